From an optimization exercise on the open Yosys and OpenROAD flow, aimed at small area, a short achievable clock period and few clock cycles per item; shortcuts taken in it are not production practice.
RTL that was checked went through simulation tests only; none was proved equivalent to the original.
Runs are listed by start time; runs that overlapped did not see each other's results, and the first one shown may already differ from the original design.
The series may have gaps, and a smaller design here may also do less where the tests do not look.
Only the layout flow was run in runs 3 to 7, 10, 14, 20 and 24 to 26; the RTL was not checked for function there.

$ cat design/flow/run.sh
#!/bin/bash
# synth_recipe.tcl (not shown) runs the flow's synth.tcl, then flattens the netlist and writes it again
# the make line also repeats each setting of config.mk as NAME=value (left out here)
make -C /OpenROAD-flow-scripts/flow DESIGN_CONFIG=/design/flow/config.mk WORK_HOME=/design/flow/orfs CLKGATE_MAP_FILE= SYNTH_SCRIPT=/design/flow/synth_recipe.tcl finish
$ cat design/flow/config.mk
export PLATFORM = sky130hd
export DESIGN_NAME = loop_compact
export DESIGN_NICKNAME = loop_compact
export VERILOG_FILES = /design/flow/design.v
export SDC_FILE = /design/flow/constraint.sdc
export NUM_CORES = 4
export LEC_CHECK = 0
export CAP_MARGIN = 20
export CORE_MARGIN = 2
export CORE_UTILIZATION = 30
export SLEW_MARGIN = 20
$ cat design/flow/constraint.sdc
create_clock -name core_clock -period 16.0 [get_ports {clk}]
set_input_delay 3.2000 -clock core_clock [delete_from_list [all_inputs] [get_ports {clk}]]
set_output_delay 3.2000 -clock core_clock [all_outputs]
set_load 0.01 [all_outputs]
$ cat design/flow/design.v
module loop_compact(
    input           clk,
    input           rst_n,
    input           input_valid_i,
    input [63:0]    input_block_index_i,
    input [63:0]    din,
    output          input_ready_o,
    output          output_valid_o,
    output [255:0]  dout
    );
    localparam [255:0] SM3_IV = 256'h7380166f4914b2b9172442d7da8a0600a96f30bc163138aae38dee4db0fb0e4e;
    localparam [31:0]  SM3_T0 = 32'h79cc4519;
    localparam [31:0]  SM3_T1 = 32'h7a879d8a;
    localparam [31:0]  SM3_T1_16 = {SM3_T1[15:0], SM3_T1[31:16]};  
    function [31:0] rotl;
        input [31:0] x;
        input integer n;
        begin
            rotl = (x << n) | (x >> (32 - n));
        end
    endfunction
    function [31:0] p0;
        input [31:0] x;
        begin
            p0 = x ^ rotl(x, 9) ^ rotl(x, 17);
        end
    endfunction
    function [31:0] p1;
        input [31:0] x;
        begin
            p1 = x ^ rotl(x, 15) ^ rotl(x, 23);
        end
    endfunction
    reg        run;       
    reg  [5:0] cnt;       
    reg        fin;       
    reg        ovalid;
    reg        idx0;      
    reg        ffsel;     
    wire accept = input_valid_i & input_ready_o;
    assign input_ready_o  = ~run | (cnt == 6'd33);
    assign output_valid_o = ovalid;
    always @(posedge clk or negedge rst_n) begin
        if (~rst_n) begin
            run    <= 1'b0;
            cnt    <= 6'd0;
            fin    <= 1'b0;
            ovalid <= 1'b0;
        end else begin
            fin    <= run & (cnt == 6'd33);
            ovalid <= fin;
            if (accept) begin
                run <= 1'b1;
                cnt <= 6'd0;
            end else begin
                if (cnt == 6'd33) run <= 1'b0;
                cnt <= cnt + 6'd1;
            end
        end
    end
    reg  [31:0] w [0:15];
    wire [31:0] w16 = p1(w[0] ^ w[7] ^ rotl(w[13], 15)) ^ rotl(w[3], 7) ^ w[10];
    wire [31:0] w17 = p1(w[1] ^ w[8] ^ rotl(w[14], 15)) ^ rotl(w[4], 7) ^ w[11];
    wire        use_exp = run & (cnt >= 6'd7) & (cnt <= 6'd32);
    integer i;
    always @(posedge clk) begin
        for (i = 0; i < 14; i = i + 1) w[i] <= w[i+2];
        w[14] <= use_exp ? w16 : din[63:32];
        w[15] <= use_exp ? w17 : din[31:0];
    end
    reg  [31:0] A, B, C, D, E, F, G, H;
    reg  [31:0] V0, V1, V2, V3, V4, V5, V6, V7;
    reg  [31:0] T;        
    wire [31:0] Wa  = w[10];
    wire [31:0] Wb  = w[11];
    wire [31:0] Wpa = w[10] ^ w[14];
    wire [31:0] Wpb = w[11] ^ w[15];
    wire [31:0] a12   = rotl(A, 12);
    wire [31:0] ss1a  = rotl(a12 + E + T, 7);
    wire [31:0] ss2a  = ss1a ^ a12;
    wire [31:0] ffa   = ffsel ? (A ^ B ^ C) : ((A & B) | (A & C) | (B & C));
    wire [31:0] gga   = ffsel ? (E ^ F ^ G) : ((E & F) | (~E & G));
    wire [31:0] tt1a  = ffa + D + ss2a + Wpa;
    wire [31:0] tt2a  = gga + H + ss1a + Wa;
    wire [31:0] A1 = tt1a, B1 = A, C1 = rotl(B, 9), D1 = C;
    wire [31:0] E1 = p0(tt2a), F1 = E, G1 = rotl(F, 19), H1 = G;
    wire [31:0] b12   = rotl(A1, 12);
    wire [31:0] ss1b  = rotl(b12 + E1 + rotl(T, 1), 7);
    wire [31:0] ss2b  = ss1b ^ b12;
    wire [31:0] ffb   = ffsel ? (A1 ^ B1 ^ C1) : ((A1 & B1) | (A1 & C1) | (B1 & C1));
    wire [31:0] ggb   = ffsel ? (E1 ^ F1 ^ G1) : ((E1 & F1) | (~E1 & G1));
    wire [31:0] tt1b  = ffb + D1 + ss2b + Wpb;
    wire [31:0] tt2b  = ggb + H1 + ss1b + Wb;
    wire init = (cnt == 6'd1);    
    wire [255:0] start = idx0 ? SM3_IV : {V0, V1, V2, V3, V4, V5, V6, V7};
    always @(posedge clk) begin
        if (accept) idx0 <= (input_block_index_i == 64'd0);
        if (init) begin
            {A, B, C, D, E, F, G, H} <= start;
            T     <= SM3_T0;
            ffsel <= 1'b1;
        end else begin
            A <= tt1b;
            B <= A1;
            C <= rotl(B1, 9);
            D <= C1;
            E <= p0(tt2b);
            F <= E1;
            G <= rotl(F1, 19);
            H <= G1;
            if (cnt == 6'd9) begin
                T     <= SM3_T1_16;
                ffsel <= 1'b0;
            end else begin
                T     <= rotl(T, 2);
            end
        end
        if (init & run)
            {V0, V1, V2, V3, V4, V5, V6, V7} <= start;
        else if (fin)
            {V0, V1, V2, V3, V4, V5, V6, V7} <= {V0 ^ A, V1 ^ B, V2 ^ C, V3 ^ D, V4 ^ E, V5 ^ F, V6 ^ G, V7 ^ H};
    end
    assign dout = {V0, V1, V2, V3, V4, V5, V6, V7};
endmodule
==> impl_metrics.py, run 1 <==
metrics = {
    "setup_path": {
        "crit_path_top_delay_cell": "fa_1",
        "start_kind": "flop",
        "worstPathArrival_ns": 16.06,
        "cp-end-kind": "flop",
        "crit_family": "compound AO/OA/AOI/OAI gates",
        "cp_slowest_stage_delay_ns": 0.51,
        "crit_type": "reg -> reg",
        "crit_path_max_fanout": 4,
        "path_buf_inv": 13,
        "cp.required_ns": 16.65,
        "cp_common_cell": "buf_4",
    },
    "clock_network": {
        "h-tree-depth": 3,
        "clk_pin_slew_ns": 0.07,
        "cts-root-buf": "clkbuf_16",
        "clock_sinks": 1067,
        "postCtsHoldBufs": 0,
        "cts_made_buffers": 115,
        "clockBufferDepth": 3,
        "cts_tree": "yes",
        "insertion_delay_ns": 0.82,
    },
    "finish": {
        "fillCellCount": 19913,
        "final_common_cell": "o21ai_0",
        "multiInputGateArea_um2": 33520,
        "top_register": "w",
        "nets": 7571,
        "regArea_um2": 23980,
        "final_cells": 9639,
        "drive_gt1_share_pct": 12.51,
        "stdcell_area_um2": 74850,
        "largest_reg_flops": 512,
        "area_growth_pct": 24.29,
        "mostFrequentLayoutCells": "901 x o21ai_0, 800 x dfxtp_1, 669 x nand2_1",
        "fin_util_pct": 37.49,
    },
    "detailed_routing": {
        "drt-vias-per-instance": 5.151,
        "vias": 49649,
        "drt_iter0_markers": 5529,
        "ant_nets": 0,
        "first_pass_iters": 9,
        "wirelength_um": 294400,
        "wl_per_cell_um": 30.55,
        "drc": 0,
    },
    "yosys": {
        "yosysWarnings": 2,
        "yosysUniqueCellTypes": 97,
        "netlist_instances": 6144,
        "synth_edf_count": 257,
        "syn_area_um2": 60230,
        "yosysSeqAreaShare_pct": 39.81,
        "syn-num-nets": 6838,
        "async_flop_share_pct": 0.8435,
        "ys.flop_type": "dfxtp_1",
        "synth_area_per_cell_um2": 9.802,
        "yosys_register_bits": 1067,
    },
    "floorplanning": {
        "core_area_um2": 199700,
        "die_width_um": 452.1,
        "rows": 164,
        "die_h_um": 452.1,
        "dieArea_um2": 204300,
        "ioPinCount": 389,
        "initial_core_util_pct": 30.16,
    },
    "timing": {
        "worstMarginPinSlew_ns": 1.377,
        "hold_viol_final": 0,
        "setup_viol": 0,
        "period_minus_slack_ns": 15.40,
        "period_share_pct": 96.28,
        "max-slew-margin-rel_pct": 8.202,
        "slew_violations": 0,
        "fin_worst_skew_ns": 0.09607,
        "max_freq_mhz": 64.92,
    },
    "placed_design": {
        "post-dp-hpwl_um": 241700,
        "dpl-instance-area_um2": 70450,
        "gp_congestion": 1.050,
        "portBuffers": 388,
        "dpl.cell_count": 9413,
    },
    "global_routing": {
        "grtUsageTotal_pct": 28.14,
        "grt_pass1_wl_um": 396500,
        "grt_overflow": 0,
        "antenna_found_initial": 20,
        "grt_pass1_vias": 47436,
        "grt_max_degree": 198,
    },
    "outcome": {
        "outcome": "timing/DRC/antenna clean",
    },
    "worst_hold_path": {
        "hold_class": "reg -> reg",
    },
    "flow_run": {
        "cap_violations": 0,
    },
}
-- cell type report --
type                    count  share of cell area, %
flip-flops and latches   1067                  32.04
multi-input cells        4250                  44.78
repair buffers            894                  10.45
well taps                2656                  4.440
clock inverters            71                  1.205
diodes                      4                0.01337
clock buffers             148                  4.321
inverters                 549                  2.753
-- Yosys cell counts, types with 48 or more instances --
master | n | area (um2)
xor2_1 | 279 | 2444
nand3b_1 | 154 | 1156
inv_1 | 549 | 2061
a21oi_1 | 171 | 855.8
a21o_1 | 80 | 600.6
nand2_1 | 671 | 2519
edfxtp_1 | 257 | 7717
ha_1 | 194 | 2427
nand3_1 | 48 | 240.2
dfxtp_1 | 801 | 16040
o31ai_1 | 68 | 510.5
nor2_1 | 109 | 409.1
clkbuf_1 | 231 | 867.1
fa_1 | 369 | 7387
xnor2_1 | 587 | 5141
o21ai_0 | 904 | 4524
-- cells by family after synthesis --
group	share of synthesized area [%]
compound gates	14.36
simple gates	9.316
flops	39.81
xor+xnor	13.23
buf+inv	5.171
fa+ha+maj	16.67
mux	1.444
-- worst paths after layout --
kind / start / to / slack [ns] / cells after the start
worst max register to register: A[20]$_DFF_P_ / A[30]$_DFF_P_ / 0.60 / 68
worst min register to register: w[12][1]$_DFF_P_ / w[10][1]$_DFF_P_ / 0.30 / 0
worst max-delay path: A[20]$_DFF_P_ / A[30]$_DFF_P_ / 0.60 / 68
min in group asynchronous: rst_n / ovalid$_DFF_PN0_ / 2.74 / 1
worst min-delay path: w[12][1]$_DFF_P_ / w[10][1]$_DFF_P_ / 0.30 / 0
max in group asynchronous: rst_n / cnt[3]$_DFF_PN0_ / 12.96 / 1
-- worst reg2reg max path: cells and delay by family, from the launching register on --
| family | cells | cell delay (ns) |
|---|---|---|
| AOI/OAI and AO/OA | 32 | 6.89 |
| xor gates and xnor gates | 5 | 0.92 |
| adders and majority gates | 10 | 4.28 |
| buffers and inverters | 13 | 1.68 |
| DFF | 1 | 0.35 |
| and+or+nand+nor | 8 | 1.15 |
-- per-stage QoR --
stage | setup TNS [ns] | setup slack [ns] | hold slack, ns
floorplan | 0 | 2.399 | 0.3096
global placement | -0.02102 | -0.02102 | 0.3097
detailed placement | 0 | 0.06851 | 0.3121
CTS | 0 | 0.2200 | 0.3078
global route | -0.01891 | -0.01171 | 0.3217
finish | 0 | 0.5954 | 0.2999
-- metal layers --
layer | track usage (%) | share of wire [%]
met1 | 37.01 | 42
met3 | 4.928 | 7.5
met4 | 14.40 | 6.0
met5 | 0 | 0.036
met2 | 44.26 | 45
-- what timing repair did --
action / 4_1_cts / 5_1_grt
pin swaps: 0 / 8
buffers inserted: 0 / 2
resized for setup: 1 / 43
endpoints found under the setup margin: 1 / 49
Testbench counts, summed over its fixed seeds: cycles 13,080, items 384.
Power of run 1 is left out: the tool's default activity adds up to more than one toggle a clock period on the data nets, which glitch-free logic cannot reach.
==> run 2, diff against run 1 <==
--- a/design/flow/design.v
+++ b/design/flow/design.v
@@ -9,8 +9,7 @@
     output [255:0]  dout
     );
-    localparam [255:0] SM3_IV = 256'h7380166f4914b2b9172442d7da8a0600a96f30bc163138aae38dee4db0fb0e4e;
-    localparam [31:0]  SM3_T0 = 32'h79cc4519;
-    localparam [31:0]  SM3_T1 = 32'h7a879d8a;
-    localparam [31:0]  SM3_T1_16 = {SM3_T1[15:0], SM3_T1[31:16]};  
+    localparam [255:0] SM3_IV    = 256'h7380166f4914b2b9172442d7da8a0600a96f30bc163138aae38dee4db0fb0e4e;
+    localparam [31:0]  SM3_T0    = 32'h79cc4519;
+    localparam [31:0]  SM3_T1_16 = 32'h9d8a7a87;    
     function [31:0] rotl;
         input [31:0] x;
@@ -32,4 +31,58 @@
         end
     endfunction
+    function [31:0] add;
+        input [31:0] x;
+        input [31:0] y;
+        reg   [31:0] g, p, gn, pn;
+        integer d, k;
+        begin
+            g = x & y;
+            p = x ^ y;
+            for (d = 1; d < 32; d = d * 2) begin
+                gn = g;
+                pn = p;
+                for (k = d; k < 32; k = k + 1) begin
+                    gn[k] = g[k] | (p[k] & g[k-d]);
+                    pn[k] = p[k] & p[k-d];
+                end
+                g = gn;
+                p = pn;
+            end
+            add = (x ^ y) ^ {g[30:0], 1'b0};
+        end
+    endfunction
+    function [31:0] csa_s;
+        input [31:0] x;
+        input [31:0] y;
+        input [31:0] z;
+        begin
+            csa_s = x ^ y ^ z;
+        end
+    endfunction
+    function [31:0] csa_c;
+        input [31:0] x;
+        input [31:0] y;
+        input [31:0] z;
+        begin
+            csa_c = {(x[30:0] & y[30:0]) | (x[30:0] & z[30:0]) | (y[30:0] & z[30:0]), 1'b0};
+        end
+    endfunction
+    function [31:0] add3;
+        input [31:0] x;
+        input [31:0] y;
+        input [31:0] z;
+        begin
+            add3 = add(csa_s(x, y, z), csa_c(x, y, z));
+        end
+    endfunction
+    function [31:0] add4;
+        input [31:0] x;
+        input [31:0] y;
+        input [31:0] u;
+        input [31:0] z;
+        begin
+            add4 = add3(csa_s(x, y, u), csa_c(x, y, u), z);
+        end
+    endfunction
     reg        run;       
     reg  [5:0] cnt;       
@@ -39,5 +92,6 @@
     reg        ffsel;     
     wire accept = input_valid_i & input_ready_o;
-    assign input_ready_o  = ~run | (cnt == 6'd33);
+    wire last   = (cnt == 6'd33);
+    assign input_ready_o  = ~run | last;
     assign output_valid_o = ovalid;
     always @(posedge clk or negedge rst_n) begin
@@ -48,5 +102,5 @@
             ovalid <= 1'b0;
         end else begin
-            fin    <= run & (cnt == 6'd33);
+            fin    <= run & last;
             ovalid <= fin;
             if (accept) begin
@@ -54,5 +108,5 @@
                 cnt <= 6'd0;
             end else begin
-                if (cnt == 6'd33) run <= 1'b0;
+                if (last) run <= 1'b0;
                 cnt <= cnt + 6'd1;
             end
@@ -63,35 +117,33 @@
     wire [31:0] w17 = p1(w[1] ^ w[8] ^ rotl(w[14], 15)) ^ rotl(w[4], 7) ^ w[11];
     wire        use_exp = run & (cnt >= 6'd7) & (cnt <= 6'd32);
+    wire [31:0] in_hi = use_exp ? w16 : din[63:32];
+    wire [31:0] in_lo = use_exp ? w17 : din[31:0];
     integer i;
     always @(posedge clk) begin
         for (i = 0; i < 14; i = i + 1) w[i] <= w[i+2];
-        w[14] <= use_exp ? w16 : din[63:32];
-        w[15] <= use_exp ? w17 : din[31:0];
+        w[14] <= in_hi;
+        w[15] <= in_lo;
     end
     reg  [31:0] A, B, C, D, E, F, G, H;
     reg  [31:0] V0, V1, V2, V3, V4, V5, V6, V7;
     reg  [31:0] T;        
-    wire [31:0] Wa  = w[10];
-    wire [31:0] Wb  = w[11];
-    wire [31:0] Wpa = w[10] ^ w[14];
-    wire [31:0] Wpb = w[11] ^ w[15];
+    wire init = (cnt == 6'd1);    
+    wire [255:0] start = idx0 ? SM3_IV : {V0, V1, V2, V3, V4, V5, V6, V7};
     wire [31:0] a12   = rotl(A, 12);
-    wire [31:0] ss1a  = rotl(a12 + E + T, 7);
+    wire [31:0] ss1a  = rotl(add3(E, T, a12), 7);
     wire [31:0] ss2a  = ss1a ^ a12;
     wire [31:0] ffa   = ffsel ? (A ^ B ^ C) : ((A & B) | (A & C) | (B & C));
     wire [31:0] gga   = ffsel ? (E ^ F ^ G) : ((E & F) | (~E & G));
-    wire [31:0] tt1a  = ffa + D + ss2a + Wpa;
-    wire [31:0] tt2a  = gga + H + ss1a + Wa;
+    wire [31:0] tt1a  = add4(ffa, D, w[10] ^ w[14], ss2a);
+    wire [31:0] tt2a  = add4(gga, H, w[10], ss1a);
     wire [31:0] A1 = tt1a, B1 = A, C1 = rotl(B, 9), D1 = C;
     wire [31:0] E1 = p0(tt2a), F1 = E, G1 = rotl(F, 19), H1 = G;
     wire [31:0] b12   = rotl(A1, 12);
-    wire [31:0] ss1b  = rotl(b12 + E1 + rotl(T, 1), 7);
+    wire [31:0] ss1b  = rotl(add3(rotl(T, 1), b12, E1), 7);
     wire [31:0] ss2b  = ss1b ^ b12;
     wire [31:0] ffb   = ffsel ? (A1 ^ B1 ^ C1) : ((A1 & B1) | (A1 & C1) | (B1 & C1));
     wire [31:0] ggb   = ffsel ? (E1 ^ F1 ^ G1) : ((E1 & F1) | (~E1 & G1));
-    wire [31:0] tt1b  = ffb + D1 + ss2b + Wpb;
-    wire [31:0] tt2b  = ggb + H1 + ss1b + Wb;
-    wire init = (cnt == 6'd1);    
-    wire [255:0] start = idx0 ? SM3_IV : {V0, V1, V2, V3, V4, V5, V6, V7};
+    wire [31:0] tt1b  = add4(D1, w[11] ^ w[15], ffb, ss2b);
+    wire [31:0] tt2b  = add4(H1, w[11], ggb, ss1b);
     always @(posedge clk) begin
         if (accept) idx0 <= (input_block_index_i == 64'd0);
==> run 2 against run 1 <==
Against the previous run: setup slack improved by 0.32 ns; cell area shrank 3.6%; global-route usage shrank 1.2 points; register-to-register slack gained 0.32 ns; fmax increased by 2.1%; synthesized cell count grew 1.8%; first-iteration DRC count is 2.5% higher; clock skew increased by 0.0022 ns; critical endpoint is now E[7]$_DFF_P_; count of clock-buffer cells in the layout rose by 10; synthesized area up 0.70%; critical path depth decreased by 9.
==> impl_metrics.py, run 2 <==
metrics = {
    "yosys": {
        "yosysMostFrequentCell": "o21ai_0",
        "synth_area_per_cell_um2": 9.694,
        "yosysTopAreaCell": "dfxtp_1",
        "netlist_top_cells_count": "916 x o21ai_0, 801 x dfxtp_1, 692 x nand2_1",
        "syn-num-nets": 6950,
        "async_flop_share_pct": 0.8435,
        "synth_top_area_share_pct": 26.44,
        "synthTopCellsByArea": "dfxtp_1 26%, edfxtp_1 13%, fa_1 12%",
        "yosysSeqAreaShare_pct": 39.54,
        "netlist_instances": 6256,
        "synth_edf_count": 257,
        "yosysWarnings": 2,
        "ys.flop_type": "dfxtp_1",
        "yosysUniqueCellTypes": 86,
        "yosys_register_bits": 1067,
        "syn_area_um2": 60650,
    },
    "floorplanning": {
        "core_area_um2": 201500,
        "ioPinCount": 389,
        "dieArea_um2": 205800,
        "die_h_um": 453.6,
        "die_width_um": 453.6,
        "initial_core_util_pct": 30.10,
        "rows": 165,
    },
    "placed_design": {
        "post-dp-hpwl_um": 231900,
        "portBuffers": 388,
        "gp_congestion": 1.041,
    },
    "detailed_routing": {
        "drt-vias-per-instance": 5.167,
        "drc": 0,
        "drt_iter0_markers": 5669,
        "wirelength_um": 285200,
        "ant_nets": 0,
        "wl_per_cell_um": 30.35,
        "first_pass_iters": 8,
        "vias": 48551,
    },
    "timing": {
        "period_minus_slack_ns": 15.09,
        "period_share_pct": 94.29,
        "fin_worst_skew_ns": 0.09830,
        "worstMarginPinSlew_ns": 1.329,
        "max-slew-margin-rel_pct": 11.13,
        "slew_violations": 0,
        "rsz0062_at_grt": "false",
        "setup_viol": 0,
        "hold_viol_final": 0,
        "max_freq_mhz": 66.28,
        "setup-tns-final_ns": 0,
    },
    "finish": {
        "largest_reg_flops": 512,
        "drive_gt1_share_pct": 6.310,
        "top_register": "w",
        "nets": 7315,
        "mostFrequentLayoutCells": "913 x o21ai_0, 800 x dfxtp_1, 689 x nand2_1",
        "final_common_cell": "o21ai_0",
        "area_growth_pct": 18.98,
    },
    "clock_network": {
        "cts_tree": "yes",
        "clockBufferDepth": 3,
        "h-tree-depth": 3,
        "clk_pin_slew_ns": 0.07,
        "cts_setup_buffers": 0,
        "ctsResizeCount": 0,
        "clock_sinks": 1067,
        "cts-root-buf": "clkbuf_16",
        "cts_made_buffers": 114,
        "postCtsHoldBufs": 0,
        "insertion_delay_ns": 0.81,
    },
    "global_routing": {
        "grt_pass1_vias": 45770,
        "grt_overflow": 0,
        "grt_pass1_wl_um": 380500,
        "grtUsageTotal_pct": 26.95,
        "grt_max_degree": 227,
        "antenna_found_initial": 23,
    },
    "setup_path": {
        "crit_type": "reg -> reg",
        "crit_path_top_delay_cell": "fa_1",
        "path_buf_inv": 6,
        "crit_path_max_fanout": 6,
        "worstPathArrival_ns": 15.74,
        "cp-end-kind": "flop",
        "cp_slowest_stage_delay_ns": 0.58,
        "crit_family": "compound AO/OA/AOI/OAI gates",
        "cp.required_ns": 16.65,
        "start_kind": "flop",
    },
    "worst_hold_path": {
        "hold_class": "reg -> reg",
    },
    "flow_run": {
        "cap_violations": 0,
    },
    "outcome": {
        "outcome": "timing/DRC/antenna clean",
    },
}
==> run 2: path summary, 6_finish.rpt <==
kind	start	end	slack [ns]	depth (start not counted)
setup reg to reg	E[1]$_DFF_P_	E[7]$_DFF_P_	0.91	59
hold / removal	w[2][14]$_DFF_P_	w[0][14]$_DFF_P_	0.31	0
setup / recovery	E[1]$_DFF_P_	E[7]$_DFF_P_	0.91	59
max in group asynchronous	rst_n	cnt[2]$_DFF_PN0_	13.01	1
hold reg to reg	w[2][14]$_DFF_P_	w[0][14]$_DFF_P_	0.31	0
min in group asynchronous	rst_n	cnt[5]$_DFF_PN0_	2.68	1
==> run 2: metal layers <==
| layer | GRT usage (%) | vias up | part of all wire (%) |
|---|---|---|---|
| met1 | 34.79 | 24178 | 41 |
| met3 | 5.262 | 486 | 7.9 |
| met5 | 0 | - | 0.024 |
| met4 | 15.74 | 12 | 6.9 |
| met2 | 41.88 | 2355 | 44 |
| li1 | - | 21520 | - |
==> run 2: through the flow <==
step	setup slack, ns	instance area, um2	hold slack [ns]	util, %	instances
floorplan	3.093	60650	0.3096	-	6256
detailed placement	0.6000	68120	0.3121	33.81	9175
global route	0.05693	72150	0.2991	35.81	9391
finish	0.9132	72160	0.3086	35.81	9396
global placement	0.7118	68080	0.3095	33.79	9175
CTS	0.6355	72050	0.2916	35.76	9389
==> run 2: area by class of cell <==
| class | instances | area, um2 |
|---|---|---|
| multi-input combinational | 4267 | 33500 |
| timing repair buffer | 519 | 4943 |
| inverter | 652 | 2447 |
| clock inverter | 56 | 694.4 |
| sequential | 1067 | 23980 |
| antenna | 5 | 12.51 |
| tap | 2672 | 3343 |
| clock buffer | 158 | 3232 |
| fill | 20390 | 129300 |
==> run 2: worst reg2reg max path, delay by kind of cell, from the launching register on <==
kind	cells	cell delay (ns)
buf+inv	6	0.76
simple gates	4	0.67
xor+xnor	6	1.29
fa+ha+maj	10	4.10
compound gates	33	7.71
flops	1	0.44
==> run 2: kinds of logic after synthesis <==
group	share of synthesized area [%]
adder cells (fa/ha/maj)	16.95
multiplexers	1.170
XOR/XNOR	13.03
AO/OA/AOI/OAI	13.83
AND/OR/NAND/NOR	9.766
flip-flops	39.54
buffers and inverters	5.719
Testbench counts for the RTL of run 2, summed over its fixed seeds: cycles 13,080, items 384.
Power of run 2 is left out for the same reason.
==> run 3, diff against run 2 <==
--- a/design/flow/design.v
+++ b/design/flow/design.v
@@ -42,7 +42,9 @@
                 gn = g;
                 pn = p;
-                for (k = d; k < 32; k = k + 1) begin
-                    gn[k] = g[k] | (p[k] & g[k-d]);
-                    pn[k] = p[k] & p[k-d];
+                for (k = 0; k < 32; k = k + 1) begin
+                    if ((k / d) % 2 == 1) begin
+                        gn[k] = g[k] | (p[k] & g[(k/d)*d-1]);
+                        pn[k] = p[k] & p[(k/d)*d-1];
+                    end
                 end
                 g = gn;
--- a/design/flow/config.mk
+++ b/design/flow/config.mk
@@ -9,3 +9,4 @@
 export CORE_MARGIN = 2
 export CORE_UTILIZATION = 30
+export SETUP_SLACK_MARGIN = 5
 export SLEW_MARGIN = 20
==> run 3 against run 2 <==
Against the previous run: cell count down 3.4%; critical path type unchanged; synthesized area down 3.3%; clock skew down 0.0045 ns; worst hold slack worse by 0.0026 ns; non-clock buffer count up 103; critical path depth up 3; still clean on timing, DRC and antenna; utilization up 1.8 points; first-iteration DRC count up 0.60%; via count down 2.6%; cell area up 1.3%.
==> impl_metrics.py, run 3 <==
metrics = {
    "yosys": {
        "yosysTopAreaCell": "dfxtp_1",
        "netlist_top_cells_count": "857 x o21ai_0, 801 x dfxtp_1, 653 x inv_1",
        "syn-num-nets": 6669,
        "syn_area_um2": 58650,
        "synth_top_area_share_pct": 27.34,
        "yosys.area_share.adder_pct": 18.25,
        "yosysSeqAreaShare_pct": 40.88,
        "synth-xor-area-share_pct": 13.17,
        "yosysWarnings": 2,
        "yosys_register_bits": 1067,
        "synthTopCellsByArea": "dfxtp_1 27%, fa_1 13%, edfxtp_1 13%",
        "synth_area_per_cell_um2": 9.845,
        "yosysUniqueCellTypes": 69,
        "ys.flop_type": "dfxtp_1",
        "synth_top_family_by_area": "adder cells",
        "async_flop_share_pct": 0.8435,
        "netlist_instances": 5957,
        "yosysMostFrequentCell": "o21ai_0",
        "synth_compound_area_share_pct": 12.17,
        "synth_edf_count": 257,
        "muxShareOfSynthArea_pct": 1.190,
        "yosys.area_share.simple_pct": 8.448,
    },
    "timing": {
        "setup-tns-final_ns": 0,
        "period_share_pct": 83.62,
        "fin_worst_skew_ns": 0.09381,
        "setup_viol": 0,
        "max_freq_mhz": 74.75,
        "period_minus_slack_ns": 13.38,
        "whs_ns": 0.3060,
        "worstMarginPinSlew_ns": 1.283,
        "hold_viol_final": 0,
        "rsz0062_at_grt": "true",
        "slew_violations": 0,
        "worst_slack_ns": 2.621,
        "max-slew-margin-rel_pct": 14.15,
    },
    "flow_run": {
        "cap_violations": 0,
    },
    "finish": {
        "top_register": "w",
        "fin_util_pct": 37.57,
        "area_growth_pct": 24.66,
        "final_common_cell": "o21ai_0",
        "nets": 7140,
        "mostFrequentLayoutCells": "809 x o21ai_0, 760 x dfxtp_1, 633 x inv_1",
        "fillCellCount": 19325,
        "largest_reg_flops": 512,
        "drive_gt1_share_pct": 12.42,
    },
    "setup_path": {
        "reg2reg_slack_ns": 2.62,
        "crit_type": "reg -> reg",
        "critPathLaunch": "E[17]$_DFF_P_",
        "crit_path_max_fanout": 7,
        "worstPathArrival_ns": 13.98,
        "worstReg2RegStart": "E[17]$_DFF_P_",
        "cp_slowest_stage_delay_ns": 0.60,
        "cp.required_ns": 16.60,
        "cp_common_cell": "o21a_1",
        "endpoint": "E[3]$_DFF_P_",
        "rr_worst_depth": 62,
        "crit_path_top_delay_cell": "fa_1",
        "cp-end-kind": "flop",
        "r2r-end": "E[3]$_DFF_P_",
        "start_kind": "flop",
    },
    "placed_design": {
        "dp_slack_ns": 1.192,
        "gp_congestion": 1.018,
        "portBuffers": 388,
        "post-dp-hpwl_um": 226200,
    },
    "global_routing": {
        "grt_pass1_vias": 44327,
        "grt_max_degree": 172,
        "grtUsageTotal_pct": 27.32,
        "antenna_found_initial": 19,
        "grt_pass1_wl_um": 372500,
        "grt_overflow": 0,
    },
    "floorplanning": {
        "die_h_um": 446.1,
        "die_width_um": 446.1,
        "dieArea_um2": 199000,
        "core_area_um2": 194600,
        "initial_core_util_pct": 30.14,
        "ioPinCount": 389,
        "rows": 162,
    },
    "detailed_routing": {
        "first_pass_iters": 7,
        "wirelength_um": 278600,
        "wl_per_cell_um": 30.70,
        "drc": 0,
        "drt_iter0_markers": 5703,
        "drt-vias-per-instance": 5.211,
        "vias": 47282,
        "ant_nets": 0,
    },
    "clock_network": {
        "cts_made_buffers": 114,
        "clock_sinks": 1067,
        "cts-root-buf": "clkbuf_16",
        "h-tree-depth": 3,
        "clockBufferDepth": 3,
        "postCtsHoldBufs": 0,
        "clk_pin_slew_ns": 0.07,
        "cts_tree": "yes",
        "insertion_delay_ns": 0.82,
    },
    "worst_hold_path": {
        "hold_class": "reg -> reg",
    },
    "outcome": {
        "outcome": "timing/DRC/antenna clean",
    },
}
run 3: changes by cell type after synthesis, moves of 11 or more:
cell      delta
a211oi_1    -11
a21o_1      -24
a21oi_1     -24
buf_1       -11
clkbuf_1    +11
fa_1        +19
nand2_1     -52
nand2b_1    -13
nand3_1    +108
nand3b_1   -134
nor2b_1     -15
o21a_1      -12
o21ai_0     -59
xnor2_1     -15
run 3: area by class of cell:
| cell class | count | area (um2) | share of cell area [%] |
|---|---|---|---|
| Inverter | 654 | 2476 | 3.387 |
| Multi-Input combinational cell | 3969 | 33430 | 45.73 |
| Clock buffer | 157 | 3264 | 4.465 |
| Clock inverter | 60 | 830.8 | 1.136 |
| Tap cell | 2542 | 3181 | 4.350 |
| Antenna cell | 3 | 7.507 | 0.01027 |
| Sequential cell | 1067 | 24080 | 32.93 |
| Timing Repair Buffer | 622 | 5842 | 7.991 |
run 3: how the worst min path moves through the flow:
stage                       from                end  slack, ns  cells past startpoint
2_1_floorplan    w[2][0]$_DFF_P_    w[0][0]$_DFF_P_       0.31                      0
3_3_place_gp    w[6][27]$_DFF_P_   w[4][27]$_DFF_P_       0.31                      0
3_5_place_dp    w[2][14]$_DFF_P_   w[0][14]$_DFF_P_       0.31                      0
4_1_cts        w[12][23]$_DFF_P_  w[10][23]$_DFF_P_       0.31                      0
5_1_grt        w[12][23]$_DFF_P_  w[10][23]$_DFF_P_       0.32                      0
6_report       w[12][23]$_DFF_P_  w[10][23]$_DFF_P_       0.31                      0
run 3: what timing repair did:
action                                  CTS  global route
endpoints found under the setup margin   64            64
buffers inserted                         76            47
gates resized for setup                 248           111
pin swaps                               142           127
run 3: metal layers:
layer  part of all wire, %  wire length, um  GRT usage (%)  up-vias
li1                      -                -              -    20546
met1                    42           116600          37.12    23795
met2                    44           123200          42.25     2461
met3                   8.2            22750          4.542      474
met4                   5.7            15950          12.89        6
met5                 0.014               40              0        -
run 3: kinds of logic (layout without fill, tap and decap cells):
family | Yosys count | count (layout)
adders and majority gates | 629 | 629
DFF | 1067 | 1067
muxes | 65 | 65
xor gates and xnor gates | 877 | 877
buffers and inverters | 921 | 1493
and+or+nand+nor | 1124 | 1124
other | 0 | 3
AOI/OAI and AO/OA | 1274 | 1274
run 3: worst max-delay path, delay by kind of cell, from the launching register on:
family / cells / cell delay, ns
and+or+nand+nor: 11 / 1.28
buffers and inverters: 7 / 0.73
DFF: 1 / 0.32
AOI/OAI and AO/OA: 29 / 6.59
adders and majority gates: 8 / 3.01
xor gates and xnor gates: 7 / 1.27
run 3: per-stage QoR:
stage | cells | area [um2]
global route | 9071 | 73100
CTS | 9024 | 72130
global placement | 8731 | 66190
finish | 9074 | 73110
floorplan | 5957 | 59110
detailed placement | 8731 | 66200
Power of run 3 is left out for the same reason.
==> run 4, diff against run 3 <==
--- a/design/flow/config.mk
+++ b/design/flow/config.mk
@@ -6,4 +6,5 @@
 export NUM_CORES = 4
 export LEC_CHECK = 0
+export ABC_AREA = 1
 export CAP_MARGIN = 20
 export CORE_MARGIN = 2
==> run 4 against run 3 <==
Against the previous run: highest routed layer unchanged; sequential share of layout area down 0.85 points; count of clock-buffer cells in the layout down 7; clock skew up 0.018 ns; still clean.
==> impl_metrics.py, run 4 <==
metrics = {
    "outcome": {
        "outcome": "timing/DRC/antenna clean",
    },
    "setup_path": {
        "cp_slowest_stage_delay_ns": 0.60,
        "start_kind": "flop",
        "cp_common_cell": "nand2_2",
        "worstReg2RegStart": "E[8]$_DFF_P_",
        "cp-end-kind": "flop",
        "crit_path_max_fanout": 3,
        "reg2reg_slack_ns": 4.48,
        "cp.required_ns": 16.68,
        "crit_path_top_delay_cell": "fa_2",
        "worstPathArrival_ns": 12.20,
        "rr_worst_depth": 72,
        "crit_type": "reg -> reg",
        "r2r-end": "A[31]$_DFF_P_",
    },
    "timing": {
        "fin_worst_skew_ns": 0.1121,
        "period_share_pct": 72.00,
        "hold_viol_final": 0,
        "max_freq_mhz": 86.80,
        "setup-tns-final_ns": 0,
        "period_minus_slack_ns": 11.52,
        "worst_slack_ns": 4.479,
        "slew_violations": 0,
        "worstMarginPinSlew_ns": 1.278,
        "rsz0062_at_grt": "true",
        "max-slew-margin-rel_pct": 14.81,
        "setup_viol": 0,
    },
    "floorplanning": {
        "rows": 163,
        "dieArea_um2": 201400,
        "die_h_um": 448.8,
        "core_area_um2": 197000,
        "initial_core_util_pct": 30.13,
        "ioPinCount": 389,
        "die_width_um": 448.8,
    },
    "worst_hold_path": {
        "worstHoldPathCells": 0,
        "min_from": "w[6][17]$_DFF_P_",
        "whs_endpoint": "w[4][17]$_DFF_P_",
        "hold_class": "reg -> reg",
    },
    "placed_design": {
        "portBuffers": 388,
        "dp_slack_ns": 2.146,
        "gp_congestion": 1.038,
        "dpl-instance-area_um2": 66610,
        "post-dp-hpwl_um": 221100,
    },
    "yosys": {
        "yosysTopAreaCell": "dfxtp_1",
        "synthTopCellsByArea": "dfxtp_1 27%, fa_1 13%, edfxtp_1 13%",
        "syn-num-nets": 7019,
        "synth_edf_count": 257,
        "synth_area_per_cell_um2": 9.411,
        "ys.flop_type": "dfxtp_1",
        "synth_top_area_share_pct": 27.02,
        "netlist_top_cells_count": "1114 x nand2_1, 869 x inv_1, 847 x xor2_1",
        "syn_area_um2": 59350,
        "netlist_instances": 6307,
        "yosysUniqueCellTypes": 67,
        "yosysSeqAreaShare_pct": 40.40,
        "yosys_register_bits": 1067,
        "yosysMostFrequentCell": "nand2_1",
        "yosysWarnings": 2,
        "async_flop_share_pct": 0.8435,
    },
    "finish": {
        "drive_gt1_share_pct": 14.20,
        "fillCellCount": 19776,
        "nets": 7601,
        "area_growth_pct": 26.65,
        "final_common_cell": "nand2_1",
        "multiInputGateArea_um2": 34040,
        "largest_reg_flops": 512,
        "regArea_um2": 24120,
        "stdcell_area_um2": 75170,
        "mostFrequentLayoutCells": "1001 x nand2_1, 829 x inv_1, 777 x xor2_1",
        "top_register": "w",
    },
    "global_routing": {
        "grt_overflow": 0,
        "grtUsageTotal_pct": 26.57,
        "grt_pass1_wl_um": 369400,
        "antenna_found_initial": 6,
        "grt_max_degree": 235,
        "grt_pass1_vias": 45151,
    },
    "clock_network": {
        "clockBufferDepth": 3,
        "h-tree-depth": 3,
        "cts_made_buffers": 116,
        "cts_tree": "yes",
        "clock_sinks": 1067,
        "cts-root-buf": "clkbuf_16",
        "insertion_delay_ns": 0.85,
        "postCtsHoldBufs": 0,
        "clk_pin_slew_ns": 0.07,
    },
    "flow_run": {
        "cap_violations": 0,
    },
    "detailed_routing": {
        "drt-vias-per-instance": 4.794,
        "drc": 0,
        "ant_nets": 0,
        "drt_iter0_markers": 4874,
        "wl_per_cell_um": 28.44,
        "first_pass_iters": 6,
        "wirelength_um": 274000,
        "vias": 46196,
    },
}
## run 4: cell count changes in the layout (fill, tap and decap cells not counted), sizes merged, moves of 88 or more
cell   previous run  this run
inv             658       876
nand2           640      1130
nor2            100       188
o21ai           858       704
xnor2           585       211
xor2            291       862
## run 4: worst max-delay path by stage
stage / start / end / slack [ns] / cells after the start
2_1_floorplan: A[28]$_DFF_P_ / E[26]$_DFF_P_ / 5.09 / 77
3_3_place_gp: A[4]$_DFF_P_ / A[29]$_DFF_P_ / 2.07 / 79
3_5_place_dp: A[4]$_DFF_P_ / E[26]$_DFF_P_ / 2.15 / 72
4_1_cts: E[8]$_DFF_P_ / A[30]$_DFF_P_ / 4.41 / 81
5_1_grt: T[4]$_SDFF_PP1_ / E[12]$_DFF_P_ / 4.00 / 85
6_report: E[8]$_DFF_P_ / A[31]$_DFF_P_ / 4.48 / 72
## run 4: final cells by class
class / instances / area share (%)
Clock inverter: 70 / 1.308
Sequential cell: 1067 / 32.09
Antenna cell: 5 / 0.01664
Multi-Input combinational cell: 4172 / 45.28
Inverter: 880 / 4.477
Tap cell: 2640 / 4.394
Clock buffer: 150 / 4.166
Timing Repair Buffer: 652 / 8.274
## run 4: logic make-up (layout without fill, tap and decap cells)
family                     count (synthesis)  in the layout  share of synthesized area (%)
DFF                                     1067           1067                          40.40
and+or+nand+nor                         1549           1549                          10.67
buffers and inverters                   1068           1752                          6.777
xor gates and xnor gates                1074           1074                          16.14
AOI/OAI and AO/OA                        943            943                          8.373
muxes                                     25             25                         0.4216
adders and majority gates                581            581                          17.22
other                                      0              5                              0
## run 4: layer usage
layer	track usage, %	vias up	wire [um]
met4	10.64	4	12430
li1	-	20909	-
met2	41.14	2030	122400
met1	35.74	22858	116700
met5	0	-	34
met3	6.098	395	22400
## run 4: repair_timing
action                                  in CTS  in global routing
resized for setup                          444                213
pin swaps                                  143                156
endpoints found under the setup margin      64                 62
buffers inserted                           126                 57
cloned                                       0                  0
## run 4: critical path: cells and delay by family (launching register included)
family / cells / cell delay [ns]
buffers and inverters: 16 / 2.06
AO/OA/AOI/OAI: 12 / 2.15
AND/OR/NAND/NOR: 32 / 3.09
flip-flops: 1 / 0.38
XOR/XNOR: 4 / 0.65
adder cells (fa/ha/maj): 8 / 3.10
## run 4: per-stage QoR
stage	hold WS [ns]	utilization, %	cells
after floorplan	0.3096	-	6307
after global placement	0.3097	33.79	9228
after detailed placement	0.3121	33.81	9228
after CTS	0.2881	37.39	9574
after global routing	0.3031	38.15	9632
final	0.2849	38.16	9636
Power of run 4 is left out for the same reason.
==> run 5, diff against run 4 <==
--- a/design/flow/config.mk
+++ b/design/flow/config.mk
@@ -6,8 +6,8 @@
 export NUM_CORES = 4
 export LEC_CHECK = 0
-export ABC_AREA = 1
 export CAP_MARGIN = 20
 export CORE_MARGIN = 2
 export CORE_UTILIZATION = 30
+export CTS_BUF_LIST = sky130_fd_sc_hd__clkbuf_4 sky130_fd_sc_hd__clkbuf_8
 export SETUP_SLACK_MARGIN = 5
 export SLEW_MARGIN = 20
==> run 5 against run 4 <==
Against the previous run: still clean; fmax shrank 14%; synthesized cell count decreased by 5.5%; worst hold slack improved by 0.028 ns; first-iteration DRC count rose by 14%; die area down 1.2%; sequential cell count did not move; wire length is 2.2% higher; cell count is 4.6% lower; register-to-register slack got worse by 2.0 ns; sequential share of layout area rose by 0.89 points; critical endpoint is now A[22]$_DFF_P_; largest cell class unchanged.
==> impl_metrics.py, run 5 <==
metrics = {
    "detailed_routing": {
        "wirelength_um": 279900,
        "drt_iter0_markers": 5571,
        "drt-vias-per-instance": 5.190,
        "ant_nets": 0,
        "first_pass_iters": 15,
        "drc": 0,
        "vias": 47733,
        "wl_per_cell_um": 30.44,
    },
    "setup_path": {
        "cp_slowest_stage_delay_ns": 0.59,
        "cp.required_ns": 16.81,
        "cp_common_cell": "o21a_1",
        "crit_path_top_delay_cell": "fa_1",
        "cp-end-kind": "flop",
        "crit_family": "compound AO/OA/AOI/OAI gates",
        "crit_type": "reg -> reg",
        "crit_path_max_fanout": 7,
        "worstPathArrival_ns": 14.28,
        "start_kind": "flop",
        "path_buf_inv": 9,
    },
    "finish": {
        "top_register": "w",
        "final_common_cell": "o21ai_0",
        "multiInputGateArea_um2": 33400,
        "drive_gt1_share_pct": 14.13,
        "largest_reg_flops": 512,
        "nets": 7206,
        "fillCellCount": 19424,
        "regArea_um2": 24080,
        "area_growth_pct": 24.51,
        "mostFrequentLayoutCells": "811 x o21ai_0, 759 x dfxtp_1, 636 x inv_1",
        "final_cells": 9197,
    },
    "yosys": {
        "syn_area_um2": 58650,
        "synth_compound_area_share_pct": 12.17,
        "yosysTopAreaCell": "dfxtp_1",
        "netlist_top_cells_count": "857 x o21ai_0, 801 x dfxtp_1, 653 x inv_1",
        "yosysUniqueCellTypes": 69,
        "synthTopCellsByArea": "dfxtp_1 27%, fa_1 13%, edfxtp_1 13%",
        "synth_area_per_cell_um2": 9.845,
        "muxShareOfSynthArea_pct": 1.190,
        "yosysWarnings": 2,
        "yosys_register_bits": 1067,
        "yosysSeqAreaShare_pct": 40.88,
        "yosys.area_share.simple_pct": 8.448,
        "synth_top_family_by_area": "adder cells",
        "ys.flop_type": "dfxtp_1",
        "yosysMostFrequentCell": "o21ai_0",
        "async_flop_share_pct": 0.8435,
        "yosys.area_share.adder_pct": 18.25,
        "netlist_instances": 5957,
        "syn-num-nets": 6669,
        "synth-xor-area-share_pct": 13.17,
        "synth_top_area_share_pct": 27.34,
        "synth_edf_count": 257,
    },
    "flow_run": {
        "cap_violations": 0,
    },
    "global_routing": {
        "antenna_found_initial": 22,
        "grt_util_met2_pct": 42.31,
        "grt_overflow": 0,
        "grt_pass1_vias": 45282,
        "grtUsageMet1_pct": 36.64,
        "grt_busiest_layer": "met2",
        "grt_max_degree": 172,
        "grtUsageTotal_pct": 27.49,
        "use_met3_pct": 5.621,
        "grt_pass1_wl_um": 375000,
    },
    "clock_network": {
        "postCtsHoldBufs": 0,
        "clk_pin_slew_ns": 0.06,
        "h-tree-depth": 4,
        "clock_sinks": 1067,
        "insertion_delay_ns": 1.01,
        "clockBufferDepth": 3,
        "cts_made_buffers": 184,
        "cts_tree": "yes",
        "cts-root-buf": "clkbuf_8",
    },
    "floorplanning": {
        "core_area_um2": 194600,
        "rows": 162,
        "die_h_um": 446.1,
        "dieArea_um2": 199000,
        "ioPinCount": 389,
        "initial_core_util_pct": 30.14,
        "die_width_um": 446.1,
    },
    "timing": {
        "max_freq_mhz": 74.23,
        "setup-tns-final_ns": 0,
        "period_minus_slack_ns": 13.47,
        "rsz0062_at_grt": "true",
        "worstMarginPinSlew_ns": 1.325,
        "setup_viol": 0,
        "fin_worst_skew_ns": 0.09470,
        "max-slew-margin-rel_pct": 11.39,
        "hold_viol_final": 0,
        "period_share_pct": 84.20,
        "slew_violations": 0,
    },
    "placed_design": {
        "dpl.cell_count": 8731,
        "portBuffers": 388,
        "post-dp-hpwl_um": 226200,
        "gp_congestion": 1.018,
    },
    "worst_hold_path": {
        "hold_class": "reg -> reg",
    },
    "outcome": {
        "outcome": "timing/DRC/antenna clean",
    },
}
==> run 5: final timing paths <==
| check | from | endpoint | slack (ns) | depth (start not counted) |
|---|---|---|---|---|
| max reg2reg | E[17]$_DFF_P_ | A[22]$_DFF_P_ | 2.53 | 62 |
| min | w[5][19]$_DFF_P_ | w[3][19]$_DFF_P_ | 0.31 | 0 |
| min reg2reg | w[5][19]$_DFF_P_ | w[3][19]$_DFF_P_ | 0.31 | 0 |
| max | E[17]$_DFF_P_ | A[22]$_DFF_P_ | 2.53 | 62 |
| max in group asynchronous | rst_n | cnt[1]$_DFF_PN0_ | 13.11 | 1 |
| min in group asynchronous | rst_n | run$_DFFE_PN0P_ | 2.57 | 1 |
==> run 5: final cells by class <==
type                    instances  area share [%]
flip-flops and latches       1067           32.97
clock buffers                 280           4.815
diodes                          8         0.02742
clock inverters                59          0.7642
multi-input cells            3969           45.75
repair buffers                618           7.928
inverters                     654           3.388
well taps                    2542           4.356
==> run 5: what timing repair did <==
action	4_1_cts	5_1_grt
endpoints found under the setup margin	64	64
buffers inserted	76	43
pin swaps	131	125
gates resized for setup	242	98
==> run 5: metal layers <==
metal / vias to the layer above / routed length [um]
li1: 20705 / -
met1: 23897 / 114800
met5: - / 50
met3: 544 / 25270
met4: 8 / 16310
met2: 2579 / 123500
==> run 5: worst register-to-register path: cells and delay by family, from the launching register on <==
kind | cells | cell delay, ns
DFF | 1 | 0.32
adders and majority gates | 8 | 3.03
buffers and inverters | 9 | 0.94
xor gates and xnor gates | 6 | 1.35
AOI/OAI and AO/OA | 28 | 6.54
and+or+nand+nor | 11 | 1.10
==> run 5: per-stage QoR <==
stage | cell area, um2 | worst slack [ns] | utilization (%) | hold WS, ns
6_report | 73020 | 2.528 | 37.53 | 0.3132
5_1_grt | 73010 | 2.173 | 37.52 | 0.3227
4_1_cts | 72100 | 2.448 | 37.05 | 0.3195
3_5_place_dp | 66200 | 1.192 | 34.02 | 0.3121
3_3_place_gp | 66190 | 1.118 | 34.01 | 0.3095
2_1_floorplan | 59110 | 3.670 | - | 0.3096
==> run 5: logic make-up (layout without fill, tap and decap cells) <==
| logic type | Yosys count | count (layout) |
|---|---|---|
| other | 0 | 8 |
| multiplexers | 65 | 65 |
| flip-flops | 1067 | 1067 |
| adder cells (fa/ha/maj) | 629 | 629 |
| AO/OA/AOI/OAI | 1274 | 1274 |
| AND/OR/NAND/NOR | 1124 | 1124 |
| XOR/XNOR | 877 | 877 |
| buffers and inverters | 921 | 1611 |
Power of run 5 is left out for the same reason.
==> run 6, diff against run 5 <==
==> design/flow/flow/run.sh (new file) <==
#!/bin/bash
# Layout: the standard flow (standard.sh, unchanged synthesis), with
# buf_1 cells as the port buffers and timing repair aiming at 5 ns of slack.
set -euo pipefail
bash standard.sh "BUFFER_PORTS_ARGS=-buffer_cell sky130_fd_sc_hd__buf_1" SETUP_SLACK_MARGIN=5 finish > standard_flow.log 2>&1
==> design/flow/standard.sh (new file) <==
#!/bin/bash
# synth_recipe.tcl (not shown) runs the flow's synth.tcl, then flattens the netlist and writes it again
# the make line also repeats each setting of config.mk as NAME=value (left out here)
make -C /OpenROAD-flow-scripts/flow DESIGN_CONFIG=/design/flow/config.mk WORK_HOME=/design/flow/orfs CLKGATE_MAP_FILE= SYNTH_SCRIPT=/design/flow/synth_recipe.tcl "${@:-finish}"
--- a/design/flow/config.mk
+++ b/design/flow/config.mk
@@ -9,5 +9,3 @@
 export CORE_MARGIN = 2
 export CORE_UTILIZATION = 30
-export CTS_BUF_LIST = sky130_fd_sc_hd__clkbuf_4 sky130_fd_sc_hd__clkbuf_8
-export SETUP_SLACK_MARGIN = 5
 export SLEW_MARGIN = 20
removed: design/flow/run.sh
==> run 6 against run 5 <==
Against the previous run: non-clock buffer count down 23; via count decreased by 1.3%; cell area down 3.5%; count of clock-buffer cells in the layout shrank 127.
==> impl_metrics.py, run 6 <==
metrics = {
    "outcome": {
        "outcome": "timing/DRC/antenna clean",
    },
    "setup_path": {
        "crit_path_max_fanout": 4,
        "reg2reg_slack_ns": 2.71,
        "cp.required_ns": 16.60,
        "cp_common_cell": "o21a_1",
        "crit_path_top_delay_cell": "fa_1",
        "worstPathArrival_ns": 13.89,
        "crit_type": "reg -> reg",
        "cp-end-kind": "flop",
        "cp_slowest_stage_delay_ns": 0.57,
        "start_kind": "flop",
    },
    "timing": {
        "period_share_pct": 83.03,
        "rsz0062_at_grt": "true",
        "slew_violations": 0,
        "setup_viol": 0,
        "period_minus_slack_ns": 13.29,
        "max_freq_mhz": 75.27,
        "setup-tns-final_ns": 0,
        "worstMarginPinSlew_ns": 1.325,
        "whs_ns": 0.2819,
        "hold_viol_final": 0,
        "max-slew-margin-rel_pct": 11.40,
        "fin_worst_skew_ns": 0.08159,
    },
    "clock_network": {
        "cts_made_buffers": 114,
        "insertion_delay_ns": 0.83,
        "cts-root-buf": "clkbuf_16",
        "postCtsHoldBufs": 0,
        "clockBufferDepth": 3,
        "h-tree-depth": 3,
        "clk_pin_slew_ns": 0.06,
        "cts_tree": "yes",
        "clock_sinks": 1067,
    },
    "yosys": {
        "async_flop_share_pct": 0.8435,
        "synth_top_area_share_pct": 27.34,
        "syn-num-nets": 6669,
        "yosys_register_bits": 1067,
        "yosysWarnings": 2,
        "yosysUniqueCellTypes": 69,
        "synthTopCellsByArea": "dfxtp_1 27%, fa_1 13%, edfxtp_1 13%",
        "synth_edf_count": 257,
        "synth_area_per_cell_um2": 9.845,
        "yosysMostFrequentCell": "o21ai_0",
        "netlist_instances": 5957,
        "syn_area_um2": 58650,
        "yosysSeqAreaShare_pct": 40.88,
        "yosysTopAreaCell": "dfxtp_1",
        "ys.flop_type": "dfxtp_1",
        "netlist_top_cells_count": "857 x o21ai_0, 801 x dfxtp_1, 653 x inv_1",
    },
    "global_routing": {
        "grt_pass1_vias": 45197,
        "grt_overflow": 0,
        "grt_pass1_wl_um": 376600,
        "grtUsageTotal_pct": 27.59,
        "grt_max_degree": 160,
        "antenna_found_initial": 22,
    },
    "detailed_routing": {
        "vias": 47109,
        "drt-vias-per-instance": 5.207,
        "drt_iter0_markers": 5528,
        "drc": 0,
        "wl_per_cell_um": 31.00,
        "ant_nets": 0,
        "first_pass_iters": 6,
        "wirelength_um": 280500,
    },
    "floorplanning": {
        "dieArea_um2": 199000,
        "initial_core_util_pct": 30.14,
        "ioPinCount": 389,
        "rows": 162,
        "die_h_um": 446.1,
        "core_area_um2": 194600,
        "die_width_um": 446.1,
    },
    "placed_design": {
        "dpl.cell_count": 8727,
        "post-dp-hpwl_um": 227800,
        "portBuffers": 388,
        "gp_congestion": 1.025,
    },
    "finish": {
        "final_cells": 9048,
        "fillCellCount": 19621,
        "area_growth_pct": 20.15,
        "final_common_cell": "o21ai_0",
        "drive_gt1_share_pct": 12.00,
        "largest_reg_flops": 512,
        "top_register": "w",
        "nets": 7113,
        "mostFrequentLayoutCells": "816 x o21ai_0, 761 x dfxtp_1, 635 x inv_1",
    },
    "worst_hold_path": {
        "hold_class": "reg -> reg",
    },
    "flow_run": {
        "cap_violations": 0,
    },
}
-- run 6: cell types whose count changed in the layout (fill, tap and decap cells not counted), moves of 6 or more --
| cell | before | now |
|---|---|---|
| clkbuf_4 | 54 | 1 |
| inv_6 | 1 | 10 |
| buf_4 | 194 | 185 |
| dfxtp_2 | 23 | 17 |
| clkinv_2 | 29 | 19 |
| buf_6 | 31 | 16 |
| a21oi_1 | 105 | 111 |
| clkbuf_8 | 226 | 17 |
| a21oi_2 | 21 | 13 |
| buf_1 | 0 | 388 |
| clkdlybuf4s50_1 | 388 | 0 |
| clkbuf_16 | 0 | 121 |
| clkinvlp_4 | 3 | 9 |
| clkbuf_1 | 0 | 15 |
-- run 6: worst max-delay path: cells and delay by family, from the launching register on --
family | cells | cell delay [ns]
buffers and inverters | 4 | 0.45
xor gates and xnor gates | 6 | 0.95
AOI/OAI and AO/OA | 37 | 7.78
DFF | 1 | 0.38
and+or+nand+nor | 3 | 0.36
adders and majority gates | 8 | 3.18
-- run 6: cells by family (layout without fill, tap and decap cells) --
| kind of cell | Yosys count | count (layout) | synth area share (%) |
|---|---|---|---|
| buf+inv | 921 | 1464 | 5.897 |
| compound gates | 1274 | 1274 | 12.17 |
| simple gates | 1124 | 1124 | 8.448 |
| fa+ha+maj | 629 | 629 | 18.25 |
| other cells | 0 | 6 | 0 |
| flops | 1067 | 1067 | 40.88 |
| xor+xnor | 877 | 877 | 13.17 |
| mux | 65 | 65 | 1.190 |
-- run 6: cell type report --
class	count	area [um2]	share of cell area, %
inverter	654	2479	3.517
multi-input combinational	3969	33490	47.53
timing repair buffer	595	3133	4.446
tap	2542	3181	4.513
clock inverter	62	764.5	1.085
antenna	6	15.01	0.02131
clock buffer	153	3318	4.709
sequential	1067	24090	34.18
-- run 6: what timing repair did --
action	CTS	global route
endpoints found under the setup margin	64	64
gates resized for setup	226	98
pin swaps	146	98
buffers inserted	72	27
-- run 6: routing by layer --
layer,global-route usage (%),up-vias,share of wire [%]
met1,36.61,23728,41
met2,42.38,2406,44
li1,-,20487,-
met5,0,-,0.030
met4,14.48,12,6.1
met3,5.462,476,8.7
-- run 6: worst paths after layout --
path,from,end,cells after the start
max in group asynchronous,rst_n,cnt[4]$_DFF_PN0_,1
min in group asynchronous,rst_n,ovalid$_DFF_PN0_,1
min,w[2][14]$_DFF_P_,w[0][14]$_DFF_P_,0
max,A[3]$_DFF_P_,A[30]$_DFF_P_,58
min reg2reg,w[2][14]$_DFF_P_,w[0][14]$_DFF_P_,0
max reg2reg,A[3]$_DFF_P_,A[30]$_DFF_P_,58
-- run 6: through the flow --
step | setup WS [ns] | util, % | instance area, um2
after CTS | 2.438 | 35.78 | 69620
after global placement | 1.064 | 32.74 | 63710
after detailed placement | 1.014 | 32.76 | 63750
after global routing | 2.313 | 36.21 | 70460
final | 2.715 | 36.21 | 70470
after floorplan | 3.670 | - | 59110
Power of run 6 is left out for the same reason.
==> run 7, diff against run 6 <==
==> design/flow/flow/run.sh (replaced) <==
#!/bin/bash
# Layout: the standard flow (standard.sh, unchanged synthesis), with
# buf_1 cells as the port buffers and timing repair aiming at 8 ns of slack.
set -euo pipefail
bash standard.sh "BUFFER_PORTS_ARGS=-buffer_cell sky130_fd_sc_hd__buf_1" SETUP_SLACK_MARGIN=8 finish > standard_flow.log 2>&1
==> run 7 against run 6 <==
Against the previous run: still clean; synthesized cell count stayed put; count of clock-buffer cells in the layout is 12 higher; fmax is 2.4% lower; worst hold slack better by 0.012 ns; critical path type unchanged; critical endpoint is now E[8]$_DFF_P_.
==> impl_metrics.py, run 7 <==
metrics = {
    "outcome": {
        "outcome": "timing/DRC/antenna clean",
    },
    "floorplanning": {
        "core_area_um2": 194600,
        "initial_core_util_pct": 30.14,
        "die_h_um": 446.1,
        "rows": 162,
        "ioPinCount": 389,
        "die_width_um": 446.1,
        "dieArea_um2": 199000,
    },
    "clock_network": {
        "insertion_delay_ns": 0.80,
        "h-tree-depth": 3,
        "clock_sinks": 1067,
        "clk_pin_slew_ns": 0.07,
        "clockBufferDepth": 3,
        "cts-root-buf": "clkbuf_16",
        "cts_made_buffers": 117,
        "cts_tree": "yes",
    },
    "detailed_routing": {
        "drt_iter0_markers": 5626,
        "wl_per_cell_um": 30.93,
        "wirelength_um": 281000,
        "ant_nets": 0,
        "vias": 47484,
        "drc": 0,
        "drt-vias-per-instance": 5.226,
        "first_pass_iters": 6,
    },
    "yosys": {
        "yosysTopAreaCell": "dfxtp_1",
        "yosys_register_bits": 1067,
        "synth_edf_count": 257,
        "async_flop_share_pct": 0.8435,
        "netlist_instances": 5957,
        "syn-num-nets": 6669,
        "synth_top_area_share_pct": 27.34,
        "netlist_top_cells_count": "857 x o21ai_0, 801 x dfxtp_1, 653 x inv_1",
        "yosysWarnings": 2,
        "synthTopCellsByArea": "dfxtp_1 27%, fa_1 13%, edfxtp_1 13%",
        "yosysSeqAreaShare_pct": 40.88,
        "yosysMostFrequentCell": "o21ai_0",
        "ys.flop_type": "dfxtp_1",
        "syn_area_um2": 58650,
        "yosysUniqueCellTypes": 69,
        "synth_area_per_cell_um2": 9.845,
    },
    "setup_path": {
        "cp_slowest_stage_delay_ns": 0.56,
        "start_kind": "flop",
        "cp-end-kind": "flop",
        "cp.required_ns": 16.56,
        "crit_path_max_fanout": 4,
        "crit_type": "reg -> reg",
        "crit_path_top_delay_cell": "fa_1",
        "reg2reg_slack_ns": 2.38,
        "worstPathArrival_ns": 14.18,
        "r2r-end": "E[8]$_DFF_P_",
        "worstReg2RegStart": "A[8]$_DFF_P_",
        "rr_worst_depth": 58,
    },
    "finish": {
        "drive_gt1_share_pct": 12.78,
        "nets": 7144,
        "top_register": "w",
        "final_common_cell": "o21ai_0",
        "largest_reg_flops": 512,
        "fillCellCount": 19596,
        "area_growth_pct": 21.02,
        "mostFrequentLayoutCells": "808 x o21ai_0, 752 x dfxtp_1, 630 x nand2_1",
    },
    "timing": {
        "period_minus_slack_ns": 13.62,
        "max-slew-margin-rel_pct": 10.83,
        "rsz0062_at_grt": "true",
        "setup_viol": 0,
        "worstMarginPinSlew_ns": 1.333,
        "worst_slack_ns": 2.382,
        "slew_violations": 0,
        "fin_worst_skew_ns": 0.1056,
        "hold_viol_final": 0,
        "period_share_pct": 85.12,
        "setup-tns-final_ns": 0,
        "max_freq_mhz": 73.43,
    },
    "global_routing": {
        "grt_pass1_wl_um": 374600,
        "antenna_found_initial": 21,
        "grt_pass1_vias": 44736,
        "grtUsageTotal_pct": 27.45,
        "grt_overflow": 0,
        "grt_max_degree": 163,
    },
    "worst_hold_path": {
        "hold_class": "reg -> reg",
        "min_from": "w[2][2]$_DFF_P_",
        "whs_endpoint": "w[0][2]$_DFF_P_",
        "worstHoldPathCells": 0,
    },
    "placed_design": {
        "dp_slack_ns": 1.158,
        "post-dp-hpwl_um": 227400,
        "portBuffers": 388,
        "gp_congestion": 1.036,
    },
    "flow_run": {
        "cap_violations": 0,
    },
}
run 7: critical path, delay by kind of cell, from the launching register on:
| kind | cells | cell delay, ns |
|---|---|---|
| XOR/XNOR | 7 | 1.54 |
| flip-flops | 1 | 0.39 |
| AO/OA/AOI/OAI | 31 | 6.18 |
| AND/OR/NAND/NOR | 8 | 1.29 |
| buffers and inverters | 4 | 0.62 |
| adder cells (fa/ha/maj) | 8 | 3.29 |
run 7: cells by family (layout without fill, tap and decap cells):
| logic type | count (synthesis) | after routing | share of synthesized area [%] |
|---|---|---|---|
| xor+xnor | 877 | 877 | 13.17 |
| compound gates | 1274 | 1274 | 12.17 |
| simple gates | 1124 | 1124 | 8.448 |
| fa+ha+maj | 629 | 629 | 18.25 |
| flops | 1067 | 1067 | 40.88 |
| buf+inv | 921 | 1500 | 5.897 |
| other cells | 0 | 8 | 0 |
| mux | 65 | 65 | 1.190 |
run 7: metal layers:
| layer | vias up | global-route usage, % | share of wire [%] |
|---|---|---|---|
| met4 | 6 | 14.00 | 6.0 |
| met3 | 478 | 4.866 | 8.5 |
| li1 | 20528 | - | - |
| met1 | 24028 | 37.54 | 42 |
| met2 | 2444 | 41.44 | 43 |
| met5 | - | 0 | 0.014 |
run 7: area by class of cell:
type | count | area [um2] | share of cell area, %
clock inverter | 58 | 929.6 | 1.310
antenna | 8 | 20.02 | 0.02821
sequential | 1067 | 24100 | 33.96
timing repair buffer | 623 | 3362 | 4.737
multi-input combinational | 3969 | 33540 | 47.25
clock buffer | 165 | 3361 | 4.735
tap | 2542 | 3181 | 4.481
inverter | 654 | 2480 | 3.494
run 7: timing repair:
item | CTS | global route
resized for setup | 261 | 113
endpoints found under the setup margin | 79 | 65
buffers inserted | 84 | 44
pin swaps | 144 | 127
hold buffers | 0 | 0
run 7: worst max-delay path by stage:
stage                       start             to  slack [ns]  depth (start not counted)
finish               A[8]$_DFF_P_   E[8]$_DFF_P_        2.38                         58
global route        A[24]$_DFF_P_   E[8]$_DFF_P_        2.15                         59
CTS                  A[1]$_DFF_P_  A[31]$_DFF_P_        2.54                         60
detailed placement  E[11]$_DFF_P_   E[8]$_DFF_P_        1.16                         53
global placement    A[28]$_DFF_P_   E[8]$_DFF_P_        1.31                         60
floorplan           E[16]$_DFF_P_  A[31]$_DFF_P_        3.67                         63
run 7: through the flow:
stage,area [um2],hold WS (ns),instances,utilization [%]
after floorplan,59150,0.3096,5957,-
after CTS,69970,0.2832,9034,35.96
after global placement,63700,0.3096,8726,32.73
after global routing,70950,0.2992,9078,36.46
after detailed placement,63700,0.3121,8727,32.74
final,70970,0.2942,9086,36.47
Power of run 7 is left out for the same reason.
==> run 8, diff against run 7 <==
--- a/design/flow/design.v
+++ b/design/flow/design.v
@@ -170,8 +170,8 @@
             end
         end
-        if (init & run)
-            {V0, V1, V2, V3, V4, V5, V6, V7} <= start;
-        else if (fin)
+        if (fin)
             {V0, V1, V2, V3, V4, V5, V6, V7} <= {V0 ^ A, V1 ^ B, V2 ^ C, V3 ^ D, V4 ^ E, V5 ^ F, V6 ^ G, V7 ^ H};
+        else if (init & run & idx0)
+            {V0, V1, V2, V3, V4, V5, V6, V7} <= SM3_IV;
     end
     assign dout = {V0, V1, V2, V3, V4, V5, V6, V7};
==> design/flow/run.sh (new file) <==
#!/bin/bash
# synth_recipe.tcl (not shown) runs the flow's synth.tcl, then flattens the netlist and writes it again
# the make line also repeats each setting of config.mk as NAME=value (left out here)
make -C /OpenROAD-flow-scripts/flow DESIGN_CONFIG=/design/flow/config.mk WORK_HOME=/design/flow/orfs CLKGATE_MAP_FILE= SYNTH_SCRIPT=/design/flow/synth_recipe.tcl finish
--- a/design/flow/config.mk
+++ b/design/flow/config.mk
@@ -6,6 +6,8 @@
 export NUM_CORES = 4
 export LEC_CHECK = 0
+export ABC_AREA = 1
 export CAP_MARGIN = 20
 export CORE_MARGIN = 2
 export CORE_UTILIZATION = 30
+export SETUP_SLACK_MARGIN = 5
 export SLEW_MARGIN = 20
removed: design/flow/flow/run.sh
removed: design/flow/standard.sh
==> run 8 against run 7 <==
Against the previous run: synthesized area fell by 2.7%; sequential share of layout area fell by 0.72 points; cell count increased by 0.34%; count of clock-buffer cells in the layout is 11 lower; first-iteration DRC count down 20%; non-clock buffer count decreased by 21; critical path depth increased by 2; synthesized cell count shrank 0.82%; sequential cell count stayed put; critical path type unchanged.
==> impl_metrics.py, run 8 <==
metrics = {
    "worst_hold_path": {
        "min_from": "w[6][27]$_DFF_P_",
        "whs_endpoint": "w[4][27]$_DFF_P_",
        "worstHoldPathCells": 0,
        "hold_class": "reg -> reg",
    },
    "yosys": {
        "netlist_top_cells_count": "952 x inv_1, 801 x dfxtp_1, 800 x nand2_1",
        "yosysSeqAreaShare_pct": 42.01,
        "yosysMostFrequentCell": "inv_1",
        "synthTopCellsByArea": "dfxtp_1 28%, fa_1 14%, edfxtp_1 14%",
        "yosysUniqueCellTypes": 62,
        "synth_area_per_cell_um2": 9.661,
        "ys.flop_type": "dfxtp_1",
        "synth_top_area_share_pct": 28.09,
        "syn_area_um2": 57080,
        "syn-num-nets": 6620,
        "async_flop_share_pct": 0.8435,
        "yosysTopAreaCell": "dfxtp_1",
        "synth_edf_count": 257,
        "yosys_register_bits": 1067,
        "yosysWarnings": 2,
        "netlist_instances": 5908,
    },
    "timing": {
        "slew_violations": 0,
        "period_minus_slack_ns": 11.41,
        "period_share_pct": 71.32,
        "rsz0062_at_grt": "true",
        "fin_worst_skew_ns": 0.1157,
        "max-slew-margin-rel_pct": 21.76,
        "hold_viol_final": 0,
        "setup_viol": 0,
        "whs_ns": 0.3018,
        "setup-tns-final_ns": 0,
        "worstMarginPinSlew_ns": 1.170,
        "max_freq_mhz": 87.63,
    },
    "floorplanning": {
        "core_area_um2": 189600,
        "initial_core_util_pct": 30.11,
        "ioPinCount": 389,
        "die_h_um": 440.2,
        "die_width_um": 440.2,
        "dieArea_um2": 193800,
        "rows": 160,
    },
    "finish": {
        "final_common_cell": "inv_1",
        "mostFrequentLayoutCells": "915 x inv_1, 764 x dfxtp_1, 696 x nand2_1",
        "fin_util_pct": 38.15,
        "drive_gt1_share_pct": 13.84,
        "area_growth_pct": 26.70,
        "top_register": "w",
        "largest_reg_flops": 512,
        "stdcell_area_um2": 72320,
        "nets": 7209,
    },
    "global_routing": {
        "grt_overflow": 0,
        "grtUsageTotal_pct": 26.49,
        "grt_pass1_vias": 42778,
        "grt_max_degree": 108,
        "antenna_found_initial": 16,
        "grt_pass1_wl_um": 350500,
    },
    "detailed_routing": {
        "drc": 0,
        "ant_nets": 0,
        "wl_per_cell_um": 28.97,
        "wirelength_um": 264100,
        "first_pass_iters": 8,
        "drt-vias-per-instance": 4.904,
        "drt_iter0_markers": 4522,
        "vias": 44710,
    },
    "setup_path": {
        "worstReg2RegStart": "E[4]$_DFF_P_",
        "reg2reg_slack_ns": 4.59,
        "start_kind": "flop",
        "worstPathArrival_ns": 12.08,
        "cp.required_ns": 16.67,
        "crit_path_top_delay_cell": "fa_2",
        "r2r-end": "E[2]$_DFF_P_",
        "path_buf_inv": 6,
        "crit_path_max_fanout": 5,
        "crit_family": "adder cells",
        "cp_slowest_stage_delay_ns": 0.63,
        "crit_type": "reg -> reg",
        "rr_worst_depth": 60,
        "cp-end-kind": "flop",
    },
    "clock_network": {
        "clockBufferDepth": 3,
        "cts_made_buffers": 110,
        "clk_pin_slew_ns": 0.07,
        "clock_sinks": 1067,
        "insertion_delay_ns": 0.82,
        "cts_tree": "yes",
        "h-tree-depth": 3,
        "cts-root-buf": "clkbuf_16",
    },
    "placed_design": {
        "post-dp-hpwl_um": 215000,
        "gp_congestion": 1.035,
        "portBuffers": 388,
        "dpl-instance-area_um2": 64080,
    },
    "outcome": {
        "outcome": "timing/DRC/antenna clean",
    },
    "flow_run": {
        "cap_violations": 0,
    },
}
-- run 8: cell types whose count changed in the layout (fill, tap and decap cells not counted), moves of 75 or more --
| cell | change |
|---|---|
| inv_1 | +288 |
| a21oi_1 | +182 |
| nor2_1 | +207 |
| xnor2_1 | -229 |
| buf_1 | -388 |
| o21ai_0 | -389 |
| clkdlybuf4s50_1 | +388 |
| nand3_1 | -85 |
| nand2_2 | +75 |
| xor2_1 | +270 |
-- run 8: cell families (layout without fill, tap and decap cells) --
| group | after synthesis | count (layout) | synth area share [%] |
|---|---|---|---|
| AOI/OAI and AO/OA | 889 | 889 | 8.433 |
| xor gates and xnor gates | 922 | 922 | 14.34 |
| adders and majority gates | 581 | 581 | 17.90 |
| buffers and inverters | 1084 | 1771 | 7.177 |
| DFF | 1067 | 1067 | 42.01 |
| muxes | 25 | 25 | 0.4384 |
| other | 0 | 11 | 0 |
| and+or+nand+nor | 1340 | 1340 | 9.693 |
-- run 8: timing repair --
action	4_1_cts	5_1_grt
buffers inserted	112	51
resized for setup	358	232
pin swaps	120	120
setup endpoints to repair	63	59
hold buffers	0	0
-- run 8: worst max path at each step --
stage / from / end / cells after the start
final: E[4]$_DFF_P_ / E[2]$_DFF_P_ / 60
after global routing: E[20]$_DFF_P_ / E[5]$_DFF_P_ / 61
after CTS: E[16]$_DFF_P_ / E[2]$_DFF_P_ / 74
after detailed placement: A[28]$_DFF_P_ / E[2]$_DFF_P_ / 79
after global placement: A[22]$_DFF_P_ / E[2]$_DFF_P_ / 77
after floorplan: A[24]$_DFF_P_ / E[17]$_DFF_P_ / 78
-- run 8: cell type report --
type                    count  area (um2)
multi-input cells        3757       31810
well taps                2511        3142
diodes                     11       27.53
clock buffers             154        3196
clock inverters            56       793.3
fillers                 18856      117300
repair buffers            602        5669
flip-flops and latches   1067       24040
inverters                 959        3645
-- run 8: per-stage QoR --
stage          worst slack (ns)  instances
6_report                  4.589       9117
5_1_grt                   4.294       9108
4_1_cts                   4.815       9055
3_5_place_dp              2.607       8733
3_3_place_gp              2.685       8733
2_1_floorplan             5.176       5908
-- run 8: layer usage --
layer  routed length, um  vias to the layer above  GRT usage (%)
met5                  13                        -              0
met4               19570                        2          16.22
met3               19370                      510          4.218
met2              119200                     2129          42.06
met1              105900                    22383          33.77
li1                    -                    19686              -
-- run 8: worst reg2reg max path: cells and delay by family (launching register included) --
family / cells / cell delay [ns]
AOI/OAI and AO/OA: 12 / 2.33
xor gates and xnor gates: 6 / 1.91
adders and majority gates: 9 / 3.57
buffers and inverters: 6 / 0.71
DFF: 1 / 0.35
and+or+nand+nor: 27 / 2.41
Testbench counts for the RTL of run 8, summed over its fixed seeds: cycles 13,080, items 384.
Power of run 8 is left out for the same reason.
==> run 9, diff against run 8 <==
--- a/design/flow/config.mk
+++ b/design/flow/config.mk
@@ -9,5 +9,5 @@
 export CAP_MARGIN = 20
 export CORE_MARGIN = 2
-export CORE_UTILIZATION = 30
+export CORE_UTILIZATION = 45
 export SETUP_SLACK_MARGIN = 5
 export SLEW_MARGIN = 20
==> run 9 against run 8 <==
Against the previous run: sequential cell count stayed put; utilization increased by 18 points; cell count fell by 9.8%; wire length is 3.9% lower; die area fell by 33%; non-clock buffer count shrank 30.
==> impl_metrics.py, run 9 <==
metrics = {
    "timing": {
        "hold_viol_final": 0,
        "max_freq_mhz": 87.50,
        "worst_slack_ns": 4.571,
        "setup-tns-final_ns": 0,
        "period_minus_slack_ns": 11.43,
        "period_share_pct": 71.43,
        "slew_violations": 0,
        "setup_viol": 0,
        "rsz0062_at_grt": "true",
        "whs_ns": 0.3127,
        "worstMarginPinSlew_ns": 1.305,
        "max-slew-margin-rel_pct": 13.02,
        "fin_worst_skew_ns": 0.06469,
    },
    "yosys": {
        "synth_top_area_share_pct": 28.09,
        "yosysWarnings": 2,
        "async_flop_share_pct": 0.8435,
        "yosysSeqAreaShare_pct": 42.01,
        "syn_area_um2": 57080,
        "yosys.area_share.adder_pct": 17.90,
        "synthTopCellsByArea": "dfxtp_1 28%, fa_1 14%, edfxtp_1 14%",
        "yosysTopAreaCell": "dfxtp_1",
        "ys.flop_type": "dfxtp_1",
        "synth-xor-area-share_pct": 14.34,
        "synth_edf_count": 257,
        "synth_compound_area_share_pct": 8.433,
        "synth_area_per_cell_um2": 9.661,
        "syn-num-nets": 6620,
        "netlist_top_cells_count": "952 x inv_1, 801 x dfxtp_1, 800 x nand2_1",
        "yosysMostFrequentCell": "inv_1",
        "yosys.area_share.simple_pct": 9.693,
        "netlist_instances": 5908,
        "yosys_register_bits": 1067,
        "synth_top_family_by_area": "adder cells",
        "yosysUniqueCellTypes": 62,
        "muxShareOfSynthArea_pct": 0.4384,
    },
    "clock_network": {
        "clk_pin_slew_ns": 0.07,
        "postCtsHoldBufs": 0,
        "clock_sinks": 1067,
        "cts-root-buf": "clkbuf_16",
        "insertion_delay_ns": 0.77,
        "cts_made_buffers": 112,
        "h-tree-depth": 3,
        "cts_tree": "yes",
        "clockBufferDepth": 3,
    },
    "detailed_routing": {
        "ant_nets": 0,
        "drc": 0,
        "wl_per_cell_um": 30.87,
        "met1_length_um": 105000,
        "drt-vias-per-instance": 5.420,
        "drt_iter0_markers": 5151,
        "dr.max_layer_used": "met5",
        "first_pass_iters": 6,
        "wl_met2_um": 105100,
        "vias": 44572,
        "wirelength_um": 253800,
        "wl_met3_um": 22520,
    },
    "worst_hold_path": {
        "hold_class": "reg -> reg",
    },
    "global_routing": {
        "grt_pass1_wl_um": 341400,
        "grt_max_degree": 136,
        "antenna_found_initial": 13,
        "grt_pass1_vias": 42303,
        "grt_overflow": 0,
        "grtUsageTotal_pct": 38.54,
    },
    "floorplanning": {
        "initial_core_util_pct": 45.40,
        "ioPinCount": 389,
        "core_area_um2": 125700,
        "rows": 130,
        "die_width_um": 360.1,
        "dieArea_um2": 129700,
        "die_h_um": 360.1,
    },
    "finish": {
        "top_register": "w",
        "mostFrequentLayoutCells": "922 x inv_1, 761 x dfxtp_1, 706 x nand2_1",
        "fillCellCount": 11176,
        "stdcell_area_um2": 70570,
        "final_common_cell": "inv_1",
        "drive_gt1_share_pct": 12.67,
        "area_growth_pct": 23.64,
        "largest_reg_flops": 512,
        "nets": 7181,
    },
    "setup_path": {
        "crit_path_top_delay_cell": "xor2_1",
        "start_kind": "flop",
        "worstPathArrival_ns": 12.12,
        "cp_slowest_stage_delay_ns": 0.75,
        "cp.required_ns": 16.69,
        "crit_type": "reg -> reg",
        "cp-end-kind": "flop",
        "crit_path_max_fanout": 4,
    },
    "placed_design": {
        "gp_congestion": 1.056,
        "dpl-instance-area_um2": 63070,
        "dp_slack_ns": 2.667,
        "post-dp-hpwl_um": 205700,
        "portBuffers": 388,
    },
    "flow_run": {
        "cap_violations": 0,
    },
    "outcome": {
        "outcome": "timing/DRC/antenna clean",
    },
}
[run 9: cells by family (layout without fill, tap and decap cells)]
| group | count (synthesis) | count (layout) |
|---|---|---|
| AOI/OAI and AO/OA | 889 | 889 |
| xor gates and xnor gates | 922 | 922 |
| adders and majority gates | 581 | 581 |
| buffers and inverters | 1084 | 1743 |
| DFF | 1067 | 1067 |
| muxes | 25 | 25 |
| other | 0 | 6 |
| and+or+nand+nor | 1340 | 1340 |
[run 9: layout make-up]
class                           count  area [um2]  area share, %
Multi-Input combinational cell   3757       31340          44.41
Sequential cell                  1067       24070          34.10
Timing Repair Buffer              572        5390          7.638
Inverter                          959        3654          5.177
Clock buffer                      146        3177          4.501
Tap cell                         1650        2064          2.925
Clock inverter                     66       865.8          1.227
Antenna cell                        6       15.01        0.02128
[run 9: what timing repair did]
item	CTS	global route
gates resized for setup	313	173
setup endpoints to repair	63	60
pin swaps	101	111
buffers inserted	90	37
cloned	0	1
[run 9: critical path, delay by kind of cell, from the launching register on]
kind | cells | cell delay (ns)
AOI/OAI and AO/OA | 9 | 1.73
xor gates and xnor gates | 6 | 2.25
adders and majority gates | 7 | 3.04
buffers and inverters | 8 | 0.93
DFF | 1 | 0.68
and+or+nand+nor | 15 | 2.68
[run 9: stage by stage]
step,cells,util (%)
6_report,8223,56.13
3_3_place_gp,7875,50.15
5_1_grt,8217,56.12
3_5_place_dp,7876,50.16
2_1_floorplan,5908,-
4_1_cts,8178,55.21
[run 9: path summary, 6_finish.rpt]
kind                            startpoint          endpoint  slack (ns)  cells past startpoint
min in group asynchronous            rst_n  ovalid$_DFF_PN0_        2.74                      1
hold reg to reg            w[5][3]$_DFF_P_   w[3][3]$_DFF_P_        0.31                      0
hold / removal             w[5][3]$_DFF_P_   w[3][3]$_DFF_P_        0.31                      0
max in group asynchronous            rst_n  cnt[4]$_DFF_PN0_       12.95                      1
setup / recovery             E[18]$_DFF_P_      E[8]$_DFF_P_        4.57                     45
setup reg to reg             E[18]$_DFF_P_      E[8]$_DFF_P_        4.57                     45
[run 9: routing by layer]
layer	up-vias	global-route usage [%]
li1	19631	-
met1	21998	52.53
met2	2423	55.24
met3	514	7.134
met4	6	26.99
met5	-	0
Power of run 9 is left out for the same reason.
==> run 10, diff against run 9 <==
--- a/design/flow/design.v
+++ b/design/flow/design.v
@@ -31,5 +31,5 @@
         end
     endfunction
-    function [31:0] add;
+    function [31:0] cry;
         input [31:0] x;
         input [31:0] y;
@@ -51,5 +51,29 @@
                 p = pn;
             end
-            add = (x ^ y) ^ {g[30:0], 1'b0};
+            cry = {g[30:0], 1'b0};
+        end
+    endfunction
+    function [31:0] late_s;
+        input [31:0] x;
+        input [31:0] y;
+        input [31:0] zp;
+        input [31:0] zc;
+        begin
+            late_s = (x ^ y ^ zp) ^ zc;
+        end
+    endfunction
+    function [31:0] late_c;
+        input [31:0] x;
+        input [31:0] y;
+        input [31:0] zp;
+        input [31:0] zc;
+        reg   [31:0] a, o, k0, k1, m;
+        begin
+            a  = x & y;
+            o  = x | y;
+            k0 = a | (o & zp);     
+            k1 = a | (o & ~zp);    
+            m  = (zc & k1) | (~zc & k0);
+            late_c = {m[30:0], 1'b0};
         end
     endfunction
@@ -68,21 +92,4 @@
         begin
             csa_c = {(x[30:0] & y[30:0]) | (x[30:0] & z[30:0]) | (y[30:0] & z[30:0]), 1'b0};
-        end
-    endfunction
-    function [31:0] add3;
-        input [31:0] x;
-        input [31:0] y;
-        input [31:0] z;
-        begin
-            add3 = add(csa_s(x, y, z), csa_c(x, y, z));
-        end
-    endfunction
-    function [31:0] add4;
-        input [31:0] x;
-        input [31:0] y;
-        input [31:0] u;
-        input [31:0] z;
-        begin
-            add4 = add3(csa_s(x, y, u), csa_c(x, y, u), z);
         end
     endfunction
@@ -132,20 +139,34 @@
     wire init = (cnt == 6'd1);    
     wire [255:0] start = idx0 ? SM3_IV : {V0, V1, V2, V3, V4, V5, V6, V7};
-    wire [31:0] a12   = rotl(A, 12);
-    wire [31:0] ss1a  = rotl(add3(E, T, a12), 7);
-    wire [31:0] ss2a  = ss1a ^ a12;
-    wire [31:0] ffa   = ffsel ? (A ^ B ^ C) : ((A & B) | (A & C) | (B & C));
-    wire [31:0] gga   = ffsel ? (E ^ F ^ G) : ((E & F) | (~E & G));
-    wire [31:0] tt1a  = add4(ffa, D, w[10] ^ w[14], ss2a);
-    wire [31:0] tt2a  = add4(gga, H, w[10], ss1a);
-    wire [31:0] A1 = tt1a, B1 = A, C1 = rotl(B, 9), D1 = C;
-    wire [31:0] E1 = p0(tt2a), F1 = E, G1 = rotl(F, 19), H1 = G;
-    wire [31:0] b12   = rotl(A1, 12);
-    wire [31:0] ss1b  = rotl(add3(rotl(T, 1), b12, E1), 7);
-    wire [31:0] ss2b  = ss1b ^ b12;
-    wire [31:0] ffb   = ffsel ? (A1 ^ B1 ^ C1) : ((A1 & B1) | (A1 & C1) | (B1 & C1));
-    wire [31:0] ggb   = ffsel ? (E1 ^ F1 ^ G1) : ((E1 & F1) | (~E1 & G1));
-    wire [31:0] tt1b  = add4(D1, w[11] ^ w[15], ffb, ss2b);
-    wire [31:0] tt2b  = add4(H1, w[11], ggb, ss1b);
+    wire [31:0] a12  = rotl(A, 12);
+    wire [31:0] sxa  = csa_s(E, T, a12), sya = csa_c(E, T, a12);
+    wire [31:0] spa  = rotl(sxa ^ sya, 7);         
+    wire [31:0] sca  = rotl(cry(sxa, sya), 7);
+    wire [31:0] ffa  = ffsel ? (A ^ B ^ C) : ((A & B) | (A & C) | (B & C));
+    wire [31:0] gga  = ffsel ? (E ^ F ^ G) : ((E & F) | (~E & G));
+    wire [31:0] u1a  = csa_s(ffa, D, w[10] ^ w[14]), v1a = csa_c(ffa, D, w[10] ^ w[14]);
+    wire [31:0] u2a  = csa_s(gga, H, w[10]),         v2a = csa_c(gga, H, w[10]);
+    wire [31:0] x1a  = late_s(u1a, v1a, spa ^ a12, sca), y1a = late_c(u1a, v1a, spa ^ a12, sca);
+    wire [31:0] x2a  = late_s(u2a, v2a, spa, sca),       y2a = late_c(u2a, v2a, spa, sca);
+    wire [31:0] p1a  = x1a ^ y1a, c1a = cry(x1a, y1a);    
+    wire [31:0] p2a  = x2a ^ y2a, c2a = cry(x2a, y2a);    
+    wire [31:0] e1p  = p0(p2a), e1c = p0(c2a);           
+    wire [31:0] A1 = p1a ^ c1a, B1 = A, C1 = rotl(B, 9), D1 = C;
+    wire [31:0] E1 = e1p ^ e1c, F1 = E, G1 = rotl(F, 19), H1 = G;
+    wire [31:0] b12  = rotl(A1, 12);
+    wire [31:0] tb   = rotl(T, 1);
+    wire [31:0] sxb  = (tb ^ b12 ^ e1p) ^ e1c;
+    wire [31:0] myb  = (E1 & (tb | b12)) | (~E1 & (tb & b12));
+    wire [31:0] syb  = {myb[30:0], 1'b0};
+    wire [31:0] spb  = rotl(sxb ^ syb, 7);
+    wire [31:0] scb  = rotl(cry(sxb, syb), 7);
+    wire [31:0] ffb  = ffsel ? (A1 ^ B1 ^ C1) : ((A1 & B1) | (A1 & C1) | (B1 & C1));
+    wire [31:0] ggb  = ffsel ? (E1 ^ F1 ^ G1) : ((E1 & F1) | (~E1 & G1));
+    wire [31:0] u1b  = csa_s(D1, w[11] ^ w[15], ffb), v1b = csa_c(D1, w[11] ^ w[15], ffb);
+    wire [31:0] u2b  = csa_s(H1, w[11], ggb),         v2b = csa_c(H1, w[11], ggb);
+    wire [31:0] x1b  = late_s(u1b, v1b, spb ^ b12, scb), y1b = late_c(u1b, v1b, spb ^ b12, scb);
+    wire [31:0] x2b  = late_s(u2b, v2b, spb, scb),       y2b = late_c(u2b, v2b, spb, scb);
+    wire [31:0] p1b  = x1b ^ y1b, c1b = cry(x1b, y1b);
+    wire [31:0] p2b  = x2b ^ y2b, c2b = cry(x2b, y2b);
     always @(posedge clk) begin
         if (accept) idx0 <= (input_block_index_i == 64'd0);
@@ -155,9 +176,9 @@
             ffsel <= 1'b1;
         end else begin
-            A <= tt1b;
+            A <= p1b ^ c1b;
             B <= A1;
             C <= rotl(B1, 9);
             D <= C1;
-            E <= p0(tt2b);
+            E <= p0(p2b) ^ p0(c2b);
             F <= E1;
             G <= rotl(F1, 19);
--- a/design/flow/config.mk
+++ b/design/flow/config.mk
@@ -9,5 +9,5 @@
 export CAP_MARGIN = 20
 export CORE_MARGIN = 2
-export CORE_UTILIZATION = 45
+export CORE_UTILIZATION = 30
 export SETUP_SLACK_MARGIN = 5
 export SLEW_MARGIN = 20
==> run 10 against run 9 <==
Against the previous run: register-to-register slack better by 0.64 ns; still clean; setup slack better by 0.64 ns; critical path depth down 1; first-iteration DRC count up 18%; sequential share of layout area down 2.7 points; die area up 63%; cell area up 8.7%; non-clock buffer count up 36.
==> impl_metrics.py, run 10 <==
metrics = {
    "outcome": {
        "outcome": "timing/DRC/antenna clean",
    },
    "timing": {
        "max-slew-margin-rel_pct": 19.17,
        "setup_viol": 0,
        "worstMarginPinSlew_ns": 1.209,
        "setup-tns-final_ns": 0,
        "rsz0062_at_grt": "true",
        "hold_viol_final": 0,
        "fin_worst_skew_ns": 0.08614,
        "slew_violations": 0,
        "period_minus_slack_ns": 10.78,
        "period_share_pct": 67.40,
        "max_freq_mhz": 92.73,
    },
    "floorplanning": {
        "die_h_um": 459.9,
        "initial_core_util_pct": 30.14,
        "ioPinCount": 389,
        "dieArea_um2": 211500,
        "core_area_um2": 206900,
        "die_width_um": 459.9,
        "rows": 167,
    },
    "detailed_routing": {
        "vias": 48788,
        "drt_iter0_markers": 6090,
        "wirelength_um": 328200,
        "wl_per_cell_um": 33.81,
        "drt-vias-per-instance": 5.026,
        "ant_nets": 0,
        "drc": 0,
        "first_pass_iters": 6,
    },
    "setup_path": {
        "crit_path_max_fanout": 21,
        "cp-end-kind": "flop",
        "cp_slowest_stage_delay_ns": 0.76,
        "crit_family": "compound AO/OA/AOI/OAI gates",
        "worstPathArrival_ns": 11.47,
        "crit_type": "reg -> reg",
        "path_buf_inv": 10,
        "cp_common_cell": "nand2_1",
        "start_kind": "flop",
        "crit_path_top_delay_cell": "xnor2_2",
        "cp.required_ns": 16.69,
    },
    "global_routing": {
        "grt_pass1_wl_um": 427400,
        "grt_pass1_vias": 47284,
        "antenna_found_initial": 20,
        "grt_max_degree": 131,
        "grt_overflow": 0,
        "grtUsageTotal_pct": 30.43,
    },
    "finish": {
        "mostFrequentLayoutCells": "847 x inv_1, 749 x dfxtp_1, 699 x nand2_1",
        "nets": 7737,
        "drive_gt1_share_pct": 11.52,
        "stdcell_area_um2": 76710,
        "top_register": "w",
        "largest_reg_flops": 512,
        "area_growth_pct": 23.04,
        "final_common_cell": "inv_1",
    },
    "yosys": {
        "netlist_instances": 6337,
        "synth_edf_count": 257,
        "synth_top_area_share_pct": 25.72,
        "yosysSeqAreaShare_pct": 38.46,
        "ys.flop_type": "dfxtp_1",
        "yosysWarnings": 2,
        "yosysTopAreaCell": "dfxtp_1",
        "netlist_top_cells_count": "864 x inv_1, 801 x dfxtp_1, 735 x nand2_1",
        "synth_area_per_cell_um2": 9.838,
        "yosys_register_bits": 1067,
        "yosysUniqueCellTypes": 64,
        "yosysMostFrequentCell": "inv_1",
        "async_flop_share_pct": 0.8435,
        "synthTopCellsByArea": "dfxtp_1 26%, fa_1 15%, edfxtp_1 12%",
        "syn-num-nets": 7177,
        "syn_area_um2": 62340,
    },
    "clock_network": {
        "clock_sinks": 1067,
        "clockBufferDepth": 3,
        "h-tree-depth": 3,
        "postCtsHoldBufs": 0,
        "cts_tree": "yes",
        "insertion_delay_ns": 0.84,
        "cts_made_buffers": 117,
        "cts-root-buf": "clkbuf_16",
        "clk_pin_slew_ns": 0.07,
    },
    "worst_hold_path": {
        "hold_class": "reg -> reg",
    },
    "placed_design": {
        "portBuffers": 388,
        "post-dp-hpwl_um": 274700,
        "gp_congestion": 1.066,
        "dpl-instance-area_um2": 69750,
    },
    "flow_run": {
        "cap_violations": 0,
    },
}
==> run 10: changes by cell type in the layout (fill, tap and decap cells not counted), sizes merged, moves of 36 or more <==
cell | previous run | this run
buf | 184 | 220
fa | 393 | 456
ha | 188 | 253
inv | 957 | 872
mux2i | 25 | 102
nand2 | 817 | 754
nand3 | 130 | 86
nor2 | 293 | 332
o21ai | 452 | 506
xnor2 | 304 | 452
xor2 | 618 | 719
==> run 10: logic make-up after synthesis <==
kind of cell	Yosys count	share of synthesized area [%]
flip-flops	1067	38.46
XOR/XNOR	1171	16.50
AO/OA/AOI/OAI	964	8.650
buffers and inverters	1039	6.318
AND/OR/NAND/NOR	1261	8.281
adder cells (fa/ha/maj)	709	19.72
multiplexers	126	2.071
==> run 10: metal layers <==
| layer | wire length [um] | vias to the layer above | global-route usage, % |
|---|---|---|---|
| li1 | - | 21010 | - |
| met1 | 134500 | 24743 | 39.88 |
| met2 | 145300 | 2461 | 46.89 |
| met3 | 27760 | 562 | 6.335 |
| met4 | 20610 | 12 | 16.44 |
| met5 | 85 | - | 0 |
==> run 10: final timing paths <==
check | startpoint | to | slack, ns | cells after the start
max in group asynchronous | rst_n | cnt[4]$_DFF_PN0_ | 12.91 | 1
worst min-delay path | w[6][2]$_DFF_P_ | w[4][2]$_DFF_P_ | 0.31 | 0
worst max register to register | ffsel$_SDFFE_PP1P_ | E[4]$_DFF_P_ | 5.22 | 44
min in group asynchronous | rst_n | ovalid$_DFF_PN0_ | 2.77 | 1
worst max-delay path | ffsel$_SDFFE_PP1P_ | E[4]$_DFF_P_ | 5.22 | 44
worst min register to register | w[6][2]$_DFF_P_ | w[4][2]$_DFF_P_ | 0.31 | 0
==> run 10: through the flow <==
stage | worst slack (ns) | instances | utilization [%] | hold WS [ns]
6_report | 5.216 | 9708 | 37.08 | 0.3116
5_1_grt | 4.902 | 9698 | 37.07 | 0.3263
4_1_cts | 5.002 | 9654 | 36.58 | 0.3220
3_5_place_dp | 1.605 | 9349 | 33.72 | 0.3121
3_3_place_gp | 1.872 | 9349 | 33.71 | 0.3097
2_1_floorplan | 5.315 | 6337 | - | 0.3096
==> run 10: worst register-to-register path, delay by kind of cell (launching register included) <==
kind | cells | cell delay (ns)
xor gates and xnor gates | 3 | 1.39
and+or+nand+nor | 13 | 1.80
buffers and inverters | 10 | 1.55
AOI/OAI and AO/OA | 13 | 3.19
adders and majority gates | 5 | 2.41
DFF | 1 | 0.40
==> run 10: layout make-up <==
type	count	area (um2)
multi-input cells	4231	36130
repair buffers	608	5715
inverters	872	3314
flip-flops and latches	1067	24110
clock inverters	52	716.9
diodes	10	25.02
clock buffers	164	3308
well taps	2704	3383
fillers	20897	130200
==> run 10: what timing repair did <==
item	CTS	global route
hold endpoints to repair	0	0
endpoints found under the setup margin	64	58
gates resized for setup	271	155
pin swaps	60	73
setup buffers	89	43
Power of run 10 is left out for the same reason.
==> run 11, diff against run 10 <==
==> design/flow/design.v: back to that of run 8 <==
==> design/flow/flow/run.sh (new file) <==
#!/bin/bash
set -euo pipefail
bash standard.sh "BUFFER_PORTS_ARGS=-buffer_cell sky130_fd_sc_hd__buf_1" SETUP_SLACK_MARGIN=7 finish > standard_flow.log 2>&1
==> design/flow/standard.sh (new file) <==
#!/bin/bash
# synth_recipe.tcl (not shown) runs the flow's synth.tcl, then flattens the netlist and writes it again
# the make line also repeats each setting of config.mk as NAME=value (left out here)
make -C /OpenROAD-flow-scripts/flow DESIGN_CONFIG=/design/flow/config.mk WORK_HOME=/design/flow/orfs CLKGATE_MAP_FILE= SYNTH_SCRIPT=/design/flow/synth_recipe.tcl "${@:-finish}"
--- a/design/flow/config.mk
+++ b/design/flow/config.mk
@@ -10,4 +10,3 @@
 export CORE_MARGIN = 2
 export CORE_UTILIZATION = 30
-export SETUP_SLACK_MARGIN = 5
 export SLEW_MARGIN = 20
removed: design/flow/run.sh
==> run 11 against run 10 <==
Against the previous run: still clean; register-to-register slack got worse by 0.73 ns; via count decreased by 8.7%; sequential cell count unchanged; highest routed layer unchanged.
==> impl_metrics.py, run 11 <==
metrics = {
    "flow_run": {
        "cap_violations": 0,
    },
    "setup_path": {
        "reg2reg_slack_ns": 4.48,
        "cp_common_cell": "nand2_2",
        "path_buf_inv": 8,
        "worstReg2RegStart": "A[4]$_DFF_P_",
        "r2r-end": "E[2]$_DFF_P_",
        "crit_path_top_delay_cell": "fa_2",
        "cp_slowest_stage_delay_ns": 0.60,
        "crit_family": "adder cells",
        "crit_type": "reg -> reg",
        "cp.required_ns": 16.66,
        "crit_path_max_fanout": 4,
        "start_kind": "flop",
        "critPathLaunch": "A[4]$_DFF_P_",
        "worstPathArrival_ns": 12.17,
        "cp-end-kind": "flop",
        "rr_worst_depth": 73,
    },
    "yosys": {
        "async_flop_share_pct": 0.8435,
        "ys.flop_type": "dfxtp_1",
        "synth_edf_count": 257,
        "yosysSeqAreaShare_pct": 42.01,
        "synthTopCellsByArea": "dfxtp_1 28%, fa_1 14%, edfxtp_1 14%",
        "yosys_register_bits": 1067,
        "yosysUniqueCellTypes": 62,
        "synth_top_area_share_pct": 28.09,
        "yosysWarnings": 2,
        "netlist_instances": 5908,
        "syn-num-nets": 6620,
        "syn_area_um2": 57080,
        "synth_area_per_cell_um2": 9.661,
        "netlist_top_cells_count": "952 x inv_1, 801 x dfxtp_1, 800 x nand2_1",
        "yosysTopAreaCell": "dfxtp_1",
        "yosysMostFrequentCell": "inv_1",
    },
    "placed_design": {
        "portBuffers": 388,
        "post-dp-hpwl_um": 220500,
        "gp_congestion": 1.030,
    },
    "floorplanning": {
        "die_h_um": 440.2,
        "initial_core_util_pct": 30.11,
        "core_area_um2": 189600,
        "dieArea_um2": 193800,
        "ioPinCount": 389,
        "die_width_um": 440.2,
        "rows": 160,
    },
    "clock_network": {
        "h-tree-depth": 3,
        "cts-root-buf": "clkbuf_16",
        "clk_pin_slew_ns": 0.06,
        "postCtsHoldBufs": 0,
        "insertion_delay_ns": 0.82,
        "clock_sinks": 1067,
        "cts_tree": "yes",
        "cts_made_buffers": 115,
        "clockBufferDepth": 3,
    },
    "timing": {
        "slew_violations": 0,
        "setup-tns-final_ns": 0,
        "period_share_pct": 71.97,
        "fin_worst_skew_ns": 0.1208,
        "period_minus_slack_ns": 11.52,
        "max-slew-margin-rel_pct": 15.63,
        "max_freq_mhz": 86.84,
        "rsz0062_at_grt": "true",
        "setup_viol": 0,
        "worstMarginPinSlew_ns": 1.261,
        "hold_viol_final": 0,
    },
    "outcome": {
        "outcome": "timing/DRC/antenna clean",
    },
    "detailed_routing": {
        "first_pass_iters": 7,
        "wl_per_cell_um": 29.32,
        "drt_iter0_markers": 4431,
        "vias": 44557,
        "ant_nets": 0,
        "wirelength_um": 268100,
        "drt-vias-per-instance": 4.873,
        "drc": 0,
    },
    "finish": {
        "area_growth_pct": 22.93,
        "nets": 7242,
        "drive_gt1_share_pct": 14.92,
        "largest_reg_flops": 512,
        "mostFrequentLayoutCells": "917 x inv_1, 741 x dfxtp_1, 683 x nand2_1",
        "fin_util_pct": 37.01,
        "top_register": "w",
        "final_common_cell": "inv_1",
    },
    "global_routing": {
        "grt_max_degree": 127,
        "grt_pass1_vias": 42659,
        "grt_overflow": 0,
        "grtUsageTotal_pct": 27.14,
        "grt_pass1_wl_um": 357100,
        "antenna_found_initial": 14,
    },
    "worst_hold_path": {
        "min_from": "w[12][25]$_DFF_P_",
        "hold_class": "reg -> reg",
        "worstHoldPathCells": 0,
        "whs_endpoint": "w[10][25]$_DFF_P_",
    },
}
[run 11: final cells by class]
type	count	area [um2]
diodes	5	12.51
clock buffers	154	3268
clock inverters	61	606.8
fillers	19044	119400
inverters	959	3664
multi-input cells	3757	31890
flip-flops and latches	1067	24120
well taps	2511	3142
repair buffers	630	3462
[run 11: logic make-up after synthesis]
group | after synthesis | share of synthesized area, %
buffers and inverters | 1084 | 7.177
xor gates and xnor gates | 922 | 14.34
and+or+nand+nor | 1340 | 9.693
DFF | 1067 | 42.01
muxes | 25 | 0.4384
AOI/OAI and AO/OA | 889 | 8.433
adders and majority gates | 581 | 17.90
[run 11: repair_timing]
| item | in CTS | in global routing |
|---|---|---|
| setup endpoints to repair | 64 | 64 |
| resized for setup | 344 | 185 |
| setup buffers | 140 | 46 |
| pin swaps | 136 | 128 |
| endpoints found under the hold margin | 0 | 0 |
[run 11: how the worst max path moves through the flow]
stage,end,slack [ns],cells after the start
final,E[2]$_DFF_P_,4.48,73
after global placement,E[2]$_DFF_P_,2.62,73
after detailed placement,E[2]$_DFF_P_,2.65,73
after global routing,A[17]$_DFF_P_,4.00,81
after floorplan,E[17]$_DFF_P_,5.77,79
after CTS,E[2]$_DFF_P_,4.63,80
[run 11: metrics by stage]
step	setup WS, ns	hold WS (ns)	area [um2]	cells
6_report	4.485	0.3204	70170	9144
5_1_grt	3.997	0.3225	70150	9139
4_1_cts	4.635	0.3200	68920	9093
3_5_place_dp	2.649	0.3121	62210	8738
3_3_place_gp	2.619	0.3096	62200	8738
2_1_floorplan	5.769	0.3096	57580	5908
[run 11: metal layers]
metal	part of all wire (%)	up-vias	track usage, %	routed length, um
met5	0.025	-	0	67
met2	45	1989	42.84	121200
met1	41	22335	34.97	109100
li1	-	19766	-	-
met4	6.9	10	15.76	18520
met3	7.2	457	4.585	19170
Testbench counts for the RTL of run 11, summed over its fixed seeds: cycles 13,080, items 384.
Power of run 11 is left out for the same reason.
==> run 12, diff against run 11 <==
==> design/flow/run.sh (new file) <==
#!/bin/bash
# synth_recipe.tcl (not shown) runs the flow's synth.tcl, then flattens the netlist and writes it again
# the make line also repeats each setting of config.mk as NAME=value (left out here)
make -C /OpenROAD-flow-scripts/flow DESIGN_CONFIG=/design/flow/config.mk WORK_HOME=/design/flow/orfs CLKGATE_MAP_FILE= SYNTH_SCRIPT=/design/flow/synth_recipe.tcl finish
--- a/design/flow/config.mk
+++ b/design/flow/config.mk
@@ -10,3 +10,6 @@
 export CORE_MARGIN = 2
 export CORE_UTILIZATION = 30
+export CTS_CLUSTER_DIAMETER = 100
+export CTS_CLUSTER_SIZE = 22
+export SETUP_SLACK_MARGIN = 5
 export SLEW_MARGIN = 20
removed: design/flow/flow/run.sh
removed: design/flow/standard.sh
==> run 12 against run 11 <==
Against the previous run: synthesized area stayed put; highest routed layer unchanged; sequential share of layout area barely moved; fmax is 1.6% higher; critical endpoint unchanged; worst hold slack lost 0.0073 ns; register-to-register slack improved by 0.18 ns; via count decreased by 1.0%; non-clock buffer count shrank 47; setup slack better by 0.18 ns; critical path type unchanged; first-iteration DRC count grew 4.6%; count of clock-buffer cells in the layout fell by 74; global-route usage down 0.82 points.
==> impl_metrics.py, run 12 <==
metrics = {
    "outcome": {
        "outcome": "timing/DRC/antenna clean",
    },
    "floorplanning": {
        "die_width_um": 440.2,
        "ioPinCount": 389,
        "rows": 160,
        "initial_core_util_pct": 30.11,
        "dieArea_um2": 193800,
        "die_h_um": 440.2,
        "core_area_um2": 189600,
    },
    "finish": {
        "largest_reg_flops": 512,
        "stdcell_area_um2": 70070,
        "fin_util_pct": 36.96,
        "top_register": "w",
        "mostFrequentLayoutCells": "913 x inv_1, 755 x dfxtp_1, 685 x nand2_1",
        "drive_gt1_share_pct": 12.61,
        "final_common_cell": "inv_1",
        "fillCellCount": 19065,
        "nets": 7140,
        "area_growth_pct": 22.77,
        "multiInputGateArea_um2": 31810,
        "regArea_um2": 24070,
    },
    "setup_path": {
        "start_kind": "flop",
        "cp_common_cell": "nand2_2",
        "worstPathArrival_ns": 11.97,
        "crit_family": "adder cells",
        "crit_path_max_fanout": 5,
        "crit_path_top_delay_cell": "fa_2",
        "cp_slowest_stage_delay_ns": 0.64,
        "path_buf_inv": 6,
        "reg2reg_slack_ns": 4.66,
        "crit_type": "reg -> reg",
        "cp-end-kind": "flop",
        "cp.required_ns": 16.64,
    },
    "clock_network": {
        "cts_tree": "yes",
        "h-tree-depth": 2,
        "clk_pin_slew_ns": 0.10,
        "clockBufferDepth": 3,
        "insertion_delay_ns": 0.75,
        "cts-root-buf": "clkbuf_16",
        "clock_sinks": 1067,
        "cts_made_buffers": 60,
    },
    "yosys": {
        "async_flop_share_pct": 0.8435,
        "yosys_register_bits": 1067,
        "synthTopCellsByArea": "dfxtp_1 28%, fa_1 14%, edfxtp_1 14%",
        "yosysSeqAreaShare_pct": 42.01,
        "yosysMostFrequentCell": "inv_1",
        "syn_area_um2": 57080,
        "yosysWarnings": 2,
        "synth_edf_count": 257,
        "netlist_instances": 5908,
        "synth_area_per_cell_um2": 9.661,
        "yosysTopAreaCell": "dfxtp_1",
        "ys.flop_type": "dfxtp_1",
        "netlist_top_cells_count": "952 x inv_1, 801 x dfxtp_1, 800 x nand2_1",
        "yosysUniqueCellTypes": 62,
        "synth_top_area_share_pct": 28.09,
        "syn-num-nets": 6620,
    },
    "timing": {
        "period_share_pct": 70.85,
        "hold_viol_final": 0,
        "setup-tns-final_ns": 0,
        "worstMarginPinSlew_ns": 1.184,
        "max_freq_mhz": 88.22,
        "max-slew-margin-rel_pct": 20.83,
        "period_minus_slack_ns": 11.34,
        "setup_viol": 0,
        "slew_violations": 0,
        "fin_worst_skew_ns": 0.04222,
        "rsz0062_at_grt": "true",
    },
    "detailed_routing": {
        "drc": 0,
        "drt_iter0_markers": 4635,
        "wirelength_um": 262200,
        "first_pass_iters": 6,
        "vias": 44105,
        "wl_per_cell_um": 29.19,
        "ant_nets": 0,
        "drt-vias-per-instance": 4.909,
    },
    "flow_run": {
        "cap_violations": 0,
    },
    "placed_design": {
        "dpl-instance-area_um2": 64080,
        "gp_congestion": 1.035,
        "portBuffers": 388,
        "post-dp-hpwl_um": 215000,
    },
    "global_routing": {
        "antenna_found_initial": 15,
        "grt_max_degree": 108,
        "grtUsageTotal_pct": 26.32,
        "grt_pass1_vias": 42327,
        "grt_pass1_wl_um": 348900,
        "grt_overflow": 0,
    },
    "worst_hold_path": {
        "hold_class": "reg -> reg",
    },
}
==> run 12: cell counts after synthesis <==
Identical to the previous run, type by type.
==> run 12: layer usage <==
| layer | vias to the layer above | GRT usage [%] | routed length, um |
|---|---|---|---|
| met3 | 477 | 4.171 | 19970 |
| met2 | 2092 | 41.56 | 117900 |
| met4 | 10 | 16.46 | 19800 |
| met5 | - | 0 | 70 |
| met1 | 22047 | 33.64 | 104400 |
| li1 | 19479 | - | - |
==> run 12: worst paths after layout <==
kind,from,endpoint,cells after the start
worst max-delay path,E[4]$_DFF_P_,E[2]$_DFF_P_,58
worst min-delay path,w[2][17]$_DFF_P_,w[0][17]$_DFF_P_,0
worst max register to register,E[4]$_DFF_P_,E[2]$_DFF_P_,58
worst min register to register,w[2][17]$_DFF_P_,w[0][17]$_DFF_P_,0
max in group asynchronous,rst_n,fin$_DFF_PN0_,1
min in group asynchronous,rst_n,cnt[2]$_DFF_PN0_,1
==> run 12: layout make-up <==
type,count,area share (%)
diodes,9,0.03214
clock buffers,80,2.278
clock inverters,18,0.3482
inverters,959,5.214
multi-input cells,3757,45.39
flip-flops and latches,1067,34.35
well taps,2511,4.483
repair buffers,583,7.903
==> run 12: repair_timing <==
action / in CTS / in global routing
hold buffers: 0 / 0
pin swaps: 125 / 145
buffers inserted: 113 / 31
setup endpoints to repair: 63 / 58
gates resized for setup: 408 / 226
==> run 12: per-stage QoR <==
stage / hold slack (ns) / std cells / setup slack [ns]
final: 0.3131 / 8984 / 4.665
after global routing: 0.3272 / 8976 / 4.290
after CTS: 0.3261 / 8944 / 4.846
after detailed placement: 0.3121 / 8733 / 2.607
after global placement: 0.3100 / 8733 / 2.685
after floorplan: 0.3096 / 5908 / 5.176
==> run 12: cells by family (layout without fill, tap and decap cells) <==
group / count (synthesis) / in the layout / synth area share, %
xor+xnor: 922 / 922 / 14.34
other cells: 0 / 9 / 0
simple gates: 1340 / 1340 / 9.693
compound gates: 889 / 889 / 8.433
flops: 1067 / 1067 / 42.01
fa+ha+maj: 581 / 581 / 17.90
mux: 25 / 25 / 0.4384
buf+inv: 1084 / 1640 / 7.177
==> run 12: worst register-to-register path, delay by kind of cell, from the launching register on <==
family | cells | cell delay [ns]
buffers and inverters | 6 | 0.72
and+or+nand+nor | 26 | 2.26
DFF | 1 | 0.37
AOI/OAI and AO/OA | 11 | 2.22
adders and majority gates | 9 | 3.67
xor gates and xnor gates | 6 | 1.98
Power of run 12 is left out for the same reason.
==> run 13, diff against run 12 <==
==> design/flow/flow/run.sh (new file) <==
#!/bin/bash
# Layout: the standard flow (standard.sh, with its synthesis unchanged and
# the settings of config.mk), except that the port buffers are buf_1 cells
# instead of the delay buffers buffer_ports picks by default. The make output
# goes to standard_flow.log; ORFS keeps each step's log under orfs/logs/.
set -euo pipefail
bash standard.sh "BUFFER_PORTS_ARGS=-buffer_cell sky130_fd_sc_hd__buf_1" finish > standard_flow.log 2>&1
==> design/flow/standard.sh (new file) <==
#!/bin/bash
# synth_recipe.tcl (not shown) runs the flow's synth.tcl, then flattens the netlist and writes it again
# the make line also repeats each setting of config.mk as NAME=value (left out here)
make -C /OpenROAD-flow-scripts/flow DESIGN_CONFIG=/design/flow/config.mk WORK_HOME=/design/flow/orfs CLKGATE_MAP_FILE= SYNTH_SCRIPT=/design/flow/synth_recipe.tcl "${@:-finish}"
--- a/design/flow/config.mk
+++ b/design/flow/config.mk
@@ -10,6 +10,4 @@
 export CORE_MARGIN = 2
 export CORE_UTILIZATION = 30
-export CTS_CLUSTER_DIAMETER = 100
-export CTS_CLUSTER_SIZE = 22
 export SETUP_SLACK_MARGIN = 5
 export SLEW_MARGIN = 20
removed: design/flow/run.sh
==> run 13 against run 12 <==
Against the previous run: cell count grew 1.6%; clock skew is 0.069 ns higher; fmax is 0.95% higher; worst hold slack got worse by 0.0073 ns; global-route usage up 0.49 points; cell area grew 0.30%; first-iteration DRC count is 1.8% lower; critical path type unchanged; critical endpoint unchanged.
==> impl_metrics.py, run 13 <==
metrics = {
    "outcome": {
        "outcome": "timing/DRC/antenna clean",
    },
    "yosys": {
        "netlist_top_cells_count": "952 x inv_1, 801 x dfxtp_1, 800 x nand2_1",
        "yosysWarnings": 2,
        "syn-num-nets": 6620,
        "yosysUniqueCellTypes": 62,
        "synth_edf_count": 257,
        "yosys_register_bits": 1067,
        "yosysMostFrequentCell": "inv_1",
        "async_flop_share_pct": 0.8435,
        "yosysSeqAreaShare_pct": 42.01,
        "yosysTopAreaCell": "dfxtp_1",
        "synth_top_area_share_pct": 28.09,
        "synthTopCellsByArea": "dfxtp_1 28%, fa_1 14%, edfxtp_1 14%",
        "synth_area_per_cell_um2": 9.661,
        "syn_area_um2": 57080,
        "ys.flop_type": "dfxtp_1",
        "netlist_instances": 5908,
    },
    "detailed_routing": {
        "wl_met2_um": 120800,
        "ant_nets": 0,
        "vias": 44395,
        "dr.max_layer_used": "met5",
        "drt_iter0_markers": 4551,
        "drc": 0,
        "wl_per_cell_um": 29.09,
        "first_pass_iters": 6,
        "drt-vias-per-instance": 4.861,
        "wl_met3_um": 17810,
        "wirelength_um": 265700,
        "met1_length_um": 107500,
    },
    "finish": {
        "nets": 7223,
        "area_growth_pct": 23.14,
        "drive_gt1_share_pct": 14.67,
        "largest_reg_flops": 512,
        "final_cells": 9132,
        "mostFrequentLayoutCells": "914 x inv_1, 755 x dfxtp_1, 686 x nand2_1",
        "stdcell_area_um2": 70290,
        "final_common_cell": "inv_1",
        "top_register": "w",
    },
    "placed_design": {
        "post-dp-hpwl_um": 218600,
        "portBuffers": 388,
        "gp_congestion": 1.017,
        "dpl-instance-area_um2": 61650,
        "dpl.cell_count": 8732,
    },
    "setup_path": {
        "critPathLaunch": "ffsel$_SDFFE_PP1P_",
        "crit_type": "reg -> reg",
        "worstReg2RegStart": "ffsel$_SDFFE_PP1P_",
        "crit_path_top_delay_cell": "xor2_1",
        "cp-end-kind": "flop",
        "crit_family": "adder cells",
        "worstPathArrival_ns": 11.90,
        "cp_common_cell": "nand2_2",
        "crit_path_max_fanout": 47,
        "cp.required_ns": 16.67,
        "cp_slowest_stage_delay_ns": 0.63,
        "path_buf_inv": 7,
        "start_kind": "flop",
    },
    "timing": {
        "max_freq_mhz": 89.06,
        "period_share_pct": 70.18,
        "max-slew-margin-rel_pct": 12.71,
        "period_minus_slack_ns": 11.23,
        "fin_worst_skew_ns": 0.1110,
        "slew_violations": 0,
        "worstMarginPinSlew_ns": 1.305,
        "rsz0062_at_grt": "true",
        "setup-tns-final_ns": 0,
        "setup_viol": 0,
        "whs_ns": 0.3058,
        "hold_viol_final": 0,
    },
    "clock_network": {
        "insertion_delay_ns": 0.82,
        "cts_tree": "yes",
        "postCtsHoldBufs": 0,
        "h-tree-depth": 3,
        "cts-root-buf": "clkbuf_16",
        "clockBufferDepth": 3,
        "clock_sinks": 1067,
        "clk_pin_slew_ns": 0.07,
        "cts_made_buffers": 113,
    },
    "floorplanning": {
        "ioPinCount": 389,
        "die_width_um": 440.2,
        "die_h_um": 440.2,
        "core_area_um2": 189600,
        "rows": 160,
        "initial_core_util_pct": 30.11,
        "dieArea_um2": 193800,
    },
    "flow_run": {
        "cap_violations": 0,
    },
    "global_routing": {
        "grtUsageTotal_pct": 26.81,
        "grt_pass1_wl_um": 353800,
        "grt_max_degree": 79,
        "grt_pass1_vias": 42798,
        "grt_overflow": 0,
        "antenna_found_initial": 12,
    },
    "worst_hold_path": {
        "min_from": "w[6][8]$_DFF_P_",
        "hold_class": "reg -> reg",
    },
}
[run 13: final timing paths]
kind,endpoint,slack (ns),depth (start not counted)
worst min-delay path,w[4][8]$_DFF_P_,0.31,0
worst max register to register,E[2]$_DFF_P_,4.77,54
worst min register to register,w[4][8]$_DFF_P_,0.31,0
max in group asynchronous,cnt[4]$_DFF_PN0_,13.28,1
min in group asynchronous,ovalid$_DFF_PN0_,2.35,1
worst max-delay path,E[2]$_DFF_P_,4.77,54
[run 13: cells by family after synthesis]
kind of cell / Yosys count / synth area share, %
AOI/OAI and AO/OA: 889 / 8.433
muxes: 25 / 0.4384
xor gates and xnor gates: 922 / 14.34
buffers and inverters: 1084 / 7.177
adders and majority gates: 581 / 17.90
DFF: 1067 / 42.01
and+or+nand+nor: 1340 / 9.693
[run 13: final cells by class]
class	instances	area, um2
Antenna cell	10	25.02
Multi-Input combinational cell	3757	32010
Fill cell	19014	119300
Timing Repair Buffer	613	3341
Clock inverter	67	913.4
Tap cell	2511	3142
Clock buffer	148	3154
Inverter	959	3638
Sequential cell	1067	24060
[run 13: metrics by stage]
| step | util [%] | setup slack, ns |
|---|---|---|
| floorplan | - | 5.176 |
| global placement | 32.51 | 2.577 |
| detailed placement | 32.52 | 2.591 |
| CTS | 36.21 | 4.831 |
| global route | 37.06 | 4.391 |
| finish | 37.07 | 4.772 |
[run 13: timing repair]
item,4_1_cts,5_1_grt
gates resized for setup,418,234
pin swaps,137,147
setup buffers,107,68
endpoints found under the setup margin,63,58
[run 13: per-layer routing]
metal	vias to the layer above	global-route usage [%]
li1	19712	-
met1	22253	34.14
met2	1936	42.43
met3	482	4.261
met4	12	16.82
met5	-	0
Power of run 13 is left out for the same reason.
==> run 14, diff against run 13 <==
==> design/flow/design.v: back to that of run 10 <==
==> design/flow/flow/run.sh (replaced) <==
#!/bin/bash
set -euo pipefail
bash standard.sh "BUFFER_PORTS_ARGS=-buffer_cell sky130_fd_sc_hd__buf_1" SETUP_SLACK_MARGIN=7 finish > standard_flow.log 2>&1
--- a/design/flow/config.mk
+++ b/design/flow/config.mk
@@ -10,4 +10,3 @@
 export CORE_MARGIN = 2
 export CORE_UTILIZATION = 30
-export SETUP_SLACK_MARGIN = 5
 export SLEW_MARGIN = 20
==> run 14 against run 13 <==
Against the previous run: wire length rose by 23%; count of clock-buffer cells in the layout stayed put; critical endpoint is now E[3]$_DFF_P_; register-to-register slack better by 0.59 ns; highest routed layer unchanged; setup slack better by 0.59 ns; utilization rose by 0.31 points; global-route usage rose by 3.6 points; fmax is 5.6% higher; synthesized area up 9.2%; largest cell class unchanged; sequential cell count stayed put; cell count increased by 7.6%; die area grew 9.1%.
==> impl_metrics.py, run 14 <==
metrics = {
    "yosys": {
        "yosys.area_share.adder_pct": 19.72,
        "synthTopCellsByArea": "dfxtp_1 26%, fa_1 15%, edfxtp_1 12%",
        "synth_top_family_by_area": "adder cells",
        "yosysMostFrequentCell": "inv_1",
        "yosys_register_bits": 1067,
        "yosysSeqAreaShare_pct": 38.46,
        "synth_top_area_share_pct": 25.72,
        "synth_compound_area_share_pct": 8.650,
        "ys.flop_type": "dfxtp_1",
        "yosys.area_share.simple_pct": 8.281,
        "netlist_instances": 6337,
        "yosysUniqueCellTypes": 64,
        "synth_edf_count": 257,
        "synth_area_per_cell_um2": 9.838,
        "syn-num-nets": 7177,
        "syn_area_um2": 62340,
        "yosysTopAreaCell": "dfxtp_1",
        "async_flop_share_pct": 0.8435,
        "muxShareOfSynthArea_pct": 2.071,
        "yosysWarnings": 2,
        "synth-xor-area-share_pct": 16.50,
        "netlist_top_cells_count": "864 x inv_1, 801 x dfxtp_1, 735 x nand2_1",
    },
    "setup_path": {
        "path_depth": 44,
        "endpoint": "E[3]$_DFF_P_",
        "path_buf_inv": 10,
        "crit_family": "adder cells",
        "worstPathArrival_ns": 11.35,
        "crit_path_top_delay_cell": "xnor2_1",
        "cp_common_cell": "nand2_4",
        "cp_slowest_stage_delay_ns": 0.80,
        "reg2reg_slack_ns": 5.37,
        "start_kind": "flop",
        "rr_worst_depth": 44,
        "crit_type": "reg -> reg",
        "cp-end-kind": "flop",
        "crit_path_max_fanout": 7,
        "r2r-end": "E[3]$_DFF_P_",
        "critPathLaunch": "E[12]$_DFF_P_",
        "cp.required_ns": 16.72,
        "worstReg2RegStart": "E[12]$_DFF_P_",
    },
    "global_routing": {
        "grt_pass1_vias": 47763,
        "grtUsageTotal_pct": 30.40,
        "grt_max_degree": 83,
        "antenna_found_initial": 24,
        "grt_pass1_wl_um": 428100,
        "grt_overflow": 0,
    },
    "detailed_routing": {
        "vias": 49252,
        "wirelength_um": 327400,
        "wl_met2_um": 141200,
        "first_pass_iters": 6,
        "drt-vias-per-instance": 5.012,
        "met1_length_um": 134000,
        "drt_iter0_markers": 6031,
        "drc": 0,
        "wl_per_cell_um": 33.32,
        "ant_nets": 0,
        "dr.max_layer_used": "met5",
        "wl_met3_um": 29300,
    },
    "timing": {
        "max_freq_mhz": 94.04,
        "period_share_pct": 66.46,
        "slew_violations": 0,
        "period_minus_slack_ns": 10.63,
        "worstMarginPinSlew_ns": 1.307,
        "setup-tns-final_ns": 0,
        "max-slew-margin-rel_pct": 12.56,
        "setup_viol": 0,
        "fin_worst_skew_ns": 0.07514,
        "rsz0062_at_grt": "true",
        "hold_viol_final": 0,
    },
    "clock_network": {
        "clockBufferDepth": 3,
        "cts_made_buffers": 115,
        "h-tree-depth": 3,
        "clk_pin_slew_ns": 0.06,
        "cts-root-buf": "clkbuf_16",
        "insertion_delay_ns": 0.84,
        "clock_sinks": 1067,
        "postCtsHoldBufs": 0,
        "cts_tree": "yes",
    },
    "finish": {
        "area_growth_pct": 24.03,
        "fillCellCount": 20710,
        "drive_gt1_share_pct": 16.43,
        "nets": 7849,
        "multiInputGateArea_um2": 37920,
        "top_register": "w",
        "largest_reg_flops": 512,
        "mostFrequentLayoutCells": "830 x inv_1, 747 x dfxtp_1, 643 x nand2_1",
        "final_common_cell": "inv_1",
        "regArea_um2": 24130,
    },
    "worst_hold_path": {
        "hold_class": "reg -> reg",
        "min_from": "w[9][0]$_DFF_P_",
    },
    "floorplanning": {
        "rows": 167,
        "core_area_um2": 206900,
        "die_h_um": 459.9,
        "initial_core_util_pct": 30.14,
        "die_width_um": 459.9,
        "dieArea_um2": 211500,
        "ioPinCount": 389,
    },
    "placed_design": {
        "portBuffers": 388,
        "post-dp-hpwl_um": 272700,
        "gp_congestion": 1.093,
    },
    "outcome": {
        "outcome": "timing/DRC/antenna clean",
    },
    "flow_run": {
        "cap_violations": 0,
    },
}
-- run 14: cell types whose count changed after synthesis, sizes merged, moves of 13 or more --
cell / previous run / this run
nand2: 817 / 754
o21ai: 452 / 506
o21bai: 11 / 28
xor2: 618 / 719
inv: 958 / 869
ha: 188 / 253
a21oi: 334 / 347
mux2: 0 / 24
mux2i: 25 / 102
xnor2: 304 / 452
nor2: 293 / 332
fa: 393 / 456
clkbuf: 103 / 150
nand3: 130 / 86
-- run 14: per-stage QoR --
step	setup WS [ns]	instances	cell area, um2	hold WS (ns)	utilization, %
after global placement	2.009	9342	67580	0.3096	32.67
after global routing	5.144	9816	77300	0.3172	37.37
after CTS	5.624	9754	75780	0.3215	36.63
after detailed placement	2.049	9342	67590	0.3121	32.67
final	5.366	9826	77320	0.3221	37.38
after floorplan	5.565	6337	62710	0.3096	-
-- run 14: repair_timing --
item,4_1_cts,5_1_grt
buffers inserted,193,61
endpoints found under the setup margin,64,63
resized for setup,514,234
pin swaps,157,174
-- run 14: final cells by class --
cell class	instances	share of cell area, %
diodes	11	0.03560
clock buffers	148	4.144
clock inverters	71	1.328
inverters	872	4.299
multi-input cells	4231	49.04
flip-flops and latches	1067	31.20
well taps	2704	4.375
repair buffers	722	5.570
-- run 14: metal layers --
metal	vias up	global-route usage (%)
met1	24880	39.94
li1	21237	-
met2	2528	45.63
met4	12	17.92
met3	595	6.889
met5	-	0
-- run 14: logic make-up (layout without fill, tap and decap cells) --
| logic type | count (synthesis) | count (layout) |
|---|---|---|
| XOR/XNOR | 1171 | 1171 |
| AND/OR/NAND/NOR | 1261 | 1261 |
| AO/OA/AOI/OAI | 964 | 964 |
| other | 0 | 11 |
| adder cells (fa/ha/maj) | 709 | 709 |
| flip-flops | 1067 | 1067 |
| buffers and inverters | 1039 | 1813 |
| multiplexers | 126 | 126 |
-- run 14: how the worst min path moves through the flow --
stage | to | slack [ns] | depth (start not counted)
floorplan | w[0][0]$_DFF_P_ | 0.31 | 0
global placement | w[10][20]$_DFF_P_ | 0.31 | 0
detailed placement | w[10][22]$_DFF_P_ | 0.31 | 0
CTS | w[7][15]$_DFF_P_ | 0.32 | 0
global route | w[7][15]$_DFF_P_ | 0.32 | 0
finish | w[7][0]$_DFF_P_ | 0.32 | 0
Power of run 14 is left out for the same reason.
==> run 15, diff against run 14 <==
==> design/flow/design.v: back to that of run 8 <==
==> design/flow/flow/run.sh (replaced) <==
#!/bin/bash
# Layout: the standard flow (standard.sh, with its synthesis unchanged and
# the settings of config.mk), except that the port buffers are buf_1 cells
# instead of the delay buffers buffer_ports picks by default. The make output
# goes to standard_flow.log; ORFS keeps each step's log under orfs/logs/.
set -euo pipefail
bash standard.sh "BUFFER_PORTS_ARGS=-buffer_cell sky130_fd_sc_hd__buf_1" finish > standard_flow.log 2>&1
--- a/design/flow/config.mk
+++ b/design/flow/config.mk
@@ -10,3 +10,6 @@
 export CORE_MARGIN = 2
 export CORE_UTILIZATION = 30
+export CTS_CLUSTER_DIAMETER = 100
+export CTS_CLUSTER_SIZE = 20
+export SETUP_SLACK_MARGIN = 5
 export SLEW_MARGIN = 20
==> run 15 against run 14 <==
Against the previous run: cell area decreased by 12%; cell count decreased by 8.2%; still clean; global-route usage down 3.5 points; critical path type unchanged; sequential share of layout area rose by 4.2 points; first-iteration DRC count is 23% lower; fmax shrank 6.3%; largest cell class unchanged; critical path depth grew 41; setup slack lost 0.72 ns; worst hold slack worse by 0.0023 ns; non-clock buffer count decreased by 107; die area down 8.4%; utilization is 1.4 points lower.
==> impl_metrics.py, run 15 <==
metrics = {
    "global_routing": {
        "grt_max_degree": 79,
        "grt_pass1_vias": 42563,
        "antenna_found_initial": 8,
        "grt_overflow": 0,
        "grtUsageTotal_pct": 26.86,
        "grt_pass1_wl_um": 354200,
    },
    "finish": {
        "final_common_cell": "inv_1",
        "mostFrequentLayoutCells": "915 x inv_1, 747 x dfxtp_1, 685 x nand2_1",
        "area_growth_pct": 19.41,
        "top_register": "w",
        "nets": 7181,
        "largest_reg_flops": 512,
        "drive_gt1_share_pct": 13.31,
    },
    "clock_network": {
        "insertion_delay_ns": 0.75,
        "cts_tree": "yes",
        "cts_made_buffers": 69,
        "clock_sinks": 1067,
        "clockBufferDepth": 3,
        "clk_pin_slew_ns": 0.09,
        "h-tree-depth": 3,
        "cts-root-buf": "clkbuf_16",
    },
    "floorplanning": {
        "dieArea_um2": 193800,
        "initial_core_util_pct": 30.11,
        "ioPinCount": 389,
        "die_width_um": 440.2,
        "rows": 160,
        "core_area_um2": 189600,
        "die_h_um": 440.2,
    },
    "placed_design": {
        "post-dp-hpwl_um": 218600,
        "gp_congestion": 1.017,
        "portBuffers": 388,
    },
    "worst_hold_path": {
        "min_from": "w[2][26]$_DFF_P_",
        "hold_class": "reg -> reg",
        "whs_endpoint": "w[0][26]$_DFF_P_",
        "worstHoldPathCells": 0,
    },
    "yosys": {
        "netlist_instances": 5908,
        "syn_area_um2": 57080,
        "yosys_register_bits": 1067,
        "yosysTopAreaCell": "dfxtp_1",
        "yosysUniqueCellTypes": 62,
        "yosysMostFrequentCell": "inv_1",
        "ys.flop_type": "dfxtp_1",
        "synth_top_area_share_pct": 28.09,
        "synth_edf_count": 257,
        "async_flop_share_pct": 0.8435,
        "syn-num-nets": 6620,
        "netlist_top_cells_count": "952 x inv_1, 801 x dfxtp_1, 800 x nand2_1",
        "synth_area_per_cell_um2": 9.661,
        "synthTopCellsByArea": "dfxtp_1 28%, fa_1 14%, edfxtp_1 14%",
        "yosysSeqAreaShare_pct": 42.01,
        "yosysWarnings": 2,
    },
    "setup_path": {
        "rr_worst_depth": 85,
        "cp_common_cell": "buf_4",
        "crit_path_top_delay_cell": "dfxtp_2",
        "start_kind": "flop",
        "reg2reg_slack_ns": 4.65,
        "crit_type": "reg -> reg",
        "cp.required_ns": 16.68,
        "worstReg2RegStart": "E[19]$_DFF_P_",
        "worstPathArrival_ns": 12.03,
        "r2r-end": "E[8]$_DFF_P_",
        "cp-end-kind": "flop",
        "cp_slowest_stage_delay_ns": 0.51,
        "crit_path_max_fanout": 6,
    },
    "timing": {
        "worstMarginPinSlew_ns": 1.365,
        "hold_viol_final": 0,
        "slew_violations": 0,
        "period_share_pct": 70.94,
        "rsz0062_at_grt": "true",
        "max-slew-margin-rel_pct": 8.686,
        "period_minus_slack_ns": 11.35,
        "setup-tns-final_ns": 0,
        "setup_viol": 0,
        "fin_worst_skew_ns": 0.05367,
        "max_freq_mhz": 88.10,
    },
    "detailed_routing": {
        "wl_per_cell_um": 29.47,
        "vias": 43851,
        "drt_iter0_markers": 4625,
        "first_pass_iters": 5,
        "ant_nets": 0,
        "wirelength_um": 265900,
        "drt-vias-per-instance": 4.860,
        "drc": 0,
    },
    "outcome": {
        "outcome": "timing/DRC/antenna clean",
    },
    "flow_run": {
        "cap_violations": 0,
    },
}
[run 15: changes by cell type in the layout (fill, tap and decap cells not counted), sizes merged, moves of 65 or more]
| cell | change |
|---|---|
| xor2 | -101 |
| inv | +85 |
| buf | -107 |
| mux2i | -77 |
| xnor2 | -148 |
| ha | -65 |
[run 15: metrics by stage]
| stage | util (%) | cell area, um2 | worst slack (ns) | hold slack (ns) | std cells |
|---|---|---|---|---|---|
| floorplan | - | 57080 | 5.176 | 0.3096 | 5908 |
| global placement | 32.51 | 61630 | 2.577 | 0.3098 | 8732 |
| detailed placement | 32.52 | 61650 | 2.591 | 0.3121 | 8732 |
| CTS | 35.22 | 66770 | 4.909 | 0.3162 | 8970 |
| global route | 35.94 | 68140 | 4.384 | 0.3190 | 9016 |
| finish | 35.95 | 68160 | 4.650 | 0.3198 | 9022 |
[run 15: layout make-up]
| type | count | area, um2 |
|---|---|---|
| well taps | 2511 | 3142 |
| clock buffers | 87 | 1826 |
| repair buffers | 615 | 3336 |
| flip-flops and latches | 1067 | 24100 |
| inverters | 959 | 3647 |
| multi-input cells | 3757 | 31830 |
| clock inverters | 20 | 265.3 |
| diodes | 6 | 15.01 |
| fillers | 19187 | 121400 |
[run 15: metal layers]
metal | track usage, % | wire [um] | vias up
met1 | 33.95 | 106800 | 21959
met3 | 4.772 | 19060 | 433
met5 | 0 | 44 | -
li1 | - | - | 19563
met2 | 42.43 | 120700 | 1890
met4 | 16.90 | 19270 | 6
[run 15: critical path, delay by kind of cell, from the launching register on]
family / cells / cell delay, ns
xor gates and xnor gates: 1 / 0.20
adders and majority gates: 4 / 1.72
buffers and inverters: 44 / 5.39
DFF: 1 / 0.51
and+or+nand+nor: 36 / 3.42
[run 15: kinds of logic (layout without fill, tap and decap cells)]
group                    Yosys count  count (layout)  synth area share (%)
other                              0               6                     0
AO/OA/AOI/OAI                    889             889                 8.433
adder cells (fa/ha/maj)          581             581                 17.90
multiplexers                      25              25                0.4384
flip-flops                      1067            1067                 42.01
buffers and inverters           1084            1681                 7.177
XOR/XNOR                         922             922                 14.34
AND/OR/NAND/NOR                 1340            1340                 9.693
[run 15: worst max path at each step]
stage / from / endpoint
floorplan: A[24]$_DFF_P_ / E[17]$_DFF_P_
global placement: A[24]$_DFF_P_ / A[22]$_DFF_P_
detailed placement: A[28]$_DFF_P_ / A[22]$_DFF_P_
CTS: E[4]$_DFF_P_ / E[16]$_DFF_P_
global route: E[12]$_DFF_P_ / E[26]$_DFF_P_
finish: E[19]$_DFF_P_ / E[8]$_DFF_P_
[run 15: timing repair]
action	CTS	global route
hold buffers	0	0
setup endpoints to repair	63	58
pin swaps	110	123
cloned	0	0
gates resized for setup	394	230
buffers inserted	131	46
endpoints found under the hold margin	0	0
Testbench counts for the RTL of run 15, summed over its fixed seeds: cycles 13,080, items 384.
Power of run 15 is left out for the same reason.
==> run 16, diff against run 15 <==
==> design/flow/flow/run.sh (replaced) <==
#!/bin/bash
set -euo pipefail
bash standard.sh "BUFFER_PORTS_ARGS=-buffer_cell sky130_fd_sc_hd__buf_1" "CTS_ARGS=-sink_clustering_enable -repair_clock_nets -sink_clustering_size 20 -sink_clustering_max_diameter 100 -dont_use_dummy_load" finish > standard_flow.log 2>&1
--- a/design/flow/config.mk
+++ b/design/flow/config.mk
@@ -10,6 +10,4 @@
 export CORE_MARGIN = 2
 export CORE_UTILIZATION = 30
-export CTS_CLUSTER_DIAMETER = 100
-export CTS_CLUSTER_SIZE = 20
 export SETUP_SLACK_MARGIN = 5
 export SLEW_MARGIN = 20
==> run 16 against run 15 <==
Against the previous run: wire length is 0.98% lower; global-route usage is 0.21 points lower; still clean; non-clock buffer count is 35 lower.
==> impl_metrics.py, run 16 <==
metrics = {
    "outcome": {
        "outcome": "timing/DRC/antenna clean",
    },
    "finish": {
        "largest_reg_flops": 512,
        "top_register": "w",
        "nets": 7146,
        "final_common_cell": "inv_1",
        "multiInputGateArea_um2": 31500,
        "mostFrequentLayoutCells": "920 x inv_1, 756 x dfxtp_1, 693 x nand2_1",
        "drive_gt1_share_pct": 11.72,
        "regArea_um2": 24060,
        "area_growth_pct": 17.68,
        "fillCellCount": 19260,
    },
    "global_routing": {
        "grtUsageTotal_pct": 26.65,
        "grt_pass1_wl_um": 351300,
        "grt_overflow": 0,
        "grt_max_degree": 79,
        "grt_pass1_vias": 42214,
        "antenna_found_initial": 10,
    },
    "setup_path": {
        "r2r-end": "E[9]$_DFF_P_",
        "reg2reg_slack_ns": 4.76,
        "rr_worst_depth": 59,
        "worstPathArrival_ns": 11.89,
        "worstReg2RegStart": "E[12]$_DFF_P_",
        "cp_common_cell": "nand2_2",
        "cp.required_ns": 16.65,
        "cp-end-kind": "flop",
        "crit_path_top_delay_cell": "fa_2",
        "cp_slowest_stage_delay_ns": 0.57,
        "crit_path_max_fanout": 3,
        "start_kind": "flop",
        "crit_type": "reg -> reg",
    },
    "floorplanning": {
        "ioPinCount": 389,
        "die_h_um": 440.2,
        "die_width_um": 440.2,
        "dieArea_um2": 193800,
        "initial_core_util_pct": 30.11,
        "core_area_um2": 189600,
        "rows": 160,
    },
    "clock_network": {
        "cts_tree": "yes",
        "insertion_delay_ns": 0.73,
        "h-tree-depth": 3,
        "cts-root-buf": "clkbuf_16",
        "clk_pin_slew_ns": 0.09,
        "cts_made_buffers": 69,
        "clockBufferDepth": 3,
        "clock_sinks": 1067,
    },
    "placed_design": {
        "post-dp-hpwl_um": 218600,
        "gp_congestion": 1.017,
        "dp_slack_ns": 2.591,
        "portBuffers": 388,
    },
    "yosys": {
        "synth_edf_count": 257,
        "synth-xor-area-share_pct": 14.34,
        "yosysSeqAreaShare_pct": 42.01,
        "yosys.area_share.adder_pct": 17.90,
        "muxShareOfSynthArea_pct": 0.4384,
        "ys.flop_type": "dfxtp_1",
        "synth_compound_area_share_pct": 8.433,
        "yosysUniqueCellTypes": 62,
        "syn-num-nets": 6620,
        "yosysMostFrequentCell": "inv_1",
        "yosys_register_bits": 1067,
        "syn_area_um2": 57080,
        "synthTopCellsByArea": "dfxtp_1 28%, fa_1 14%, edfxtp_1 14%",
        "yosysTopAreaCell": "dfxtp_1",
        "synth_top_family_by_area": "adder cells",
        "netlist_instances": 5908,
        "netlist_top_cells_count": "952 x inv_1, 801 x dfxtp_1, 800 x nand2_1",
        "synth_top_area_share_pct": 28.09,
        "yosysWarnings": 2,
        "yosys.area_share.simple_pct": 9.693,
        "async_flop_share_pct": 0.8435,
        "synth_area_per_cell_um2": 9.661,
    },
    "timing": {
        "rsz0062_at_grt": "true",
        "hold_viol_final": 0,
        "setup_viol": 0,
        "worstMarginPinSlew_ns": 1.256,
        "period_share_pct": 70.24,
        "slew_violations": 0,
        "worst_slack_ns": 4.761,
        "max_freq_mhz": 88.98,
        "period_minus_slack_ns": 11.24,
        "max-slew-margin-rel_pct": 16.01,
        "fin_worst_skew_ns": 0.1077,
        "setup-tns-final_ns": 0,
    },
    "detailed_routing": {
        "wirelength_um": 263300,
        "drt_iter0_markers": 4641,
        "vias": 43698,
        "drc": 0,
        "ant_nets": 0,
        "wl_per_cell_um": 29.41,
        "drt-vias-per-instance": 4.881,
        "first_pass_iters": 6,
    },
    "worst_hold_path": {
        "worstHoldPathCells": 0,
        "whs_endpoint": "w[7][2]$_DFF_P_",
        "hold_class": "reg -> reg",
        "min_from": "w[9][2]$_DFF_P_",
    },
    "flow_run": {
        "cap_violations": 0,
    },
}
run 16: cell counts after synthesis:
Identical to the previous run, type by type.
run 16: worst max path at each step:
| stage | cells after the start | slack, ns | end | startpoint |
|---|---|---|---|---|
| 6_report | 59 | 4.76 | E[9]$_DFF_P_ | E[12]$_DFF_P_ |
| 5_1_grt | 73 | 4.37 | E[2]$_DFF_P_ | E[4]$_DFF_P_ |
| 4_1_cts | 77 | 4.86 | E[1]$_DFF_P_ | E[4]$_DFF_P_ |
| 3_5_place_dp | 82 | 2.59 | A[22]$_DFF_P_ | A[28]$_DFF_P_ |
| 3_3_place_gp | 82 | 2.58 | A[22]$_DFF_P_ | A[24]$_DFF_P_ |
| 2_1_floorplan | 78 | 5.18 | E[17]$_DFF_P_ | A[24]$_DFF_P_ |
run 16: cell type report:
type | instances | share of cell area (%)
Multi-Input combinational cell | 3757 | 46.90
Sequential cell | 1067 | 35.83
Inverter | 959 | 5.413
Tap cell | 2511 | 4.677
Timing Repair Buffer | 580 | 4.577
Clock buffer | 69 | 2.571
Antenna cell | 9 | 0.03353
run 16: logic make-up after synthesis:
family,count (synthesis)
muxes,25
adders and majority gates,581
and+or+nand+nor,1340
buffers and inverters,1084
xor gates and xnor gates,922
DFF,1067
AOI/OAI and AO/OA,889
run 16: layer usage:
layer  routed length, um  global-route usage (%)  share of wire, %
met5                  44                       0             0.017
met1              106400                   34.07                40
met4               18530                   16.07               7.0
met2              120300                   42.54                46
met3               17990                   3.950               6.8
run 16: metrics by stage:
stage	area (um2)	utilization, %	instances	hold WS [ns]
after floorplan	57080	-	5908	0.3096
after global placement	61630	32.51	8732	0.3098
after detailed placement	61650	32.52	8732	0.3121
after CTS	66100	34.87	8898	0.3248
after global routing	67150	35.42	8943	0.3279
final	67170	35.43	8952	0.3207
run 16: worst max-delay path: cells and delay by family, from the launching register on:
kind | cells | cell delay (ns)
flip-flops | 1 | 0.37
XOR/XNOR | 9 | 2.36
AND/OR/NAND/NOR | 28 | 3.17
buffers and inverters | 9 | 1.17
AO/OA/AOI/OAI | 5 | 0.77
adder cells (fa/ha/maj) | 8 | 3.25
run 16: what timing repair did:
| item | in CTS | in global routing |
|---|---|---|
| endpoints found under the setup margin | 63 | 59 |
| pin swaps | 119 | 105 |
| setup buffers | 97 | 45 |
| hold buffers | 0 | 0 |
| gates resized for setup | 384 | 152 |
Power of run 16 is left out for the same reason.
==> run 17, diff against run 16 <==
==> design/flow/flow/run.sh (replaced) <==
#!/bin/bash
# Layout: the standard flow (standard.sh, with its synthesis unchanged and
# the settings of config.mk), except that the port buffers are buf_1 cells
# instead of the delay buffers buffer_ports picks by default. The make output
# goes to standard_flow.log; ORFS keeps each step's log under orfs/logs/.
set -euo pipefail
bash standard.sh "BUFFER_PORTS_ARGS=-buffer_cell sky130_fd_sc_hd__buf_1" finish > standard_flow.log 2>&1
--- a/design/flow/config.mk
+++ b/design/flow/config.mk
@@ -7,7 +7,9 @@
 export LEC_CHECK = 0
 export ABC_AREA = 1
-export CAP_MARGIN = 20
+export CAP_MARGIN = 5
 export CORE_MARGIN = 2
 export CORE_UTILIZATION = 30
+export CTS_CLUSTER_DIAMETER = 100
+export CTS_CLUSTER_SIZE = 20
 export SETUP_SLACK_MARGIN = 5
-export SLEW_MARGIN = 20
+export SLEW_MARGIN = 5
==> run 17 against run 16 <==
Against the previous run: utilization increased by 0.62 points; sequential share of layout area is 0.59 points lower; critical path depth fell by 13; synthesized area unchanged; still clean; critical endpoint is now E[2]$_DFF_P_; largest cell class unchanged; synthesized cell count did not move.
==> impl_metrics.py, run 17 <==
metrics = {
    "yosys": {
        "yosysMostFrequentCell": "inv_1",
        "yosys_register_bits": 1067,
        "netlist_instances": 5908,
        "syn-num-nets": 6620,
        "yosys.area_share.simple_pct": 9.693,
        "muxShareOfSynthArea_pct": 0.4384,
        "synth-xor-area-share_pct": 14.34,
        "yosysSeqAreaShare_pct": 42.01,
        "yosysTopAreaCell": "dfxtp_1",
        "yosysUniqueCellTypes": 62,
        "synth_top_area_share_pct": 28.09,
        "synth_top_family_by_area": "adder cells",
        "yosys.area_share.adder_pct": 17.90,
        "synthTopCellsByArea": "dfxtp_1 28%, fa_1 14%, edfxtp_1 14%",
        "synth_area_per_cell_um2": 9.661,
        "synth_compound_area_share_pct": 8.433,
        "netlist_top_cells_count": "952 x inv_1, 801 x dfxtp_1, 800 x nand2_1",
        "synth_edf_count": 257,
        "ys.flop_type": "dfxtp_1",
        "yosysWarnings": 2,
        "async_flop_share_pct": 0.8435,
        "syn_area_um2": 57080,
    },
    "setup_path": {
        "worstPathArrival_ns": 11.91,
        "cp-end-kind": "flop",
        "path_buf_inv": 7,
        "rr_worst_depth": 46,
        "r2r-end": "E[2]$_DFF_P_",
        "crit_path_max_fanout": 47,
        "reg2reg_slack_ns": 4.70,
        "worstReg2RegStart": "ffsel$_SDFFE_PP1P_",
        "cp.required_ns": 16.62,
        "crit_type": "reg -> reg",
        "start_kind": "flop",
        "cp_slowest_stage_delay_ns": 0.59,
        "crit_family": "adder cells",
        "crit_path_top_delay_cell": "xor2_1",
        "cp_common_cell": "nand2_1",
    },
    "worst_hold_path": {
        "worstHoldPathCells": 0,
        "hold_class": "reg -> reg",
        "min_from": "w[2][18]$_DFF_P_",
        "whs_endpoint": "w[0][18]$_DFF_P_",
    },
    "finish": {
        "final_cells": 9007,
        "final_common_cell": "inv_1",
        "largest_reg_flops": 512,
        "top_register": "w",
        "fin_util_pct": 36.05,
        "fillCellCount": 19287,
        "drive_gt1_share_pct": 13.40,
        "nets": 7165,
        "mostFrequentLayoutCells": "917 x inv_1, 748 x dfxtp_1, 677 x nand2_1",
        "area_growth_pct": 19.74,
    },
    "global_routing": {
        "grt_pass1_wl_um": 352200,
        "grt_max_degree": 79,
        "grt_pass1_vias": 42446,
        "grt_overflow": 0,
        "grtUsageTotal_pct": 26.73,
        "antenna_found_initial": 8,
    },
    "floorplanning": {
        "core_area_um2": 189600,
        "ioPinCount": 389,
        "die_width_um": 440.2,
        "dieArea_um2": 193800,
        "die_h_um": 440.2,
        "initial_core_util_pct": 30.11,
        "rows": 160,
    },
    "clock_network": {
        "cts-root-buf": "clkbuf_16",
        "clk_pin_slew_ns": 0.09,
        "clock_sinks": 1067,
        "postCtsHoldBufs": 0,
        "h-tree-depth": 3,
        "cts_made_buffers": 69,
        "clockBufferDepth": 3,
        "cts_tree": "yes",
        "insertion_delay_ns": 0.75,
    },
    "timing": {
        "setup_viol": 0,
        "period_minus_slack_ns": 11.30,
        "worstMarginPinSlew_ns": 1.356,
        "max_freq_mhz": 88.53,
        "rsz0062_at_grt": "true",
        "fin_worst_skew_ns": 0.07677,
        "slew_violations": 0,
        "whs_ns": 0.2984,
        "hold_viol_final": 0,
        "period_share_pct": 70.60,
        "max-slew-margin-rel_pct": 9.282,
        "setup-tns-final_ns": 0,
    },
    "outcome": {
        "outcome": "timing/DRC/antenna clean",
    },
    "detailed_routing": {
        "drt_iter0_markers": 4415,
        "ant_nets": 0,
        "drc": 0,
        "vias": 43855,
        "wl_per_cell_um": 29.33,
        "wirelength_um": 264200,
        "drt-vias-per-instance": 4.869,
        "first_pass_iters": 6,
    },
    "placed_design": {
        "post-dp-hpwl_um": 218400,
        "dpl.cell_count": 8732,
        "portBuffers": 388,
        "gp_congestion": 1.017,
    },
    "flow_run": {
        "cap_violations": 0,
    },
}
==> run 17: how the worst max path moves through the flow <==
stage               slack (ns)             to          startpoint  depth (start not counted)
CTS                       4.90   E[2]$_DFF_P_        E[4]$_DFF_P_                         78
global route              4.35  E[16]$_DFF_P_       E[20]$_DFF_P_                         75
finish                    4.70   E[2]$_DFF_P_  ffsel$_SDFFE_PP1P_                         46
detailed placement        2.59  A[22]$_DFF_P_       A[28]$_DFF_P_                         83
floorplan                 5.18  E[17]$_DFF_P_       A[24]$_DFF_P_                         78
global placement          2.58  A[22]$_DFF_P_       A[24]$_DFF_P_                         82
==> run 17: metrics by stage <==
| stage | setup WS [ns] | instance area (um2) |
|---|---|---|
| final | 4.705 | 68350 |
| after global routing | 4.349 | 68330 |
| after CTS | 4.899 | 66620 |
| after detailed placement | 2.592 | 61630 |
| after global placement | 2.577 | 61630 |
| after floorplan | 5.176 | 57080 |
==> run 17: cell families (layout without fill, tap and decap cells) <==
group,after synthesis,in the layout
flip-flops,1067,1067
AO/OA/AOI/OAI,889,889
other,0,5
buffers and inverters,1084,1667
adder cells (fa/ha/maj),581,581
XOR/XNOR,922,922
multiplexers,25,25
AND/OR/NAND/NOR,1340,1340
==> run 17: routing by layer <==
layer	wire, um	vias to the layer above	part of all wire [%]	track usage (%)
li1	-	19537	-	-
met1	105800	21997	40	33.58
met2	120500	1872	46	42.76
met3	18340	447	6.9	4.491
met4	19530	2	7.4	16.55
met5	13	-	0.0049	0
==> run 17: layout make-up <==
| cell class | instances | area, um2 | area share (%) |
|---|---|---|---|
| diodes | 5 | 12.51 | 0.01831 |
| clock buffers | 89 | 1854 | 2.713 |
| clock inverters | 20 | 251.5 | 0.3680 |
| inverters | 959 | 3646 | 5.335 |
| multi-input cells | 3757 | 32110 | 46.99 |
| flip-flops and latches | 1067 | 24080 | 35.23 |
| well taps | 2511 | 3142 | 4.597 |
| repair buffers | 599 | 3244 | 4.747 |
==> run 17: repair_timing <==
| item | in CTS | in global routing |
|---|---|---|
| resized for setup | 398 | 274 |
| pin swaps | 127 | 161 |
| setup endpoints to repair | 63 | 59 |
| buffers inserted | 109 | 52 |
Power of run 17 is left out for the same reason.
==> run 18, diff against run 17 <==
==> design/flow/flow/run.sh (replaced) <==
#!/bin/bash
# Layout: the standard flow (standard.sh, with its synthesis unchanged and
# the settings of config.mk), with two changes to how the layout is made:
#  - the port buffers are buf_1 cells instead of the delay buffers that
#    buffer_ports picks by default (every port still gets its own buffer);
#  - clock tree synthesis clusters up to 20 sinks within 100 um per leaf
#    buffer and inserts no dummy loads.
# The make output goes to standard_flow.log; ORFS keeps each step's full log
# under orfs/logs/.
set -euo pipefail
bash standard.sh \
  "BUFFER_PORTS_ARGS=-buffer_cell sky130_fd_sc_hd__buf_1" \
  "CTS_ARGS=-sink_clustering_enable -repair_clock_nets -sink_clustering_size 20 -sink_clustering_max_diameter 100 -dont_use_dummy_load" \
  finish > standard_flow.log 2>&1
--- a/design/flow/config.mk
+++ b/design/flow/config.mk
@@ -7,9 +7,7 @@
 export LEC_CHECK = 0
 export ABC_AREA = 1
-export CAP_MARGIN = 5
+export CAP_MARGIN = 20
 export CORE_MARGIN = 2
 export CORE_UTILIZATION = 30
-export CTS_CLUSTER_DIAMETER = 100
-export CTS_CLUSTER_SIZE = 20
 export SETUP_SLACK_MARGIN = 5
-export SLEW_MARGIN = 5
+export SLEW_MARGIN = 20
==> run 18 against run 17 <==
Against the previous run: largest cell class unchanged; fmax is 0.50% higher; die area did not move; wire length decreased by 0.35%; utilization is 0.62 points lower; worst hold slack gained 0.022 ns; still clean; synthesized area unchanged.
==> impl_metrics.py, run 18 <==
metrics = {
    "outcome": {
        "outcome": "timing/DRC/antenna clean",
    },
    "detailed_routing": {
        "first_pass_iters": 6,
        "wirelength_um": 263300,
        "wl_per_cell_um": 29.41,
        "ant_nets": 0,
        "drc": 0,
        "drt_iter0_markers": 4641,
        "vias": 43698,
        "drt-vias-per-instance": 4.881,
    },
    "setup_path": {
        "crit_path_max_fanout": 3,
        "reg2reg_slack_ns": 4.76,
        "endpoint": "E[9]$_DFF_P_",
        "r2r-end": "E[9]$_DFF_P_",
        "critPathLaunch": "E[12]$_DFF_P_",
        "worstReg2RegStart": "E[12]$_DFF_P_",
        "cp-end-kind": "flop",
        "rr_worst_depth": 59,
        "cp.required_ns": 16.65,
        "cp_common_cell": "nand2_2",
        "start_kind": "flop",
        "worstPathArrival_ns": 11.89,
        "crit_type": "reg -> reg",
        "crit_path_top_delay_cell": "fa_2",
        "cp_slowest_stage_delay_ns": 0.57,
    },
    "timing": {
        "max-slew-margin-rel_pct": 16.01,
        "period_minus_slack_ns": 11.24,
        "hold_viol_final": 0,
        "rsz0062_at_grt": "true",
        "worstMarginPinSlew_ns": 1.256,
        "period_share_pct": 70.24,
        "setup_viol": 0,
        "slew_violations": 0,
        "setup-tns-final_ns": 0,
        "max_freq_mhz": 88.98,
        "fin_worst_skew_ns": 0.1077,
    },
    "finish": {
        "largest_reg_flops": 512,
        "area_growth_pct": 17.68,
        "top_register": "w",
        "final_common_cell": "inv_1",
        "final_cells": 8952,
        "fillCellCount": 19260,
        "mostFrequentLayoutCells": "920 x inv_1, 756 x dfxtp_1, 693 x nand2_1",
        "nets": 7146,
        "drive_gt1_share_pct": 11.72,
        "multiInputGateArea_um2": 31500,
        "regArea_um2": 24060,
    },
    "clock_network": {
        "cts-root-buf": "clkbuf_16",
        "h-tree-depth": 3,
        "clock_sinks": 1067,
        "cts_tree": "yes",
        "insertion_delay_ns": 0.73,
        "clockBufferDepth": 3,
        "clk_pin_slew_ns": 0.09,
        "postCtsHoldBufs": 0,
        "cts_made_buffers": 69,
    },
    "yosys": {
        "yosysSeqAreaShare_pct": 42.01,
        "yosysMostFrequentCell": "inv_1",
        "netlist_instances": 5908,
        "syn-num-nets": 6620,
        "yosysWarnings": 2,
        "synth_edf_count": 257,
        "yosysUniqueCellTypes": 62,
        "synth_top_area_share_pct": 28.09,
        "synth_compound_area_share_pct": 8.433,
        "syn_area_um2": 57080,
        "muxShareOfSynthArea_pct": 0.4384,
        "yosys_register_bits": 1067,
        "yosysTopAreaCell": "dfxtp_1",
        "yosys.area_share.adder_pct": 17.90,
        "async_flop_share_pct": 0.8435,
        "synth_top_family_by_area": "adder cells",
        "yosys.area_share.simple_pct": 9.693,
        "synth_area_per_cell_um2": 9.661,
        "synthTopCellsByArea": "dfxtp_1 28%, fa_1 14%, edfxtp_1 14%",
        "ys.flop_type": "dfxtp_1",
        "netlist_top_cells_count": "952 x inv_1, 801 x dfxtp_1, 800 x nand2_1",
        "synth-xor-area-share_pct": 14.34,
    },
    "global_routing": {
        "grt_max_degree": 79,
        "grt_pass1_vias": 42214,
        "grt_overflow": 0,
        "grt_pass1_wl_um": 351300,
        "antenna_found_initial": 10,
        "grtUsageTotal_pct": 26.65,
    },
    "floorplanning": {
        "rows": 160,
        "die_h_um": 440.2,
        "die_width_um": 440.2,
        "initial_core_util_pct": 30.11,
        "core_area_um2": 189600,
        "dieArea_um2": 193800,
        "ioPinCount": 389,
    },
    "placed_design": {
        "portBuffers": 388,
        "dpl.cell_count": 8732,
        "gp_congestion": 1.017,
        "post-dp-hpwl_um": 218600,
    },
    "flow_run": {
        "cap_violations": 0,
    },
    "worst_hold_path": {
        "worstHoldPathCells": 0,
        "hold_class": "reg -> reg",
    },
}
run 18: logic make-up (layout without fill, tap and decap cells):
kind of cell | count (synthesis) | count (layout)
flops | 1067 | 1067
compound gates | 889 | 889
fa+ha+maj | 581 | 581
xor+xnor | 922 | 922
other cells | 0 | 9
buf+inv | 1084 | 1608
mux | 25 | 25
simple gates | 1340 | 1340
run 18: layout make-up:
class	instances	area share, %
Clock buffer	69	2.571
Inverter	959	5.413
Antenna cell	9	0.03353
Sequential cell	1067	35.83
Tap cell	2511	4.677
Multi-Input combinational cell	3757	46.90
Timing Repair Buffer	580	4.577
run 18: what timing repair did:
item / in CTS / in global routing
buffers inserted: 97 / 45
gates resized for setup: 384 / 152
endpoints found under the setup margin: 63 / 59
pin swaps: 119 / 105
run 18: how the worst min path moves through the flow:
stage	startpoint	end	slack, ns
finish	w[9][2]$_DFF_P_	w[7][2]$_DFF_P_	0.32
floorplan	w[2][0]$_DFF_P_	w[0][0]$_DFF_P_	0.31
global placement	w[6][13]$_DFF_P_	w[4][13]$_DFF_P_	0.31
CTS	w[12][5]$_DFF_P_	w[10][5]$_DFF_P_	0.32
detailed placement	w[2][18]$_DFF_P_	w[0][18]$_DFF_P_	0.31
global route	w[12][11]$_DFF_P_	w[10][11]$_DFF_P_	0.33
run 18: routing by layer:
metal / GRT usage, % / vias up / part of all wire [%] / wire (um)
met5: 0 / - / 0.017 / 44
li1: - / 19438 / - / -
met4: 16.07 / 8 / 7.0 / 18530
met1: 34.07 / 21924 / 40 / 106400
met3: 3.950 / 453 / 6.8 / 17990
met2: 42.54 / 1875 / 46 / 120300
run 18: metrics by stage:
stage	hold slack [ns]	setup WS, ns	instance area [um2]	utilization, %
detailed placement	0.3121	2.591	61650	32.52
floorplan	0.3096	5.176	57080	-
finish	0.3207	4.761	67170	35.43
global route	0.3279	4.367	67150	35.42
global placement	0.3098	2.577	61630	32.51
CTS	0.3248	4.864	66100	34.87
run 18: critical path: cells and delay by family, from the launching register on:
| family | cells | cell delay, ns |
|---|---|---|
| AOI/OAI and AO/OA | 5 | 0.77 |
| and+or+nand+nor | 28 | 3.17 |
| DFF | 1 | 0.37 |
| adders and majority gates | 8 | 3.25 |
| xor gates and xnor gates | 9 | 2.36 |
| buffers and inverters | 9 | 1.17 |
Power of run 18 is left out for the same reason.
==> run 19, diff against run 18 <==
--- a/design/flow/flow/run.sh
+++ b/design/flow/flow/run.sh
@@ -11,4 +11,4 @@
 bash standard.sh \
   "BUFFER_PORTS_ARGS=-buffer_cell sky130_fd_sc_hd__buf_1" \
-  "CTS_ARGS=-sink_clustering_enable -repair_clock_nets -sink_clustering_size 20 -sink_clustering_max_diameter 100 -dont_use_dummy_load" \
+  "CTS_ARGS=-sink_clustering_enable -repair_clock_nets -sink_clustering_size 25 -sink_clustering_max_diameter 100 -dont_use_dummy_load" \
   finish > standard_flow.log 2>&1
==> run 19 against run 18 <==
Against the previous run: still clean; utilization rose by 0.12 points; non-clock buffer count grew 51; cell count rose by 0.38%; cell area rose by 0.35%.
==> impl_metrics.py, run 19 <==
metrics = {
    "setup_path": {
        "crit_path_max_fanout": 47,
        "cp.required_ns": 16.60,
        "cp_common_cell": "nand2_1",
        "worstReg2RegStart": "ffsel$_SDFFE_PP1P_",
        "crit_path_top_delay_cell": "xor2_1",
        "start_kind": "flop",
        "critPathLaunch": "ffsel$_SDFFE_PP1P_",
        "worstPathArrival_ns": 11.90,
        "crit_type": "reg -> reg",
        "cp-end-kind": "flop",
        "cp_slowest_stage_delay_ns": 0.59,
        "reg2reg_slack_ns": 4.70,
    },
    "finish": {
        "largest_reg_flops": 512,
        "top_register": "w",
        "final_common_cell": "inv_1",
        "fillCellCount": 19286,
        "drive_gt1_share_pct": 12.75,
        "mostFrequentLayoutCells": "918 x inv_1, 759 x dfxtp_1, 690 x nand2_1",
        "area_growth_pct": 18.09,
        "nets": 7184,
    },
    "clock_network": {
        "h-tree-depth": 2,
        "postCtsHoldBufs": 0,
        "cts_tree": "yes",
        "cts_made_buffers": 56,
        "clk_pin_slew_ns": 0.10,
        "cts-root-buf": "clkbuf_16",
        "clockBufferDepth": 3,
        "insertion_delay_ns": 0.76,
        "clock_sinks": 1067,
    },
    "timing": {
        "hold_viol_final": 0,
        "rsz0062_at_grt": "true",
        "worstMarginPinSlew_ns": 1.267,
        "setup_viol": 0,
        "setup-tns-final_ns": 0,
        "period_share_pct": 70.63,
        "fin_worst_skew_ns": 0.1325,
        "max_freq_mhz": 88.49,
        "period_minus_slack_ns": 11.30,
        "max-slew-margin-rel_pct": 15.27,
        "slew_violations": 0,
    },
    "yosys": {
        "synth_edf_count": 257,
        "async_flop_share_pct": 0.8435,
        "ys.flop_type": "dfxtp_1",
        "yosysMostFrequentCell": "inv_1",
        "yosysSeqAreaShare_pct": 42.01,
        "yosysTopAreaCell": "dfxtp_1",
        "yosysUniqueCellTypes": 62,
        "netlist_instances": 5908,
        "netlist_top_cells_count": "952 x inv_1, 801 x dfxtp_1, 800 x nand2_1",
        "yosys_register_bits": 1067,
        "syn-num-nets": 6620,
        "yosysWarnings": 2,
        "synthTopCellsByArea": "dfxtp_1 28%, fa_1 14%, edfxtp_1 14%",
        "synth_top_area_share_pct": 28.09,
        "syn_area_um2": 57080,
        "synth_area_per_cell_um2": 9.661,
    },
    "detailed_routing": {
        "drt-vias-per-instance": 4.860,
        "vias": 43670,
        "ant_nets": 0,
        "wirelength_um": 264400,
        "first_pass_iters": 6,
        "drt_iter0_markers": 4594,
        "wl_per_cell_um": 29.43,
        "drc": 0,
    },
    "placed_design": {
        "portBuffers": 388,
        "post-dp-hpwl_um": 218600,
        "gp_congestion": 1.017,
    },
    "global_routing": {
        "grt_overflow": 0,
        "antenna_found_initial": 7,
        "grt_pass1_wl_um": 351900,
        "grtUsageMet1_pct": 33.99,
        "grt_util_met2_pct": 42.48,
        "grt_pass1_vias": 42181,
        "grtUsageTotal_pct": 26.64,
        "grt_busiest_layer": "met2",
        "grt_max_degree": 79,
        "use_met3_pct": 4.388,
    },
    "floorplanning": {
        "die_width_um": 440.2,
        "die_h_um": 440.2,
        "dieArea_um2": 193800,
        "rows": 160,
        "core_area_um2": 189600,
        "ioPinCount": 389,
        "initial_core_util_pct": 30.11,
    },
    "worst_hold_path": {
        "hold_class": "reg -> reg",
        "min_from": "w[9][11]$_DFF_P_",
    },
    "flow_run": {
        "cap_violations": 0,
    },
    "outcome": {
        "outcome": "timing/DRC/antenna clean",
    },
}
[run 19: critical path, delay by kind of cell (launching register included)]
family          cells  cell delay [ns]
compound gates     10             1.87
simple gates       22             2.62
xor+xnor            4             1.12
flops               1             0.48
buf+inv             6             1.41
fa+ha+maj           8             3.59
[run 19: worst paths after layout]
path                       cells after the start          endpoint
setup / recovery                              50      E[2]$_DFF_P_
max in group asynchronous                      1  cnt[4]$_DFF_PN0_
hold / removal                                 0  w[7][11]$_DFF_P_
setup reg to reg                              50      E[2]$_DFF_P_
min in group asynchronous                      1  ovalid$_DFF_PN0_
hold reg to reg                                0  w[7][11]$_DFF_P_
[run 19: final cells by class]
cell class	instances	area, um2	share of cell area [%]
diodes	5	12.51	0.01856
clock buffers	56	1401	2.079
inverters	959	3636	5.394
multi-input cells	3757	31700	47.03
flip-flops and latches	1067	24060	35.69
well taps	2511	3142	4.661
repair buffers	631	3456	5.127
[run 19: stage by stage]
stage	utilization [%]	setup slack (ns)	instances	hold WS (ns)	instance area (um2)
after floorplan	-	5.176	5908	0.3096	57080
after detailed placement	32.52	2.591	8732	0.3121	61650
after global routing	35.55	4.343	8981	0.3311	67390
after global placement	32.51	2.577	8732	0.3098	61630
final	35.55	4.700	8986	0.3278	67400
after CTS	34.74	4.863	8916	0.3116	65850
[run 19: per-layer routing]
layer	wire (um)	part of all wire (%)	vias to the layer above
met4	19050	7.2	6
met5	40	0.015	-
met1	107100	40	21811
li1	-	-	19518
met3	18480	7.0	443
met2	119800	45	1892
[run 19: cell families (layout without fill, tap and decap cells)]
group / count (synthesis) / count (layout) / share of synthesized area, %
XOR/XNOR: 922 / 922 / 14.34
AND/OR/NAND/NOR: 1340 / 1340 / 9.693
multiplexers: 25 / 25 / 0.4384
AO/OA/AOI/OAI: 889 / 889 / 8.433
flip-flops: 1067 / 1067 / 42.01
buffers and inverters: 1084 / 1646 / 7.177
other: 0 / 5 / 0
adder cells (fa/ha/maj): 581 / 581 / 17.90
[run 19: what timing repair did]
action,in CTS,in global routing
endpoints found under the setup margin,63,59
buffers inserted,128,65
gates resized for setup,351,235
pin swaps,98,150
Power of run 19 is left out for the same reason.
==> run 20, diff against run 19 <==
--- a/design/flow/design.v
+++ b/design/flow/design.v
@@ -31,5 +31,5 @@
         end
     endfunction
-    function [31:0] add;
+    function [31:0] cry;
         input [31:0] x;
         input [31:0] y;
@@ -51,5 +51,5 @@
                 p = pn;
             end
-            add = (x ^ y) ^ {g[30:0], 1'b0};
+            cry = {g[30:0], 1'b0};
         end
     endfunction
@@ -68,21 +68,4 @@
         begin
             csa_c = {(x[30:0] & y[30:0]) | (x[30:0] & z[30:0]) | (y[30:0] & z[30:0]), 1'b0};
-        end
-    endfunction
-    function [31:0] add3;
-        input [31:0] x;
-        input [31:0] y;
-        input [31:0] z;
-        begin
-            add3 = add(csa_s(x, y, z), csa_c(x, y, z));
-        end
-    endfunction
-    function [31:0] add4;
-        input [31:0] x;
-        input [31:0] y;
-        input [31:0] u;
-        input [31:0] z;
-        begin
-            add4 = add3(csa_s(x, y, u), csa_c(x, y, u), z);
         end
     endfunction
@@ -132,20 +115,36 @@
     wire init = (cnt == 6'd1);    
     wire [255:0] start = idx0 ? SM3_IV : {V0, V1, V2, V3, V4, V5, V6, V7};
-    wire [31:0] a12   = rotl(A, 12);
-    wire [31:0] ss1a  = rotl(add3(E, T, a12), 7);
-    wire [31:0] ss2a  = ss1a ^ a12;
-    wire [31:0] ffa   = ffsel ? (A ^ B ^ C) : ((A & B) | (A & C) | (B & C));
-    wire [31:0] gga   = ffsel ? (E ^ F ^ G) : ((E & F) | (~E & G));
-    wire [31:0] tt1a  = add4(ffa, D, w[10] ^ w[14], ss2a);
-    wire [31:0] tt2a  = add4(gga, H, w[10], ss1a);
-    wire [31:0] A1 = tt1a, B1 = A, C1 = rotl(B, 9), D1 = C;
-    wire [31:0] E1 = p0(tt2a), F1 = E, G1 = rotl(F, 19), H1 = G;
-    wire [31:0] b12   = rotl(A1, 12);
-    wire [31:0] ss1b  = rotl(add3(rotl(T, 1), b12, E1), 7);
-    wire [31:0] ss2b  = ss1b ^ b12;
-    wire [31:0] ffb   = ffsel ? (A1 ^ B1 ^ C1) : ((A1 & B1) | (A1 & C1) | (B1 & C1));
-    wire [31:0] ggb   = ffsel ? (E1 ^ F1 ^ G1) : ((E1 & F1) | (~E1 & G1));
-    wire [31:0] tt1b  = add4(D1, w[11] ^ w[15], ffb, ss2b);
-    wire [31:0] tt2b  = add4(H1, w[11], ggb, ss1b);
+    wire [31:0] a12  = rotl(A, 12);
+    wire [31:0] sxa  = csa_s(E, T, a12), sya = csa_c(E, T, a12);
+    wire [31:0] spa  = rotl(sxa ^ sya, 7);          
+    wire [31:0] sca  = rotl(cry(sxa, sya), 7);
+    wire [31:0] ss1a = spa ^ sca;
+    wire [31:0] ss2a = (spa ^ a12) ^ sca;
+    wire [31:0] ffa  = ffsel ? (A ^ B ^ C) : ((A & B) | (A & C) | (B & C));
+    wire [31:0] gga  = ffsel ? (E ^ F ^ G) : ((E & F) | (~E & G));
+    wire [31:0] u1a  = csa_s(ffa, D, w[10] ^ w[14]), v1a = csa_c(ffa, D, w[10] ^ w[14]);
+    wire [31:0] u2a  = csa_s(gga, H, w[10]),         v2a = csa_c(gga, H, w[10]);
+    wire [31:0] x1a  = csa_s(u1a, v1a, ss2a), y1a = csa_c(u1a, v1a, ss2a);
+    wire [31:0] x2a  = csa_s(u2a, v2a, ss1a), y2a = csa_c(u2a, v2a, ss1a);
+    wire [31:0] p2a  = x2a ^ y2a, c2a = cry(x2a, y2a);     
+    wire [31:0] e1p  = p0(p2a);                          
+    wire [31:0] A1 = x1a ^ y1a ^ cry(x1a, y1a), B1 = A, C1 = rotl(B, 9), D1 = C;
+    wire [31:0] E1 = e1p ^ p0(c2a), F1 = E, G1 = rotl(F, 19), H1 = G;
+    wire [31:0] b12  = rotl(A1, 12);
+    wire [31:0] tb   = rotl(T, 1);
+    wire [31:0] sxb  = (tb ^ b12) ^ E1;
+    wire [31:0] myb  = (E1 & (tb | b12)) | (~E1 & (tb & b12));
+    wire [31:0] syb  = {myb[30:0], 1'b0};
+    wire [31:0] spb  = rotl(sxb ^ syb, 7);
+    wire [31:0] scb  = rotl(cry(sxb, syb), 7);
+    wire [31:0] ss1b = spb ^ scb;
+    wire [31:0] ss2b = (spb ^ b12) ^ scb;
+    wire [31:0] ffb  = ffsel ? (A1 ^ B1 ^ C1) : ((A1 & B1) | (A1 & C1) | (B1 & C1));
+    wire [31:0] ggb  = ffsel ? (E1 ^ F1 ^ G1) : ((E1 & F1) | (~E1 & G1));
+    wire [31:0] u1b  = csa_s(D1, w[11] ^ w[15], ffb), v1b = csa_c(D1, w[11] ^ w[15], ffb);
+    wire [31:0] u2b  = csa_s(H1, w[11], ggb),         v2b = csa_c(H1, w[11], ggb);
+    wire [31:0] x1b  = csa_s(u1b, v1b, ss2b), y1b = csa_c(u1b, v1b, ss2b);
+    wire [31:0] x2b  = csa_s(u2b, v2b, ss1b), y2b = csa_c(u2b, v2b, ss1b);
+    wire [31:0] p2b  = x2b ^ y2b, c2b = cry(x2b, y2b);
     always @(posedge clk) begin
         if (accept) idx0 <= (input_block_index_i == 64'd0);
@@ -155,9 +154,9 @@
             ffsel <= 1'b1;
         end else begin
-            A <= tt1b;
+            A <= x1b ^ y1b ^ cry(x1b, y1b);
             B <= A1;
             C <= rotl(B1, 9);
             D <= C1;
-            E <= p0(tt2b);
+            E <= p0(p2b) ^ p0(c2b);
             F <= E1;
             G <= rotl(F1, 19);
--- a/design/flow/flow/run.sh
+++ b/design/flow/flow/run.sh
@@ -11,4 +11,4 @@
 bash standard.sh \
   "BUFFER_PORTS_ARGS=-buffer_cell sky130_fd_sc_hd__buf_1" \
-  "CTS_ARGS=-sink_clustering_enable -repair_clock_nets -sink_clustering_size 25 -sink_clustering_max_diameter 100 -dont_use_dummy_load" \
+  "CTS_ARGS=-sink_clustering_enable -repair_clock_nets -sink_clustering_size 20 -sink_clustering_max_diameter 100 -dont_use_dummy_load" \
   finish > standard_flow.log 2>&1
==> run 20 against run 19 <==
Against the previous run: still clean on timing, DRC and antenna; setup slack gained 0.17 ns; clock skew up 0.015 ns; cell area increased by 3.1%; fmax rose by 1.6%; sequential cell count is the same; critical path depth is 5 higher.
==> impl_metrics.py, run 20 <==
metrics = {
    "global_routing": {
        "grt_pass1_wl_um": 365400,
        "grt_overflow": 0,
        "antenna_found_initial": 13,
        "grtUsageTotal_pct": 26.98,
        "grt_max_degree": 130,
        "grt_pass1_vias": 43733,
    },
    "yosys": {
        "yosys_register_bits": 1067,
        "yosysSeqAreaShare_pct": 41.00,
        "async_flop_share_pct": 0.8435,
        "syn-num-nets": 6812,
        "synth_top_area_share_pct": 27.42,
        "ys.flop_type": "dfxtp_1",
        "synth_edf_count": 257,
        "netlist_top_cells_count": "935 x inv_1, 801 x dfxtp_1, 735 x nand2_1",
        "netlist_instances": 6083,
        "synth_area_per_cell_um2": 9.615,
        "yosysWarnings": 2,
        "synthTopCellsByArea": "dfxtp_1 27%, edfxtp_1 13%, fa_1 12%",
        "yosysUniqueCellTypes": 63,
        "yosysMostFrequentCell": "inv_1",
        "syn_area_um2": 58490,
        "yosysTopAreaCell": "dfxtp_1",
    },
    "finish": {
        "regArea_um2": 24040,
        "final_cells": 9171,
        "drive_gt1_share_pct": 12.66,
        "fillCellCount": 19580,
        "nets": 7357,
        "top_register": "w",
        "largest_reg_flops": 512,
        "final_common_cell": "inv_1",
        "fin_util_pct": 35.76,
        "area_growth_pct": 18.84,
        "mostFrequentLayoutCells": "898 x inv_1, 765 x dfxtp_1, 638 x nand2_1",
        "multiInputGateArea_um2": 33310,
    },
    "placed_design": {
        "dpl.cell_count": 8909,
        "dp_slack_ns": 1.433,
        "gp_congestion": 1.020,
        "post-dp-hpwl_um": 225900,
        "portBuffers": 388,
    },
    "setup_path": {
        "start_kind": "flop",
        "cp.required_ns": 16.52,
        "cp-end-kind": "flop",
        "crit_type": "reg -> reg",
        "worstReg2RegStart": "E[4]$_DFF_P_",
        "worstPathArrival_ns": 11.65,
        "rr_worst_depth": 55,
        "crit_path_top_delay_cell": "fa_2",
        "endpoint": "E[16]$_DFF_P_",
        "crit_path_max_fanout": 7,
        "r2r-end": "E[16]$_DFF_P_",
        "critPathLaunch": "E[4]$_DFF_P_",
        "cp_common_cell": "nand2_1",
        "cp_slowest_stage_delay_ns": 0.62,
        "reg2reg_slack_ns": 4.87,
    },
    "detailed_routing": {
        "drc": 0,
        "wirelength_um": 274400,
        "ant_nets": 0,
        "first_pass_iters": 6,
        "wl_per_cell_um": 29.92,
        "vias": 44907,
        "drt_iter0_markers": 4735,
        "drt-vias-per-instance": 4.897,
    },
    "floorplanning": {
        "die_width_um": 445.5,
        "rows": 162,
        "core_area_um2": 194400,
        "initial_core_util_pct": 30.09,
        "ioPinCount": 389,
        "die_h_um": 445.5,
        "dieArea_um2": 198500,
    },
    "clock_network": {
        "cts_tree": "yes",
        "clockBufferDepth": 3,
        "insertion_delay_ns": 0.75,
        "cts-root-buf": "clkbuf_16",
        "h-tree-depth": 3,
        "cts_made_buffers": 71,
        "postCtsHoldBufs": 0,
        "clk_pin_slew_ns": 0.09,
        "clock_sinks": 1067,
    },
    "timing": {
        "rsz0062_at_grt": "true",
        "period_minus_slack_ns": 11.13,
        "setup-tns-final_ns": 0,
        "max-slew-margin-rel_pct": 18.44,
        "period_share_pct": 69.54,
        "setup_viol": 0,
        "max_freq_mhz": 89.87,
        "slew_violations": 0,
        "worst_slack_ns": 4.873,
        "hold_viol_final": 0,
        "fin_worst_skew_ns": 0.1478,
        "worstMarginPinSlew_ns": 1.219,
    },
    "flow_run": {
        "cap_violations": 0,
    },
    "outcome": {
        "outcome": "timing/DRC/antenna clean",
    },
    "worst_hold_path": {
        "hold_class": "reg -> reg",
    },
}
[run 20: cell types whose count changed in the layout (fill, tap and decap cells not counted), sizes merged, moves of 18 or more]
cell,change
a21oi,+18
fa,-38
ha,+55
nand2,-70
nand3,-22
o21ai,+40
xnor2,+98
xor2,+72
[run 20: cell type report]
class                   instances  share of cell area (%)
diodes                          3                 0.01080
clock buffers                  71                   2.556
inverters                     942                   5.136
multi-input cells            3908                   47.93
flip-flops and latches       1067                   34.58
well taps                    2542                   4.576
repair buffers                638                   5.208
[run 20: worst max-delay path: cells and delay by family (launching register included)]
| kind | cells | cell delay, ns |
|---|---|---|
| adder cells (fa/ha/maj) | 8 | 3.37 |
| flip-flops | 1 | 0.36 |
| XOR/XNOR | 6 | 1.57 |
| AO/OA/AOI/OAI | 9 | 2.04 |
| AND/OR/NAND/NOR | 21 | 2.29 |
| buffers and inverters | 11 | 1.20 |
[run 20: logic make-up after synthesis]
| kind of cell | share of synthesized area [%] |
|---|---|
| buffers and inverters | 7.179 |
| adders and majority gates | 17.35 |
| and+or+nand+nor | 8.647 |
| DFF | 41.00 |
| xor gates and xnor gates | 16.39 |
| muxes | 0.5305 |
| AOI/OAI and AO/OA | 8.908 |
[run 20: stage by stage]
| step | area (um2) | hold slack [ns] |
|---|---|---|
| 6_report | 69510 | 0.2738 |
| 5_1_grt | 69500 | 0.2860 |
| 4_1_cts | 68040 | 0.2761 |
| 3_5_place_dp | 63130 | 0.3121 |
| 3_3_place_gp | 63110 | 0.3097 |
| 2_1_floorplan | 58490 | 0.3096 |
[run 20: repair_timing]
item | 4_1_cts | 5_1_grt
endpoints found under the setup margin | 63 | 60
pin swaps | 139 | 165
buffers inserted | 127 | 59
gates cloned | 2 | 0
gates resized for setup | 414 | 210
[run 20: routing by layer]
| metal | track usage [%] | vias to the layer above | part of all wire (%) | routed length, um |
|---|---|---|---|---|
| met5 | 0 | - | 0.020 | 56 |
| met4 | 14.15 | 8 | 6.3 | 17290 |
| met3 | 6.240 | 486 | 8.3 | 22750 |
| met2 | 42.61 | 1977 | 45 | 123800 |
| met1 | 34.27 | 22403 | 40 | 110500 |
| li1 | - | 20033 | - | - |
[run 20: how the worst min path moves through the flow]
| stage | end | depth (start not counted) | startpoint |
|---|---|---|---|
| final | w[0][24]$_DFF_P_ | 0 | w[2][24]$_DFF_P_ |
| after floorplan | w[0][0]$_DFF_P_ | 0 | w[2][0]$_DFF_P_ |
| after global placement | w[7][31]$_DFF_P_ | 0 | w[9][31]$_DFF_P_ |
| after CTS | w[3][24]$_DFF_P_ | 0 | w[5][24]$_DFF_P_ |
| after detailed placement | w[0][7]$_DFF_P_ | 0 | w[2][7]$_DFF_P_ |
| after global routing | w[0][24]$_DFF_P_ | 0 | w[2][24]$_DFF_P_ |
Power of run 20 is left out for the same reason.
==> run 21, diff against run 20 <==
--- a/design/flow/design.v
+++ b/design/flow/design.v
@@ -31,5 +31,5 @@
         end
     endfunction
-    function [31:0] cry;
+    function [31:0] add;
         input [31:0] x;
         input [31:0] y;
@@ -51,5 +51,5 @@
                 p = pn;
             end
-            cry = {g[30:0], 1'b0};
+            add = (x ^ y) ^ {g[30:0], 1'b0};
         end
     endfunction
@@ -68,4 +68,21 @@
         begin
             csa_c = {(x[30:0] & y[30:0]) | (x[30:0] & z[30:0]) | (y[30:0] & z[30:0]), 1'b0};
+        end
+    endfunction
+    function [31:0] add3;
+        input [31:0] x;
+        input [31:0] y;
+        input [31:0] z;
+        begin
+            add3 = add(csa_s(x, y, z), csa_c(x, y, z));
+        end
+    endfunction
+    function [31:0] add4;
+        input [31:0] x;
+        input [31:0] y;
+        input [31:0] u;
+        input [31:0] z;
+        begin
+            add4 = add3(csa_s(x, y, u), csa_c(x, y, u), z);
         end
     endfunction
@@ -98,7 +115,7 @@
         end
     end
-    reg  [31:0] w [0:15];
-    wire [31:0] w16 = p1(w[0] ^ w[7] ^ rotl(w[13], 15)) ^ rotl(w[3], 7) ^ w[10];
-    wire [31:0] w17 = p1(w[1] ^ w[8] ^ rotl(w[14], 15)) ^ rotl(w[4], 7) ^ w[11];
+    reg  [31:0] nw [0:15];
+    wire [31:0] w16 = p1((~nw[0]) ^ (~nw[7]) ^ rotl((~nw[13]), 15)) ^ rotl((~nw[3]), 7) ^ (~nw[10]);
+    wire [31:0] w17 = p1((~nw[1]) ^ (~nw[8]) ^ rotl((~nw[14]), 15)) ^ rotl((~nw[4]), 7) ^ (~nw[11]);
     wire        use_exp = run & (cnt >= 6'd7) & (cnt <= 6'd32);
     wire [31:0] in_hi = use_exp ? w16 : din[63:32];
@@ -106,60 +123,45 @@
     integer i;
     always @(posedge clk) begin
-        for (i = 0; i < 14; i = i + 1) w[i] <= w[i+2];
-        w[14] <= in_hi;
-        w[15] <= in_lo;
+        for (i = 0; i < 14; i = i + 1) nw[i] <= nw[i+2];
+        nw[14] <= ~in_hi;
+        nw[15] <= ~in_lo;
     end
-    reg  [31:0] A, B, C, D, E, F, G, H;
+    reg  [31:0] nA, nB, nC, nD, nE, nF, nG, nH;    
+    wire [31:0] A = ~nA, B = ~nB, C = ~nC, D = ~nD, E = ~nE, F = ~nF, G = ~nG, H = ~nH;
     reg  [31:0] V0, V1, V2, V3, V4, V5, V6, V7;
     reg  [31:0] T;        
     wire init = (cnt == 6'd1);    
     wire [255:0] start = idx0 ? SM3_IV : {V0, V1, V2, V3, V4, V5, V6, V7};
-    wire [31:0] a12  = rotl(A, 12);
-    wire [31:0] sxa  = csa_s(E, T, a12), sya = csa_c(E, T, a12);
-    wire [31:0] spa  = rotl(sxa ^ sya, 7);          
-    wire [31:0] sca  = rotl(cry(sxa, sya), 7);
-    wire [31:0] ss1a = spa ^ sca;
-    wire [31:0] ss2a = (spa ^ a12) ^ sca;
-    wire [31:0] ffa  = ffsel ? (A ^ B ^ C) : ((A & B) | (A & C) | (B & C));
-    wire [31:0] gga  = ffsel ? (E ^ F ^ G) : ((E & F) | (~E & G));
-    wire [31:0] u1a  = csa_s(ffa, D, w[10] ^ w[14]), v1a = csa_c(ffa, D, w[10] ^ w[14]);
-    wire [31:0] u2a  = csa_s(gga, H, w[10]),         v2a = csa_c(gga, H, w[10]);
-    wire [31:0] x1a  = csa_s(u1a, v1a, ss2a), y1a = csa_c(u1a, v1a, ss2a);
-    wire [31:0] x2a  = csa_s(u2a, v2a, ss1a), y2a = csa_c(u2a, v2a, ss1a);
-    wire [31:0] p2a  = x2a ^ y2a, c2a = cry(x2a, y2a);     
-    wire [31:0] e1p  = p0(p2a);                          
-    wire [31:0] A1 = x1a ^ y1a ^ cry(x1a, y1a), B1 = A, C1 = rotl(B, 9), D1 = C;
-    wire [31:0] E1 = e1p ^ p0(c2a), F1 = E, G1 = rotl(F, 19), H1 = G;
-    wire [31:0] b12  = rotl(A1, 12);
-    wire [31:0] tb   = rotl(T, 1);
-    wire [31:0] sxb  = (tb ^ b12) ^ E1;
-    wire [31:0] myb  = (E1 & (tb | b12)) | (~E1 & (tb & b12));
-    wire [31:0] syb  = {myb[30:0], 1'b0};
-    wire [31:0] spb  = rotl(sxb ^ syb, 7);
-    wire [31:0] scb  = rotl(cry(sxb, syb), 7);
-    wire [31:0] ss1b = spb ^ scb;
-    wire [31:0] ss2b = (spb ^ b12) ^ scb;
-    wire [31:0] ffb  = ffsel ? (A1 ^ B1 ^ C1) : ((A1 & B1) | (A1 & C1) | (B1 & C1));
-    wire [31:0] ggb  = ffsel ? (E1 ^ F1 ^ G1) : ((E1 & F1) | (~E1 & G1));
-    wire [31:0] u1b  = csa_s(D1, w[11] ^ w[15], ffb), v1b = csa_c(D1, w[11] ^ w[15], ffb);
-    wire [31:0] u2b  = csa_s(H1, w[11], ggb),         v2b = csa_c(H1, w[11], ggb);
-    wire [31:0] x1b  = csa_s(u1b, v1b, ss2b), y1b = csa_c(u1b, v1b, ss2b);
-    wire [31:0] x2b  = csa_s(u2b, v2b, ss1b), y2b = csa_c(u2b, v2b, ss1b);
-    wire [31:0] p2b  = x2b ^ y2b, c2b = cry(x2b, y2b);
+    wire [31:0] a12   = rotl(A, 12);
+    wire [31:0] ss1a  = rotl(add3(E, T, a12), 7);
+    wire [31:0] ss2a  = ss1a ^ a12;
+    wire [31:0] ffa   = ffsel ? (A ^ B ^ C) : ((A & B) | (A & C) | (B & C));
+    wire [31:0] gga   = ffsel ? (E ^ F ^ G) : ((E & F) | (~E & G));
+    wire [31:0] tt1a  = add4(ffa, D, (~nw[10]) ^ (~nw[14]), ss2a);
+    wire [31:0] tt2a  = add4(gga, H, (~nw[10]), ss1a);
+    wire [31:0] A1 = tt1a, B1 = A, C1 = rotl(B, 9), D1 = C;
+    wire [31:0] E1 = p0(tt2a), F1 = E, G1 = rotl(F, 19), H1 = G;
+    wire [31:0] b12   = rotl(A1, 12);
+    wire [31:0] ss1b  = rotl(add3(rotl(T, 1), b12, E1), 7);
+    wire [31:0] ss2b  = ss1b ^ b12;
+    wire [31:0] ffb   = ffsel ? (A1 ^ B1 ^ C1) : ((A1 & B1) | (A1 & C1) | (B1 & C1));
+    wire [31:0] ggb   = ffsel ? (E1 ^ F1 ^ G1) : ((E1 & F1) | (~E1 & G1));
+    wire [31:0] tt1b  = add4(D1, (~nw[11]) ^ (~nw[15]), ffb, ss2b);
+    wire [31:0] tt2b  = add4(H1, (~nw[11]), ggb, ss1b);
     always @(posedge clk) begin
         if (accept) idx0 <= (input_block_index_i == 64'd0);
         if (init) begin
-            {A, B, C, D, E, F, G, H} <= start;
+            {nA, nB, nC, nD, nE, nF, nG, nH} <= ~start;
             T     <= SM3_T0;
             ffsel <= 1'b1;
         end else begin
-            A <= x1b ^ y1b ^ cry(x1b, y1b);
-            B <= A1;
-            C <= rotl(B1, 9);
-            D <= C1;
-            E <= p0(p2b) ^ p0(c2b);
-            F <= E1;
-            G <= rotl(F1, 19);
-            H <= G1;
+            nA <= ~tt1b;
+            nB <= ~A1;
+            nC <= ~rotl(B1, 9);
+            nD <= ~C1;
+            nE <= ~p0(tt2b);
+            nF <= ~E1;
+            nG <= ~rotl(F1, 19);
+            nH <= ~G1;
             if (cnt == 6'd9) begin
                 T     <= SM3_T1_16;
==> run 21 against run 20 <==
Against the previous run: largest cell class unchanged; cell count decreased by 8.4%; sequential cell count unchanged; wire length decreased by 6.9%; setup slack got worse by 0.40 ns; die area decreased by 5.0%.
==> impl_metrics.py, run 21 <==
metrics = {
    "clock_network": {
        "cts_tree": "yes",
        "postCtsHoldBufs": 0,
        "clock_sinks": 1067,
        "cts_made_buffers": 69,
        "clockBufferDepth": 3,
        "h-tree-depth": 3,
        "insertion_delay_ns": 0.74,
        "clk_pin_slew_ns": 0.10,
        "cts-root-buf": "clkbuf_16",
    },
    "global_routing": {
        "antenna_found_initial": 15,
        "grt_pass1_vias": 40263,
        "use_met3_pct": 5.304,
        "grt_max_degree": 134,
        "grtUsageTotal_pct": 26.55,
        "grt_busiest_layer": "met2",
        "grtUsageMet1_pct": 33.70,
        "grt_util_met2_pct": 41.41,
        "grt_overflow": 0,
        "grt_pass1_wl_um": 339100,
    },
    "placed_design": {
        "post-dp-hpwl_um": 209000,
        "portBuffers": 388,
        "gp_congestion": 1.041,
    },
    "yosys": {
        "syn-num-nets": 6104,
        "yosysTopAreaCell": "dfxtp_1",
        "async_flop_share_pct": 0.8435,
        "netlist_top_cells_count": "801 x dfxtp_1, 673 x inv_1, 653 x nand2_1",
        "ys.flop_type": "dfxtp_1",
        "netlist_instances": 5392,
        "synth_edf_count": 257,
        "yosys_register_bits": 1067,
        "syn_area_um2": 55550,
        "yosysMostFrequentCell": "dfxtp_1",
        "yosysSeqAreaShare_pct": 43.16,
        "synthTopCellsByArea": "dfxtp_1 29%, fa_1 14%, edfxtp_1 14%",
        "synth_top_area_share_pct": 28.86,
        "yosysUniqueCellTypes": 63,
        "yosysWarnings": 2,
        "synth_area_per_cell_um2": 10.30,
    },
    "timing": {
        "period_minus_slack_ns": 11.53,
        "worstMarginPinSlew_ns": 1.210,
        "fin_worst_skew_ns": 0.1136,
        "hold_viol_final": 0,
        "setup_viol": 0,
        "rsz0062_at_grt": "true",
        "max-slew-margin-rel_pct": 18.74,
        "setup-tns-final_ns": 0,
        "slew_violations": 0,
        "max_freq_mhz": 86.75,
        "period_share_pct": 72.05,
    },
    "detailed_routing": {
        "first_pass_iters": 6,
        "drt-vias-per-instance": 5.006,
        "ant_nets": 0,
        "drt_iter0_markers": 4296,
        "vias": 42072,
        "wirelength_um": 255500,
        "wl_per_cell_um": 30.40,
        "drc": 0,
    },
    "finish": {
        "final_common_cell": "dfxtp_1",
        "top_register": "nw",
        "drive_gt1_share_pct": 13.44,
        "largest_reg_flops": 512,
        "fillCellCount": 18641,
        "nets": 6646,
        "mostFrequentLayoutCells": "762 x dfxtp_1, 615 x inv_1, 552 x nand2_1",
        "area_growth_pct": 18.95,
    },
    "setup_path": {
        "worstReg2RegStart": "ffsel$_SDFFE_PP1P_",
        "critPathLaunch": "ffsel$_SDFFE_PP1P_",
        "cp_slowest_stage_delay_ns": 0.77,
        "worstPathArrival_ns": 12.10,
        "crit_path_top_delay_cell": "dfxtp_4",
        "crit_path_max_fanout": 43,
        "cp.required_ns": 16.57,
        "crit_family": "adder cells",
        "path_buf_inv": 8,
        "crit_type": "reg -> reg",
        "start_kind": "flop",
        "cp-end-kind": "flop",
        "cp_common_cell": "nand2_4",
    },
    "floorplanning": {
        "initial_core_util_pct": 30.28,
        "core_area_um2": 183500,
        "die_width_um": 434.3,
        "ioPinCount": 389,
        "dieArea_um2": 188600,
        "die_h_um": 434.3,
        "rows": 157,
    },
    "flow_run": {
        "cap_violations": 0,
    },
    "worst_hold_path": {
        "hold_class": "reg -> reg",
        "min_from": "nw[5][30]$_DFF_P_",
    },
    "outcome": {
        "outcome": "timing/DRC/antenna clean",
    },
}
[run 21: cell types whose count changed after synthesis, sizes merged, moves of 59 or more]
cell	previous run	this run
inv	942	675
xor2	690	474
o21ai	492	284
o22ai	0	93
nand2	745	661
a22oi	25	91
xnor2	402	461
[run 21: area by class of cell]
| class | instances | area [um2] | share of cell area [%] |
|---|---|---|---|
| timing repair buffer | 592 | 3171 | 4.798 |
| tap | 2464 | 3083 | 4.666 |
| sequential | 1067 | 24060 | 36.41 |
| clock buffer | 69 | 1727 | 2.613 |
| antenna | 8 | 20.02 | 0.03030 |
| inverter | 676 | 2615 | 3.957 |
| multi-input combinational | 3528 | 31410 | 47.53 |
[run 21: per-stage QoR]
step	hold WS [ns]	instance area, um2	instances	util, %	setup WS [ns]
after floorplan	0.3096	55570	5392	-	5.043
after global placement	0.3095	60160	8178	32.79	1.657
after detailed placement	0.3121	60190	8181	32.81	1.618
after CTS	0.2563	64710	8352	35.27	4.576
after global routing	0.2754	66060	8396	36.00	4.222
final	0.2572	66080	8404	36.02	4.472
[run 21: cells by family (layout without fill, tap and decap cells)]
logic type	after synthesis	after routing	synth area share, %
other	0	8	0
flip-flops	1067	1067	43.16
adder cells (fa/ha/maj)	581	581	18.31
multiplexers	47	47	0.8468
XOR/XNOR	936	936	15.15
buffers and inverters	797	1337	5.387
AO/OA/AOI/OAI	876	876	9.112
AND/OR/NAND/NOR	1088	1088	8.031
[run 21: worst paths after layout]
check / depth (start not counted) / endpoint / slack, ns
max in group asynchronous: 1 / cnt[2]$_DFF_PN0_ / 13.16
worst min register to register: 0 / nw[3][30]$_DFF_P_ / 0.26
worst max-delay path: 46 / nE[13]$_DFF_P_ / 4.47
worst max register to register: 46 / nE[13]$_DFF_P_ / 4.47
min in group asynchronous: 1 / ovalid$_DFF_PN0_ / 2.45
worst min-delay path: 0 / nw[3][30]$_DFF_P_ / 0.26
[run 21: per-layer routing]
| layer | vias up | wire, um |
|---|---|---|
| met3 | 504 | 20230 |
| li1 | 18405 | - |
| met5 | - | 141 |
| met2 | 1964 | 114100 |
| met4 | 20 | 19190 |
| met1 | 21179 | 101800 |
[run 21: what timing repair did]
action,4_1_cts,5_1_grt
pin swaps,124,144
resized for setup,419,200
buffers inserted,102,44
endpoints found under the setup margin,64,62
Testbench counts for the RTL of run 21, summed over its fixed seeds: cycles 13,080, items 384.
Power of run 21 is left out for the same reason.
==> run 22, diff against run 21 <==
--- a/design/flow/config.mk
+++ b/design/flow/config.mk
@@ -10,4 +10,5 @@
 export CORE_MARGIN = 2
 export CORE_UTILIZATION = 30
+export GPL_ROUTABILITY_DRIVEN = 0
 export SETUP_SLACK_MARGIN = 5
 export SLEW_MARGIN = 20
==> run 22 against run 21 <==
Against the previous run: utilization is essentially flat; synthesized cell count is the same; die area is the same; sequential share of layout area is essentially flat; via count grew 2.7%; count of clock-buffer cells in the layout shrank 2.
==> impl_metrics.py, run 22 <==
metrics = {
    "floorplanning": {
        "rows": 157,
        "ioPinCount": 389,
        "core_area_um2": 183500,
        "die_width_um": 434.3,
        "die_h_um": 434.3,
        "initial_core_util_pct": 30.28,
        "dieArea_um2": 188600,
    },
    "yosys": {
        "syn-num-nets": 6104,
        "yosysUniqueCellTypes": 63,
        "yosys_register_bits": 1067,
        "yosysTopAreaCell": "dfxtp_1",
        "netlist_instances": 5392,
        "synth_area_per_cell_um2": 10.30,
        "ys.flop_type": "dfxtp_1",
        "synthTopCellsByArea": "dfxtp_1 29%, fa_1 14%, edfxtp_1 14%",
        "yosysMostFrequentCell": "dfxtp_1",
        "synth_top_area_share_pct": 28.86,
        "syn_area_um2": 55550,
        "yosysSeqAreaShare_pct": 43.16,
        "async_flop_share_pct": 0.8435,
        "yosysWarnings": 2,
        "netlist_top_cells_count": "801 x dfxtp_1, 673 x inv_1, 653 x nand2_1",
        "synth_edf_count": 257,
    },
    "timing": {
        "max-slew-margin-rel_pct": 22.43,
        "period_share_pct": 71.53,
        "rsz0062_at_grt": "true",
        "period_minus_slack_ns": 11.44,
        "setup-tns-final_ns": 0,
        "max_freq_mhz": 87.38,
        "setup_viol": 0,
        "hold_viol_final": 0,
        "worstMarginPinSlew_ns": 1.160,
        "slew_violations": 0,
        "fin_worst_skew_ns": 0.09307,
    },
    "setup_path": {
        "crit_path_max_fanout": 48,
        "crit_type": "reg -> reg",
        "cp_common_cell": "nand2_4",
        "worstPathArrival_ns": 11.99,
        "crit_path_top_delay_cell": "dfxtp_4",
        "cp.required_ns": 16.54,
        "cp-end-kind": "flop",
        "cp_slowest_stage_delay_ns": 0.77,
        "start_kind": "flop",
    },
    "clock_network": {
        "clock_sinks": 1067,
        "cts_tree": "yes",
        "cts-root-buf": "clkbuf_16",
        "clk_pin_slew_ns": 0.09,
        "postCtsHoldBufs": 0,
        "insertion_delay_ns": 0.73,
        "h-tree-depth": 3,
        "cts_made_buffers": 67,
        "clockBufferDepth": 3,
    },
    "finish": {
        "nets": 6643,
        "drive_gt1_share_pct": 13.31,
        "largest_reg_flops": 512,
        "fin_util_pct": 35.98,
        "area_growth_pct": 18.81,
        "top_register": "nw",
        "mostFrequentLayoutCells": "764 x dfxtp_1, 619 x inv_1, 561 x nand2_1",
        "fillCellCount": 18266,
        "final_common_cell": "dfxtp_1",
    },
    "placed_design": {
        "portBuffers": 388,
        "post-dp-hpwl_um": 193900,
    },
    "detailed_routing": {
        "first_pass_iters": 6,
        "drt-vias-per-instance": 5.148,
        "drc": 0,
        "wl_per_cell_um": 29.05,
        "wirelength_um": 243900,
        "ant_nets": 0,
        "vias": 43222,
        "drt_iter0_markers": 5583,
    },
    "global_routing": {
        "grt_pass1_wl_um": 325400,
        "antenna_found_initial": 11,
        "grt_max_degree": 112,
        "grt_pass1_vias": 41192,
        "grt_overflow": 0,
        "grtUsageTotal_pct": 25.05,
    },
    "worst_hold_path": {
        "hold_class": "reg -> reg",
    },
    "outcome": {
        "outcome": "timing/DRC/antenna clean",
    },
    "flow_run": {
        "cap_violations": 0,
    },
}
[run 22: cell counts after synthesis]
No cell type changed its count.
[run 22: kinds of logic (layout without fill, tap and decap cells)]
| group | Yosys count | count (layout) | share of synthesized area, % |
|---|---|---|---|
| and+or+nand+nor | 1088 | 1088 | 8.031 |
| AOI/OAI and AO/OA | 876 | 876 | 9.112 |
| DFF | 1067 | 1067 | 43.16 |
| other | 0 | 3 | 0 |
| muxes | 47 | 47 | 0.8468 |
| buffers and inverters | 797 | 1334 | 5.387 |
| xor gates and xnor gates | 936 | 936 | 15.15 |
| adders and majority gates | 581 | 581 | 18.31 |
[run 22: metrics by stage]
| stage | cell area [um2] | instances | hold slack, ns | setup WS, ns |
|---|---|---|---|---|
| after floorplan | 55570 | 5392 | 0.3096 | 5.043 |
| after global placement | 59960 | 8157 | 0.3097 | 2.521 |
| after detailed placement | 59970 | 8157 | 0.3121 | 2.405 |
| after CTS | 63980 | 8314 | 0.2741 | 4.832 |
| after global routing | 66000 | 8393 | 0.2846 | 4.096 |
| final | 66000 | 8396 | 0.2843 | 4.555 |
[run 22: final cells by class]
type / instances / area, um2 / area share (%)
Inverter: 676 / 2597 / 3.935
Multi-Input combinational cell: 3528 / 31370 / 47.52
Sequential cell: 1067 / 24060 / 36.45
Timing Repair Buffer: 591 / 3213 / 4.868
Tap cell: 2464 / 3083 / 4.671
Antenna cell: 3 / 7.507 / 0.01137
Clock buffer: 67 / 1677 / 2.540
[run 22: repair_timing]
action	CTS	global route
gates resized for setup	354	258
gates cloned	0	0
pin swaps	129	168
buffers inserted	90	77
endpoints found under the setup margin	63	62
[run 22: worst paths after layout]
path / slack, ns / cells after the start / endpoint / startpoint
worst min-delay path: 0.28 / 0 / nw[7][30]$_DFF_P_ / nw[9][30]$_DFF_P_
worst max-delay path: 4.56 / 51 / nE[21]$_DFF_P_ / ffsel$_SDFFE_PP1P_
min in group asynchronous: 2.49 / 1 / ovalid$_DFF_PN0_ / rst_n
max in group asynchronous: 13.15 / 1 / cnt[3]$_DFF_PN0_ / rst_n
worst max register to register: 4.56 / 51 / nE[21]$_DFF_P_ / ffsel$_SDFFE_PP1P_
worst min register to register: 0.28 / 0 / nw[7][30]$_DFF_P_ / nw[9][30]$_DFF_P_
[run 22: critical path: cells and delay by family, from the launching register on]
family / cells / cell delay [ns]
buf+inv: 8 / 1.65
simple gates: 27 / 2.97
compound gates: 3 / 0.57
xor+xnor: 6 / 2.15
flops: 1 / 0.77
fa+ha+maj: 7 / 3.11
[run 22: per-layer routing]
metal | track usage (%) | vias up | part of all wire, %
li1 | - | 18378 | -
met1 | 29.15 | 21206 | 35
met2 | 37.51 | 2787 | 43
met3 | 9.487 | 839 | 12
met4 | 18.57 | 12 | 9.5
met5 | 0 | - | 0.028
Power of run 22 is left out for the same reason.
==> run 23, diff against run 22 <==
--- a/design/flow/flow/run.sh
+++ b/design/flow/flow/run.sh
@@ -12,3 +12,3 @@
   "BUFFER_PORTS_ARGS=-buffer_cell sky130_fd_sc_hd__buf_1" \
   "CTS_ARGS=-sink_clustering_enable -repair_clock_nets -sink_clustering_size 20 -sink_clustering_max_diameter 100 -dont_use_dummy_load" \
-  finish > standard_flow.log 2>&1
+  SETUP_SLACK_MARGIN=6 finish > standard_flow.log 2>&1
--- a/design/flow/config.mk
+++ b/design/flow/config.mk
@@ -10,5 +10,3 @@
 export CORE_MARGIN = 2
 export CORE_UTILIZATION = 30
-export GPL_ROUTABILITY_DRIVEN = 0
-export SETUP_SLACK_MARGIN = 5
 export SLEW_MARGIN = 20
==> run 23 against run 22 <==
Against the previous run: wire length grew 5.7%; cell area up 1.6%; still clean; worst hold slack worse by 0.016 ns; count of clock-buffer cells in the layout rose by 1; via count shrank 2.1%; non-clock buffer count is 51 higher; register-to-register slack gained 0.02 ns; global-route usage increased by 1.8 points; die area unchanged; clock skew up 0.023 ns; critical path depth up 9; fmax up 0.14%.
==> impl_metrics.py, run 23 <==
metrics = {
    "floorplanning": {
        "core_area_um2": 183500,
        "dieArea_um2": 188600,
        "ioPinCount": 389,
        "rows": 157,
        "die_width_um": 434.3,
        "initial_core_util_pct": 30.28,
        "die_h_um": 434.3,
    },
    "finish": {
        "area_growth_pct": 20.70,
        "final_common_cell": "dfxtp_1",
        "top_register": "nw",
        "largest_reg_flops": 512,
        "nets": 6695,
        "mostFrequentLayoutCells": "767 x dfxtp_1, 600 x inv_1, 541 x nand2_1",
        "drive_gt1_share_pct": 15.23,
    },
    "setup_path": {
        "crit_path_top_delay_cell": "fa_1",
        "crit_path_max_fanout": 4,
        "cp.required_ns": 16.50,
        "cp-end-kind": "flop",
        "start_kind": "flop",
        "path_buf_inv": 9,
        "cp_slowest_stage_delay_ns": 0.93,
        "cp_common_cell": "nand2_2",
        "worstPathArrival_ns": 11.93,
        "crit_type": "reg -> reg",
        "crit_family": "adder cells",
    },
    "global_routing": {
        "grt_overflow": 0,
        "grt_max_degree": 134,
        "grt_pass1_vias": 40831,
        "antenna_found_initial": 9,
        "grtUsageTotal_pct": 26.84,
        "grt_pass1_wl_um": 343400,
    },
    "timing": {
        "period_minus_slack_ns": 11.43,
        "max_freq_mhz": 87.50,
        "max-slew-margin-rel_pct": 7.302,
        "setup-tns-final_ns": 0,
        "period_share_pct": 71.43,
        "worstMarginPinSlew_ns": 1.381,
        "setup_viol": 0,
        "slew_violations": 0,
        "hold_viol_final": 0,
        "rsz0062_at_grt": "true",
        "fin_worst_skew_ns": 0.1157,
    },
    "placed_design": {
        "portBuffers": 388,
        "post-dp-hpwl_um": 209000,
        "gp_congestion": 1.027,
    },
    "flow_run": {
        "cap_violations": 0,
    },
    "yosys": {
        "yosysUniqueCellTypes": 63,
        "syn-num-nets": 6104,
        "async_flop_share_pct": 0.8435,
        "netlist_top_cells_count": "801 x dfxtp_1, 673 x inv_1, 653 x nand2_1",
        "yosys_register_bits": 1067,
        "syn_area_um2": 55550,
        "yosysTopAreaCell": "dfxtp_1",
        "synth_top_area_share_pct": 28.86,
        "synthTopCellsByArea": "dfxtp_1 29%, fa_1 14%, edfxtp_1 14%",
        "yosysWarnings": 2,
        "yosysSeqAreaShare_pct": 43.16,
        "synth_edf_count": 257,
        "yosysMostFrequentCell": "dfxtp_1",
        "synth_area_per_cell_um2": 10.30,
        "ys.flop_type": "dfxtp_1",
        "netlist_instances": 5392,
    },
    "detailed_routing": {
        "vias": 42321,
        "first_pass_iters": 6,
        "drc": 0,
        "met1_length_um": 104000,
        "ant_nets": 0,
        "dr.max_layer_used": "met5",
        "wl_per_cell_um": 30.53,
        "wl_met3_um": 20970,
        "wirelength_um": 257900,
        "drt_iter0_markers": 4561,
        "wl_met2_um": 115100,
        "drt-vias-per-instance": 5.010,
    },
    "clock_network": {
        "clk_pin_slew_ns": 0.09,
        "h-tree-depth": 3,
        "clockBufferDepth": 3,
        "cts_tree": "yes",
        "postCtsHoldBufs": 0,
        "cts_made_buffers": 68,
        "clock_sinks": 1067,
        "cts-root-buf": "clkbuf_16",
        "insertion_delay_ns": 0.74,
    },
    "outcome": {
        "outcome": "timing/DRC/antenna clean",
    },
    "worst_hold_path": {
        "hold_class": "reg -> reg",
    },
}
## run 23: worst paths after layout
path	slack, ns	cells past startpoint	to	start
max	4.57	60	nA[22]$_DFF_P_	nA[26]$_DFF_P_
min	0.27	0	nw[10][21]$_DFF_P_	nw[12][21]$_DFF_P_
max reg2reg	4.57	60	nA[22]$_DFF_P_	nA[26]$_DFF_P_
min reg2reg	0.27	0	nw[10][21]$_DFF_P_	nw[12][21]$_DFF_P_
max in group asynchronous	13.03	1	cnt[1]$_DFF_PN0_	rst_n
min in group asynchronous	2.52	1	cnt[4]$_DFF_PN0_	rst_n
## run 23: area by class of cell
class	instances	area (um2)
antenna	3	7.507
clock buffer	68	1702
fill	18490	116400
inverter	676	2616
multi-input combinational	3528	31970
sequential	1067	24050
tap	2464	3083
timing repair buffer	642	3628
## run 23: kinds of logic (layout without fill, tap and decap cells)
logic type,count (synthesis),after routing,share of synthesized area (%)
other,0,3,0
AO/OA/AOI/OAI,876,876,9.112
flip-flops,1067,1067,43.16
buffers and inverters,797,1386,5.387
XOR/XNOR,936,936,15.15
multiplexers,47,47,0.8468
AND/OR/NAND/NOR,1088,1088,8.031
adder cells (fa/ha/maj),581,581,18.31
## run 23: layer usage
metal / vias up / GRT usage, %
li1: 18507 / -
met1: 21257 / 34.88
met2: 2074 / 41.75
met3: 471 / 4.984
met4: 12 / 15.51
met5: - / 0
## run 23: timing repair
action | in CTS | in global routing
pin swaps | 170 | 152
endpoints found under the hold margin | 0 | 0
endpoints found under the setup margin | 64 | 63
setup buffers | 143 | 59
resized for setup | 391 | 219
## run 23: through the flow
step	hold slack, ns	setup slack (ns)	instances	utilization (%)	area, um2
2_1_floorplan	0.3096	5.820	5392	-	55900
3_3_place_gp	0.3097	3.136	8175	32.98	60500
3_5_place_dp	0.3121	2.983	8175	32.99	60530
4_1_cts	0.2587	4.846	8386	35.67	65450
5_1_grt	0.2652	4.211	8445	36.54	67050
6_report	0.2679	4.571	8448	36.55	67060
## run 23: worst register-to-register path: cells and delay by family (launching register included)
kind,cells,cell delay (ns)
adder cells (fa/ha/maj),9,4.33
AND/OR/NAND/NOR,28,2.78
AO/OA/AOI/OAI,10,1.89
buffers and inverters,9,1.01
XOR/XNOR,4,0.84
flip-flops,1,0.39
Power of run 23 is left out for the same reason.
==> run 24, diff against run 23 <==
--- a/design/flow/design.v
+++ b/design/flow/design.v
@@ -93,4 +93,9 @@
     reg        idx0;      
     reg        ffsel;     
+    reg        fs_gga;    
+    reg        nfs_ffb;   
+    reg        nfs_ggb;   
+    wire       fs_ffb = ~nfs_ffb;
+    wire       fs_ggb = ~nfs_ggb;
     wire accept = input_valid_i & input_ready_o;
     wire last   = (cnt == 6'd33);
@@ -137,5 +142,5 @@
     wire [31:0] ss2a  = ss1a ^ a12;
     wire [31:0] ffa   = ffsel ? (A ^ B ^ C) : ((A & B) | (A & C) | (B & C));
-    wire [31:0] gga   = ffsel ? (E ^ F ^ G) : ((E & F) | (~E & G));
+    wire [31:0] gga   = fs_gga ? (E ^ F ^ G) : ((E & F) | (~E & G));
     wire [31:0] tt1a  = add4(ffa, D, (~nw[10]) ^ (~nw[14]), ss2a);
     wire [31:0] tt2a  = add4(gga, H, (~nw[10]), ss1a);
@@ -145,14 +150,17 @@
     wire [31:0] ss1b  = rotl(add3(rotl(T, 1), b12, E1), 7);
     wire [31:0] ss2b  = ss1b ^ b12;
-    wire [31:0] ffb   = ffsel ? (A1 ^ B1 ^ C1) : ((A1 & B1) | (A1 & C1) | (B1 & C1));
-    wire [31:0] ggb   = ffsel ? (E1 ^ F1 ^ G1) : ((E1 & F1) | (~E1 & G1));
+    wire [31:0] ffb   = fs_ffb ? (A1 ^ B1 ^ C1) : ((A1 & B1) | (A1 & C1) | (B1 & C1));
+    wire [31:0] ggb   = fs_ggb ? (E1 ^ F1 ^ G1) : ((E1 & F1) | (~E1 & G1));
     wire [31:0] tt1b  = add4(D1, (~nw[11]) ^ (~nw[15]), ffb, ss2b);
     wire [31:0] tt2b  = add4(H1, (~nw[11]), ggb, ss1b);
     always @(posedge clk) begin
         if (accept) idx0 <= (input_block_index_i == 64'd0);
+        fs_gga  <=   (cnt >= 6'd1) & (cnt <= 6'd8);
+        nfs_ffb <= ~((cnt >= 6'd1) & (cnt <= 6'd8));
         if (init) begin
             {nA, nB, nC, nD, nE, nF, nG, nH} <= ~start;
             T     <= SM3_T0;
-            ffsel <= 1'b1;
+            ffsel   <= 1'b1;
+            nfs_ggb <= 1'b0;
         end else begin
             nA <= ~tt1b;
@@ -166,5 +174,6 @@
             if (cnt == 6'd9) begin
                 T     <= SM3_T1_16;
-                ffsel <= 1'b0;
+                ffsel   <= 1'b0;
+                nfs_ggb <= 1'b1;
             end else begin
                 T     <= rotl(T, 2);
--- a/design/flow/flow/run.sh
+++ b/design/flow/flow/run.sh
@@ -12,3 +12,3 @@
   "BUFFER_PORTS_ARGS=-buffer_cell sky130_fd_sc_hd__buf_1" \
   "CTS_ARGS=-sink_clustering_enable -repair_clock_nets -sink_clustering_size 20 -sink_clustering_max_diameter 100 -dont_use_dummy_load" \
-  SETUP_SLACK_MARGIN=6 finish > standard_flow.log 2>&1
+  finish > standard_flow.log 2>&1
--- a/design/flow/config.mk
+++ b/design/flow/config.mk
@@ -10,3 +10,4 @@
 export CORE_MARGIN = 2
 export CORE_UTILIZATION = 30
+export SETUP_SLACK_MARGIN = 5
 export SLEW_MARGIN = 20
==> run 24 against run 23 <==
Against the previous run: sequential share of layout area decreased by 0.077 points; synthesized area up 0.53%; critical path depth increased by 14; cell count is essentially flat; die area grew 0.52%; clock skew decreased by 0.045 ns; fmax is 1.5% higher; cell area up 0.56%; largest cell class unchanged.
==> impl_metrics.py, run 24 <==
metrics = {
    "timing": {
        "slew_violations": 0,
        "worst_slack_ns": 4.735,
        "rsz0062_at_grt": "true",
        "period_share_pct": 70.40,
        "setup-tns-final_ns": 0,
        "period_minus_slack_ns": 11.26,
        "hold_viol_final": 0,
        "fin_worst_skew_ns": 0.07095,
        "max-slew-margin-rel_pct": 18.10,
        "setup_viol": 0,
        "whs_ns": 0.2839,
        "worstMarginPinSlew_ns": 1.220,
        "max_freq_mhz": 88.77,
    },
    "detailed_routing": {
        "drt_iter0_markers": 4799,
        "vias": 42320,
        "ant_nets": 0,
        "wirelength_um": 254700,
        "first_pass_iters": 6,
        "drc": 0,
        "drt-vias-per-instance": 5.005,
        "wl_per_cell_um": 30.12,
    },
    "yosys": {
        "async_flop_share_pct": 0.8411,
        "yosysUniqueCellTypes": 66,
        "ys.flop_type": "dfxtp_1",
        "yosysMostFrequentCell": "dfxtp_1",
        "syn_area_um2": 55850,
        "yosysSeqAreaShare_pct": 43.04,
        "yosys_register_bits": 1070,
        "yosysWarnings": 2,
        "netlist_top_cells_count": "804 x dfxtp_1, 699 x inv_1, 495 x xor2_1",
        "synthTopCellsByArea": "dfxtp_1 29%, fa_1 14%, edfxtp_1 14%",
        "yosysTopAreaCell": "dfxtp_1",
        "syn-num-nets": 6046,
        "synth_area_per_cell_um2": 10.47,
        "synth_edf_count": 257,
        "synth_top_area_share_pct": 28.82,
        "netlist_instances": 5334,
    },
    "finish": {
        "fillCellCount": 18450,
        "mostFrequentLayoutCells": "762 x dfxtp_1, 629 x inv_1, 412 x xor2_1",
        "regArea_um2": 24140,
        "top_register": "nw",
        "stdcell_area_um2": 67430,
        "drive_gt1_share_pct": 16.63,
        "nets": 6685,
        "final_common_cell": "dfxtp_1",
        "area_growth_pct": 20.74,
        "multiInputGateArea_um2": 31710,
        "largest_reg_flops": 512,
    },
    "placed_design": {
        "portBuffers": 388,
        "dp_slack_ns": 1.894,
        "gp_congestion": 1.066,
        "post-dp-hpwl_um": 207700,
        "dpl-instance-area_um2": 60480,
    },
    "global_routing": {
        "grt_pass1_wl_um": 339300,
        "grt_overflow": 0,
        "grt_pass1_vias": 40692,
        "antenna_found_initial": 7,
        "grt_max_degree": 74,
        "grtUsageTotal_pct": 26.03,
    },
    "worst_hold_path": {
        "hold_class": "reg -> reg",
    },
    "clock_network": {
        "cts_tree": "yes",
        "insertion_delay_ns": 0.70,
        "clk_pin_slew_ns": 0.10,
        "cts-root-buf": "clkbuf_16",
        "clockBufferDepth": 3,
        "cts_made_buffers": 67,
        "h-tree-depth": 3,
        "clock_sinks": 1070,
    },
    "floorplanning": {
        "ioPinCount": 389,
        "die_h_um": 435.5,
        "core_area_um2": 185200,
        "dieArea_um2": 189600,
        "initial_core_util_pct": 30.15,
        "die_width_um": 435.5,
        "rows": 158,
    },
    "setup_path": {
        "worstPathArrival_ns": 11.84,
        "cp_slowest_stage_delay_ns": 0.55,
        "start_kind": "flop",
        "cp_common_cell": "nand2_2",
        "crit_path_top_delay_cell": "fa_2",
        "cp-end-kind": "flop",
        "crit_type": "reg -> reg",
        "cp.required_ns": 16.57,
        "crit_path_max_fanout": 7,
    },
    "outcome": {
        "outcome": "timing/DRC/antenna clean",
    },
    "flow_run": {
        "cap_violations": 0,
    },
}
==> run 24: cell count changes after synthesis, sizes merged, moves of 4 or more <==
cell | previous run | this run
nor2 | 244 | 229
nand3 | 93 | 144
clkbuf | 106 | 113
mux2 | 0 | 25
xnor2 | 461 | 432
nor3 | 13 | 17
nand2 | 661 | 474
xor2 | 474 | 510
a21oi | 318 | 279
inv | 675 | 704
o21ai | 284 | 334
==> run 24: cell type report <==
cell class                 instances  share of cell area (%)
inverter                         706                   4.058
tap                             2480                   4.602
timing repair buffer             696                   6.016
sequential                      1070                   35.79
antenna                            4                 0.01484
multi-input combinational       3432                   47.03
clock buffer                      67                   2.486
==> run 24: stage by stage <==
step / util, % / std cells
after floorplan: - / 5334
after CTS: 35.28 / 8366
after global placement: 32.63 / 8135
after detailed placement: 32.65 / 8136
final: 36.40 / 8455
after global routing: 36.40 / 8451
==> run 24: final timing paths <==
check                                    endpoint  cells past startpoint              start  slack [ns]
worst min-delay path            nw[4][30]$_DFF_P_                      0  nw[6][30]$_DFF_P_        0.28
max in group asynchronous        cnt[3]$_DFF_PN0_                      1              rst_n       13.14
worst max-delay path                nE[2]$_DFF_P_                     74     nE[13]$_DFF_P_        4.74
worst min register to register  nw[4][30]$_DFF_P_                      0  nw[6][30]$_DFF_P_        0.28
min in group asynchronous        cnt[4]$_DFF_PN0_                      1              rst_n        2.47
worst max register to register      nE[2]$_DFF_P_                     74     nE[13]$_DFF_P_        4.74
==> run 24: critical path: cells and delay by family, from the launching register on <==
family	cells	cell delay [ns]
AOI/OAI and AO/OA	7	1.02
xor gates and xnor gates	8	1.52
adders and majority gates	10	4.04
buffers and inverters	9	0.93
DFF	1	0.40
and+or+nand+nor	40	3.24
==> run 24: kinds of logic (layout without fill, tap and decap cells) <==
group           after synthesis  in the layout  synth area share [%]
other cells                   0              4                     0
flops                      1070           1070                 43.04
xor+xnor                    944            944                 15.29
fa+ha+maj                   581            581                 18.22
simple gates                944            944                 7.234
compound gates              891            891                 9.269
buf+inv                     832           1469                 5.599
mux                          72             72                 1.346
==> run 24: timing repair <==
action | in CTS | in global routing
pin swaps | 148 | 201
setup endpoints to repair | 64 | 62
buffers inserted | 163 | 84
hold buffers | 0 | 0
gates resized for setup | 426 | 296
==> run 24: per-layer routing <==
layer / wire length [um] / GRT usage (%) / vias up
li1: - / - / 18463
met1: 102100 / 33.86 / 21265
met2: 113400 / 40.32 / 2090
met3: 19730 / 4.216 / 498
met4: 19400 / 16.29 / 4
met5: 26 / 0 / -
Power of run 24 is left out for the same reason.
==> run 25, diff against run 24 <==
--- a/design/flow/design.v
+++ b/design/flow/design.v
@@ -134,4 +134,5 @@
     reg  [31:0] nA, nB, nC, nD, nE, nF, nG, nH;    
     wire [31:0] A = ~nA, B = ~nB, C = ~nC, D = ~nD, E = ~nE, F = ~nF, G = ~nG, H = ~nH;
+    reg  [31:0] Ad, Ed;
     reg  [31:0] V0, V1, V2, V3, V4, V5, V6, V7;
     reg  [31:0] T;        
@@ -141,10 +142,10 @@
     wire [31:0] ss1a  = rotl(add3(E, T, a12), 7);
     wire [31:0] ss2a  = ss1a ^ a12;
-    wire [31:0] ffa   = ffsel ? (A ^ B ^ C) : ((A & B) | (A & C) | (B & C));
-    wire [31:0] gga   = fs_gga ? (E ^ F ^ G) : ((E & F) | (~E & G));
+    wire [31:0] ffa   = ffsel ? (Ad ^ B ^ C) : ((Ad & B) | (Ad & C) | (B & C));
+    wire [31:0] gga   = fs_gga ? (Ed ^ F ^ G) : ((Ed & F) | (~Ed & G));
     wire [31:0] tt1a  = add4(ffa, D, (~nw[10]) ^ (~nw[14]), ss2a);
     wire [31:0] tt2a  = add4(gga, H, (~nw[10]), ss1a);
-    wire [31:0] A1 = tt1a, B1 = A, C1 = rotl(B, 9), D1 = C;
-    wire [31:0] E1 = p0(tt2a), F1 = E, G1 = rotl(F, 19), H1 = G;
+    wire [31:0] A1 = tt1a, B1 = Ad, C1 = rotl(B, 9), D1 = C;
+    wire [31:0] E1 = p0(tt2a), F1 = Ed, G1 = rotl(F, 19), H1 = G;
     wire [31:0] b12   = rotl(A1, 12);
     wire [31:0] ss1b  = rotl(add3(rotl(T, 1), b12, E1), 7);
@@ -160,4 +161,6 @@
         if (init) begin
             {nA, nB, nC, nD, nE, nF, nG, nH} <= ~start;
+            Ad <= start[255:224];
+            Ed <= start[127:96];
             T     <= SM3_T0;
             ffsel   <= 1'b1;
@@ -165,8 +168,10 @@
         end else begin
             nA <= ~tt1b;
+            Ad <= tt1b;
             nB <= ~A1;
             nC <= ~rotl(B1, 9);
             nD <= ~C1;
             nE <= ~p0(tt2b);
+            Ed <= p0(tt2b);
             nF <= ~E1;
             nG <= ~rotl(F1, 19);
==> run 25 against run 24 <==
Against the previous run: clock skew increased by 0.028 ns; critical path depth decreased by 5; register-to-register slack got worse by 0.58 ns; sequential cell count grew 64; worst hold slack improved by 0.0073 ns; sequential share of layout area up 0.97 points; first-iteration DRC count is 11% lower; synthesized cell count is 2.4% higher; via count grew 1.1%; critical path type unchanged.
==> impl_metrics.py, run 25 <==
metrics = {
    "yosys": {
        "synth_area_per_cell_um2": 10.53,
        "syn_area_um2": 57500,
        "netlist_top_cells_count": "868 x dfxtp_1, 861 x inv_1, 492 x xor2_1",
        "syn-num-nets": 6173,
        "synthTopCellsByArea": "dfxtp_1 30%, fa_1 14%, edfxtp_1 13%",
        "ys.flop_type": "dfxtp_1",
        "yosysMostFrequentCell": "dfxtp_1",
        "netlist_instances": 5460,
        "async_flop_share_pct": 0.7937,
        "yosys_register_bits": 1134,
        "yosysWarnings": 2,
        "yosysSeqAreaShare_pct": 44.03,
        "synth_top_area_share_pct": 30.22,
        "synth_edf_count": 257,
        "yosysUniqueCellTypes": 63,
        "yosysTopAreaCell": "dfxtp_1",
    },
    "clock_network": {
        "insertion_delay_ns": 0.74,
        "clockBufferDepth": 3,
        "cts-root-buf": "clkbuf_16",
        "cts_made_buffers": 71,
        "clk_pin_slew_ns": 0.09,
        "cts_tree": "yes",
        "clock_sinks": 1134,
        "h-tree-depth": 3,
        "postCtsHoldBufs": 0,
    },
    "floorplanning": {
        "die_h_um": 441.8,
        "ioPinCount": 389,
        "initial_core_util_pct": 30.20,
        "dieArea_um2": 195200,
        "rows": 160,
        "core_area_um2": 190400,
        "die_width_um": 441.8,
    },
    "outcome": {
        "outcome": "timing/DRC/antenna clean",
    },
    "finish": {
        "multiInputGateArea_um2": 31700,
        "final_common_cell": "dfxtp_1",
        "drive_gt1_share_pct": 16.08,
        "top_register": "nw",
        "area_growth_pct": 20.28,
        "regArea_um2": 25430,
        "mostFrequentLayoutCells": "817 x dfxtp_1, 808 x inv_1, 411 x xor2_1",
        "largest_reg_flops": 512,
        "nets": 6777,
        "fillCellCount": 18868,
    },
    "setup_path": {
        "r2r-end": "Ed[4]$_DFF_P_",
        "crit_type": "reg -> reg",
        "cp.required_ns": 16.63,
        "worstPathArrival_ns": 12.47,
        "reg2reg_slack_ns": 4.15,
        "cp_common_cell": "nand2_4",
        "start_kind": "flop",
        "cp-end-kind": "flop",
        "crit_path_max_fanout": 5,
        "cp_slowest_stage_delay_ns": 0.57,
        "worstReg2RegStart": "nE[10]$_DFF_P_",
        "crit_path_top_delay_cell": "fa_1",
        "rr_worst_depth": 69,
    },
    "timing": {
        "slew_violations": 0,
        "max-slew-margin-rel_pct": 18.45,
        "setup-tns-final_ns": 0,
        "period_share_pct": 74.05,
        "worstMarginPinSlew_ns": 1.215,
        "setup_viol": 0,
        "hold_viol_final": 0,
        "fin_worst_skew_ns": 0.09883,
        "period_minus_slack_ns": 11.85,
        "max_freq_mhz": 84.40,
        "rsz0062_at_grt": "true",
    },
    "detailed_routing": {
        "drc": 0,
        "first_pass_iters": 7,
        "ant_nets": 0,
        "drt_iter0_markers": 4275,
        "vias": 42775,
        "drt-vias-per-instance": 4.986,
        "wl_per_cell_um": 30.65,
        "wirelength_um": 262900,
    },
    "flow_run": {
        "cap_violations": 0,
    },
    "worst_hold_path": {
        "whs_endpoint": "nw[0][3]$_DFF_P_",
        "hold_class": "reg -> reg",
        "min_from": "nw[2][3]$_DFF_P_",
        "worstHoldPathCells": 0,
    },
    "global_routing": {
        "grt_pass1_vias": 41535,
        "grt_max_degree": 71,
        "grt_pass1_wl_um": 351000,
        "antenna_found_initial": 15,
        "grt_overflow": 0,
        "grtUsageTotal_pct": 26.26,
    },
    "placed_design": {
        "post-dp-hpwl_um": 215000,
        "gp_congestion": 1.051,
        "portBuffers": 388,
    },
}
[run 25: cell type report]
type / instances / share of cell area, %
Inverter: 874 / 4.808
Timing Repair Buffer: 651 / 5.463
Clock buffer: 71 / 2.569
Tap cell: 2511 / 4.542
Antenna cell: 6 / 0.02171
Multi-Input combinational cell: 3332 / 45.83
Sequential cell: 1134 / 36.77
[run 25: through the flow]
stage	area [um2]	std cells	hold slack, ns	worst slack [ns]	util [%]
detailed placement	62160	8290	0.3121	1.100	32.65
finish	69160	8579	0.2912	4.152	36.33
CTS	67370	8493	0.2933	4.055	35.38
global placement	62140	8290	0.3097	1.174	32.64
floorplan	57510	5460	0.3096	5.019	-
global route	69150	8573	0.2987	3.737	36.32
[run 25: critical path, delay by kind of cell (launching register included)]
family / cells / cell delay, ns
AO/OA/AOI/OAI: 13 / 2.32
XOR/XNOR: 8 / 1.97
adder cells (fa/ha/maj): 8 / 3.17
buffers and inverters: 13 / 1.46
flip-flops: 1 / 0.38
AND/OR/NAND/NOR: 27 / 2.43
[run 25: timing repair]
item	4_1_cts	5_1_grt
setup buffers	132	80
pin swaps	152	187
gates cloned	0	0
hold endpoints to repair	0	0
setup endpoints to repair	128	124
resized for setup	473	257
[run 25: cell families (layout without fill, tap and decap cells)]
logic type               Yosys count  count (layout)  synth area share [%]
XOR/XNOR                         932             932                 14.37
AO/OA/AOI/OAI                    896             896                 9.010
flip-flops                      1134            1134                 44.03
buffers and inverters            994            1596                 6.506
other                              0               6                     0
multiplexers                     106             106                 1.860
AND/OR/NAND/NOR                  816             816                 6.410
adder cells (fa/ha/maj)          582             582                 17.81
[run 25: how the worst max path moves through the flow]
stage | cells past startpoint | from | to | slack [ns]
detailed placement | 76 | nA[22]$_DFF_P_ | nE[12]$_DFF_P_ | 1.10
finish | 69 | nE[10]$_DFF_P_ | Ed[4]$_DFF_P_ | 4.15
CTS | 81 | nA[25]$_DFF_P_ | Ed[4]$_DFF_P_ | 4.06
global route | 69 | nA[27]$_DFF_P_ | Ed[4]$_DFF_P_ | 3.74
floorplan | 71 | nA[23]$_DFF_P_ | nE[2]$_DFF_P_ | 5.02
global placement | 76 | nA[22]$_DFF_P_ | nE[12]$_DFF_P_ | 1.17
[run 25: layer usage]
metal	vias to the layer above	global-route usage, %	share of wire (%)
met3	482	5.794	8.1
met2	1950	41.22	45
met1	21660	33.78	41
met4	10	13.80	6.3
met5	-	0	0.024
li1	18673	-	-
Power of run 25 is left out for the same reason.
==> run 26, diff against run 25 <==
--- a/design/flow/design.v
+++ b/design/flow/design.v
@@ -120,7 +120,7 @@
         end
     end
-    reg  [31:0] nw [0:15];
-    wire [31:0] w16 = p1((~nw[0]) ^ (~nw[7]) ^ rotl((~nw[13]), 15)) ^ rotl((~nw[3]), 7) ^ (~nw[10]);
-    wire [31:0] w17 = p1((~nw[1]) ^ (~nw[8]) ^ rotl((~nw[14]), 15)) ^ rotl((~nw[4]), 7) ^ (~nw[11]);
+    reg  [31:0] w [0:15];
+    wire [31:0] w16 = p1(w[0] ^ w[7] ^ rotl(w[13], 15)) ^ rotl(w[3], 7) ^ w[10];
+    wire [31:0] w17 = p1(w[1] ^ w[8] ^ rotl(w[14], 15)) ^ rotl(w[4], 7) ^ w[11];
     wire        use_exp = run & (cnt >= 6'd7) & (cnt <= 6'd32);
     wire [31:0] in_hi = use_exp ? w16 : din[63:32];
@@ -128,11 +128,9 @@
     integer i;
     always @(posedge clk) begin
-        for (i = 0; i < 14; i = i + 1) nw[i] <= nw[i+2];
-        nw[14] <= ~in_hi;
-        nw[15] <= ~in_lo;
+        for (i = 0; i < 14; i = i + 1) w[i] <= w[i+2];
+        w[14] <= in_hi;
+        w[15] <= in_lo;
     end
-    reg  [31:0] nA, nB, nC, nD, nE, nF, nG, nH;    
-    wire [31:0] A = ~nA, B = ~nB, C = ~nC, D = ~nD, E = ~nE, F = ~nF, G = ~nG, H = ~nH;
-    reg  [31:0] Ad, Ed;
+    reg  [31:0] A, B, C, D, E, F, G, H;
     reg  [31:0] V0, V1, V2, V3, V4, V5, V6, V7;
     reg  [31:0] T;        
@@ -142,10 +140,10 @@
     wire [31:0] ss1a  = rotl(add3(E, T, a12), 7);
     wire [31:0] ss2a  = ss1a ^ a12;
-    wire [31:0] ffa   = ffsel ? (Ad ^ B ^ C) : ((Ad & B) | (Ad & C) | (B & C));
-    wire [31:0] gga   = fs_gga ? (Ed ^ F ^ G) : ((Ed & F) | (~Ed & G));
-    wire [31:0] tt1a  = add4(ffa, D, (~nw[10]) ^ (~nw[14]), ss2a);
-    wire [31:0] tt2a  = add4(gga, H, (~nw[10]), ss1a);
-    wire [31:0] A1 = tt1a, B1 = Ad, C1 = rotl(B, 9), D1 = C;
-    wire [31:0] E1 = p0(tt2a), F1 = Ed, G1 = rotl(F, 19), H1 = G;
+    wire [31:0] ffa   = ffsel ? (A ^ B ^ C) : ((A & B) | (A & C) | (B & C));
+    wire [31:0] gga   = fs_gga ? (E ^ F ^ G) : ((E & F) | (~E & G));
+    wire [31:0] tt1a  = add4(ffa, D, w[10] ^ w[14], ss2a);
+    wire [31:0] tt2a  = add4(gga, H, w[10], ss1a);
+    wire [31:0] A1 = tt1a, B1 = A, C1 = rotl(B, 9), D1 = C;
+    wire [31:0] E1 = p0(tt2a), F1 = E, G1 = rotl(F, 19), H1 = G;
     wire [31:0] b12   = rotl(A1, 12);
     wire [31:0] ss1b  = rotl(add3(rotl(T, 1), b12, E1), 7);
@@ -153,6 +151,6 @@
     wire [31:0] ffb   = fs_ffb ? (A1 ^ B1 ^ C1) : ((A1 & B1) | (A1 & C1) | (B1 & C1));
     wire [31:0] ggb   = fs_ggb ? (E1 ^ F1 ^ G1) : ((E1 & F1) | (~E1 & G1));
-    wire [31:0] tt1b  = add4(D1, (~nw[11]) ^ (~nw[15]), ffb, ss2b);
-    wire [31:0] tt2b  = add4(H1, (~nw[11]), ggb, ss1b);
+    wire [31:0] tt1b  = add4(D1, w[11] ^ w[15], ffb, ss2b);
+    wire [31:0] tt2b  = add4(H1, w[11], ggb, ss1b);
     always @(posedge clk) begin
         if (accept) idx0 <= (input_block_index_i == 64'd0);
@@ -160,21 +158,17 @@
         nfs_ffb <= ~((cnt >= 6'd1) & (cnt <= 6'd8));
         if (init) begin
-            {nA, nB, nC, nD, nE, nF, nG, nH} <= ~start;
-            Ad <= start[255:224];
-            Ed <= start[127:96];
+            {A, B, C, D, E, F, G, H} <= start;
             T     <= SM3_T0;
             ffsel   <= 1'b1;
             nfs_ggb <= 1'b0;
         end else begin
-            nA <= ~tt1b;
-            Ad <= tt1b;
-            nB <= ~A1;
-            nC <= ~rotl(B1, 9);
-            nD <= ~C1;
-            nE <= ~p0(tt2b);
-            Ed <= p0(tt2b);
-            nF <= ~E1;
-            nG <= ~rotl(F1, 19);
-            nH <= ~G1;
+            A <= tt1b;
+            B <= A1;
+            C <= rotl(B1, 9);
+            D <= C1;
+            E <= p0(tt2b);
+            F <= E1;
+            G <= rotl(F1, 19);
+            H <= G1;
             if (cnt == 6'd9) begin
                 T     <= SM3_T1_16;
==> run 26 against run 25 <==
Against the previous run: fmax grew 3.3%; via count increased by 0.43%; global-route usage about the same; cell area down 2.7%; critical endpoint is now A[28]$_DFF_P_.
==> impl_metrics.py, run 26 <==
metrics = {
    "outcome": {
        "outcome": "timing/DRC/antenna clean",
    },
    "yosys": {
        "synth_area_per_cell_um2": 9.861,
        "yosysMostFrequentCell": "inv_1",
        "netlist_instances": 5767,
        "syn-num-nets": 6480,
        "yosysSeqAreaShare_pct": 42.27,
        "yosys_register_bits": 1070,
        "netlist_top_cells_count": "959 x inv_1, 804 x dfxtp_1, 623 x xor2_1",
        "synth_top_area_share_pct": 28.30,
        "ys.flop_type": "dfxtp_1",
        "synth_edf_count": 257,
        "yosysWarnings": 2,
        "yosysUniqueCellTypes": 59,
        "syn_area_um2": 56870,
        "async_flop_share_pct": 0.8411,
        "yosysTopAreaCell": "dfxtp_1",
        "synthTopCellsByArea": "dfxtp_1 28%, fa_1 14%, edfxtp_1 14%",
    },
    "detailed_routing": {
        "first_pass_iters": 8,
        "drc": 0,
        "drt_iter0_markers": 4560,
        "drt-vias-per-instance": 4.872,
        "vias": 42960,
        "wirelength_um": 259400,
        "ant_nets": 0,
        "wl_per_cell_um": 29.42,
    },
    "finish": {
        "fin_util_pct": 35.78,
        "mostFrequentLayoutCells": "920 x inv_1, 757 x dfxtp_1, 550 x xor2_1",
        "final_common_cell": "inv_1",
        "drive_gt1_share_pct": 12.84,
        "top_register": "w",
        "area_growth_pct": 18.28,
        "nets": 7031,
        "largest_reg_flops": 512,
    },
    "floorplanning": {
        "ioPinCount": 389,
        "initial_core_util_pct": 30.25,
        "core_area_um2": 188000,
        "rows": 159,
        "die_width_um": 439.4,
        "die_h_um": 439.4,
        "dieArea_um2": 193100,
    },
    "global_routing": {
        "grt_max_degree": 105,
        "grt_util_met2_pct": 41.60,
        "grtUsageMet1_pct": 33.44,
        "grtUsageTotal_pct": 26.30,
        "grt_pass1_vias": 41991,
        "grt_busiest_layer": "met2",
        "antenna_found_initial": 7,
        "use_met3_pct": 4.735,
        "grt_pass1_wl_um": 346000,
        "grt_overflow": 0,
    },
    "placed_design": {
        "portBuffers": 388,
        "dp_slack_ns": 1.889,
        "post-dp-hpwl_um": 214500,
        "gp_congestion": 1.056,
    },
    "setup_path": {
        "crit_path_top_delay_cell": "xnor2_1",
        "cp.required_ns": 16.52,
        "endpoint": "A[28]$_DFF_P_",
        "reg2reg_slack_ns": 4.53,
        "crit_type": "reg -> reg",
        "worstPathArrival_ns": 11.99,
        "cp_common_cell": "nand2_2",
        "start_kind": "flop",
        "r2r-end": "A[28]$_DFF_P_",
        "rr_worst_depth": 53,
        "path_depth": 53,
        "cp_slowest_stage_delay_ns": 0.89,
        "cp-end-kind": "flop",
        "crit_path_max_fanout": 4,
        "path_buf_inv": 10,
        "worstReg2RegStart": "A[24]$_DFF_P_",
        "critPathLaunch": "A[24]$_DFF_P_",
        "crit_family": "adder cells",
    },
    "clock_network": {
        "postCtsHoldBufs": 0,
        "clockBufferDepth": 3,
        "clk_pin_slew_ns": 0.10,
        "cts_tree": "yes",
        "clock_sinks": 1070,
        "cts_made_buffers": 70,
        "insertion_delay_ns": 0.74,
        "h-tree-depth": 3,
        "cts-root-buf": "clkbuf_16",
    },
    "timing": {
        "setup-tns-final_ns": 0,
        "setup_viol": 0,
        "slew_violations": 0,
        "max-slew-margin-rel_pct": 7.226,
        "worstMarginPinSlew_ns": 1.382,
        "hold_viol_final": 0,
        "period_minus_slack_ns": 11.47,
        "worst_slack_ns": 4.533,
        "whs_ns": 0.2969,
        "rsz0062_at_grt": "true",
        "period_share_pct": 71.67,
        "max_freq_mhz": 87.21,
        "fin_worst_skew_ns": 0.1152,
    },
    "worst_hold_path": {
        "hold_class": "reg -> reg",
    },
    "flow_run": {
        "cap_violations": 0,
    },
}
-- run 26: cell types whose count changed in the layout (fill, tap and decap cells not counted), moves of 60 or more --
cell,change
nand2_1,+275
o21ai_0,+144
xor2_1,+139
xnor2_1,-125
inv_1,+112
o22ai_1,-94
a22oi_1,-79
nor2_1,+77
mux2i_1,-73
dfxtp_1,-60
-- run 26: worst min-delay path by stage --
stage,slack [ns],to,depth (start not counted),startpoint
global route,0.30,w[10][4]$_DFF_P_,0,w[12][4]$_DFF_P_
detailed placement,0.31,w[3][11]$_DFF_P_,0,w[5][11]$_DFF_P_
finish,0.30,w[10][4]$_DFF_P_,0,w[12][4]$_DFF_P_
global placement,0.31,w[10][1]$_DFF_P_,0,w[12][1]$_DFF_P_
CTS,0.30,w[10][4]$_DFF_P_,0,w[12][4]$_DFF_P_
floorplan,0.31,w[0][0]$_DFF_P_,0,w[2][0]$_DFF_P_
-- run 26: per-layer routing --
metal	up-vias	part of all wire (%)
met5	-	0.0081
li1	19124	-
met3	457	7.6
met4	4	7.1
met2	1970	45
met1	21405	40
-- run 26: layout make-up --
type / count / area [um2]
Tap cell: 2495 / 3122
Sequential cell: 1070 / 24130
Antenna cell: 6 / 15.01
Fill cell: 19064 / 120700
Timing Repair Buffer: 601 / 3239
Clock buffer: 70 / 1752
Inverter: 962 / 3647
Multi-Input combinational cell: 3613 / 31360
-- run 26: stage by stage --
| stage | cells | area, um2 |
|---|---|---|
| 2_1_floorplan | 5767 | 56870 |
| 3_3_place_gp | 8586 | 61490 |
| 3_5_place_dp | 8586 | 61490 |
| 4_1_cts | 8762 | 66020 |
| 5_1_grt | 8811 | 67250 |
| 6_report | 8817 | 67270 |
-- run 26: logic make-up (layout without fill, tap and decap cells) --
| group | after synthesis | after routing | synth area share, % |
|---|---|---|---|
| xor gates and xnor gates | 936 | 936 | 14.53 |
| buffers and inverters | 1084 | 1633 | 7.177 |
| AOI/OAI and AO/OA | 871 | 871 | 8.325 |
| other | 0 | 6 | 0 |
| adders and majority gates | 582 | 582 | 17.99 |
| DFF | 1070 | 1070 | 42.27 |
| muxes | 64 | 64 | 1.210 |
| and+or+nand+nor | 1160 | 1160 | 8.499 |
-- run 26: repair_timing --
action / 4_1_cts / 5_1_grt
gates cloned: 1 / 0
pin swaps: 139 / 120
gates resized for setup: 406 / 188
endpoints found under the setup margin: 63 / 56
buffers inserted: 105 / 49
Power of run 26 is left out for the same reason.
==> run 27, diff against run 26 <==
--- a/design/flow/design.v
+++ b/design/flow/design.v
@@ -93,9 +93,4 @@
     reg        idx0;      
     reg        ffsel;     
-    reg        fs_gga;    
-    reg        nfs_ffb;   
-    reg        nfs_ggb;   
-    wire       fs_ffb = ~nfs_ffb;
-    wire       fs_ggb = ~nfs_ggb;
     wire accept = input_valid_i & input_ready_o;
     wire last   = (cnt == 6'd33);
@@ -141,5 +136,5 @@
     wire [31:0] ss2a  = ss1a ^ a12;
     wire [31:0] ffa   = ffsel ? (A ^ B ^ C) : ((A & B) | (A & C) | (B & C));
-    wire [31:0] gga   = fs_gga ? (E ^ F ^ G) : ((E & F) | (~E & G));
+    wire [31:0] gga   = ffsel ? (E ^ F ^ G) : ((E & F) | (~E & G));
     wire [31:0] tt1a  = add4(ffa, D, w[10] ^ w[14], ss2a);
     wire [31:0] tt2a  = add4(gga, H, w[10], ss1a);
@@ -149,17 +144,14 @@
     wire [31:0] ss1b  = rotl(add3(rotl(T, 1), b12, E1), 7);
     wire [31:0] ss2b  = ss1b ^ b12;
-    wire [31:0] ffb   = fs_ffb ? (A1 ^ B1 ^ C1) : ((A1 & B1) | (A1 & C1) | (B1 & C1));
-    wire [31:0] ggb   = fs_ggb ? (E1 ^ F1 ^ G1) : ((E1 & F1) | (~E1 & G1));
+    wire [31:0] ffb   = ffsel ? (A1 ^ B1 ^ C1) : ((A1 & B1) | (A1 & C1) | (B1 & C1));
+    wire [31:0] ggb   = ffsel ? (E1 ^ F1 ^ G1) : ((E1 & F1) | (~E1 & G1));
     wire [31:0] tt1b  = add4(D1, w[11] ^ w[15], ffb, ss2b);
     wire [31:0] tt2b  = add4(H1, w[11], ggb, ss1b);
     always @(posedge clk) begin
         if (accept) idx0 <= (input_block_index_i == 64'd0);
-        fs_gga  <=   (cnt >= 6'd1) & (cnt <= 6'd8);
-        nfs_ffb <= ~((cnt >= 6'd1) & (cnt <= 6'd8));
         if (init) begin
             {A, B, C, D, E, F, G, H} <= start;
             T     <= SM3_T0;
-            ffsel   <= 1'b1;
-            nfs_ggb <= 1'b0;
+            ffsel <= 1'b1;
         end else begin
             A <= tt1b;
@@ -173,6 +165,5 @@
             if (cnt == 6'd9) begin
                 T     <= SM3_T1_16;
-                ffsel   <= 1'b0;
-                nfs_ggb <= 1'b1;
+                ffsel <= 1'b0;
             end else begin
                 T     <= rotl(T, 2);
--- a/design/flow/flow/run.sh
+++ b/design/flow/flow/run.sh
@@ -11,4 +11,4 @@
 bash standard.sh \
   "BUFFER_PORTS_ARGS=-buffer_cell sky130_fd_sc_hd__buf_1" \
-  "CTS_ARGS=-sink_clustering_enable -repair_clock_nets -sink_clustering_size 20 -sink_clustering_max_diameter 100 -dont_use_dummy_load" \
+  "CTS_ARGS=-sink_clustering_enable -repair_clock_nets -sink_clustering_size 16 -sink_clustering_max_diameter 80 -dont_use_dummy_load" \
   finish > standard_flow.log 2>&1
==> run 27 against run 26 <==
Against the previous run: die area increased by 0.36%; count of clock-buffer cells in the layout increased by 17; sequential share of layout area decreased by 0.55 points; synthesized area increased by 0.37%; clock skew decreased by 0.024 ns; cell area increased by 1.2%; non-clock buffer count increased by 11; cell count increased by 2.1%; critical endpoint is now A[17]$_DFF_P_.
==> impl_metrics.py, run 27 <==
metrics = {
    "setup_path": {
        "worstReg2RegStart": "ffsel$_SDFFE_PP1P_",
        "cp_common_cell": "buf_4",
        "cp_slowest_stage_delay_ns": 0.81,
        "critPathLaunch": "ffsel$_SDFFE_PP1P_",
        "endpoint": "A[17]$_DFF_P_",
        "reg2reg_slack_ns": 4.63,
        "crit_path_top_delay_cell": "xnor2_1",
        "crit_path_max_fanout": 47,
        "r2r-end": "A[17]$_DFF_P_",
        "rr_worst_depth": 45,
        "cp.required_ns": 16.59,
        "path_depth": 45,
        "path_buf_inv": 12,
        "worstPathArrival_ns": 11.96,
        "crit_family": "adder cells",
        "start_kind": "flop",
        "cp-end-kind": "flop",
        "crit_type": "reg -> reg",
    },
    "finish": {
        "top_register": "w",
        "nets": 7196,
        "mostFrequentLayoutCells": "917 x inv_1, 756 x dfxtp_1, 690 x nand2_1",
        "area_growth_pct": 19.31,
        "final_common_cell": "inv_1",
        "largest_reg_flops": 512,
        "drive_gt1_share_pct": 13.04,
        "fillCellCount": 19213,
    },
    "clock_network": {
        "h-tree-depth": 3,
        "clk_pin_slew_ns": 0.08,
        "cts_tree": "yes",
        "clockBufferDepth": 3,
        "insertion_delay_ns": 0.75,
        "cts_made_buffers": 87,
        "clock_sinks": 1067,
        "cts-root-buf": "clkbuf_16",
    },
    "yosys": {
        "netlist_top_cells_count": "952 x inv_1, 801 x dfxtp_1, 800 x nand2_1",
        "synth_edf_count": 257,
        "syn_area_um2": 57080,
        "synthTopCellsByArea": "dfxtp_1 28%, fa_1 14%, edfxtp_1 14%",
        "synth_area_per_cell_um2": 9.661,
        "synth_top_area_share_pct": 28.09,
        "yosysSeqAreaShare_pct": 42.01,
        "yosysTopAreaCell": "dfxtp_1",
        "yosysWarnings": 2,
        "yosysUniqueCellTypes": 62,
        "netlist_instances": 5908,
        "async_flop_share_pct": 0.8435,
        "yosysMostFrequentCell": "inv_1",
        "yosys_register_bits": 1067,
        "syn-num-nets": 6620,
        "ys.flop_type": "dfxtp_1",
    },
    "global_routing": {
        "antenna_found_initial": 6,
        "grt_pass1_vias": 42696,
        "grt_overflow": 0,
        "grt_pass1_wl_um": 353500,
        "grtUsageTotal_pct": 26.82,
        "grt_max_degree": 79,
    },
    "timing": {
        "setup-tns-final_ns": 0,
        "hold_viol_final": 0,
        "period_minus_slack_ns": 11.37,
        "worstMarginPinSlew_ns": 1.338,
        "max_freq_mhz": 87.97,
        "fin_worst_skew_ns": 0.09159,
        "period_share_pct": 71.05,
        "max-slew-margin-rel_pct": 10.50,
        "slew_violations": 0,
        "setup_viol": 0,
        "rsz0062_at_grt": "true",
    },
    "worst_hold_path": {
        "hold_class": "reg -> reg",
        "min_from": "w[12][31]$_DFF_P_",
    },
    "outcome": {
        "outcome": "timing/DRC/antenna clean",
    },
    "detailed_routing": {
        "wirelength_um": 265300,
        "wl_per_cell_um": 29.49,
        "drt-vias-per-instance": 4.893,
        "first_pass_iters": 6,
        "ant_nets": 0,
        "drc": 0,
        "vias": 44027,
        "drt_iter0_markers": 4560,
    },
    "floorplanning": {
        "die_h_um": 440.2,
        "core_area_um2": 189600,
        "dieArea_um2": 193800,
        "initial_core_util_pct": 30.11,
        "die_width_um": 440.2,
        "ioPinCount": 389,
        "rows": 160,
    },
    "placed_design": {
        "portBuffers": 388,
        "post-dp-hpwl_um": 218600,
        "gp_congestion": 1.017,
    },
    "flow_run": {
        "cap_violations": 0,
    },
}
[run 27: changes by cell type after synthesis, moves of 15 or more]
cell     change
nand2_1    +202
nand3_1     -46
a21oi_1     +42
mux2_2      -38
o21ai_0     -27
xor2_1      -15
[run 27: area by class of cell]
type / instances / area (um2) / area share, %
Tap cell: 2511 / 3142 / 4.613
Antenna cell: 5 / 12.51 / 0.01837
Clock buffer: 87 / 2177 / 3.197
Multi-Input combinational cell: 3757 / 31760 / 46.63
Timing Repair Buffer: 612 / 3317 / 4.870
Inverter: 959 / 3638 / 5.343
Sequential cell: 1067 / 24060 / 35.32
[run 27: cell families after synthesis]
logic type | after synthesis | share of synthesized area, %
AND/OR/NAND/NOR | 1340 | 9.693
buffers and inverters | 1084 | 7.177
flip-flops | 1067 | 42.01
XOR/XNOR | 922 | 14.34
AO/OA/AOI/OAI | 889 | 8.433
adder cells (fa/ha/maj) | 581 | 17.90
multiplexers | 25 | 0.4384
[run 27: through the flow]
step,instances,worst slack (ns),hold slack [ns],area [um2],utilization (%)
floorplan,5908,5.176,0.3096,57080,-
global placement,8732,2.577,0.3098,61630,32.51
detailed placement,8732,2.591,0.3121,61650,32.52
CTS,8949,4.884,0.2784,66800,35.24
global route,8993,4.306,0.2842,68090,35.92
finish,8998,4.632,0.2783,68100,35.92
[run 27: worst min-delay path by stage]
| stage | endpoint | slack [ns] | depth (start not counted) |
|---|---|---|---|
| 2_1_floorplan | w[0][0]$_DFF_P_ | 0.31 | 0 |
| 3_3_place_gp | w[4][13]$_DFF_P_ | 0.31 | 0 |
| 3_5_place_dp | w[0][18]$_DFF_P_ | 0.31 | 0 |
| 4_1_cts | w[10][31]$_DFF_P_ | 0.28 | 0 |
| 5_1_grt | w[10][31]$_DFF_P_ | 0.28 | 0 |
| 6_report | w[10][31]$_DFF_P_ | 0.28 | 0 |
[run 27: worst register-to-register path: cells and delay by family, from the launching register on]
family                     cells  cell delay [ns]
and+or+nand+nor               13             1.12
DFF                            1             0.48
buffers and inverters         12             2.06
adders and majority gates      9             4.22
AOI/OAI and AO/OA              5             1.11
xor gates and xnor gates       6             2.23
[run 27: layer usage]
metal  vias to the layer above  wire length (um)  GRT usage [%]
li1                      19560                 -              -
met1                     22099            107000          33.95
met3                       479             18250          4.435
met2                      1885            120500          42.54
met5                         -                21              0
met4                         4             19640          16.87
[run 27: what timing repair did]
| action | CTS | global route |
|---|---|---|
| setup buffers | 130 | 44 |
| pin swaps | 108 | 118 |
| hold buffers | 0 | 0 |
| gates resized for setup | 380 | 208 |
| setup endpoints to repair | 63 | 58 |
Testbench counts for the RTL of run 27, summed over its fixed seeds: cycles 13,080, items 384.
Power of run 27 is left out for the same reason.

static timing again, ports no longer ideal:
Ports are ideal in the flow. The routed layouts listed here were re-timed in OpenROAD. Step 1, drivers: a clkbuf_16 drives clk and a buf_2 each remaining input, both assumed. Step 2 times the ports against the registers' clock, not the clock port: input delays grow and output delays shrink by t, the midpoint of the rising clock arrivals with the driver on. Three values: ideal ports, drivers, drivers and shift; two values: the first two.
run	shift t [ns]	slack for setup (ns)	worst setup path at the end	latest minus earliest clock arrival (ns)	slew at the worst register clock pin (ns)
run 1	0.863	0.595 / 0.595 / 0.595	register to register	0.096 / 0.096	0.07 / 0.07
run 2	0.848	0.913 / 0.913 / 0.913	register to register	0.098 / 0.098	0.07 / 0.07
run 3	0.867	2.621 / 2.621 / 2.621	register to register	0.098 / 0.097	0.08 / 0.08
run 4	0.890	4.479 / 4.479 / 4.479	register to register	0.112 / 0.112	0.08 / 0.08
run 5	1.052	2.528 / 2.528 / 2.528	register to register	0.095 / 0.095	0.08 / 0.08
run 6	0.875	2.715 / 2.715 / 2.715	register to register	0.083 / 0.083	0.07 / 0.07
run 7	0.838	2.381 / 2.381 / 2.381	register to register	0.106 / 0.106	0.08 / 0.08
run 8	0.848	4.589 / 4.589 / 4.589	register to register	0.116 / 0.116	0.07 / 0.07
run 9	0.818	4.571 / 4.571 / 4.571	register to register	0.066 / 0.065	0.07 / 0.07
run 10	0.887	5.216 / 5.216 / 5.216	register to register	0.086 / 0.086	0.07 / 0.07
run 11	0.849	4.485 / 4.485 / 4.485	register to register	0.122 / 0.122	0.07 / 0.07
run 12	0.820	4.665 / 4.665 / 4.665	register to register	0.042 / 0.042	0.11 / 0.11
run 13	0.856	4.772 / 4.772 / 4.772	register to register	0.111 / 0.112	0.07 / 0.07
run 14	0.895	5.366 / 5.366 / 5.366	register to register	0.075 / 0.075	0.07 / 0.07
run 15	0.809	4.650 / 4.650 / 4.650	register to register	0.053 / 0.054	0.10 / 0.10
run 16	0.769	4.761 / 4.761 / 4.761	register to register	0.108 / 0.108	0.09 / 0.09
run 17	0.804	4.705 / 4.705 / 4.705	register to register	0.077 / 0.077	0.10 / 0.10
run 18	0.769	4.761 / 4.761 / 4.761	register to register	0.108 / 0.108	0.09 / 0.09
run 19	0.781	4.700 / 4.700 / 4.700	register to register	0.133 / 0.133	0.12 / 0.12
run 20	0.769	4.873 / 4.873 / 4.873	register to register	0.149 / 0.148	0.10 / 0.10
run 21	0.765	4.472 / 4.472 / 4.472	register to register	0.114 / 0.115	0.10 / 0.10
run 22	0.768	4.555 / 4.555 / 4.555	register to register	0.093 / 0.094	0.10 / 0.10
run 23	0.758	4.571 / 4.571 / 4.571	register to register	0.115 / 0.116	0.10 / 0.10
run 24	0.746	4.735 / 4.735 / 4.735	register to register	0.079 / 0.079	0.10 / 0.10
run 25	0.775	4.152 / 4.152 / 4.152	register to register	0.099 / 0.100	0.10 / 0.10
run 26	0.765	4.533 / 4.533 / 4.533	register to register	0.116 / 0.116	0.10 / 0.10
run 27	0.787	4.632 / 4.632 / 4.632	register to register	0.091 / 0.091	0.08 / 0.08
After both steps every run listed still meets setup and hold.
